Context: an optimization exercise on an open-source flow, tuned for small area. The choices shown serve that exercise and are no tape-out recipe.
At most, simulation tests tie the RTL to the original design; equivalence was not proved.
Runs are listed by start time; runs that overlapped did not see each other's results, and the first one shown may already differ from the original design.
Not every run is shown, and edits may drop behaviour that the tests do not exercise.
Function not checked in run 7: the RTL went through the layout flow alone.
The flow treats the clock pin as an ideal source, which a real chip does not have.
Power figures rest on the tool's default switching activity, not on a simulated workload.

### flow/config.mk
export PLATFORM = sky130hd
export DESIGN_NAME = pdm_mic
export DESIGN_NICKNAME = pdm_mic
export VERILOG_FILES = /design/flow/design.v
export SDC_FILE = /design/flow/constraint.sdc
export NUM_CORES = 4
export LEC_CHECK = 0
export CAP_MARGIN = 20
export CORE_MARGIN = 2
export CORE_UTILIZATION = 40
export SLEW_MARGIN = 20
### flow/constraint.sdc
create_clock -name core_clock -period 10.0 [get_ports {clk}]
set_input_delay 2.0000 -clock core_clock [delete_from_list [all_inputs] [get_ports {clk}]]
set_output_delay 2.0000 -clock core_clock [all_outputs]
set_load 0.01 [all_outputs]
### flow/design.v
module cic3_pdm (
    input  wire        clk,         
    input  wire        ce,          
    input  wire        rst,         
    input  wire        pdm_in,      
    output wire signed [15:0] pcm_out,  
    output wire        pcm_valid
);
    parameter OUTPUT_SHIFT = 8;  
    reg signed [31:0] integrator_0;
    reg signed [31:0] integrator_1;
    reg signed [31:0] integrator_2;
    reg [5:0] decim_counter;
    reg signed [31:0] comb_0;
    reg signed [31:0] comb_1;
    /*verilator lint_off UNUSEDSIGNAL*/
    reg signed [31:0] comb_2;
    reg signed [31:0] delay_0, delay_1, delay_2;
    reg signed [15:0] pcm_out_r;
    reg pcm_valid_r;
    always @(posedge clk) begin
        if (rst) begin
            integrator_0 <= 0;
            integrator_1 <= 0;
            integrator_2 <= 0;
        end else if (ce) begin
            integrator_0 <= integrator_0 + (pdm_in ? 1 : -1);
            integrator_1 <= integrator_1 + integrator_0;
            integrator_2 <= integrator_2 + integrator_1;
        end
    end
    always @(posedge clk) begin
        if (rst)
            decim_counter <= 0;
        else if (ce)
            decim_counter <= decim_counter + 1;
    end
    always @(posedge clk) begin
        if (rst) begin
            comb_0 <= 0;
            comb_1 <= 0;
            comb_2 <= 0;
            delay_0 <= 0;
            delay_1 <= 0;
            delay_2 <= 0;
            pcm_valid_r <= 0;
            pcm_out_r <= 0;
        end else if (ce) begin
            if (decim_counter == 63) begin
                comb_0 <= integrator_2 - delay_0;
                delay_0 <= integrator_2;
                comb_1 <= comb_0 - delay_1;
                delay_1 <= comb_0;
                comb_2 <= comb_1 - delay_2;
                delay_2 <= comb_1;
                pcm_out_r <= comb_2[OUTPUT_SHIFT + 15 : OUTPUT_SHIFT];
                pcm_valid_r <= 1;
            end else begin
                pcm_valid_r <= 0;  
            end
        end
    end
    assign pcm_out = pcm_out_r;
    assign pcm_valid = pcm_valid_r;
endmodule
`default_nettype none
module pdm_mic (
    input wire clk,
    input wire rst,
    input wire enable,
    input wire [15:0] period,   
    input wire pdm_data_in,
    output wire pdm_clk_out,
    output reg [15:0] pcm_sample,
    output reg pcm_valid
);
    reg [15:0] pdm_counter;
    reg pdm_clk;
    wire pdm_tick = !rst && enable && (pdm_counter >= (period >> 1)) && !pdm_clk;
    always @(posedge clk) begin
        if (rst || !enable) begin
            pdm_counter <= 0;
            pdm_clk <= 0;
        end else begin
            if (pdm_counter >= (period >> 1)) begin   
                pdm_counter <= 0;
                pdm_clk <= ~pdm_clk;
            end else begin
                pdm_counter <= pdm_counter + 1;
            end
        end
    end
    assign pdm_clk_out = enable & pdm_clk;
    wire [15:0] pcm_from_filter;
    wire pcm_valid_from_filter;
    cic3_pdm cic(
        .clk(clk),
        .ce(pdm_tick),
        .rst(rst),
        .pdm_in(pdm_data_in),
        .pcm_out(pcm_from_filter),
        .pcm_valid(pcm_valid_from_filter)
    );
    reg pcm_valid_sync1, pcm_valid_sync2, pcm_valid_sync3;
    always @(posedge clk) begin
        if (rst) begin
            pcm_valid_sync1 <= 0;
            pcm_valid_sync2 <= 0;
            pcm_valid_sync3 <= 0;
            pcm_valid <= 0;
            pcm_sample <= 0;
        end else begin
            pcm_valid_sync1 <= pcm_valid_from_filter;
            pcm_valid_sync2 <= pcm_valid_sync1;
            pcm_valid_sync3 <= pcm_valid_sync2;
            pcm_valid <= pcm_valid_sync2 & ~pcm_valid_sync3;
            if (pcm_valid_sync2 & ~pcm_valid_sync3) begin
                pcm_sample <= pcm_from_filter;
            end
        end
    end
endmodule
`default_nettype wire
### flow/run.sh
#!/bin/bash
# synth_recipe.tcl (not shown) runs the flow's synth.tcl, then flattens the netlist and writes it again
# the make line also repeats each setting of config.mk as NAME=value (left out here)
make -C /OpenROAD-flow-scripts/flow DESIGN_CONFIG=/design/flow/config.mk WORK_HOME=/design/flow/orfs CLKGATE_MAP_FILE= SYNTH_SCRIPT=/design/flow/synth_recipe.tcl finish
==> flow_metrics.py, run 1 <==
metrics = {
    "run_status": {
        "status": "no timing/DRC/antenna violations",
    },
    "setup_path": {
        "critical_path.startpoint_type": "input port",
        "delay_contributed_by_the_slowest_stage_of_the_critical_path_ns": 0.70,
        "path_class": "input port to flop",
        "critical_path_s_top_delay_family": "buffers and inverters",
        "crit_path_max_fanout": 86,
        "worstPathBufferInverterCount": 5,
        "timing.reg2reg.worst_path_depth": 13,
        "timing.critical_path.required_ns": 10.50,
        "critPathArrivalTime_ns": 6.27,
        "crit_path_cells": "clkdlybuf4s50_1, inv_1, ha_1, a211o_2, o221ai_2, nor2_1, a2111oi_2, or3_2, buf_4, nor4_4, buf_4, buf_4, o21ai_0, a21oi_1",
        "endpoint_kind": "flop",
        "crit_top_cell": "buf_4",
        "critical-path-slowest-cell": "buf_4",
        "cp_num_cells": 14,
    },
    "synth": {
        "synth_edf_count": 0,
        "fraction_of_the_mapped_netlist_area_in_compound_gates_pct": 22.38,
        "post_synth_xor_area_fraction_pct": 5.976,
        "syn-num-nets": 2287,
        "synthesis.area_per_instance_um2": 7.713,
        "netlist-cell-type-count": 67,
        "synth.yosys.seq_area_share_pct": 32.98,
        "syn-cell-area_um2": 16270,
        "netlist.area_leader.share_pct": 32.98,
        "synth_top_area_cells": "dfxtp_1 (33%), ha_1 (12%), nand2_1 (9.4%), a21oi_1 (9.0%), xnor2_1 (3.6%)",
        "synth_top_cell_by_area": "dfxtp_1",
        "synth_seq_cells": 268,
        "yosys.area_share.simple_pct": 20.98,
        "dominant_combinational_cell_family_by_area_after_synthesis": "compound AO/OA/AOI/OAI gates",
        "post_synth_fa_ha_maj_area_fraction_pct": 12.38,
        "synth-main-ff-cell": "dfxtp_1",
        "synth.mux.area_fraction_pct": 0.4384,
        "async_reset_ff_share_pct": 0,
        "netlist_instances": 2109,
        "warning_count_from_the_yosys_run": 2,
    },
    "drt": {
        "wl_per_cell_um": 12.69,
        "drt_iter0_drc": 473,
        "avgViaCountPerCell": 5.172,
        "dr_total_vias": 13650,
        "postRouteAntennaNets": 0,
        "drt_wl_total_um": 33490,
        "drt_pass1_iterations": 4,
        "drc": 0,
    },
    "floorplanning": {
        "core_ar_um2": 39910,
        "design.die.area_um2": 42300,
        "placementRows": 73,
        "die_width_um": 205.7,
        "initial_core_util_pct": 40.75,
        "dieHeight_um": 205.7,
        "design.portCount": 38,
    },
    "clock_tree": {
        "clk_root_buffer_cell": "clkbuf_16",
        "clock_buffers_created_by_tritoncts": 30,
        "cts.clk_slew.worst_paths_ns": 0.06,
        "clk_latency_ns": 0.56,
        "max-clock-path-buffers": 3,
        "ctsResizeCount": 0,
        "cts_htree_levels": 1,
        "post_cts.repair.setup_buffers": 0,
        "cts.sinks": 268,
        "cts_hold_buf": 0,
        "clock_tree_from_tritoncts": "built",
    },
    "timing": {
        "setup_tns_ns": 0,
        "period_share_pct": 57.74,
        "period_needed_ns": 5.774,
        "setup-violations-final": 0,
        "slew_violations": 0,
        "max_transition_margin_pct": 28.53,
        "hold_violations": 0,
        "grt_setup_unrepaired": "no",
        "worst-slew-pin-transition_ns": 1.072,
        "skew_ns": 0.02222,
        "max_freq_mhz": 173.2,
    },
    "job": {
        "cap_viol_max_count": 0,
    },
    "pwr": {
        "pwr_density_cell_nw_per_um2": 124.8,
        "worst_ir_drop_on_vdd_uv": 118.9,
        "power_leakage_nw": 7.122,
    },
    "finish": {
        "fin_nets": 2270,
        "layout_commonest_cell": "nand2_1",
        "stdcell_count": 2639,
        "num_antenna_cells": 0,
        "syn2layout_area_growth_pct": 10.81,
        "fillCellCount": 3968,
        "layout-drive-gt1-share_pct": 3.879,
        "mostFrequentLayoutCells": "nand2_1 (406), a21oi_1 (294), dfxtp_1 (268)",
    },
    "grt": {
        "maximum_number_of_pins_on_one_net_before_global_route_repair": 100,
        "initial_antenna_violation_count": 0,
        "global_route.overflow_total": 0,
        "groute.usage.overall_pct": 16.08,
        "grt_first_pass_wirelength_um": 59060,
        "number_of_global_route_vias_before_repair": 13020,
    },
    "worst_hold_path": {
        "holdCritPathClass": "flop to flop",
        "hold_path_cell_cnt": 2,
    },
    "placed_design": {
        "place.port_buffers": 36,
        "dp_hpwl_um": 23120,
        "post-place-cells": 2585,
        "place.gp.congestion": 0.8566,
    },
}
==> synth_stat cells, types with 8 or more instances <==
cell	instances
o21a_1	24
xnor2_1	67
nor2b_1	29
a21o_1	65
dfxtp_1	268
and2_1	8
nand2b_1	19
a31oi_1	18
a211oi_1	36
clkbuf_1	68
ha_1	153
a21oi_1	294
nand2_1	406
nand4_1	19
nor2_1	115
xor2_1	44
inv_1	106
and3_1	26
o21ai_0	80
nand3_1	54
nor3_1	31
buf_2	22
nand3b_1	9
o21bai_1	13
or3_1	9
==> sequential cells by signal, summed over array words and instances, names as in the netlist <==
| signal | count |
|---|---|
| pdm_clk | 1 |
| cic.delay_2 | 24 |
| pcm_sample | 16 |
| cic.integrator_2 | 24 |
| cic.delay_0 | 24 |
| cic.integrator_0 | 24 |
| pcm_valid_sync1 | 1 |
| cic.pcm_valid_r | 1 |
| cic.comb_1 | 24 |
| pcm_valid | 1 |
| pdm_counter | 16 |
| pcm_valid_sync2 | 1 |
| cic.decim_counter | 6 |
| cic.comb_0 | 24 |
| cic.pcm_out_r | 16 |
| cic.comb_2 | 16 |
| cic.delay_1 | 24 |
| pcm_valid_sync3 | 1 |
| cic.integrator_1 | 24 |
==> report_power, final <==
part	internal, mW	leakage, nW	switching [mW]	total [mW]
sequential	1.07	2.16	0.000589	1.07
clock	0.692	0.502	0.434	1.13
combinational	0.0190	4.46	0.0358	0.0549
total	1.78	7.12	0.470	2.25
==> metal layers <==
metal | part of all wire [%] | GRT usage [%]
met1 | 49 | 20.26
met2 | 46 | 28.52
met3 | 2.3 | 2.138
met4 | 2.4 | 4.625
met5 | 0 | 0
==> layout make-up <==
type	count	area, µm²	area share [%]
Clock buffer	44	894.6	4.963
Inverter	107	401.6	2.228
Tap cell	525	656.9	3.644
Multi-Input combinational cell	1638	10130	56.22
Clock inverter	10	130.1	0.7219
Sequential cell	268	5365	29.76
Timing Repair Buffer	47	444.2	2.464
==> metrics by stage <==
| step | setup slack [ns] | utilization, % | cell area [µm²] | power (mW) | hold WS, ns |
|---|---|---|---|---|---|
| detailed placement | 3.556 | 42.59 | 17000 | 1.147 | 0.4279 |
| CTS | 4.155 | 45.16 | 18020 | 2.283 | 0.4378 |
| global route | 3.845 | 45.16 | 18030 | 2.333 | 0.4672 |
| global placement | 3.606 | 42.57 | 16990 | 1.146 | 0.4221 |
| floorplan | 5.219 | - | 16270 | 1.130 | 0.4059 |
| finish | 4.226 | 45.16 | 18030 | 2.249 | 0.4475 |
==> worst paths after layout <==
kind	startpoint	endpoint	slack (ns)
setup / recovery	period[9]	cic.comb_0[13]	4.23
hold / removal	cic.pcm_out_r[14]	pcm_sample[14]	0.45
setup reg to reg	pdm_counter[0]	cic.comb_0[13]	5.72
hold reg to reg	cic.pcm_out_r[14]	pcm_sample[14]	0.45
==> tightest hold or removal path, stage by stage, from the launching register on <==
cell and delay (ns):
dfxtp_1 0.31, nand2_1 0.05, a21oi_1 0.05
==> cell families (layout without fill, tap and decap cells) <==
| group | Yosys count | in the layout |
|---|---|---|
| AND/OR/NAND/NOR | 761 | 761 |
| flip-flops | 268 | 268 |
| XOR/XNOR | 111 | 111 |
| adder cells (fa/ha/maj) | 158 | 158 |
| multiplexers | 7 | 7 |
| AO/OA/AOI/OAI | 601 | 601 |
| buffers and inverters | 203 | 208 |
==> inputs of run 2 (changes only) <==
==> flow/design.v (replaced) <==
module cic3_pdm (
    input  wire        clk,
    input  wire        ce,          
    input  wire        rst,         
    input  wire        pdm_in,      
    output wire [15:0] pcm_out,     
    output wire        pcm_valid    
);
    reg [5:0]  decim_counter;
    reg [19:0] integrator_0, integrator_1, integrator_2;
    reg [19:0] comb_0, comb_1;
    reg [11:0] res_0, res_1, res_2, res_3, sample;
    reg [1:0]  dly;
    reg        valid;
    wire dec = ce & (&decim_counter);
    wire [19:0] diff_1 = integrator_2 - comb_0;
    wire [19:0] diff_2 = diff_1 - comb_1;
    always @(posedge clk) begin
        if (rst) begin
            decim_counter <= 0;
            integrator_0 <= 0;
            integrator_1 <= 0;
            integrator_2 <= 0;
            comb_0 <= 0;
            comb_1 <= 0;
            res_0 <= 0;
            res_1 <= 0;
            res_2 <= 0;
            res_3 <= 0;
            sample <= 0;
            dly <= 0;
            valid <= 0;
        end else begin
            if (ce) begin
                decim_counter <= decim_counter + 1'b1;
                integrator_0 <= integrator_0 + {{19{~pdm_in}}, 1'b1};
                integrator_1 <= integrator_1 + integrator_0;
                integrator_2 <= (dec ? 20'd0 : integrator_2) + integrator_1;
            end
            if (dec) begin
                comb_0 <= integrator_2;
                comb_1 <= diff_1;
                res_0 <= diff_2[19:8];
                res_1 <= res_0;
                res_2 <= res_1;
                res_3 <= res_2;
            end
            if (dly == 2'd3)
                sample <= res_3;
            valid <= (dly == 2'd3);
            if (dec)
                dly <= 2'd1;
            else if (dly != 2'd0)
                dly <= dly + 1'b1;
        end
    end
    assign pcm_out = {{4{sample[11]}}, sample};
    assign pcm_valid = valid;
endmodule
`default_nettype none
module pdm_mic (
    input wire clk,
    input wire rst,
    input wire enable,
    input wire [15:0] period,
    input wire pdm_data_in,
    output wire pdm_clk_out,
    output wire [15:0] pcm_sample,
    output wire pcm_valid
);
    reg [14:0] pdm_counter;
    reg pdm_clk;
    wire wrap = (pdm_counter >= period[15:1]);
    wire pdm_tick = !rst && enable && wrap && !pdm_clk;
    always @(posedge clk) begin
        if (rst || !enable) begin
            pdm_counter <= 0;
            pdm_clk <= 0;
        end else if (wrap) begin
            pdm_counter <= 0;
            pdm_clk <= ~pdm_clk;
        end else begin
            pdm_counter <= pdm_counter + 1'b1;
        end
    end
    assign pdm_clk_out = enable & pdm_clk;
    cic3_pdm cic (
        .clk(clk),
        .ce(pdm_tick),
        .rst(rst),
        .pdm_in(pdm_data_in),
        .pcm_out(pcm_sample),
        .pcm_valid(pcm_valid)
    );
endmodule
`default_nettype wire
==> run 2 against run 1 <==
Still clean. Fmax decreased by 18%. Register-to-register slack got worse by 1.1 ns. Via count decreased by 35%. Area after synthesis decreased by 32%. Worst hold slack improved by 0.0024 ns. Sequential power decreased by 31%. Clock-buffer cell count decreased by 27. Critical path depth increased by 6. Highest routed layer unchanged.
==> flow_metrics.py, run 2 <==
metrics = {
    "run_status": {
        "status": "no timing/DRC/antenna violations",
    },
    "setup_path": {
        "timing.reg2reg.worst_path_depth": 20,
        "critical_path.startpoint_type": "input port",
        "crit_path_cells": "clkdlybuf4s50_1, inv_1, ha_1, nand3_1, nor4_1, a21o_1, o31a_2, buf_4, nand2b_4, and2_1, ha_1, and3_1, a221oi_1, a211oi_2, a41oi_1, a21oi_1, nor4_1, a311oi_1, or3_1, o311ai_1",
        "reg2reg_setup_slack_ns": 4.59,
        "critPathArrivalTime_ns": 7.41,
        "critical-path-slowest-cell": "buf_4",
        "path_class": "input port to flop",
        "timing.critical_path.required_ns": 10.34,
        "crit_path_max_fanout": 61,
        "r2r_endpoint": "cic.integrator_2[19]",
        "delay_contributed_by_the_slowest_stage_of_the_critical_path_ns": 0.53,
        "crit-reg2reg-launch": "pdm_counter[0]",
        "endpoint_kind": "flop",
    },
    "placed_design": {
        "place.port_buffers": 36,
        "pre_cts_ws_ns": 2.461,
        "dp_hpwl_um": 14560,
        "place.gp.congestion": 0.8257,
    },
    "drt": {
        "drt_wl_total_um": 21360,
        "drc": 0,
        "wl_per_cell_um": 11.91,
        "avgViaCountPerCell": 4.977,
        "dr_total_vias": 8924,
        "drt_iter0_drc": 522,
        "postRouteAntennaNets": 0,
        "drt_pass1_iterations": 5,
    },
    "worst_hold_path": {
        "holdCritPathClass": "flop to flop",
        "min_delay_worst_endpoint": "cic.res_1[11]",
        "hold_start": "cic.res_0[11]",
        "hold_path_cell_cnt": 2,
    },
    "timing": {
        "setup-violations-final": 0,
        "grt_setup_unrepaired": "no",
        "hold_ws_ns": 0.4499,
        "max_transition_margin_pct": 40.50,
        "skew_ns": 0.02036,
        "max_freq_mhz": 141.4,
        "worst-slew-pin-transition_ns": 0.8925,
        "final_setup_margin_ns": 2.930,
        "slew_violations": 0,
        "period_needed_ns": 7.070,
        "hold_violations": 0,
        "setup_tns_ns": 0,
        "period_share_pct": 70.70,
    },
    "finish": {
        "num_antenna_cells": 0,
        "layout-drive-gt1-share_pct": 3.659,
        "seqCellArea_um2": 3704,
        "multi_input_area_um2": 6820,
        "fillCellCount": 2696,
        "syn2layout_area_growth_pct": 11.51,
        "fin_nets": 1544,
        "layout_commonest_cell": "nand2_1",
        "mostFrequentLayoutCells": "nand2_1 (281), a21oi_1 (186), dfxtp_1 (185)",
    },
    "clock_tree": {
        "cts_hold_buf": 0,
        "clock_buffers_created_by_tritoncts": 17,
        "ctsResizeCount": 0,
        "cts.sinks": 185,
        "cts.clk_slew.worst_paths_ns": 0.09,
        "clk_latency_ns": 0.44,
        "clock_tree_from_tritoncts": "built",
        "cts_htree_levels": 4,
        "post_cts.repair.setup_buffers": 0,
        "clk_root_buffer_cell": "clkbuf_16",
        "max-clock-path-buffers": 2,
    },
    "synth": {
        "syn-num-nets": 1544,
        "warning_count_from_the_yosys_run": 2,
        "synth.yosys.seq_area_share_pct": 33.45,
        "synthesis.area_per_instance_um2": 7.864,
        "synth.top_cells.by_count": "nand2_1 (281), a21oi_1 (186), dfxtp_1 (185)",
        "netlist.area_leader.share_pct": 33.45,
        "synth_top_area_cells": "dfxtp_1 (33%), ha_1 (13%), nand2_1 (9.5%), a21oi_1 (8.4%), xnor2_1 (4.4%)",
        "netlist-cell-type-count": 62,
        "synthMostInstantiatedCell": "nand2_1",
        "netlist_instances": 1408,
        "synth_edf_count": 0,
        "syn-cell-area_um2": 11070,
        "synth_top_cell_by_area": "dfxtp_1",
        "async_reset_ff_share_pct": 0,
        "synth-main-ff-cell": "dfxtp_1",
        "synth_seq_cells": 185,
    },
    "grt": {
        "grt_util_met2_pct": 27.82,
        "met3_track_demand_over_resource_in_global_routing_pct": 2.605,
        "top_usage_layer": "met2",
        "initial_antenna_violation_count": 0,
        "maximum_number_of_pins_on_one_net_before_global_route_repair": 88,
        "grt_first_pass_wirelength_um": 38320,
        "global_route.overflow_total": 0,
        "number_of_global_route_vias_before_repair": 8515,
        "groute.usage.overall_pct": 15.52,
        "grt_use_met1_pct": 19.55,
    },
    "floorplanning": {
        "placementRows": 60,
        "design.portCount": 38,
        "dieHeight_um": 170.4,
        "design.die.area_um2": 29030,
        "initial_core_util_pct": 40.86,
        "die_width_um": 170.4,
        "core_ar_um2": 27100,
    },
    "pwr": {
        "pwr_density_cell_nw_per_um2": 122.2,
        "power_leakage_nw": 4.906,
        "worst_ir_drop_on_vdd_uv": 107.5,
    },
    "job": {
        "cap_viol_max_count": 0,
    },
}
-- run 2: changes by cell type after synthesis, moves of 20 or more --
cell,delta
nor3_1,-20
ha_1,-41
a21o_1,-34
dfxtp_1,-83
nand2_1,-125
o21ai_0,-50
nand3_1,-32
inv_1,-25
a21oi_1,-108
a211oi_1,-20
nor2_1,-26
-- run 2: report_power, final --
part           leakage (nW)  switching (mW)  internal (mW)
Sequential             1.49         0.00316          0.739
Clock                 0.309           0.363          0.354
Combinational          3.11          0.0296         0.0212
Total                  4.91           0.396           1.11
-- run 2: final cells by class --
class / instances / area share, %
Clock buffer: 17 / 3.445
Clock inverter: 15 / 1.773
Inverter: 81 / 2.462
Multi-Input combinational cell: 1080 / 55.23
Sequential cell: 185 / 29.99
Tap cell: 372 / 3.769
Timing Repair Buffer: 43 / 3.324
-- run 2: critical path: cells and delay by family --
kind / cells / cell delay [ns]
AO/OA/AOI/OAI: 8 / 1.77
adder cells (fa/ha/maj): 2 / 0.64
buffers and inverters: 3 / 1.02
AND/OR/NAND/NOR: 7 / 1.95
-- run 2: cells by family (layout without fill, tap and decap cells) --
group,after synthesis,after routing,synth area share (%)
fa+ha+maj,116,116,13.38
xor+xnor,92,92,7.277
mux,16,16,1.458
compound gates,357,357,19.58
flops,185,185,33.45
buf+inv,143,156,5.186
simple gates,499,499,19.67
-- run 2: worst max-delay path by stage --
stage	endpoint	start	cells after the start
after floorplan	cic.integrator_2[19]	period[5]	23
after global placement	cic.integrator_2[19]	period[14]	20
after detailed placement	cic.integrator_2[19]	period[14]	20
after CTS	cic.integrator_2[19]	period[14]	20
after global routing	cic.integrator_2[19]	period[14]	20
final	cic.integrator_2[19]	period[14]	20
-- run 2: through the flow --
step	std cells	area, µm²	power [mW]	util, %
final	1793	12350	1.509	45.56
after global routing	1793	12350	1.570	45.56
after CTS	1793	12350	1.537	45.56
after detailed placement	1761	11700	0.8106	43.19
after global placement	1761	11700	0.8096	43.19
after floorplan	1408	11070	0.7956	-
-- run 2: per-layer routing --
layer / share of wire, % / wire length (µm)
met2: 47 / 10070
met5: 0 / 0
met3: 1.8 / 395
met1: 50 / 10770
met4: 0.54 / 116
==> inputs of run 3 (changes only) <==
==> flow/design.v (replaced) <==
module cic3_pdm (
    input  wire        clk,
    input  wire        ce,          
    input  wire        rst,         
    input  wire        pdm_in,      
    output wire [15:0] pcm_out,     
    output wire        pcm_valid    
);
    reg [5:0] decim_counter;
    reg v1, v2, v3, v4;
    reg x1, x2, x3, x4;
    reg d1, d2, d3, d4;
    reg ph, rst_d;
    reg act, ax, adec;           
    reg [9:0] i0a, i0b, i1a, i1b, j2a, j2b, c0a, c0b, sa, sb;
    reg c_i0, c_i1, c_j2, c_s, c_f, j9;
    reg [11:0] h, q3, q2, sample;
    wire clr  = rst | rst_d;
    wire go   = ~ph & (v3 | v4) & ~rst;       
    wire px   = v3 ? x3 : x4;
    wire pd   = v3 ? d3 : d4;
    wire HI   = act & ~rst;                   
    wire P    = go | HI;                      
    wire X    = HI ? ax : px;
    wire D    = HI ? adec : go & pd;         
    wire [9:0] add_i0_b = {{9{P & ~X}}, P & (HI ? ~X : 1'b1)};
    wire [9:0] s_i0, s_i1, s_j2, s_s, s_f;
    wire co_i0, co_i1, co_j2, co_s, co_f;
    rca10 u_i0 (.a(clr ? 10'd0 : i0b),        .b(add_i0_b),
                .ci(HI & c_i0), .s(s_i0), .co(co_i0));
    rca10 u_i1 (.a(clr ? 10'd0 : i1b),        .b(P ? i0b : 10'd0),
                .ci(HI & c_i1), .s(s_i1), .co(co_i1));
    rca10 u_j2 (.a((clr | D) ? 10'd0 : j2b),  .b(P ? i1b : 10'd0),
                .ci(HI & c_j2), .s(s_j2), .co(co_j2));
    rca10 u_s  (.a({j2b[8:0], HI & j9}),      .b(~c0b),
                .ci(HI ? c_s : 1'b1), .s(s_s), .co(co_s));
    rca10 u_f  (.a(j2b),                      .b(~sb),
                .ci(HI ? c_f : 1'b1), .s(s_f), .co(co_f));
    always @(posedge clk) begin
        i0a <= s_i0;  i0b <= i0a;
        i1a <= s_i1;  i1b <= i1a;
        j2a <= s_j2;  j2b <= j2a;
        c0a <= clr ? 10'd0 : D ? j2b : c0b;   c0b <= c0a;
        sa  <= clr ? 10'd0 : D ? s_s : sb;    sb  <= sa;
        c_i0 <= co_i0;
        c_i1 <= co_i1;
        c_j2 <= co_j2;
        c_s  <= co_s;
        c_f  <= co_f;
        j9   <= j2b[9];
        rst_d <= rst;
        x1 <= pdm_in;
        x2 <= x1;
        x3 <= x2;
        x4 <= x3;
        d1 <= &decim_counter;
        d2 <= d1;
        d3 <= d2;
        d4 <= d3;
        ax <= px;
        adec <= pd;
        if (rst) begin
            decim_counter <= 0;
            v1 <= 0; v2 <= 0; v3 <= 0; v4 <= 0;
            ph <= 0;
            act <= 0;
            h <= 0;
            q3 <= 0;
            q2 <= 0;
            sample <= 0;
        end else begin
            if (ce)
                decim_counter <= decim_counter + 1'b1;
            v1 <= ce;
            v2 <= v1;
            v3 <= v2;
            v4 <= v3;
            ph <= ~ph;
            act <= go;
            if (D & ~HI)
                h[1:0] <= s_f[9:8];
            if (D & HI)
                h[11:2] <= s_f;
            if (v3 & d3) begin
                sample <= q2;
                q2 <= q3;
                q3 <= h;
            end
        end
    end
    assign pcm_out = {{4{sample[11]}}, sample};
    assign pcm_valid = v4 & d4;
endmodule
module rca10 (
    input  wire [9:0] a,
    input  wire [9:0] b,
    input  wire       ci,
    output wire [9:0] s,
    output wire       co
);
    wire [10:0] c;
    assign c[0] = ci;
    genvar k;
    generate
        for (k = 0; k < 10; k = k + 1) begin : g
            assign s[k] = a[k] ^ b[k] ^ c[k];
            assign c[k+1] = (a[k] & b[k]) | (c[k] & (a[k] ^ b[k]));
        end
    endgenerate
    assign co = c[10];
endmodule
`default_nettype none
module pdm_mic (
    input wire clk,
    input wire rst,
    input wire enable,
    input wire [15:0] period,
    input wire pdm_data_in,
    output wire pdm_clk_out,
    output wire [15:0] pcm_sample,
    output wire pcm_valid
);
    reg [14:0] pdm_counter;
    reg pdm_clk;
    wire wrap = (pdm_counter >= period[15:1]);
    wire pdm_tick = !rst && enable && wrap && !pdm_clk;
    always @(posedge clk) begin
        if (rst || !enable) begin
            pdm_counter <= 0;
            pdm_clk <= 0;
        end else if (wrap) begin
            pdm_counter <= 0;
            pdm_clk <= ~pdm_clk;
        end else begin
            pdm_counter <= pdm_counter + 1'b1;
        end
    end
    assign pdm_clk_out = enable & pdm_clk;
    cic3_pdm cic (
        .clk(clk),
        .ce(pdm_tick),
        .rst(rst),
        .pdm_in(pdm_data_in),
        .pcm_out(pcm_sample),
        .pcm_valid(pcm_valid)
    );
endmodule
`default_nettype wire
==> run 3 against run 2 <==
Clock-buffer cell count stayed put. Non-clock buffer count is 4 lower. Design area is 31% lower. Clock skew is 0.0087 ns lower. Register-to-register slack worse by 0.73 ns. Largest cell class is now flip-flops and latches. Clock power is 0.8% higher. Global-route usage is 2.2 points lower. Wire length is 43% lower. Via count is 49% lower. Cell count is 45% lower.
==> flow_metrics.py, run 3 <==
metrics = {
    "run_status": {
        "status": "no timing/DRC/antenna violations",
    },
    "synth": {
        "synth.top_cells.by_count": "dfxtp_1 (193), nand2_1 (133), a21oi_1 (60)",
        "async_reset_ff_share_pct": 0,
        "netlist-cell-type-count": 43,
        "synthesis.area_per_instance_um2": 10.26,
        "netlist.area_leader.share_pct": 51.86,
        "synthMostInstantiatedCell": "dfxtp_1",
        "synth_top_cell_by_area": "dfxtp_1",
        "warning_count_from_the_yosys_run": 2,
        "synth_top_area_cells": "dfxtp_1 (52%), fa_1 (13%), nand2_1 (6.7%), a21oi_1 (4.0%), inv_1 (3.0%)",
        "synth_seq_cells": 193,
        "synth-main-ff-cell": "dfxtp_1",
        "synth_edf_count": 0,
        "netlist_instances": 726,
        "synth.yosys.seq_area_share_pct": 51.86,
        "syn-cell-area_um2": 7450,
        "syn-num-nets": 813,
    },
    "finish": {
        "largest_register_ffs": 15,
        "max_flop_register": "pdm_counter",
        "fin_nets": 836,
        "layout-drive-gt1-share_pct": 6.316,
        "multi_input_area_um2": 3187,
        "mostFrequentLayoutCells": "dfxtp_1 (193), nand2_1 (132), a21oi_1 (60)",
        "num_antenna_cells": 0,
        "fillCellCount": 1685,
        "seqCellArea_um2": 3864,
        "layout_commonest_cell": "dfxtp_1",
        "syn2layout_area_growth_pct": 15.08,
    },
    "drt": {
        "dr_total_vias": 4593,
        "drt_iter0_drc": 169,
        "drt_pass1_iterations": 4,
        "postRouteAntennaNets": 0,
        "avgViaCountPerCell": 4.644,
        "drt_wl_total_um": 12110,
        "wl_per_cell_um": 12.24,
        "drc": 0,
    },
    "clock_tree": {
        "ctsResizeCount": 0,
        "clock_buffers_created_by_tritoncts": 17,
        "max-clock-path-buffers": 2,
        "clk_root_buffer_cell": "clkbuf_16",
        "clk_latency_ns": 0.43,
        "cts.sinks": 193,
        "post_cts.repair.setup_buffers": 0,
        "cts_hold_buf": 0,
        "cts_htree_levels": 4,
        "clock_tree_from_tritoncts": "built",
        "cts.clk_slew.worst_paths_ns": 0.07,
    },
    "setup_path": {
        "endpoint_kind": "flop",
        "critical-path-slowest-cell": "a21boi_0",
        "path_class": "input port to flop",
        "crit_top_cell": "fa_1",
        "crit_path_cells": "buf_2, buf_4, nor2_1, a21boi_0, a21boi_0, inv_1, fa_1, fa_1, fa_1, fa_1, fa_1, fa_1, fa_1, inv_1, fa_1, fa_1",
        "crit_path_max_fanout": 42,
        "delay_contributed_by_the_slowest_stage_of_the_critical_path_ns": 0.61,
        "timing.critical_path.required_ns": 10.31,
        "critical_path.startpoint_type": "input port",
        "critPathArrivalTime_ns": 8.05,
    },
    "timing": {
        "grt_setup_unrepaired": "no",
        "hold_ws_ns": 0.3209,
        "skew_ns": 0.01162,
        "max_freq_mhz": 129.2,
        "period_needed_ns": 7.743,
        "hold_violations": 0,
        "period_share_pct": 77.43,
        "slew_violations": 0,
        "max_transition_margin_pct": 53.94,
        "setup-violations-final": 0,
        "worst-slew-pin-transition_ns": 0.6847,
        "setup_tns_ns": 0,
    },
    "floorplanning": {
        "core_ar_um2": 18150,
        "design.die.area_um2": 19730,
        "design.portCount": 38,
        "initial_core_util_pct": 41.05,
        "dieHeight_um": 140.5,
        "die_width_um": 140.5,
        "placementRows": 49,
    },
    "placed_design": {
        "place.gp.congestion": 0.7582,
        "place.port_buffers": 36,
        "dp_hpwl_um": 8488,
    },
    "job": {
        "cap_viol_max_count": 0,
    },
    "grt": {
        "grt_first_pass_wirelength_um": 21340,
        "groute.usage.overall_pct": 13.37,
        "global_route.overflow_total": 0,
        "maximum_number_of_pins_on_one_net_before_global_route_repair": 43,
        "initial_antenna_violation_count": 0,
        "number_of_global_route_vias_before_repair": 4691,
    },
    "worst_hold_path": {
        "holdCritPathClass": "flop to flop",
    },
    "pwr": {
        "pwr_density_cell_nw_per_um2": 177.3,
        "worst_ir_drop_on_vdd_uv": 148.1,
        "power_leakage_nw": 3.299,
    },
}
## run 3: cell types whose count changed after synthesis, moves of 26 or more
cell | previous run | this run
clkbuf_1 | 51 | 17
fa_1 | 4 | 50
a21o_1 | 31 | 1
xnor2_1 | 56 | 6
nor2_1 | 89 | 43
a21oi_1 | 186 | 60
xor2_1 | 36 | 7
o21ai_0 | 30 | 4
ha_1 | 112 | 17
nand2_1 | 281 | 133
## run 3: worst paths after layout
check	start	end	slack (ns)	cells after the start
worst min register to register	cic.i1a[0]	cic.i1b[0]	0.32	0
worst max-delay path	rst	cic.i0a[9]	2.26	16
worst max register to register	cic.v3	cic.i0a[9]	3.86	16
worst min-delay path	cic.i1a[0]	cic.i1b[0]	0.32	0
## run 3: final cells by class
| type | count | share of cell area [%] |
|---|---|---|
| clock buffers | 17 | 4.962 |
| inverters | 59 | 2.583 |
| clock inverters | 13 | 2.466 |
| multi-input cells | 439 | 37.17 |
| flip-flops and latches | 193 | 45.07 |
| well taps | 229 | 3.342 |
| repair buffers | 39 | 4.407 |
## run 3: kinds of logic after synthesis
logic type	count (synthesis)	synth area share, %
compound gates	92	7.525
xor+xnor	13	1.528
fa+ha+maj	67	16.29
buf+inv	94	5.408
flops	193	51.86
mux	9	1.360
simple gates	258	16.02
## run 3: metal layers
layer  up-vias  global-route usage [%]  share of wire [%]
met1      2181                   17.11                 48
met2        54                   21.75                 48
met3        13                   3.521                2.8
li1       2345                       -                  -
met5         -                       0                  0
met4         0                   5.211                1.7
## run 3: worst max-delay path, delay by kind of cell
family | cells | cell delay [ns]
adder cells (fa/ha/maj) | 9 | 3.44
buffers and inverters | 4 | 1.44
AO/OA/AOI/OAI | 2 | 0.95
AND/OR/NAND/NOR | 1 | 0.20
## run 3: power breakdown
group / internal (mW) / switching [mW] / leakage [nW] / total [mW]
Combinational: 0.0109 / 0.0143 / 1.44 / 0.0252
Clock: 0.441 / 0.282 / 0.297 / 0.723
Sequential: 0.770 / 0.000922 / 1.56 / 0.771
## run 3: metrics by stage
stage          instance area, µm²  instances  worst slack [ns]  util (%)  total power [mW]
2_1_floorplan                7450        726             2.811         -            0.8031
3_3_place_gp                 7933        959             1.892     43.71            0.8130
3_5_place_dp                 7933        959             1.770     43.71            0.8140
4_1_cts                      8569        989             2.250     47.22             1.539
5_1_grt                      8573        989             1.742     47.24             1.574
6_report                     8573        989             2.257     47.24             1.520
==> inputs of run 4 (changes only) <==
--- a/flow/config.mk
+++ b/flow/config.mk
@@ -9,3 +9,4 @@
 export CORE_MARGIN = 2
 export CORE_UTILIZATION = 40
+export CTS_BUF_LIST = sky130_fd_sc_hd__clkbuf_8
 export SLEW_MARGIN = 20
==> run 4 against run 3 <==
Still clean on timing, DRC and antenna. Utilization down 1.1 points. Sequential share of layout area grew 1.0 points. Worst hold slack improved by 0.0040 ns. Clock power decreased by 23%. Critical path depth unchanged. Cell count stayed put. Die area unchanged. Non-clock buffer count unchanged. Synthesized cell count stayed put. Via count is essentially flat. Sequential power about the same. Combinational power is essentially flat. Largest cell class unchanged. Highest routed layer unchanged.
==> flow_metrics.py, run 4 <==
metrics = {
    "clock_tree": {
        "clk_root_buffer_cell": "clkbuf_8",
        "ctsResizeCount": 0,
        "clock_buffers_created_by_tritoncts": 17,
        "cts.sinks": 193,
        "cts_htree_levels": 4,
        "clk_latency_ns": 0.46,
        "cts_hold_buf": 0,
        "clock_tree_from_tritoncts": "built",
        "max-clock-path-buffers": 2,
        "post_cts.repair.setup_buffers": 0,
        "cts.clk_slew.worst_paths_ns": 0.09,
    },
    "worst_hold_path": {
        "hold_start": "cic.d1",
        "holdCritPathClass": "flop to flop",
        "min_delay_worst_endpoint": "cic.d2",
        "hold_path_cell_cnt": 0,
    },
    "drt": {
        "dr_total_vias": 4591,
        "postRouteAntennaNets": 0,
        "drt_iter0_drc": 164,
        "drt_wl_total_um": 12030,
        "drt_pass1_iterations": 4,
        "avgViaCountPerCell": 4.642,
        "drc": 0,
        "wl_per_cell_um": 12.16,
    },
    "synth": {
        "syn-cell-area_um2": 7450,
        "synthMostInstantiatedCell": "dfxtp_1",
        "synth_top_area_cells": "dfxtp_1 (52%), fa_1 (13%), nand2_1 (6.7%), a21oi_1 (4.0%), inv_1 (3.0%)",
        "synth.top_cells.by_count": "dfxtp_1 (193), nand2_1 (133), a21oi_1 (60)",
        "warning_count_from_the_yosys_run": 2,
        "synth.yosys.seq_area_share_pct": 51.86,
        "synth_seq_cells": 193,
        "synth-main-ff-cell": "dfxtp_1",
        "netlist-cell-type-count": 43,
        "syn-num-nets": 813,
        "synth_top_cell_by_area": "dfxtp_1",
        "synth_edf_count": 0,
        "synthesis.area_per_instance_um2": 10.26,
        "netlist.area_leader.share_pct": 51.86,
        "netlist_instances": 726,
        "async_reset_ff_share_pct": 0,
    },
    "finish": {
        "max_flop_register": "pdm_counter",
        "fillCellCount": 1707,
        "largest_register_ffs": 15,
        "num_antenna_cells": 0,
        "finalCoreUtilization_pct": 46.19,
        "layout_commonest_cell": "dfxtp_1",
        "fin_nets": 836,
        "syn2layout_area_growth_pct": 12.51,
        "mostFrequentLayoutCells": "dfxtp_1 (193), nand2_1 (132), a21oi_1 (60)",
        "layout-drive-gt1-share_pct": 6.316,
    },
    "placed_design": {
        "place.gp.congestion": 0.7582,
        "place.port_buffers": 36,
        "dp_hpwl_um": 8488,
    },
    "grt": {
        "groute.usage.overall_pct": 13.25,
        "number_of_global_route_vias_before_repair": 4694,
        "grt_first_pass_wirelength_um": 21260,
        "initial_antenna_violation_count": 0,
        "maximum_number_of_pins_on_one_net_before_global_route_repair": 43,
        "global_route.overflow_total": 0,
    },
    "setup_path": {
        "critical_path_s_top_delay_family": "adder cells",
        "reg2reg_setup_slack_ns": 3.86,
        "timing.critical_path.required_ns": 10.35,
        "delay_contributed_by_the_slowest_stage_of_the_critical_path_ns": 0.60,
        "critPathArrivalTime_ns": 8.05,
        "endpoint_kind": "flop",
        "r2r_endpoint": "cic.i0a[9]",
        "cp_num_cells": 16,
        "worst_setup_path_startpoint": "rst",
        "critical-path-slowest-cell": "a21boi_0",
        "path_class": "input port to flop",
        "timing.reg2reg.worst_path_depth": 16,
        "crit_top_cell": "fa_1",
        "critical_path.startpoint_type": "input port",
        "worstPathBufferInverterCount": 4,
        "crit_path_max_fanout": 42,
        "crit_path_cells": "buf_2, buf_4, nor2_1, a21boi_0, a21boi_0, inv_1, fa_1, fa_1, fa_1, fa_1, fa_1, fa_1, fa_1, inv_1, fa_1, fa_1",
        "crit-reg2reg-launch": "cic.v3",
    },
    "job": {
        "cap_viol_max_count": 0,
    },
    "floorplanning": {
        "design.die.area_um2": 19730,
        "initial_core_util_pct": 41.05,
        "die_width_um": 140.5,
        "core_ar_um2": 18150,
        "design.portCount": 38,
        "dieHeight_um": 140.5,
        "placementRows": 49,
    },
    "pwr": {
        "worst_ir_drop_on_vdd_uv": 101.8,
        "pwr_density_cell_nw_per_um2": 161.4,
        "power_leakage_nw": 3.212,
    },
    "timing": {
        "setup-violations-final": 0,
        "period_needed_ns": 7.703,
        "hold_violations": 0,
        "max_freq_mhz": 129.8,
        "setup_tns_ns": 0,
        "max_transition_margin_pct": 53.90,
        "slew_violations": 0,
        "skew_ns": 0.01123,
        "period_share_pct": 77.03,
        "grt_setup_unrepaired": "no",
        "worst-slew-pin-transition_ns": 0.6914,
    },
    "run_status": {
        "status": "no timing/DRC/antenna violations",
    },
}
## run 4: worst max-delay path by stage
stage | end | slack, ns
3_3_place_gp | cic.i0a[9] | 1.89
2_1_floorplan | cic.h[11] | 2.81
6_report | cic.i0a[9] | 2.30
5_1_grt | cic.i0a[9] | 1.79
4_1_cts | cic.i0a[9] | 2.29
3_5_place_dp | cic.i0a[9] | 1.77
## run 4: through the flow
stage	instance area (µm²)	worst slack, ns	total power, mW	hold WS, ns	instances
CTS	8378	2.292	1.369	0.3274	989
detailed placement	7933	1.770	0.8140	0.3121	959
global route	8382	1.793	1.405	0.3271	989
floorplan	7450	2.811	0.8031	0.3096	726
global placement	7933	1.892	0.8130	0.3098	959
finish	8382	2.297	1.353	0.3250	989
## run 4: layout make-up
class	count	area [µm²]	share of cell area (%)
clock buffer	17	234.0	2.791
clock inverter	13	211.5	2.523
inverter	59	221.5	2.642
multi-input combinational	439	3187	38.02
sequential	193	3864	46.10
tap	229	286.5	3.418
timing repair buffer	39	377.9	4.508
## run 4: routing by layer
metal,wire length (µm),up-vias,global-route usage [%]
li1,-,2336,-
met1,5714,2186,17.13
met2,5738,55,21.70
met3,410,14,3.521
met4,167,0,4.421
met5,0,-,0
## run 4: cell families after synthesis
kind of cell / synth area share, %
compound gates: 7.525
fa+ha+maj: 16.29
buf+inv: 5.408
xor+xnor: 1.528
mux: 1.360
simple gates: 16.02
flops: 51.86
## run 4: power breakdown
part	switching [mW]	internal, mW
registers	0.000923	0.770
clock network	0.262	0.295
logic	0.0142	0.0109
total	0.277	1.08
==> inputs of run 5 (changes only) <==
--- a/flow/config.mk
+++ b/flow/config.mk
@@ -8,5 +8,5 @@
 export CAP_MARGIN = 20
 export CORE_MARGIN = 2
-export CORE_UTILIZATION = 40
+export CORE_UTILIZATION = 70
 export CTS_BUF_LIST = sky130_fd_sc_hd__clkbuf_8
 export SLEW_MARGIN = 20
==> run 5 against run 4 <==
Sequential cell count did not move. Fmax rose by 4.1%. Synthesized cell count did not move. Worst hold slack barely moved. Highest routed layer unchanged. Via count rose by 1.0%. Die area fell by 42%. Largest power group unchanged. Wire length rose by 2.1%. Critical endpoint unchanged. Clock-buffer cell count rose by 5. Register-to-register slack got worse by 0.08 ns. Combinational power barely moved. Largest cell class unchanged. Utilization rose by 33 points.
==> flow_metrics.py, run 5 <==
metrics = {
    "finish": {
        "layout-drive-gt1-share_pct": 6.562,
        "largest_register_ffs": 15,
        "syn2layout_area_growth_pct": 10.14,
        "fillCellCount": 665,
        "fin_nets": 836,
        "seqCellArea_um2": 3864,
        "layout_commonest_cell": "dfxtp_1",
        "num_antenna_cells": 0,
        "multi_input_area_um2": 3187,
        "mostFrequentLayoutCells": "dfxtp_1 (193), nand2_1 (132), a21oi_1 (60)",
        "final_area_um2": 8205,
        "max_flop_register": "pdm_counter",
    },
    "timing": {
        "setup-violations-final": 0,
        "worst-slew-pin-transition_ns": 0.7708,
        "hold_violations": 0,
        "period_needed_ns": 7.402,
        "max_transition_margin_pct": 48.15,
        "setup_tns_ns": 0,
        "grt_setup_unrepaired": "no",
        "period_share_pct": 74.02,
        "slew_violations": 0,
        "max_freq_mhz": 135.1,
        "final_setup_margin_ns": 2.598,
        "skew_ns": 0.01183,
    },
    "drt": {
        "dr_total_vias": 4639,
        "routed_wl_met3_um": 353,
        "drt_pass1_iterations": 5,
        "drt_iter0_drc": 237,
        "drc": 0,
        "met2RoutedLength_um": 6072,
        "postRouteAntennaNets": 0,
        "wl_per_cell_um": 13.67,
        "drt_wl_total_um": 12280,
        "avgViaCountPerCell": 5.166,
        "m1WireLength_um": 5671,
        "routed.top_layer": "met4",
    },
    "grt": {
        "maximum_number_of_pins_on_one_net_before_global_route_repair": 50,
        "initial_antenna_violation_count": 0,
        "number_of_global_route_vias_before_repair": 4750,
        "global_route.overflow_total": 0,
        "groute.usage.overall_pct": 24.11,
        "grt_first_pass_wirelength_um": 21450,
    },
    "synth": {
        "warning_count_from_the_yosys_run": 2,
        "synth.yosys.seq_area_share_pct": 51.86,
        "synth_seq_cells": 193,
        "syn-num-nets": 813,
        "synth_top_area_cells": "dfxtp_1 (52%), fa_1 (13%), nand2_1 (6.7%), a21oi_1 (4.0%), inv_1 (3.0%)",
        "netlist-cell-type-count": 43,
        "synthMostInstantiatedCell": "dfxtp_1",
        "synth.top_cells.by_count": "dfxtp_1 (193), nand2_1 (133), a21oi_1 (60)",
        "netlist_instances": 726,
        "synth_top_cell_by_area": "dfxtp_1",
        "syn-cell-area_um2": 7450,
        "synth_edf_count": 0,
        "async_reset_ff_share_pct": 0,
        "synth-main-ff-cell": "dfxtp_1",
        "synthesis.area_per_instance_um2": 10.26,
        "netlist.area_leader.share_pct": 51.86,
    },
    "pwr": {
        "seq_power_share_pct": 60.3,
        "worst_ir_drop_on_vdd_uv": 133.0,
        "internal_power_mw": 1.009,
        "sw_frac_of_total_pct": 21.05,
        "pwr_density_cell_nw_per_um2": 155.7,
        "p_comb_share_pct": 1.9,
        "clkPwrFrac_pct": 37.7,
        "power_leakage_nw": 3.209,
        "netSwitchingPower_uw": 268.9,
    },
    "setup_path": {
        "timing.reg2reg.worst_path_depth": 16,
        "critical-path-slowest-cell": "a21boi_0",
        "endpoint_kind": "flop",
        "crit_path_max_fanout": 26,
        "reg2reg_setup_slack_ns": 3.78,
        "crit-reg2reg-launch": "cic.v3",
        "critPathArrivalTime_ns": 7.74,
        "crit_top_cell": "fa_1",
        "r2r_endpoint": "cic.i0a[9]",
        "path_class": "input port to flop",
        "delay_contributed_by_the_slowest_stage_of_the_critical_path_ns": 0.68,
        "critical_path.startpoint_type": "input port",
        "crit_path_cells": "buf_2, a21oi_2, buf_4, a21boi_0, a21boi_0, inv_1, fa_1, fa_1, fa_1, fa_1, fa_1, fa_1, fa_1, inv_1, fa_1, fa_1",
        "timing.critical_path.required_ns": 10.34,
    },
    "placed_design": {
        "placedInstanceArea_um2": 7816,
        "pre_cts_ws_ns": 2.166,
        "dp_hpwl_um": 8397,
        "place.gp.congestion": 0.8088,
        "place.port_buffers": 36,
    },
    "clock_tree": {
        "cts.sinks": 193,
        "clk_latency_ns": 0.46,
        "max-clock-path-buffers": 2,
        "ctsResizeCount": 0,
        "post_cts.repair.setup_buffers": 0,
        "cts_htree_levels": 4,
        "cts.clk_slew.worst_paths_ns": 0.09,
        "clock_tree_from_tritoncts": "built",
        "clk_root_buffer_cell": "clkbuf_8",
        "clock_buffers_created_by_tritoncts": 17,
        "cts_hold_buf": 0,
    },
    "floorplanning": {
        "initial_core_util_pct": 72.16,
        "core_ar_um2": 10320,
        "design.die.area_um2": 11480,
        "design.portCount": 38,
        "placementRows": 37,
        "dieHeight_um": 107.2,
        "die_width_um": 107.2,
    },
    "worst_hold_path": {
        "hold_start": "cic.sa[9]",
        "min_delay_worst_endpoint": "cic.sb[9]",
        "holdCritPathClass": "flop to flop",
        "hold_path_cell_cnt": 0,
    },
    "job": {
        "cap_viol_max_count": 0,
    },
    "run_status": {
        "status": "no timing/DRC/antenna violations",
    },
}
[run 5: cell counts after synthesis]
No cell type changed its count.
[run 5: per-layer routing]
| layer | up-vias | global-route usage, % |
|---|---|---|
| li1 | 2344 | - |
| met2 | 55 | 39.15 |
| met3 | 22 | 6.444 |
| met5 | - | 0 |
| met4 | 0 | 7.885 |
| met1 | 2218 | 31.63 |
[run 5: worst max-delay path, delay by kind of cell]
| kind | cells | cell delay [ns] |
|---|---|---|
| buffers and inverters | 4 | 1.03 |
| AOI/OAI and AO/OA | 3 | 1.17 |
| adders and majority gates | 9 | 3.54 |
[run 5: area by class of cell]
cell class	count	share of cell area [%]
sequential	193	47.09
clock buffer	22	3.690
tap	136	2.074
multi-input combinational	439	38.84
clock inverter	10	1.006
timing repair buffer	39	4.605
inverter	59	2.699
[run 5: worst max-delay path by stage]
| stage | slack [ns] | end | cells past startpoint | startpoint |
|---|---|---|---|---|
| finish | 2.60 | cic.i0a[9] | 16 | rst |
| global route | 2.20 | cic.i0a[9] | 16 | rst |
| CTS | 2.63 | cic.i0a[9] | 16 | rst |
| detailed placement | 2.17 | cic.i0a[9] | 16 | rst |
| global placement | 2.26 | cic.h[11] | 16 | rst |
| floorplan | 2.81 | cic.h[11] | 16 | rst |
[run 5: power by group through the flow]
stage / Clock (mW) / Sequential, mW / Combinational (mW)
5_1_grt: 0.520 / 0.771 / 0.0279
6_report: 0.482 / 0.771 / 0.0248
4_1_cts: 0.490 / 0.771 / 0.0251
3_3_place_gp: 0 / 0.789 / 0.0241
2_1_floorplan: 0 / 0.788 / 0.0146
3_5_place_dp: 0 / 0.789 / 0.0248
[run 5: through the flow]
step | cells | util, % | hold slack (ns) | total power, mW
floorplan | 726 | - | 0.3096 | 0.8031
CTS | 898 | 79.44 | 0.3284 | 1.285
global placement | 866 | 75.71 | 0.3095 | 0.8128
global route | 898 | 79.48 | 0.3299 | 1.319
finish | 898 | 79.48 | 0.3251 | 1.277
detailed placement | 866 | 75.71 | 0.3121 | 0.8136
[run 5: cell families after synthesis]
family          count (synthesis)  synth area share [%]
compound gates                 92                 7.525
xor+xnor                       13                 1.528
fa+ha+maj                      67                 16.29
buf+inv                        94                 5.408
flops                         193                 51.86
mux                             9                 1.360
simple gates                  258                 16.02
==> inputs of run 6 (changes only) <==
--- a/flow/config.mk
+++ b/flow/config.mk
@@ -9,4 +9,4 @@
 export CORE_MARGIN = 2
 export CORE_UTILIZATION = 70
-export CTS_BUF_LIST = sky130_fd_sc_hd__clkbuf_8
+export CTS_BUF_LIST = sky130_fd_sc_hd__clkbuf_4 sky130_fd_sc_hd__clkbuf_8
 export SLEW_MARGIN = 20
==> run 6 against run 5 <==
Combinational power hardly changed. Critical path depth unchanged. Largest power group unchanged. Die area unchanged. First-iteration DRC count did not move. Still clean on timing, DRC and antenna. Critical path type unchanged. Largest cell class unchanged. Clock power hardly changed.
==> flow_metrics.py, run 6 <==
metrics = {
    "clock_tree": {
        "post_cts.repair.setup_buffers": 0,
        "clk_root_buffer_cell": "clkbuf_8",
        "clock_buffers_created_by_tritoncts": 17,
        "cts.sinks": 193,
        "cts.clk_slew.worst_paths_ns": 0.09,
        "clock_tree_from_tritoncts": "built",
        "max-clock-path-buffers": 2,
        "cts_hold_buf": 0,
        "ctsResizeCount": 0,
        "clk_latency_ns": 0.46,
        "cts_htree_levels": 4,
    },
    "grt": {
        "grt_first_pass_wirelength_um": 21450,
        "maximum_number_of_pins_on_one_net_before_global_route_repair": 50,
        "groute.usage.overall_pct": 24.11,
        "initial_antenna_violation_count": 0,
        "global_route.overflow_total": 0,
        "number_of_global_route_vias_before_repair": 4750,
    },
    "synth": {
        "syn-cell-area_um2": 7450,
        "netlist.area_leader.share_pct": 51.86,
        "dominant_combinational_cell_family_by_area_after_synthesis": "adder cells",
        "netlist_instances": 726,
        "async_reset_ff_share_pct": 0,
        "synth_seq_cells": 193,
        "synth.mux.area_fraction_pct": 1.360,
        "netlist-cell-type-count": 43,
        "yosys.area_share.simple_pct": 16.02,
        "synth_top_cell_by_area": "dfxtp_1",
        "synthMostInstantiatedCell": "dfxtp_1",
        "synth_top_area_cells": "dfxtp_1 (52%), fa_1 (13%), nand2_1 (6.7%), a21oi_1 (4.0%), inv_1 (3.0%)",
        "synth-main-ff-cell": "dfxtp_1",
        "warning_count_from_the_yosys_run": 2,
        "fraction_of_the_mapped_netlist_area_in_compound_gates_pct": 7.524,
        "syn-num-nets": 813,
        "synth_edf_count": 0,
        "post_synth_xor_area_fraction_pct": 1.528,
        "post_synth_fa_ha_maj_area_fraction_pct": 16.29,
        "synth.yosys.seq_area_share_pct": 51.86,
        "synthesis.area_per_instance_um2": 10.26,
        "synth.top_cells.by_count": "dfxtp_1 (193), nand2_1 (133), a21oi_1 (60)",
    },
    "timing": {
        "skew_ns": 0.01183,
        "hold_violations": 0,
        "max_freq_mhz": 135.1,
        "setup_tns_ns": 0,
        "setup-violations-final": 0,
        "period_share_pct": 74.02,
        "worst-slew-pin-transition_ns": 0.7708,
        "grt_setup_unrepaired": "no",
        "period_needed_ns": 7.402,
        "slew_violations": 0,
        "max_transition_margin_pct": 48.15,
    },
    "setup_path": {
        "critical_path_s_top_delay_family": "adder cells",
        "worstPathBufferInverterCount": 4,
        "endpoint_kind": "flop",
        "path_class": "input port to flop",
        "reg2reg_setup_slack_ns": 3.78,
        "crit_top_cell": "fa_1",
        "crit-reg2reg-launch": "cic.v3",
        "delay_contributed_by_the_slowest_stage_of_the_critical_path_ns": 0.68,
        "crit_path_max_fanout": 26,
        "critPathArrivalTime_ns": 7.74,
        "critical_path.startpoint_type": "input port",
        "worst_setup_path_startpoint": "rst",
        "critical-path-slowest-cell": "a21boi_0",
        "cp_num_cells": 16,
        "crit_path_cells": "buf_2, a21oi_2, buf_4, a21boi_0, a21boi_0, inv_1, fa_1, fa_1, fa_1, fa_1, fa_1, fa_1, fa_1, inv_1, fa_1, fa_1",
        "timing.critical_path.required_ns": 10.34,
        "timing.reg2reg.worst_path_depth": 16,
        "r2r_endpoint": "cic.i0a[9]",
    },
    "pwr": {
        "worst_ir_drop_on_vdd_uv": 133.0,
        "clkPwrFrac_pct": 37.7,
        "pwr_density_cell_nw_per_um2": 155.7,
        "internal_power_mw": 1.009,
        "netSwitchingPower_uw": 268.9,
        "sw_frac_of_total_pct": 21.05,
        "seq_power_share_pct": 60.3,
        "p_comb_share_pct": 1.9,
        "power_leakage_nw": 3.209,
    },
    "drt": {
        "drt_iter0_drc": 237,
        "postRouteAntennaNets": 0,
        "wl_per_cell_um": 13.67,
        "drc": 0,
        "drt_wl_total_um": 12280,
        "avgViaCountPerCell": 5.166,
        "drt_pass1_iterations": 5,
        "dr_total_vias": 4639,
    },
    "floorplanning": {
        "design.die.area_um2": 11480,
        "design.portCount": 38,
        "die_width_um": 107.2,
        "initial_core_util_pct": 72.16,
        "core_ar_um2": 10320,
        "placementRows": 37,
        "dieHeight_um": 107.2,
    },
    "finish": {
        "num_antenna_cells": 0,
        "mostFrequentLayoutCells": "dfxtp_1 (193), nand2_1 (132), a21oi_1 (60)",
        "stdcell_count": 898,
        "fin_nets": 836,
        "largest_register_ffs": 15,
        "syn2layout_area_growth_pct": 10.14,
        "max_flop_register": "pdm_counter",
        "layout_commonest_cell": "dfxtp_1",
        "layout-drive-gt1-share_pct": 6.562,
        "final_area_um2": 8205,
    },
    "placed_design": {
        "place.port_buffers": 36,
        "dp_hpwl_um": 8397,
        "place.gp.congestion": 0.8088,
        "post-place-cells": 866,
        "placedInstanceArea_um2": 7816,
    },
    "worst_hold_path": {
        "min_delay_worst_endpoint": "cic.sb[9]",
        "hold_path_cell_cnt": 0,
        "holdCritPathClass": "flop to flop",
        "hold_start": "cic.sa[9]",
    },
    "run_status": {
        "status": "no timing/DRC/antenna violations",
    },
    "job": {
        "cap_viol_max_count": 0,
    },
}
## run 6: cell families (layout without fill, tap and decap cells)
kind of cell    after synthesis  in the layout
fa+ha+maj                    67             67
compound gates               92             92
mux                           9              9
flops                       193            193
xor+xnor                     13             13
buf+inv                      94            130
simple gates                258            258
## run 6: per-layer routing
metal	part of all wire (%)	wire [µm]	track usage [%]
met3	2.9	353	6.444
met2	49	6072	39.15
met4	1.5	181	7.885
met1	46	5671	31.63
met5	0	0	0
## run 6: worst max path at each step
stage	slack, ns	to
finish	2.60	cic.i0a[9]
global route	2.20	cic.i0a[9]
CTS	2.63	cic.i0a[9]
detailed placement	2.17	cic.i0a[9]
global placement	2.26	cic.h[11]
floorplan	2.81	cic.h[11]
## run 6: cell type report
cell class | count | area, µm²
clock inverter | 10 | 82.58
tap | 136 | 170.2
multi-input combinational | 439 | 3187
sequential | 193 | 3864
inverter | 59 | 221.5
fill | 665 | 2118
clock buffer | 22 | 302.8
timing repair buffer | 39 | 377.9
## run 6: power groups by stage
stage / clock network (mW) / registers (mW) / logic (mW)
after floorplan: 0 / 0.788 / 0.0146
after global placement: 0 / 0.789 / 0.0241
after detailed placement: 0 / 0.789 / 0.0248
after CTS: 0.490 / 0.771 / 0.0251
after global routing: 0.520 / 0.771 / 0.0279
final: 0.482 / 0.771 / 0.0248
## run 6: per-stage QoR
| stage | power (mW) | setup WS (ns) | hold slack [ns] | utilization [%] |
|---|---|---|---|---|
| global route | 1.319 | 2.198 | 0.3299 | 79.48 |
| global placement | 0.8128 | 2.264 | 0.3095 | 75.71 |
| finish | 1.277 | 2.598 | 0.3251 | 79.48 |
| floorplan | 0.8031 | 2.811 | 0.3096 | - |
| detailed placement | 0.8136 | 2.166 | 0.3121 | 75.71 |
| CTS | 1.285 | 2.627 | 0.3284 | 79.44 |
==> inputs of run 7 (changes only) <==
--- a/flow/design.v
+++ b/flow/design.v
@@ -13,5 +13,5 @@
     reg ph, rst_d;
     reg act, ax, adec;           
-    reg [9:0] i0a, i0b, i1a, i1b, j2a, j2b, c0a, c0b, sa, sb;
+    reg [9:0] i0a, i0b, i1a, i1b, j2a, j2b, c0a, c0b, nsa, nsb;
     reg c_i0, c_i1, c_j2, c_s, c_f, j9;
     reg [11:0] h, q3, q2, sample;
@@ -33,7 +33,7 @@
     rca10 u_j2 (.a((clr | D) ? 10'd0 : j2b),  .b(P ? i1b : 10'd0),
                 .ci(HI & c_j2), .s(s_j2), .co(co_j2));
-    rca10 u_s  (.a({j2b[8:0], HI & j9}),      .b(~c0b),
-                .ci(HI ? c_s : 1'b1), .s(s_s), .co(co_s));
-    rca10 u_f  (.a(j2b),                      .b(~sb),
+    rca10 u_s  (.a(~{j2b[8:0], HI & j9}),     .b(c0b),
+                .ci(HI & c_s), .s(s_s), .co(co_s));
+    rca10 u_f  (.a(j2b),                      .b(nsb),
                 .ci(HI ? c_f : 1'b1), .s(s_f), .co(co_f));
     always @(posedge clk) begin
@@ -42,5 +42,5 @@
         j2a <= s_j2;  j2b <= j2a;
         c0a <= clr ? 10'd0 : D ? j2b : c0b;   c0b <= c0a;
-        sa  <= clr ? 10'd0 : D ? s_s : sb;    sb  <= sa;
+        nsa <= clr ? 10'h3ff : D ? s_s : nsb; nsb <= nsa;
         c_i0 <= co_i0;
         c_i1 <= co_i1;
@@ -105,5 +105,5 @@
         for (k = 0; k < 10; k = k + 1) begin : g
             assign s[k] = a[k] ^ b[k] ^ c[k];
-            assign c[k+1] = (a[k] & b[k]) | (c[k] & (a[k] ^ b[k]));
+            assign c[k+1] = (a[k] & b[k]) | (a[k] & c[k]) | (b[k] & c[k]);
         end
     endgenerate
@@ -123,5 +123,14 @@
     reg [14:0] pdm_counter;
     reg pdm_clk;
-    wire wrap = (pdm_counter >= period[15:1]);
+    wire [15:0] ge;
+    assign ge[0] = 1'b1;
+    genvar k;
+    generate
+        for (k = 0; k < 15; k = k + 1) begin : g_cmp
+            assign ge[k+1] = pdm_counter[k] ? (~period[k+1] | ge[k])
+                                            : (~period[k+1] & ge[k]);
+        end
+    endgenerate
+    wire wrap = ge[15];
     wire pdm_tick = !rst && enable && wrap && !pdm_clk;
     always @(posedge clk) begin
==> flow/flow/run.sh (new file) <==
#!/bin/bash
# The standard layout (standard.sh), with two changes: the port buffers
# are the smallest buffer cell, and the clock tree uses clkbuf_8 without
# dummy loads. All tool output goes to standard.log here; ORFS keeps its
# per-step logs under orfs/logs.
set -euo pipefail
export BUFFER_PORTS_ARGS="-buffer_cell sky130_fd_sc_hd__buf_1"
export CTS_ARGS="-sink_clustering_enable -repair_clock_nets -buf_list sky130_fd_sc_hd__clkbuf_8 -dont_use_dummy_load"
bash standard.sh > standard.log 2>&1
==> flow/standard.sh (new file) <==
#!/bin/bash
# synth_recipe.tcl (not shown) runs the flow's synth.tcl, then flattens the netlist and writes it again
# the make line also repeats each setting of config.mk as NAME=value (left out here)
make -C /OpenROAD-flow-scripts/flow DESIGN_CONFIG=/design/flow/config.mk WORK_HOME=/design/flow/orfs CLKGATE_MAP_FILE= SYNTH_SCRIPT=/design/flow/synth_recipe.tcl "${@:-finish}"
--- a/flow/config.mk
+++ b/flow/config.mk
@@ -9,4 +9,4 @@
 export CORE_MARGIN = 2
 export CORE_UTILIZATION = 70
-export CTS_BUF_LIST = sky130_fd_sc_hd__clkbuf_4 sky130_fd_sc_hd__clkbuf_8
+export CTS_BUF_LIST = sky130_fd_sc_hd__clkbuf_8
 export SLEW_MARGIN = 20
removed: flow/run.sh
==> run 7 against run 6 <==
Critical path depth decreased by 1. Combinational power decreased by 25%. Highest routed layer unchanged. Power decreased by 9.2%. First-iteration DRC count increased by 4.6%. Critical path type unchanged. Largest cell class unchanged. Clock skew increased by 0.0074 ns. Still clean on timing, DRC and antenna. Clock-buffer cell count decreased by 5. Non-clock buffer count decreased by 1. Design area decreased by 6.4%. Sequential share of layout area increased by 3.2 points. Wire length decreased by 4.4%. Sequential power about the same. Global-route usage decreased by 0.24 points.
==> flow_metrics.py, run 7 <==
metrics = {
    "run_status": {
        "status": "no timing/DRC/antenna violations",
    },
    "timing": {
        "grt_setup_unrepaired": "no",
        "period_share_pct": 79.94,
        "worst-slew-pin-transition_ns": 0.9808,
        "setup_tns_ns": 0,
        "max_freq_mhz": 125.1,
        "hold_violations": 0,
        "final_setup_margin_ns": 2.006,
        "slew_violations": 0,
        "hold_ws_ns": 0.3179,
        "max_transition_margin_pct": 34.62,
        "skew_ns": 0.01924,
        "setup-violations-final": 0,
        "period_needed_ns": 7.994,
    },
    "clock_tree": {
        "cts_hold_buf": 0,
        "clk_root_buffer_cell": "clkbuf_8",
        "clock_buffers_created_by_tritoncts": 17,
        "post_cts.repair.setup_buffers": 0,
        "clock_tree_from_tritoncts": "built",
        "cts.sinks": 193,
        "cts_htree_levels": 4,
        "clk_latency_ns": 0.45,
        "ctsResizeCount": 0,
        "max-clock-path-buffers": 2,
        "cts.clk_slew.worst_paths_ns": 0.09,
    },
    "synth": {
        "synth_top_area_cells": "dfxtp_1 (53%), fa_1 (14%), nand2_1 (7.2%), and2_1 (3.6%), a21oi_1 (3.2%)",
        "warning_count_from_the_yosys_run": 2,
        "synth.yosys.seq_area_share_pct": 53.21,
        "netlist-cell-type-count": 55,
        "syn-num-nets": 768,
        "async_reset_ff_share_pct": 0,
        "netlist_instances": 696,
        "synthMostInstantiatedCell": "dfxtp_1",
        "synth_seq_cells": 193,
        "synth_edf_count": 0,
        "synthesis.area_per_instance_um2": 10.43,
        "syn-cell-area_um2": 7261,
        "synth.top_cells.by_count": "dfxtp_1 (193), nand2_1 (139), fa_1 (50)",
        "synth-main-ff-cell": "dfxtp_1",
        "synth_top_cell_by_area": "dfxtp_1",
        "netlist.area_leader.share_pct": 53.21,
    },
    "placed_design": {
        "placedInstanceArea_um2": 7441,
        "post-place-cells": 839,
        "pre_cts_ws_ns": 1.485,
        "place.gp.congestion": 0.7645,
        "dp_hpwl_um": 8225,
        "place.port_buffers": 36,
    },
    "finish": {
        "fin_nets": 794,
        "num_antenna_cells": 0,
        "final_area_um2": 7679,
        "multi_input_area_um2": 3090,
        "layout-drive-gt1-share_pct": 5.694,
        "max_flop_register": "pdm_counter",
        "largest_register_ffs": 15,
        "seqCellArea_um2": 3864,
        "stdcell_count": 856,
        "syn2layout_area_growth_pct": 5.756,
        "fillCellCount": 725,
        "mostFrequentLayoutCells": "dfxtp_1 (193), nand2_1 (138), fa_1 (50)",
        "layout_commonest_cell": "dfxtp_1",
        "finalCoreUtilization_pct": 75.39,
    },
    "floorplanning": {
        "placementRows": 37,
        "dieHeight_um": 105.8,
        "core_ar_um2": 10180,
        "design.portCount": 38,
        "design.die.area_um2": 11200,
        "die_width_um": 105.8,
        "initial_core_util_pct": 71.29,
    },
    "setup_path": {
        "critPathArrivalTime_ns": 8.34,
        "endpoint_kind": "flop",
        "critical_path.startpoint_type": "input port",
        "crit_path_max_fanout": 52,
        "crit-reg2reg-launch": "cic.act",
        "path_class": "input port to flop",
        "worst_setup_path_startpoint": "rst",
        "timing.critical_path.required_ns": 10.35,
    },
    "grt": {
        "groute.usage.overall_pct": 23.87,
        "number_of_global_route_vias_before_repair": 4635,
        "maximum_number_of_pins_on_one_net_before_global_route_repair": 53,
        "global_route.overflow_total": 0,
        "grt_first_pass_wirelength_um": 20930,
        "initial_antenna_violation_count": 0,
    },
    "drt": {
        "drt_iter0_drc": 248,
        "avgViaCountPerCell": 5.290,
        "postRouteAntennaNets": 0,
        "drt_pass1_iterations": 7,
        "drt_wl_total_um": 11730,
        "dr_total_vias": 4528,
        "wl_per_cell_um": 13.71,
        "drc": 0,
    },
    "pwr": {
        "worst_ir_drop_on_vdd_uv": 139.5,
        "pwr_density_cell_nw_per_um2": 151.0,
        "finalPower_mw": 1.160,
        "power_leakage_nw": 3.070,
    },
    "worst_hold_path": {
        "hold_start": "cic.i0a[0]",
        "holdCritPathClass": "flop to flop",
    },
    "job": {
        "cap_viol_max_count": 0,
    },
}
## run 7: final cells by class
cell class              count  share of cell area [%]
flip-flops and latches    193                   50.32
multi-input cells         427                   40.25
clock buffers              17                   3.047
well taps                 136                   2.216
inverters                  45                   2.200
repair buffers             38                   1.972
## run 7: final timing paths
kind	end	slack [ns]	depth (start not counted)
hold reg to reg	cic.i0b[0]	0.32	0
setup reg to reg	cic.h[11]	3.87	14
hold / removal	cic.i0b[0]	0.32	0
setup / recovery	cic.h[11]	2.01	15
## run 7: worst max-delay path: stages
cell      delay, ns
clkbuf_2       0.52
nor2b_1        0.69
nand2b_1       0.19
fa_1           0.49
fa_1           0.48
fa_1           0.47
fa_1           0.46
fa_1           0.46
fa_1           0.46
fa_1           0.46
fa_1           0.46
fa_1           0.42
inv_1          0.09
fa_1           0.43
a211oi_1       0.23
## run 7: power by group
| part | switching [mW] | internal [mW] |
|---|---|---|
| Sequential | 0.00102 | 0.770 |
| Clock | 0.220 | 0.150 |
| Combinational | 0.0129 | 0.00561 |
| Total | 0.234 | 0.926 |
## run 7: layer usage
metal  wire [µm]  up-vias  track usage [%]
met2        5883       69            38.85
met1        5260     2189            30.77
met4         199        0            9.023
li1            -     2253                -
met3         391       17            6.432
met5           0        -                0
## run 7: cell families after synthesis
family	after synthesis	synth area share (%)
muxes	5	0.7754
adders and majority gates	54	14.42
DFF	193	53.21
buffers and inverters	76	4.308
and+or+nand+nor	272	18.03
AOI/OAI and AO/OA	83	7.686
xor gates and xnor gates	13	1.568
==> inputs of run 8 (changes only) <==
--- a/flow/design.v
+++ b/flow/design.v
@@ -10,5 +10,7 @@
     reg v1, v2, v3, v4;
     reg x1, x2, x3, x4;
-    reg d1, d2, d3, d4;
+    wire c_lo = ~|decim_counter[5:1];
+    wire d3 = c_lo & (decim_counter[0] == v1);
+    wire d4 = c_lo & (decim_counter[0] == (v1 | v2));
     reg ph, rst_d;
     reg act, ax, adec;           
@@ -16,4 +18,5 @@
     reg c_i0, c_i1, c_j2, c_s, c_f, j9;
     reg [11:0] h, q3, q2, sample;
+    reg [1:0] nd;
     wire clr  = rst | rst_d;
     wire go   = ~ph & (v3 | v4) & ~rst;       
@@ -54,8 +57,4 @@
         x3 <= x2;
         x4 <= x3;
-        d1 <= &decim_counter;
-        d2 <= d1;
-        d3 <= d2;
-        d4 <= d3;
         ax <= px;
         adec <= pd;
@@ -65,7 +64,5 @@
             ph <= 0;
             act <= 0;
-            h <= 0;
-            q3 <= 0;
-            q2 <= 0;
+            nd <= 0;
             sample <= 0;
         end else begin
@@ -78,13 +75,17 @@
             ph <= ~ph;
             act <= go;
-            if (D & ~HI)
-                h[1:0] <= s_f[9:8];
-            if (D & HI)
-                h[11:2] <= s_f;
             if (v3 & d3) begin
-                sample <= q2;
-                q2 <= q3;
-                q3 <= h;
+                sample <= (&nd) ? q2 : 12'd0;
+                if (~&nd)
+                    nd <= nd + 1'b1;
             end
+        end
+        if (D & ~HI)
+            h[1:0] <= s_f[9:8];
+        if (D & HI)
+            h[11:2] <= s_f;
+        if (v3 & d3) begin
+            q2 <= q3;
+            q3 <= h;
         end
     end
==> flow/run.sh (new file) <==
#!/bin/bash
# synth_recipe.tcl (not shown) runs the flow's synth.tcl, then flattens the netlist and writes it again
# the make line also repeats each setting of config.mk as NAME=value (left out here)
make -C /OpenROAD-flow-scripts/flow DESIGN_CONFIG=/design/flow/config.mk WORK_HOME=/design/flow/orfs CLKGATE_MAP_FILE= SYNTH_SCRIPT=/design/flow/synth_recipe.tcl finish
removed: flow/flow/run.sh
removed: flow/standard.sh
==> run 8 against run 7 <==
Utilization increased by 4.5 points. Worst setup slack improved by 0.16 ns. Cell count decreased by 7.1%. Clock skew decreased by 0.0087 ns. Largest cell class unchanged. First-iteration DRC count decreased by 41%. Register-to-register slack about the same. Clock power increased by 51%. Critical path depth increased by 2. Via count decreased by 6.9%. Area after synthesis decreased by 0.74%.
==> flow_metrics.py, run 8 <==
metrics = {
    "drt": {
        "drc": 0,
        "dr_total_vias": 4215,
        "drt_pass1_iterations": 4,
        "postRouteAntennaNets": 0,
        "avgViaCountPerCell": 5.302,
        "drt_wl_total_um": 12120,
        "drt_iter0_drc": 147,
        "wl_per_cell_um": 15.24,
    },
    "synth": {
        "synth-main-ff-cell": "dfxtp_1",
        "synth_top_cell_by_area": "dfxtp_1",
        "netlist.area_leader.share_pct": 43.06,
        "async_reset_ff_share_pct": 0,
        "synth.top_cells.by_count": "dfxtp_1 (155), and2_1 (56), fa_1 (50), inv_1 (50), nor2_1 (44)",
        "synth_top_area_cells": "dfxtp_1 (43%), edfxtp_1 (15%), fa_1 (14%), and2_1 (4.9%), inv_1 (2.6%)",
        "synthMostInstantiatedCell": "dfxtp_1",
        "synth_edf_count": 36,
        "syn-num-nets": 683,
        "synth.yosys.seq_area_share_pct": 58.06,
        "netlist-cell-type-count": 50,
        "warning_count_from_the_yosys_run": 2,
        "netlist_instances": 610,
        "synthesis.area_per_instance_um2": 11.81,
        "syn-cell-area_um2": 7207,
        "synth_seq_cells": 191,
    },
    "timing": {
        "hold_violations": 0,
        "period_share_pct": 78.36,
        "period_needed_ns": 7.836,
        "setup-violations-final": 0,
        "max_freq_mhz": 127.6,
        "final_setup_margin_ns": 2.164,
        "worst-slew-pin-transition_ns": 0.7088,
        "slew_violations": 0,
        "setup_tns_ns": 0,
        "max_transition_margin_pct": 52.61,
        "skew_ns": 0.01052,
        "grt_setup_unrepaired": "no",
    },
    "clock_tree": {
        "cts_htree_levels": 4,
        "ctsResizeCount": 0,
        "post_cts.repair.setup_buffers": 0,
        "clk_latency_ns": 0.45,
        "cts_hold_buf": 0,
        "clock_tree_from_tritoncts": "built",
        "clk_root_buffer_cell": "clkbuf_8",
        "cts.clk_slew.worst_paths_ns": 0.09,
        "clock_buffers_created_by_tritoncts": 17,
        "max-clock-path-buffers": 2,
        "cts.sinks": 191,
    },
    "setup_path": {
        "timing.critical_path.required_ns": 10.33,
        "reg2reg_setup_slack_ns": 3.87,
        "timing.reg2reg.worst_path_depth": 21,
        "endpoint_kind": "flop",
        "path_class": "input port to flop",
        "worst_setup_path_startpoint": "rst",
        "critical_path.startpoint_type": "input port",
        "critPathArrivalTime_ns": 8.16,
        "crit-reg2reg-launch": "cic.v3",
        "crit_path_max_fanout": 25,
        "r2r_endpoint": "cic.j2a[9]",
    },
    "grt": {
        "groute.usage.overall_pct": 24.48,
        "maximum_number_of_pins_on_one_net_before_global_route_repair": 37,
        "number_of_global_route_vias_before_repair": 4315,
        "initial_antenna_violation_count": 0,
        "grt_first_pass_wirelength_um": 20600,
        "global_route.overflow_total": 0,
    },
    "finish": {
        "syn2layout_area_growth_pct": 12.34,
        "max_flop_register": "pdm_counter",
        "layout_commonest_cell": "dfxtp_1",
        "largest_register_ffs": 15,
        "mostFrequentLayoutCells": "dfxtp_1 (155), and2_1 (56), inv_1 (51)",
        "num_antenna_cells": 0,
        "layout-drive-gt1-share_pct": 6.525,
        "stdcell_count": 795,
        "fin_nets": 719,
    },
    "pwr": {
        "netSwitchingPower_uw": 270.6,
        "clkPwrFrac_pct": 40.9,
        "worst_ir_drop_on_vdd_uv": 146.1,
        "power_leakage_nw": 3.206,
        "sw_frac_of_total_pct": 19.90,
        "p_comb_share_pct": 1.5,
        "seq_power_share_pct": 57.6,
        "internal_power_mw": 1.089,
        "pwr_density_cell_nw_per_um2": 167.9,
    },
    "floorplanning": {
        "design.die.area_um2": 11120,
        "core_ar_um2": 10140,
        "dieHeight_um": 105.5,
        "design.portCount": 38,
        "initial_core_util_pct": 71.08,
        "die_width_um": 105.5,
        "placementRows": 37,
    },
    "worst_hold_path": {
        "hold_path_cell_cnt": 0,
        "holdCritPathClass": "flop to flop",
        "hold_start": "cic.i0a[2]",
        "min_delay_worst_endpoint": "cic.i0b[2]",
    },
    "run_status": {
        "status": "no timing/DRC/antenna violations",
    },
    "placed_design": {
        "post-place-cells": 763,
        "place.port_buffers": 36,
        "pre_cts_ws_ns": 1.819,
        "dp_hpwl_um": 7815,
        "place.gp.congestion": 0.8113,
    },
    "job": {
        "cap_viol_max_count": 0,
    },
}
## run 8: cell count changes after synthesis, sizes merged, moves of 5 or more
cell,delta
dfxtp,-38
nand3,+5
and2,+14
o211ai,-8
a21oi,-21
xor2,+5
inv,+5
nor3,+14
o21ai,+12
clkbuf,-7
nand2,-101
nor2,+15
and3,-7
edfxtp,+36
## run 8: power by group through the flow
stage	Clock, mW	Sequential [mW]	Combinational (mW)
CTS	0.564	0.783	0.0206
global placement	0	0.801	0.0197
finish	0.557	0.783	0.0205
global route	0.591	0.783	0.0226
floorplan	0	0.800	0.00948
detailed placement	0	0.801	0.0203
## run 8: how the worst max path moves through the flow
stage | cells after the start | endpoint | slack [ns]
floorplan | 15 | cic.nsa[9] | 2.92
global placement | 16 | cic.h[1] | 1.93
detailed placement | 17 | cic.nsa[9] | 1.82
CTS | 17 | cic.nsa[9] | 2.18
global route | 22 | cic.j2a[9] | 1.92
finish | 17 | cic.nsa[9] | 2.16
## run 8: cell families after synthesis
family	count (synthesis)	synth area share [%]
simple gates	209	14.91
flops	191	58.06
buf+inv	74	4.392
compound gates	61	5.417
fa+ha+maj	53	14.41
xor+xnor	16	1.944
mux	6	0.8681
## run 8: metrics by stage
step	hold WS (ns)	power, mW	util [%]	cell area (µm²)
floorplan	0.3096	0.8099	-	7207
global placement	0.3106	0.8203	75.42	7646
detailed placement	0.3121	0.8210	75.42	7646
CTS	0.3285	1.367	79.86	8097
global route	0.3283	1.396	79.86	8097
finish	0.3315	1.360	79.86	8097
## run 8: per-layer routing
| metal | wire (µm) | track usage (%) | vias to the layer above | part of all wire [%] |
|---|---|---|---|---|
| li1 | - | - | 2052 | - |
| met1 | 5097 | 29.29 | 2038 | 42 |
| met2 | 6208 | 42.58 | 97 | 51 |
| met3 | 507 | 6.246 | 28 | 4.2 |
| met4 | 303 | 9.333 | 0 | 2.5 |
| met5 | 0 | 0 | - | 0 |
## run 8: cell type report
| type | instances | area [µm²] |
|---|---|---|
| inverters | 50 | 187.7 |
| well taps | 136 | 170.2 |
| multi-input cells | 345 | 2706 |
| clock buffers | 17 | 234.0 |
| fillers | 605 | 2042 |
| repair buffers | 41 | 397.9 |
| flip-flops and latches | 191 | 4184 |
| clock inverters | 15 | 216.5 |
## run 8: critical path, cell delays in order
cell and delay [ns]:
clkdlybuf4s50_1 0.40, buf_4 0.22, nor2b_1 0.51, nand2_1 0.19
fa_1 0.45, fa_1 0.47, fa_1 0.47, fa_1 0.49
fa_1 0.47, fa_1 0.47, fa_1 0.47, fa_1 0.47
fa_1 0.43, inv_1 0.09, fa_1 0.38, nand2_1 0.07
o211ai_1 0.08
==> inputs of run 9 (changes only) <==
==> flow/flow/run.sh (new file) <==
#!/bin/bash
# The standard layout (standard.sh), with two changes: the port buffers
# are the smallest buffer cell, and the clock tree uses clkbuf_8 without
# dummy loads. All tool output goes to standard.log here; ORFS keeps its
# per-step logs under orfs/logs.
set -euo pipefail
export BUFFER_PORTS_ARGS="-buffer_cell sky130_fd_sc_hd__buf_1"
export CTS_ARGS="-sink_clustering_enable -repair_clock_nets -buf_list sky130_fd_sc_hd__clkbuf_8 -dont_use_dummy_load"
bash standard.sh > standard.log 2>&1
==> flow/standard.sh (new file) <==
#!/bin/bash
# synth_recipe.tcl (not shown) runs the flow's synth.tcl, then flattens the netlist and writes it again
# the make line also repeats each setting of config.mk as NAME=value (left out here)
make -C /OpenROAD-flow-scripts/flow DESIGN_CONFIG=/design/flow/config.mk WORK_HOME=/design/flow/orfs CLKGATE_MAP_FILE= SYNTH_SCRIPT=/design/flow/synth_recipe.tcl "${@:-finish}"
removed: flow/run.sh
==> run 9 against run 8 <==
Still clean. Highest routed layer unchanged. Sequential share of layout area rose by 3.0 points. Cell count fell by 1.9%. Critical path type unchanged. Register-to-register slack improved by 0.21 ns.
==> flow_metrics.py, run 9 <==
metrics = {
    "synth": {
        "synthMostInstantiatedCell": "dfxtp_1",
        "synth_top_area_cells": "dfxtp_1 (43%), edfxtp_1 (15%), fa_1 (14%), and2_1 (4.9%), inv_1 (2.6%)",
        "netlist_instances": 610,
        "warning_count_from_the_yosys_run": 2,
        "syn-cell-area_um2": 7207,
        "synth.yosys.seq_area_share_pct": 58.06,
        "post_synth_fa_ha_maj_area_fraction_pct": 14.41,
        "synth_edf_count": 36,
        "yosys.area_share.simple_pct": 14.91,
        "fraction_of_the_mapped_netlist_area_in_compound_gates_pct": 5.417,
        "synthesis.area_per_instance_um2": 11.81,
        "async_reset_ff_share_pct": 0,
        "netlist-cell-type-count": 50,
        "post_synth_xor_area_fraction_pct": 1.944,
        "dominant_combinational_cell_family_by_area_after_synthesis": "simple AND/OR/NAND/NOR gates",
        "synth_top_cell_by_area": "dfxtp_1",
        "synth.top_cells.by_count": "dfxtp_1 (155), and2_1 (56), fa_1 (50), inv_1 (50), nor2_1 (44)",
        "synth.mux.area_fraction_pct": 0.8681,
        "synth-main-ff-cell": "dfxtp_1",
        "synth_seq_cells": 191,
        "netlist.area_leader.share_pct": 43.06,
        "syn-num-nets": 683,
    },
    "timing": {
        "max_transition_margin_pct": 53.78,
        "worst-slew-pin-transition_ns": 0.6912,
        "period_needed_ns": 7.292,
        "grt_setup_unrepaired": "no",
        "setup_tns_ns": 0,
        "slew_violations": 0,
        "max_freq_mhz": 137.1,
        "skew_ns": 0.02828,
        "period_share_pct": 72.92,
        "hold_violations": 0,
        "setup-violations-final": 0,
        "final_setup_margin_ns": 2.708,
    },
    "clock_tree": {
        "ctsResizeCount": 0,
        "clock_tree_from_tritoncts": "built",
        "clk_latency_ns": 0.44,
        "clock_buffers_created_by_tritoncts": 17,
        "cts.clk_slew.worst_paths_ns": 0.07,
        "post_cts.repair.setup_buffers": 0,
        "clk_root_buffer_cell": "clkbuf_8",
        "cts_htree_levels": 4,
        "cts_hold_buf": 0,
        "cts.sinks": 191,
        "max-clock-path-buffers": 2,
    },
    "finish": {
        "layout_commonest_cell": "dfxtp_1",
        "syn2layout_area_growth_pct": 6.215,
        "num_antenna_cells": 0,
        "fin_nets": 719,
        "mostFrequentLayoutCells": "dfxtp_1 (155), and2_1 (56), fa_1 (50)",
        "final_area_um2": 7655,
        "largest_register_ffs": 15,
        "layout-drive-gt1-share_pct": 4.658,
        "max_flop_register": "pdm_counter",
        "finalCoreUtilization_pct": 75.50,
    },
    "drt": {
        "dr_total_vias": 4087,
        "postRouteAntennaNets": 0,
        "wl_per_cell_um": 13.76,
        "drt_pass1_iterations": 6,
        "drt_wl_total_um": 10740,
        "avgViaCountPerCell": 5.240,
        "drt_iter0_drc": 168,
        "drc": 0,
    },
    "floorplanning": {
        "placementRows": 37,
        "die_width_um": 105.5,
        "design.die.area_um2": 11120,
        "design.portCount": 38,
        "core_ar_um2": 10140,
        "initial_core_util_pct": 71.08,
        "dieHeight_um": 105.5,
    },
    "pwr": {
        "sw_frac_of_total_pct": 19.16,
        "netSwitchingPower_uw": 222.4,
        "worst_ir_drop_on_vdd_uv": 111.2,
        "power_leakage_nw": 3.002,
        "seq_power_share_pct": 67.5,
        "internal_power_uw": 937.9,
        "clkPwrFrac_pct": 31.2,
        "pwr_density_cell_nw_per_um2": 151.6,
        "p_comb_share_pct": 1.4,
    },
    "grt": {
        "initial_antenna_violation_count": 0,
        "groute.usage.overall_pct": 21.90,
        "maximum_number_of_pins_on_one_net_before_global_route_repair": 37,
        "number_of_global_route_vias_before_repair": 4042,
        "grt_first_pass_wirelength_um": 18800,
        "global_route.overflow_total": 0,
    },
    "setup_path": {
        "timing.reg2reg.worst_path_depth": 20,
        "crit_path_max_fanout": 25,
        "endpoint_kind": "flop",
        "r2r_endpoint": "cic.j2a[9]",
        "critPathArrivalTime_ns": 7.59,
        "critical_path.startpoint_type": "input port",
        "reg2reg_setup_slack_ns": 4.08,
        "timing.critical_path.required_ns": 10.30,
        "crit-reg2reg-launch": "cic.decim_counter[0]",
        "path_class": "input port to flop",
    },
    "placed_design": {
        "place.gp.congestion": 0.8090,
        "placedInstanceArea_um2": 7421,
        "pre_cts_ws_ns": 2.226,
        "place.port_buffers": 36,
        "dp_hpwl_um": 7485,
    },
    "worst_hold_path": {
        "holdCritPathClass": "flop to flop",
        "hold_start": "cic.i0a[2]",
        "hold_path_cell_cnt": 0,
        "min_delay_worst_endpoint": "cic.i0b[2]",
    },
    "run_status": {
        "status": "no timing/DRC/antenna violations",
    },
    "job": {
        "cap_viol_max_count": 0,
    },
}
## run 9: cell types whose count changed in the layout (fill, tap and decap cells not counted)
cell	previous run	this run
bufinv_16	5	0
buf_1	0	36
inv_1	51	49
clkinv_2	3	0
clkinv_4	2	0
clkdlybuf4s50_1	36	0
inv_6	3	0
## run 9: power groups by stage
stage | logic (mW) | clock network (mW) | registers, mW
global placement | 0.0151 | 0 | 0.801
global route | 0.0177 | 0.401 | 0.783
CTS | 0.0159 | 0.373 | 0.783
detailed placement | 0.0158 | 0 | 0.801
finish | 0.0159 | 0.361 | 0.783
floorplan | 0.00948 | 0 | 0.800
## run 9: final cells by class
| cell class | instances | area (µm²) |
|---|---|---|
| clock buffers | 17 | 234.0 |
| fillers | 670 | 2484 |
| inverters | 50 | 187.7 |
| multi-input cells | 345 | 2706 |
| flip-flops and latches | 191 | 4184 |
| well taps | 136 | 170.2 |
| repair buffers | 41 | 172.7 |
## run 9: critical path, cell delays in order
cell and delay [ns]:
buf_1 0.07, buf_4 0.21, nor2b_1 0.42, nand2b_1 0.15, fa_1 0.46, fa_1 0.47
fa_1 0.46, fa_1 0.46, fa_1 0.46, fa_1 0.46, fa_1 0.46, fa_1 0.47
fa_1 0.44, inv_1 0.10, fa_1 0.42, inv_1 0.09
## run 9: kinds of logic (layout without fill, tap and decap cells)
| kind of cell | after synthesis | count (layout) |
|---|---|---|
| mux | 6 | 6 |
| fa+ha+maj | 53 | 53 |
| flops | 191 | 191 |
| compound gates | 61 | 61 |
| buf+inv | 74 | 108 |
| simple gates | 209 | 209 |
| xor+xnor | 16 | 16 |
## run 9: how the worst max path moves through the flow
stage,from,to,slack (ns),depth (start not counted)
4_1_cts,rst,cic.h[11],2.69,16
5_1_grt,rst,cic.h[11],2.41,16
3_5_place_dp,rst,cic.h[1],2.23,16
6_report,rst,cic.h[11],2.71,16
3_3_place_gp,rst,cic.h[1],2.27,16
2_1_floorplan,rst,cic.nsa[9],2.92,15
## run 9: per-stage QoR
step / power (mW) / std cells / hold WS (ns)
after floorplan: 0.8099 / 610 / 0.3096
after global placement: 0.8157 / 763 / 0.3102
after detailed placement: 0.8165 / 763 / 0.3121
after CTS: 1.172 / 780 / 0.3014
after global routing: 1.201 / 780 / 0.3160
final: 1.160 / 780 / 0.3053
## run 9: routing by layer
layer	part of all wire, %	GRT usage (%)	wire [µm]	vias to the layer above
met5	0	0	0	-
met4	2.0	9.333	218	0
met3	3.3	5.257	351	22
met2	47	34.10	5057	72
met1	48	29.69	5108	1955
li1	-	-	-	2038
==> inputs of run 10 (changes only) <==
--- a/flow/config.mk
+++ b/flow/config.mk
@@ -6,4 +6,5 @@
 export NUM_CORES = 4
 export LEC_CHECK = 0
+export ABC_AREA = 1
 export CAP_MARGIN = 20
 export CORE_MARGIN = 2
==> run 10 against run 9 <==
Still clean. Clock skew is 0.0055 ns lower. Die area decreased by 0.40%. Worst hold slack improved by 0.0093 ns. Combinational power up 6%. Cell count up 6.9%. Design area hardly changed. Synthesized cell count grew 8.4%. Utilization increased by 2.1 points. Worst setup slack lost 0.66 ns.
==> flow_metrics.py, run 10 <==
metrics = {
    "run_status": {
        "status": "no timing/DRC/antenna violations",
    },
    "synth": {
        "netlist_instances": 661,
        "netlist.area_leader.share_pct": 43.24,
        "synth.yosys.seq_area_share_pct": 58.30,
        "synth-main-ff-cell": "dfxtp_1",
        "netlist-cell-type-count": 38,
        "warning_count_from_the_yosys_run": 2,
        "synthesis.area_per_instance_um2": 10.86,
        "synth_seq_cells": 191,
        "syn-num-nets": 734,
        "async_reset_ff_share_pct": 0,
        "synth.top_cells.by_count": "dfxtp_1 (155), inv_1 (113), nand2_1 (77)",
        "synth_top_cell_by_area": "dfxtp_1",
        "synth_edf_count": 36,
        "syn-cell-area_um2": 7177,
        "synthMostInstantiatedCell": "dfxtp_1",
        "synth_top_area_cells": "dfxtp_1 (43%), edfxtp_1 (15%), fa_1 (14%), inv_1 (5.9%), nand2_1 (4.0%)",
    },
    "finish": {
        "max_flop_register": "pdm_counter",
        "finalCoreUtilization_pct": 77.56,
        "layout_commonest_cell": "dfxtp_1",
        "seqCellArea_um2": 4184,
        "fin_nets": 776,
        "num_antenna_cells": 0,
        "multi_input_area_um2": 2455,
        "fillCellCount": 650,
        "layout-drive-gt1-share_pct": 7.133,
        "largest_register_ffs": 15,
        "mostFrequentLayoutCells": "dfxtp_1 (155), inv_1 (112), nand2_1 (77)",
        "stdcell_count": 834,
        "final_area_um2": 7651,
        "syn2layout_area_growth_pct": 6.607,
    },
    "grt": {
        "maximum_number_of_pins_on_one_net_before_global_route_repair": 38,
        "initial_antenna_violation_count": 0,
        "groute.usage.overall_pct": 22.42,
        "number_of_global_route_vias_before_repair": 4340,
        "global_route.overflow_total": 0,
        "grt_first_pass_wirelength_um": 19260,
    },
    "worst_hold_path": {
        "hold_path_cell_cnt": 0,
        "holdCritPathClass": "flop to flop",
        "hold_start": "cic.nsa[2]",
    },
    "floorplanning": {
        "core_ar_um2": 9864,
        "design.portCount": 38,
        "design.die.area_um2": 11080,
        "placementRows": 36,
        "initial_core_util_pct": 72.75,
        "die_width_um": 105.3,
        "dieHeight_um": 105.3,
    },
    "setup_path": {
        "endpoint_kind": "flop",
        "timing.reg2reg.worst_path_depth": 23,
        "path_class": "input port to flop",
        "critical_path.startpoint_type": "input port",
        "critPathArrivalTime_ns": 8.35,
        "cp_num_cells": 24,
        "crit-reg2reg-launch": "cic.act",
        "crit_path_cells": "buf_1, buf_4, nor2_1, inv_1, nor2_1, nor2_4, inv_2, nor2_2, inv_2, nor2_1, fa_1, inv_1, fa_1, inv_1, fa_1, fa_1, fa_1, fa_1, fa_1, fa_1, fa_1, inv_1, fa_1, inv_1",
        "critical_path_s_top_delay_family": "adder cells",
        "worst_setup_path_startpoint": "rst",
        "critical-path-slowest-cell": "nor2_1",
        "delay_contributed_by_the_slowest_stage_of_the_critical_path_ns": 0.75,
        "timing.critical_path.required_ns": 10.40,
        "crit_top_cell": "fa_1",
        "crit_path_max_fanout": 37,
        "worstPathBufferInverterCount": 9,
    },
    "placed_design": {
        "post-place-cells": 817,
        "place.gp.congestion": 0.8244,
        "place.port_buffers": 36,
        "pre_cts_ws_ns": 1.518,
        "placedInstanceArea_um2": 7417,
        "dp_hpwl_um": 7728,
    },
    "timing": {
        "max_transition_margin_pct": 37.35,
        "period_share_pct": 79.48,
        "hold_ws_ns": 0.3146,
        "period_needed_ns": 7.948,
        "setup_tns_ns": 0,
        "slew_violations": 0,
        "hold_violations": 0,
        "max_freq_mhz": 125.8,
        "worst-slew-pin-transition_ns": 0.9363,
        "final_setup_margin_ns": 2.052,
        "grt_setup_unrepaired": "no",
        "skew_ns": 0.02280,
        "setup-violations-final": 0,
    },
    "clock_tree": {
        "post_cts.repair.setup_buffers": 0,
        "max-clock-path-buffers": 2,
        "cts_htree_levels": 4,
        "cts.sinks": 191,
        "clk_latency_ns": 0.45,
        "clock_buffers_created_by_tritoncts": 17,
        "ctsResizeCount": 0,
        "clock_tree_from_tritoncts": "built",
        "cts.clk_slew.worst_paths_ns": 0.09,
        "cts_hold_buf": 0,
        "clk_root_buffer_cell": "clkbuf_8",
    },
    "drt": {
        "avgViaCountPerCell": 5.048,
        "drt_pass1_iterations": 5,
        "drt_iter0_drc": 186,
        "drc": 0,
        "postRouteAntennaNets": 0,
        "dr_total_vias": 4210,
        "wl_per_cell_um": 13.21,
        "drt_wl_total_um": 11020,
    },
    "job": {
        "cap_viol_max_count": 0,
    },
    "pwr": {
        "power_leakage_nw": 3.055,
        "pwr_density_cell_nw_per_um2": 152.8,
        "finalPower_mw": 1.169,
        "worst_ir_drop_on_vdd_uv": 133.5,
    },
}
run 10: power breakdown:
group	internal (mW)	total [mW]	switching [mW]
Combinational	0.00533	0.0169	0.0116
Clock	0.150	0.370	0.219
Sequential	0.782	0.783	0.000808
run 10: final timing paths:
kind	endpoint	slack [ns]
max	cic.j2a[9]	2.05
min	cic.nsb[2]	0.31
max reg2reg	cic.j2a[9]	3.55
min reg2reg	cic.nsb[2]	0.31
run 10: layout make-up:
cell class	instances	area share (%)
clock buffers	17	3.058
inverters	119	5.838
multi-input cells	334	32.08
flip-flops and latches	191	54.69
well taps	133	2.175
repair buffers	40	2.159
run 10: layer usage:
layer  wire length, µm  GRT usage (%)
met1              5030          28.42
met2              5405          36.91
met3               387          6.370
met4               191          8.381
met5                 0              0
run 10: kinds of logic after synthesis:
family	Yosys count	share of synthesized area (%)
flip-flops	191	58.30
XOR/XNOR	9	1.098
AND/OR/NAND/NOR	197	12.57
AO/OA/AOI/OAI	75	6.067
buffers and inverters	136	7.497
adder cells (fa/ha/maj)	53	14.47
==> inputs of run 11 (changes only) <==
--- a/flow/design.v
+++ b/flow/design.v
@@ -8,4 +8,5 @@
 );
     reg [5:0] decim_counter;
+    wire lfsr_in = decim_counter[5] ^ decim_counter[4] ^ ~|decim_counter[4:0];
     reg v1, v2, v3, v4;
     reg x1, x2, x3, x4;
@@ -68,5 +69,5 @@
         end else begin
             if (ce)
-                decim_counter <= decim_counter + 1'b1;
+                decim_counter <= {decim_counter[4:0], lfsr_in};
             v1 <= ce;
             v2 <= v1;
==> run 11 against run 10 <==
Fmax grew 6.3%. Worst setup slack gained 0.47 ns. Power shrank 0.40%. Synthesized cell count grew 0.30%. Largest cell class unchanged. Wire length shrank 1.5%. Design area shrank 0.64%. First-iteration DRC count shrank 3.8%. Area after synthesis shrank 0.92%. Largest power group unchanged.
==> flow_metrics.py, run 11 <==
metrics = {
    "finish": {
        "layout_commonest_cell": "dfxtp_1",
        "syn2layout_area_growth_pct": 6.915,
        "max_flop_register": "pdm_counter",
        "mostFrequentLayoutCells": "dfxtp_1 (155), inv_1 (110), nand2_1 (87)",
        "layout-drive-gt1-share_pct": 5.824,
        "largest_register_ffs": 15,
        "num_antenna_cells": 0,
        "finalCoreUtilization_pct": 77.42,
        "fillCellCount": 663,
        "fin_nets": 778,
    },
    "synth": {
        "synth.mux.area_fraction_pct": 0,
        "netlist_instances": 663,
        "syn-num-nets": 735,
        "post_synth_xor_area_fraction_pct": 0.7390,
        "synth_top_cell_by_area": "dfxtp_1",
        "netlist.area_leader.share_pct": 43.64,
        "synth_edf_count": 36,
        "synth_top_area_cells": "dfxtp_1 (44%), edfxtp_1 (15%), fa_1 (14%), inv_1 (5.8%), nand2_1 (4.6%)",
        "syn-cell-area_um2": 7111,
        "synth.yosys.seq_area_share_pct": 58.84,
        "async_reset_ff_share_pct": 0,
        "synthesis.area_per_instance_um2": 10.72,
        "warning_count_from_the_yosys_run": 2,
        "fraction_of_the_mapped_netlist_area_in_compound_gates_pct": 6.194,
        "post_synth_fa_ha_maj_area_fraction_pct": 14.43,
        "synth-main-ff-cell": "dfxtp_1",
        "yosys.area_share.simple_pct": 12.14,
        "synth.top_cells.by_count": "dfxtp_1 (155), inv_1 (110), nand2_1 (87)",
        "synth_seq_cells": 191,
        "synthMostInstantiatedCell": "dfxtp_1",
        "dominant_combinational_cell_family_by_area_after_synthesis": "adder cells",
        "netlist-cell-type-count": 35,
    },
    "clock_tree": {
        "max-clock-path-buffers": 2,
        "clock_buffers_created_by_tritoncts": 17,
        "cts_hold_buf": 0,
        "clock_tree_from_tritoncts": "built",
        "clk_root_buffer_cell": "clkbuf_8",
        "clk_latency_ns": 0.45,
        "post_cts.repair.setup_buffers": 0,
        "ctsResizeCount": 0,
        "cts_htree_levels": 4,
        "cts.sinks": 191,
        "cts.clk_slew.worst_paths_ns": 0.10,
    },
    "floorplanning": {
        "core_ar_um2": 9819,
        "placementRows": 36,
        "dieHeight_um": 104.8,
        "design.portCount": 38,
        "design.die.area_um2": 10980,
        "die_width_um": 104.8,
        "initial_core_util_pct": 72.41,
    },
    "job": {
        "cap_viol_max_count": 0,
    },
    "setup_path": {
        "path_class": "input port to flop",
        "timing.critical_path.required_ns": 10.32,
        "crit_top_cell": "fa_1",
        "crit_path_cells": "buf_1, buf_4, nor2_1, inv_1, or2_2, fa_1, fa_1, fa_1, fa_1, fa_1, fa_1, fa_1, fa_1, fa_1, inv_1, fa_1, inv_1",
        "critical_path.startpoint_type": "input port",
        "critical-path-slowest-cell": "fa_1",
        "endpoint_kind": "flop",
        "reg2reg_setup_slack_ns": 3.85,
        "critPathArrivalTime_ns": 7.80,
        "crit_path_max_fanout": 21,
        "delay_contributed_by_the_slowest_stage_of_the_critical_path_ns": 0.48,
        "timing.reg2reg.worst_path_depth": 26,
    },
    "timing": {
        "worst-slew-pin-transition_ns": 0.7393,
        "hold_ws_ns": 0.3189,
        "period_share_pct": 74.80,
        "setup_tns_ns": 0,
        "grt_setup_unrepaired": "no",
        "period_needed_ns": 7.480,
        "skew_ns": 0.03596,
        "setup-violations-final": 0,
        "hold_violations": 0,
        "max_transition_margin_pct": 50.60,
        "slew_violations": 0,
        "max_freq_mhz": 133.7,
    },
    "drt": {
        "postRouteAntennaNets": 0,
        "avgViaCountPerCell": 4.970,
        "drt_iter0_drc": 179,
        "drc": 0,
        "wl_per_cell_um": 12.97,
        "drt_wl_total_um": 10850,
        "drt_pass1_iterations": 4,
        "dr_total_vias": 4160,
    },
    "pwr": {
        "finalPower_mw": 1.165,
        "power_leakage_nw": 3.074,
        "worst_ir_drop_on_vdd_uv": 88.96,
        "pwr_density_cell_nw_per_um2": 153.2,
    },
    "placed_design": {
        "place.port_buffers": 36,
        "dp_hpwl_um": 7788,
        "place.gp.congestion": 0.7696,
    },
    "grt": {
        "initial_antenna_violation_count": 0,
        "maximum_number_of_pins_on_one_net_before_global_route_repair": 38,
        "global_route.overflow_total": 0,
        "number_of_global_route_vias_before_repair": 4241,
        "groute.usage.overall_pct": 22.13,
        "grt_first_pass_wirelength_um": 18990,
    },
    "worst_hold_path": {
        "hold_path_cell_cnt": 0,
        "holdCritPathClass": "flop to flop",
    },
    "run_status": {
        "status": "no timing/DRC/antenna violations",
    },
}
## run 11: cell types whose count changed after synthesis, sizes merged, moves of 2 or more
cell / change
nor2: +10
nor4: -4
nand4: +2
nor3: -5
inv: -4
nand2: +7
xor2: -3
## run 11: worst max-delay path, delay by kind of cell
family | cells | cell delay [ns]
adders and majority gates | 10 | 4.55
buffers and inverters | 5 | 0.65
and+or+nand+nor | 2 | 0.59
## run 11: logic make-up (layout without fill, tap and decap cells)
| logic type | Yosys count | in the layout |
|---|---|---|
| adders and majority gates | 52 | 52 |
| AOI/OAI and AO/OA | 74 | 74 |
| DFF | 191 | 191 |
| buffers and inverters | 134 | 175 |
| xor gates and xnor gates | 6 | 6 |
| and+or+nand+nor | 206 | 206 |
## run 11: power breakdown
| group | switching [mW] | internal (mW) |
|---|---|---|
| Sequential | 0.000879 | 0.782 |
| Clock | 0.215 | 0.151 |
| Combinational | 0.0111 | 0.00516 |
## run 11: cell type report
class | count | area [µm²] | area share (%)
Multi-Input combinational cell | 338 | 2382 | 31.34
Sequential cell | 191 | 4184 | 55.04
Inverter | 116 | 435.4 | 5.727
Timing Repair Buffer | 42 | 200.2 | 2.633
Tap cell | 133 | 166.4 | 2.189
Clock buffer | 17 | 234.0 | 3.078
## run 11: final timing paths
check | start | to
max reg2reg | cic.decim_counter[2] | cic.j2a[9]
max | rst | cic.h[1]
min reg2reg | cic.c0a[5] | cic.c0b[5]
min | cic.c0a[5] | cic.c0b[5]
## run 11: through the flow
stage / cells / setup WS [ns] / instance area [µm²]
final: 837 / 2.520 / 7602
after global routing: 837 / 2.248 / 7602
after CTS: 837 / 2.473 / 7602
after detailed placement: 820 / 1.997 / 7368
after global placement: 819 / 2.069 / 7341
after floorplan: 663 / 2.597 / 7111
## run 11: metal layers
layer | GRT usage (%) | routed length (µm)
met1 | 28.82 | 5036
met4 | 7.333 | 87
met2 | 36.36 | 5451
met5 | 0 | 0
met3 | 5.864 | 278
==> inputs of run 12 (changes only) <==
--- a/flow/config.mk
+++ b/flow/config.mk
@@ -6,5 +6,4 @@
 export NUM_CORES = 4
 export LEC_CHECK = 0
-export ABC_AREA = 1
 export CAP_MARGIN = 20
 export CORE_MARGIN = 2
==> run 12 against run 11 <==
Worst hold slack lost 0.0044 ns. First-iteration DRC count grew 1.7%. Design area shrank 0.21%. Critical path depth is the same. Clock-buffer cell count is the same. Cell count shrank 8.1%. Largest cell class unchanged. Highest routed layer unchanged.
==> flow_metrics.py, run 12 <==
metrics = {
    "timing": {
        "max_freq_mhz": 133.8,
        "skew_ns": 0.02505,
        "hold_ws_ns": 0.3145,
        "setup_tns_ns": 0,
        "period_needed_ns": 7.474,
        "slew_violations": 0,
        "hold_violations": 0,
        "grt_setup_unrepaired": "no",
        "worst-slew-pin-transition_ns": 0.6417,
        "max_transition_margin_pct": 57.16,
        "setup-violations-final": 0,
        "period_share_pct": 74.74,
    },
    "synth": {
        "synth_edf_count": 36,
        "warning_count_from_the_yosys_run": 2,
        "post_synth_xor_area_fraction_pct": 1.841,
        "syn-cell-area_um2": 7137,
        "netlist.area_leader.share_pct": 43.48,
        "fraction_of_the_mapped_netlist_area_in_compound_gates_pct": 6.119,
        "netlist_instances": 602,
        "synth-main-ff-cell": "dfxtp_1",
        "synth_top_cell_by_area": "dfxtp_1",
        "synth.top_cells.by_count": "dfxtp_1 (155), and2_1 (54), fa_1 (50)",
        "synthMostInstantiatedCell": "dfxtp_1",
        "netlist-cell-type-count": 44,
        "async_reset_ff_share_pct": 0,
        "dominant_combinational_cell_family_by_area_after_synthesis": "simple AND/OR/NAND/NOR gates",
        "synth_seq_cells": 191,
        "synthesis.area_per_instance_um2": 11.86,
        "yosys.area_share.simple_pct": 14.48,
        "synth_top_area_cells": "dfxtp_1 (43%), edfxtp_1 (15%), fa_1 (14%), and2_1 (4.7%), inv_1 (2.4%)",
        "syn-num-nets": 674,
        "synth.mux.area_fraction_pct": 0.4558,
        "synth.yosys.seq_area_share_pct": 58.63,
        "post_synth_fa_ha_maj_area_fraction_pct": 14.38,
    },
    "placed_design": {
        "dp_hpwl_um": 7823,
        "place.port_buffers": 36,
        "place.gp.congestion": 0.8264,
        "placedInstanceArea_um2": 7352,
    },
    "worst_hold_path": {
        "hold_start": "cic.i0a[1]",
        "holdCritPathClass": "flop to flop",
    },
    "setup_path": {
        "critPathArrivalTime_ns": 7.78,
        "crit_path_max_fanout": 30,
        "crit_path_cells": "buf_1, buf_4, nor2b_1, nand2_1, fa_1, fa_1, fa_1, fa_1, fa_1, fa_1, fa_1, fa_1, fa_1, inv_1, fa_1, nand2_1, o211ai_1",
        "worstPathBufferInverterCount": 3,
        "delay_contributed_by_the_slowest_stage_of_the_critical_path_ns": 0.50,
        "worst_setup_path_startpoint": "rst",
        "critical-path-slowest-cell": "nor2b_1",
        "endpoint_kind": "flop",
        "crit-reg2reg-launch": "cic.decim_counter[1]",
        "timing.critical_path.required_ns": 10.30,
        "path_class": "input port to flop",
        "critical_path.startpoint_type": "input port",
        "critical_path_s_top_delay_family": "adder cells",
        "crit_top_cell": "fa_1",
    },
    "finish": {
        "num_antenna_cells": 0,
        "layout-drive-gt1-share_pct": 4.245,
        "final_area_um2": 7586,
        "layout_commonest_cell": "dfxtp_1",
        "mostFrequentLayoutCells": "dfxtp_1 (155), and2_1 (54), fa_1 (50)",
        "fin_nets": 710,
        "largest_register_ffs": 15,
        "max_flop_register": "pdm_counter",
        "finalCoreUtilization_pct": 77.26,
        "syn2layout_area_growth_pct": 6.294,
        "fillCellCount": 673,
    },
    "grt": {
        "global_route.overflow_total": 0,
        "initial_antenna_violation_count": 0,
        "grt_use_met1_pct": 30.66,
        "met3_track_demand_over_resource_in_global_routing_pct": 5.864,
        "top_usage_layer": "met2",
        "grt_util_met2_pct": 38.27,
        "number_of_global_route_vias_before_repair": 4174,
        "maximum_number_of_pins_on_one_net_before_global_route_repair": 37,
        "grt_first_pass_wirelength_um": 19720,
        "groute.usage.overall_pct": 23.13,
    },
    "run_status": {
        "status": "no timing/DRC/antenna violations",
    },
    "floorplanning": {
        "design.die.area_um2": 11020,
        "initial_core_util_pct": 72.68,
        "design.portCount": 38,
        "placementRows": 36,
        "die_width_um": 105.0,
        "core_ar_um2": 9819,
        "dieHeight_um": 105.0,
    },
    "drt": {
        "wl_per_cell_um": 14.68,
        "drt_pass1_iterations": 4,
        "drt_wl_total_um": 11290,
        "drt_iter0_drc": 182,
        "dr_total_vias": 4100,
        "avgViaCountPerCell": 5.332,
        "drc": 0,
        "postRouteAntennaNets": 0,
    },
    "clock_tree": {
        "max-clock-path-buffers": 2,
        "cts_htree_levels": 4,
        "clock_tree_from_tritoncts": "built",
        "clock_buffers_created_by_tritoncts": 17,
        "clk_root_buffer_cell": "clkbuf_8",
        "post_cts.repair.setup_buffers": 0,
        "clk_latency_ns": 0.44,
        "ctsResizeCount": 0,
        "cts.sinks": 191,
        "cts.clk_slew.worst_paths_ns": 0.08,
        "cts_hold_buf": 0,
    },
    "pwr": {
        "worst_ir_drop_on_vdd_uv": 97.66,
        "finalPower_mw": 1.165,
        "pwr_density_cell_nw_per_um2": 153.5,
        "power_leakage_nw": 2.946,
    },
    "job": {
        "cap_viol_max_count": 0,
    },
}
[run 12: logic make-up (layout without fill, tap and decap cells)]
group,after synthesis,in the layout
DFF,191,191
AOI/OAI and AO/OA,72,72
muxes,3,3
and+or+nand+nor,200,200
xor gates and xnor gates,15,15
buffers and inverters,69,103
adders and majority gates,52,52
[run 12: path summary, 6_finish.rpt]
| check | end | slack, ns | cells after the start |
|---|---|---|---|
| setup / recovery | cic.nsa[9] | 2.53 | 17 |
| hold / removal | cic.i0b[1] | 0.31 | 0 |
| setup reg to reg | cic.j2a[9] | 3.84 | 21 |
| hold reg to reg | cic.i0b[1] | 0.31 | 0 |
[run 12: area by class of cell]
| cell class | instances | area [µm²] | share of cell area [%] |
|---|---|---|---|
| multi-input cells | 342 | 2660 | 35.07 |
| clock buffers | 17 | 234.0 | 3.084 |
| repair buffers | 41 | 172.7 | 2.276 |
| flip-flops and latches | 191 | 4184 | 55.15 |
| inverters | 45 | 168.9 | 2.227 |
| well taps | 133 | 166.4 | 2.194 |
[run 12: power by group]
part           leakage [nW]  internal, mW  switching (mW)  total, mW
combinational          1.25       0.00518          0.0105     0.0156
clock                 0.122         0.151           0.215      0.366
sequential             1.58         0.782         0.00101      0.783
total                  2.95         0.938           0.227       1.16
[run 12: layer usage]
| metal | share of wire (%) | vias to the layer above |
|---|---|---|
| li1 | - | 2012 |
| met1 | 45 | 1988 |
| met2 | 51 | 86 |
| met3 | 3.4 | 14 |
| met4 | 1.4 | 0 |
| met5 | 0 | - |
[run 12: through the flow]
stage | setup slack, ns | instances
2_1_floorplan | 2.698 | 602
5_1_grt | 2.364 | 769
3_5_place_dp | 2.103 | 752
4_1_cts | 2.557 | 769
6_report | 2.526 | 769
3_3_place_gp | 2.228 | 752
[run 12: worst register-to-register path, delay by kind of cell (launching register included)]
| family | cells | cell delay [ns] |
|---|---|---|
| buffers and inverters | 5 | 0.53 |
| and+or+nand+nor | 5 | 1.29 |
| DFF | 1 | 0.33 |
| AOI/OAI and AO/OA | 1 | 0.31 |
| adders and majority gates | 10 | 3.66 |
==> inputs of run 13 (changes only) <==
--- a/flow/flow/run.sh
+++ b/flow/flow/run.sh
@@ -6,4 +6,4 @@
 set -euo pipefail
 export BUFFER_PORTS_ARGS="-buffer_cell sky130_fd_sc_hd__buf_1"
-export CTS_ARGS="-sink_clustering_enable -repair_clock_nets -buf_list sky130_fd_sc_hd__clkbuf_8 -dont_use_dummy_load"
+export CTS_ARGS="-sink_clustering_enable -repair_clock_nets -buf_list sky130_fd_sc_hd__clkbuf_16 -sink_clustering_size 30 -sink_clustering_max_diameter 100 -dont_use_dummy_load"
 bash standard.sh > standard.log 2>&1
==> run 13 against run 12 <==
Utilization grew 1.9 points. Worst hold slack improved by 0.0054 ns. Still clean. Sequential power is essentially flat.
==> flow_metrics.py, run 13 <==
metrics = {
    "synth": {
        "netlist.area_leader.share_pct": 43.48,
        "synth_seq_cells": 191,
        "synth.yosys.seq_area_share_pct": 58.63,
        "post_synth_fa_ha_maj_area_fraction_pct": 14.38,
        "warning_count_from_the_yosys_run": 2,
        "synth_edf_count": 36,
        "synth_top_cell_by_area": "dfxtp_1",
        "synthMostInstantiatedCell": "dfxtp_1",
        "dominant_combinational_cell_family_by_area_after_synthesis": "simple AND/OR/NAND/NOR gates",
        "async_reset_ff_share_pct": 0,
        "synth.mux.area_fraction_pct": 0.4558,
        "post_synth_xor_area_fraction_pct": 1.841,
        "synth_top_area_cells": "dfxtp_1 (43%), edfxtp_1 (15%), fa_1 (14%), and2_1 (4.7%), inv_1 (2.4%)",
        "syn-num-nets": 674,
        "synthesis.area_per_instance_um2": 11.86,
        "netlist_instances": 602,
        "netlist-cell-type-count": 44,
        "synth.top_cells.by_count": "dfxtp_1 (155), and2_1 (54), fa_1 (50)",
        "syn-cell-area_um2": 7137,
        "fraction_of_the_mapped_netlist_area_in_compound_gates_pct": 6.119,
        "yosys.area_share.simple_pct": 14.48,
        "synth-main-ff-cell": "dfxtp_1",
    },
    "timing": {
        "max_transition_margin_pct": 55.81,
        "hold_violations": 0,
        "skew_ns": 0.01903,
        "setup_tns_ns": 0,
        "slew_violations": 0,
        "hold_ws_ns": 0.3199,
        "worst-slew-pin-transition_ns": 0.6619,
        "max_freq_mhz": 133.1,
        "period_needed_ns": 7.514,
        "grt_setup_unrepaired": "no",
        "period_share_pct": 75.14,
        "setup-violations-final": 0,
    },
    "grt": {
        "maximum_number_of_pins_on_one_net_before_global_route_repair": 37,
        "initial_antenna_violation_count": 0,
        "grt_first_pass_wirelength_um": 20840,
        "groute.usage.overall_pct": 24.62,
        "number_of_global_route_vias_before_repair": 4367,
        "global_route.overflow_total": 0,
    },
    "clock_tree": {
        "cts_hold_buf": 0,
        "clock_buffers_created_by_tritoncts": 17,
        "clock_tree_from_tritoncts": "built",
        "max-clock-path-buffers": 2,
        "cts.sinks": 191,
        "ctsResizeCount": 0,
        "clk_root_buffer_cell": "clkbuf_16",
        "cts.clk_slew.worst_paths_ns": 0.06,
        "post_cts.repair.setup_buffers": 0,
        "cts_htree_levels": 4,
        "clk_latency_ns": 0.42,
    },
    "run_status": {
        "status": "no timing/DRC/antenna violations",
    },
    "finish": {
        "largest_register_ffs": 15,
        "layout_commonest_cell": "dfxtp_1",
        "mostFrequentLayoutCells": "dfxtp_1 (155), and2_1 (54), fa_1 (50)",
        "syn2layout_area_growth_pct": 8.976,
        "max_flop_register": "pdm_counter",
        "fin_nets": 710,
        "layout-drive-gt1-share_pct": 4.245,
        "num_antenna_cells": 0,
    },
    "setup_path": {
        "crit_path_cells": "buf_1, buf_4, nor2b_1, nand2b_1, fa_1, fa_1, fa_1, fa_1, fa_1, fa_1, fa_1, fa_1, fa_1, inv_1, fa_1, inv_1",
        "crit-reg2reg-launch": "cic.decim_counter[1]",
        "r2r_endpoint": "cic.j2a[9]",
        "termination_of_the_worst_setup_path": "cic.h[11]",
        "crit_path_max_fanout": 30,
        "path_class": "input port to flop",
        "delay_contributed_by_the_slowest_stage_of_the_critical_path_ns": 0.49,
        "endpoint_kind": "flop",
        "critPathArrivalTime_ns": 7.79,
        "worst_setup_path_startpoint": "rst",
        "timing.reg2reg.worst_path_depth": 21,
        "critical_path.startpoint_type": "input port",
        "crit_top_cell": "fa_1",
        "cp_num_cells": 16,
        "reg2reg_setup_slack_ns": 3.82,
        "worstPathBufferInverterCount": 4,
        "critical-path-slowest-cell": "nor2b_1",
        "timing.critical_path.required_ns": 10.28,
        "critical_path_s_top_delay_family": "adder cells",
    },
    "drt": {
        "postRouteAntennaNets": 0,
        "avgViaCountPerCell": 5.443,
        "drt_wl_total_um": 12170,
        "drt_pass1_iterations": 4,
        "dr_total_vias": 4186,
        "wl_per_cell_um": 15.82,
        "drc": 0,
        "drt_iter0_drc": 169,
    },
    "floorplanning": {
        "die_width_um": 105.0,
        "core_ar_um2": 9819,
        "placementRows": 36,
        "initial_core_util_pct": 72.68,
        "design.die.area_um2": 11020,
        "dieHeight_um": 105.0,
        "design.portCount": 38,
    },
    "pwr": {
        "worst_ir_drop_on_vdd_uv": 129.7,
        "power_leakage_nw": 3.033,
        "pwr_density_cell_nw_per_um2": 171.9,
    },
    "placed_design": {
        "dp_hpwl_um": 7823,
        "place.port_buffers": 36,
        "place.gp.congestion": 0.8264,
    },
    "job": {
        "cap_viol_max_count": 0,
    },
    "worst_hold_path": {
        "holdCritPathClass": "flop to flop",
    },
}
run 13: through the flow:
stage	utilization, %	std cells	power (mW)	setup slack, ns	cell area (µm²)
floorplan	-	602	0.8098	2.698	7137
global placement	74.87	752	0.8152	2.228	7352
detailed placement	74.87	752	0.8161	2.103	7352
CTS	79.20	769	1.344	2.484	7777
global route	79.20	769	1.376	2.322	7777
finish	79.20	769	1.337	2.486	7777
run 13: cells by family after synthesis:
group,count (synthesis)
xor+xnor,15
buf+inv,69
mux,3
simple gates,200
fa+ha+maj,52
flops,191
compound gates,72
run 13: cell type report:
class,instances,area (µm²)
fill,612,2042
inverter,45,168.9
timing repair buffer,41,172.7
sequential,191,4184
multi-input combinational,342,2660
clock buffer,17,425.4
tap,133,166.4
run 13: layer usage:
metal / wire length (µm) / track usage (%) / share of wire, % / vias to the layer above
li1: - / - / - / 2013
met1: 5193 / 30.73 / 43 / 2056
met2: 6224 / 41.79 / 51 / 96
met3: 528 / 6.550 / 4.3 / 21
met4: 223 / 8.286 / 1.8 / 0
met5: 0 / 0 / 0 / -
run 13: worst min path at each step:
stage                    start    endpoint  slack, ns  cells past startpoint
finish              cic.i1a[6]  cic.i1b[6]       0.32                      0
global route        cic.c0a[1]  cic.c0b[1]       0.33                      0
CTS                 cic.i0a[1]  cic.i0b[1]       0.32                      0
detailed placement  cic.c0a[8]  cic.c0b[8]       0.31                      0
global placement    cic.c0a[4]  cic.c0b[4]       0.31                      0
floorplan           cic.c0a[0]  cic.c0b[0]       0.31                      0
run 13: power by group:
group	switching, mW	internal [mW]
logic	0.0105	0.00518
registers	0.00104	0.783
clock network	0.242	0.296
total	0.253	1.08
==> inputs of run 14 (changes only) <==
--- a/flow/flow/run.sh
+++ b/flow/flow/run.sh
@@ -6,4 +6,4 @@
 set -euo pipefail
 export BUFFER_PORTS_ARGS="-buffer_cell sky130_fd_sc_hd__buf_1"
-export CTS_ARGS="-sink_clustering_enable -repair_clock_nets -buf_list sky130_fd_sc_hd__clkbuf_16 -sink_clustering_size 30 -sink_clustering_max_diameter 100 -dont_use_dummy_load"
+export CTS_ARGS="-repair_clock_nets -buf_list sky130_fd_sc_hd__clkbuf_8 -dont_use_dummy_load"
 bash standard.sh > standard.log 2>&1
==> run 14 against run 13 <==
Area after synthesis unchanged. Design area decreased by 2.5%. Via count decreased by 2.1%. Register-to-register slack improved by 0.02 ns. Critical path type unchanged. Fmax increased by 0.54%.
==> flow_metrics.py, run 14 <==
metrics = {
    "synth": {
        "synth_seq_cells": 191,
        "syn-cell-area_um2": 7137,
        "post_synth_xor_area_fraction_pct": 1.841,
        "async_reset_ff_share_pct": 0,
        "netlist.area_leader.share_pct": 43.48,
        "netlist-cell-type-count": 44,
        "synth.yosys.seq_area_share_pct": 58.63,
        "synthMostInstantiatedCell": "dfxtp_1",
        "syn-num-nets": 674,
        "synth-main-ff-cell": "dfxtp_1",
        "netlist_instances": 602,
        "synth.top_cells.by_count": "dfxtp_1 (155), and2_1 (54), fa_1 (50)",
        "fraction_of_the_mapped_netlist_area_in_compound_gates_pct": 6.119,
        "dominant_combinational_cell_family_by_area_after_synthesis": "simple AND/OR/NAND/NOR gates",
        "yosys.area_share.simple_pct": 14.48,
        "synthesis.area_per_instance_um2": 11.86,
        "synth_top_area_cells": "dfxtp_1 (43%), edfxtp_1 (15%), fa_1 (14%), and2_1 (4.7%), inv_1 (2.4%)",
        "post_synth_fa_ha_maj_area_fraction_pct": 14.38,
        "warning_count_from_the_yosys_run": 2,
        "synth.mux.area_fraction_pct": 0.4558,
        "synth_top_cell_by_area": "dfxtp_1",
        "synth_edf_count": 36,
    },
    "finish": {
        "mostFrequentLayoutCells": "dfxtp_1 (155), and2_1 (54), fa_1 (50)",
        "layout-drive-gt1-share_pct": 4.245,
        "final_area_um2": 7586,
        "layout_commonest_cell": "dfxtp_1",
        "fillCellCount": 673,
        "syn2layout_area_growth_pct": 6.294,
        "max_flop_register": "pdm_counter",
        "finalCoreUtilization_pct": 77.26,
        "largest_register_ffs": 15,
        "num_antenna_cells": 0,
        "fin_nets": 710,
    },
    "grt": {
        "maximum_number_of_pins_on_one_net_before_global_route_repair": 37,
        "initial_antenna_violation_count": 0,
        "groute.usage.overall_pct": 23.13,
        "number_of_global_route_vias_before_repair": 4174,
        "global_route.overflow_total": 0,
        "grt_first_pass_wirelength_um": 19720,
    },
    "setup_path": {
        "crit_path_max_fanout": 30,
        "r2r_endpoint": "cic.j2a[9]",
        "crit_top_cell": "fa_1",
        "delay_contributed_by_the_slowest_stage_of_the_critical_path_ns": 0.50,
        "critical-path-slowest-cell": "nor2b_1",
        "critPathArrivalTime_ns": 7.78,
        "critical_path_s_top_delay_family": "adder cells",
        "timing.reg2reg.worst_path_depth": 21,
        "endpoint_kind": "flop",
        "crit_path_cells": "buf_1, buf_4, nor2b_1, nand2_1, fa_1, fa_1, fa_1, fa_1, fa_1, fa_1, fa_1, fa_1, fa_1, inv_1, fa_1, nand2_1, o211ai_1",
        "worst_setup_path_startpoint": "rst",
        "termination_of_the_worst_setup_path": "cic.nsa[9]",
        "timing.critical_path.required_ns": 10.30,
        "worstPathBufferInverterCount": 3,
        "reg2reg_setup_slack_ns": 3.84,
        "cp_num_cells": 17,
        "crit-reg2reg-launch": "cic.decim_counter[1]",
        "path_class": "input port to flop",
        "critical_path.startpoint_type": "input port",
    },
    "clock_tree": {
        "clk_latency_ns": 0.44,
        "cts.sinks": 191,
        "post_cts.repair.setup_buffers": 0,
        "clock_buffers_created_by_tritoncts": 17,
        "cts_hold_buf": 0,
        "clk_root_buffer_cell": "clkbuf_8",
        "ctsResizeCount": 0,
        "clock_tree_from_tritoncts": "built",
        "cts.clk_slew.worst_paths_ns": 0.08,
        "cts_htree_levels": 4,
        "max-clock-path-buffers": 2,
    },
    "timing": {
        "setup-violations-final": 0,
        "slew_violations": 0,
        "setup_tns_ns": 0,
        "grt_setup_unrepaired": "no",
        "max_freq_mhz": 133.8,
        "final_setup_margin_ns": 2.526,
        "skew_ns": 0.02505,
        "hold_ws_ns": 0.3145,
        "max_transition_margin_pct": 57.16,
        "period_share_pct": 74.74,
        "period_needed_ns": 7.474,
        "worst-slew-pin-transition_ns": 0.6417,
        "hold_violations": 0,
    },
    "floorplanning": {
        "design.die.area_um2": 11020,
        "die_width_um": 105.0,
        "initial_core_util_pct": 72.68,
        "dieHeight_um": 105.0,
        "placementRows": 36,
        "design.portCount": 38,
        "core_ar_um2": 9819,
    },
    "placed_design": {
        "pre_cts_ws_ns": 2.103,
        "place.port_buffers": 36,
        "placedInstanceArea_um2": 7352,
        "dp_hpwl_um": 7823,
        "place.gp.congestion": 0.8264,
    },
    "job": {
        "cap_viol_max_count": 0,
    },
    "drt": {
        "wl_per_cell_um": 14.68,
        "drc": 0,
        "drt_pass1_iterations": 4,
        "drt_iter0_drc": 182,
        "dr_total_vias": 4100,
        "avgViaCountPerCell": 5.332,
        "postRouteAntennaNets": 0,
        "drt_wl_total_um": 11290,
    },
    "pwr": {
        "power_leakage_nw": 2.946,
        "pwr_density_cell_nw_per_um2": 153.5,
        "worst_ir_drop_on_vdd_uv": 97.66,
    },
    "run_status": {
        "status": "no timing/DRC/antenna violations",
    },
    "worst_hold_path": {
        "holdCritPathClass": "flop to flop",
    },
}
run 14: cell counts after synthesis:
No cell type changed its count.
run 14: kinds of logic after synthesis:
kind of cell | count (synthesis)
xor gates and xnor gates | 15
muxes | 3
buffers and inverters | 69
AOI/OAI and AO/OA | 72
DFF | 191
and+or+nand+nor | 200
adders and majority gates | 52
run 14: worst register-to-register path: cells and delay by family (launching register included):
family	cells	cell delay, ns
AO/OA/AOI/OAI	1	0.31
flip-flops	1	0.33
buffers and inverters	5	0.53
adder cells (fa/ha/maj)	10	3.66
AND/OR/NAND/NOR	5	1.29
run 14: power by group:
part / switching (mW) / internal (mW) / leakage, nW / total [mW]
clock network: 0.215 / 0.151 / 0.122 / 0.366
registers: 0.00101 / 0.782 / 1.58 / 0.783
logic: 0.0105 / 0.00518 / 1.25 / 0.0156
total: 0.227 / 0.938 / 2.95 / 1.16
run 14: area by class of cell:
cell class	instances	area [µm²]	area share (%)
clock buffer	17	234.0	3.084
inverter	45	168.9	2.227
multi-input combinational	342	2660	35.07
sequential	191	4184	55.15
tap	133	166.4	2.194
timing repair buffer	41	172.7	2.276
run 14: through the flow:
step                power [mW]  std cells
floorplan               0.8098        602
global placement        0.8152        752
detailed placement      0.8161        752
CTS                      1.171        769
global route             1.203        769
finish                   1.165        769
run 14: routing by layer:
| layer | GRT usage [%] | part of all wire, % | vias to the layer above |
|---|---|---|---|
| met5 | 0 | 0 | - |
| met4 | 6.381 | 1.4 | 0 |
| met3 | 5.864 | 3.4 | 14 |
| met2 | 38.27 | 51 | 86 |
| met1 | 30.66 | 45 | 1988 |
| li1 | - | - | 2012 |
run 14: worst min-delay path by stage:
stage          slack (ns)       start  cells after the start    endpoint
2_1_floorplan        0.31  cic.c0a[0]                      0  cic.c0b[0]
3_3_place_gp         0.31  cic.c0a[4]                      0  cic.c0b[4]
5_1_grt              0.33  cic.i0a[4]                      0  cic.i0b[4]
6_report             0.31  cic.i0a[1]                      0  cic.i0b[1]
3_5_place_dp         0.31  cic.c0a[8]                      0  cic.c0b[8]
4_1_cts              0.32  cic.i0a[1]                      0  cic.i0b[1]
==> inputs of run 15 (changes only) <==
--- a/flow/design.v
+++ b/flow/design.v
@@ -15,5 +15,5 @@
     wire d4 = c_lo & (decim_counter[0] == (v1 | v2));
     reg ph, rst_d;
-    reg act, ax, adec;           
+    reg act, adec;               
     reg [9:0] i0a, i0b, i1a, i1b, j2a, j2b, c0a, c0b, nsa, nsb;
     reg c_i0, c_i1, c_j2, c_s, c_f, j9;
@@ -26,14 +26,13 @@
     wire HI   = act & ~rst;                   
     wire P    = go | HI;                      
-    wire X    = HI ? ax : px;
     wire D    = HI ? adec : go & pd;         
-    wire [9:0] add_i0_b = {{9{P & ~X}}, P & (HI ? ~X : 1'b1)};
+    wire [9:0] add_i0_b = {8'd0, go & px, 1'b0};    
     wire [9:0] s_i0, s_i1, s_j2, s_s, s_f;
     wire co_i0, co_i1, co_j2, co_s, co_f;
-    rca10 u_i0 (.a(clr ? 10'd0 : i0b),        .b(add_i0_b),
+    rca10 u_i0 (.a(clr ? (rst ? 10'h040 : 10'h040) : i0b),        .b(add_i0_b),
                 .ci(HI & c_i0), .s(s_i0), .co(co_i0));
-    rca10 u_i1 (.a(clr ? 10'd0 : i1b),        .b(P ? i0b : 10'd0),
+    rca10 u_i1 (.a(clr ? (rst ? 10'h3e1 : 10'h3e0) : i1b),        .b(P ? i0b : 10'd0),
                 .ci(HI & c_i1), .s(s_i1), .co(co_i1));
-    rca10 u_j2 (.a((clr | D) ? 10'd0 : j2b),  .b(P ? i1b : 10'd0),
+    rca10 u_j2 (.a(clr ? (rst ? 10'h3a1 : 10'h3a1) : D ? 10'd0 : j2b),  .b(P ? i1b : 10'd0),
                 .ci(HI & c_j2), .s(s_j2), .co(co_j2));
     rca10 u_s  (.a(~{j2b[8:0], HI & j9}),     .b(c0b),
@@ -45,6 +44,6 @@
         i1a <= s_i1;  i1b <= i1a;
         j2a <= s_j2;  j2b <= j2a;
-        c0a <= clr ? 10'd0 : D ? j2b : c0b;   c0b <= c0a;
-        nsa <= clr ? 10'h3ff : D ? s_s : nsb; nsb <= nsa;
+        c0a <= clr ? (rst ? 10'h026 : 10'h320) : D ? j2b : c0b;  c0b <= c0a;
+        nsa <= clr ? (rst ? 10'h3e1 : 10'h0df) : D ? s_s : nsb;  nsb <= nsa;
         c_i0 <= co_i0;
         c_i1 <= co_i1;
@@ -58,5 +57,4 @@
         x3 <= x2;
         x4 <= x3;
-        ax <= px;
         adec <= pd;
         if (rst) begin
@@ -85,5 +83,5 @@
             h[1:0] <= s_f[9:8];
         if (D & HI)
-            h[11:2] <= s_f;
+            h[11:2] <= {s_f[9] ^ ~s_f[8], ~s_f[8], s_f[7:0]};   
         if (v3 & d3) begin
             q2 <= q3;
--- a/flow/flow/run.sh
+++ b/flow/flow/run.sh
@@ -6,4 +6,4 @@
 set -euo pipefail
 export BUFFER_PORTS_ARGS="-buffer_cell sky130_fd_sc_hd__buf_1"
-export CTS_ARGS="-repair_clock_nets -buf_list sky130_fd_sc_hd__clkbuf_8 -dont_use_dummy_load"
+export CTS_ARGS="-sink_clustering_enable -repair_clock_nets -buf_list sky130_fd_sc_hd__clkbuf_8 -dont_use_dummy_load"
 bash standard.sh > standard.log 2>&1
==> run 15 against run 14 <==
Die area is 0.52% lower. Critical endpoint is now cic.nsa[9]. Sequential cell count decreased by 1. Worst hold slack improved by 0.00089 ns. Still clean. Via count fell by 2.6%. Cell count is 1.4% lower. Highest routed layer unchanged.
==> flow_metrics.py, run 15 <==
metrics = {
    "timing": {
        "max_freq_mhz": 134.1,
        "period_needed_ns": 7.456,
        "hold_violations": 0,
        "setup-violations-final": 0,
        "setup_tns_ns": 0,
        "worst-slew-pin-transition_ns": 0.7245,
        "final_setup_margin_ns": 2.544,
        "max_transition_margin_pct": 51.59,
        "period_share_pct": 74.56,
        "grt_setup_unrepaired": "no",
        "skew_ns": 0.01582,
        "slew_violations": 0,
    },
    "floorplanning": {
        "core_ar_um2": 9819,
        "design.die.area_um2": 10960,
        "design.portCount": 38,
        "initial_core_util_pct": 72.29,
        "placementRows": 36,
        "die_width_um": 104.7,
        "dieHeight_um": 104.7,
    },
    "synth": {
        "netlist_instances": 593,
        "synth_top_cell_by_area": "dfxtp_1",
        "synth.yosys.seq_area_share_pct": 58.66,
        "async_reset_ff_share_pct": 0,
        "synthMostInstantiatedCell": "dfxtp_1",
        "synth_top_area_cells": "dfxtp_1 (43%), edfxtp_1 (15%), fa_1 (12%), and2_1 (2.7%), inv_1 (2.6%)",
        "post_synth_xor_area_fraction_pct": 2.098,
        "dominant_combinational_cell_family_by_area_after_synthesis": "adder cells",
        "synthesis.area_per_instance_um2": 11.97,
        "yosys.area_share.simple_pct": 13.01,
        "fraction_of_the_mapped_netlist_area_in_compound_gates_pct": 5.905,
        "post_synth_fa_ha_maj_area_fraction_pct": 13.66,
        "syn-cell-area_um2": 7098,
        "synth.top_cells.by_count": "dfxtp_1 (154), inv_1 (50), fa_1 (41), nand2_1 (41), nor2_1 (39)",
        "warning_count_from_the_yosys_run": 2,
        "synth-main-ff-cell": "dfxtp_1",
        "synth_edf_count": 36,
        "netlist-cell-type-count": 48,
        "synth.mux.area_fraction_pct": 2.133,
        "synth_seq_cells": 190,
        "netlist.area_leader.share_pct": 43.43,
        "syn-num-nets": 665,
    },
    "grt": {
        "global_route.overflow_total": 0,
        "initial_antenna_violation_count": 0,
        "grt_first_pass_wirelength_um": 19170,
        "number_of_global_route_vias_before_repair": 4057,
        "groute.usage.overall_pct": 22.73,
        "maximum_number_of_pins_on_one_net_before_global_route_repair": 40,
    },
    "setup_path": {
        "critical_path.startpoint_type": "input port",
        "crit_path_max_fanout": 39,
        "timing.reg2reg.worst_path_depth": 15,
        "critPathArrivalTime_ns": 7.77,
        "reg2reg_setup_slack_ns": 4.13,
        "r2r_endpoint": "cic.nsa[9]",
        "endpoint_kind": "flop",
        "timing.critical_path.required_ns": 10.31,
        "crit-reg2reg-launch": "cic.act",
        "path_class": "input port to flop",
    },
    "pwr": {
        "worst_ir_drop_on_vdd_uv": 117.9,
        "power_leakage_nw": 3.073,
        "pwr_density_cell_nw_per_um2": 157.4,
    },
    "finish": {
        "multi_input_area_um2": 2613,
        "fin_nets": 699,
        "largest_register_ffs": 15,
        "mostFrequentLayoutCells": "dfxtp_1 (154), inv_1 (49), nand2_1 (41), fa_1 (41), nor2_1 (39)",
        "fillCellCount": 657,
        "finalCoreUtilization_pct": 76.64,
        "syn2layout_area_growth_pct": 6.029,
        "num_antenna_cells": 0,
        "layout-drive-gt1-share_pct": 4.800,
        "seqCellArea_um2": 4164,
        "max_flop_register": "pdm_counter",
        "final_area_um2": 7526,
        "layout_commonest_cell": "dfxtp_1",
    },
    "drt": {
        "postRouteAntennaNets": 0,
        "dr_total_vias": 3992,
        "avgViaCountPerCell": 5.266,
        "drt_pass1_iterations": 4,
        "drt_wl_total_um": 11140,
        "drc": 0,
        "wl_per_cell_um": 14.70,
        "drt_iter0_drc": 148,
    },
    "clock_tree": {
        "cts_htree_levels": 4,
        "cts.sinks": 190,
        "cts_hold_buf": 0,
        "max-clock-path-buffers": 2,
        "clk_latency_ns": 0.44,
        "clock_buffers_created_by_tritoncts": 17,
        "post_cts.repair.setup_buffers": 0,
        "clock_tree_from_tritoncts": "built",
        "ctsResizeCount": 0,
        "cts.clk_slew.worst_paths_ns": 0.08,
        "clk_root_buffer_cell": "clkbuf_8",
    },
    "worst_hold_path": {
        "holdCritPathClass": "flop to flop",
        "hold_start": "cic.i1a[3]",
        "hold_path_cell_cnt": 0,
        "min_delay_worst_endpoint": "cic.i1b[3]",
    },
    "placed_design": {
        "placedInstanceArea_um2": 7292,
        "place.port_buffers": 36,
        "dp_hpwl_um": 7669,
        "pre_cts_ws_ns": 2.017,
        "place.gp.congestion": 0.7962,
    },
    "run_status": {
        "status": "no timing/DRC/antenna violations",
    },
    "job": {
        "cap_viol_max_count": 0,
    },
}
run 15: worst max path at each step:
stage                     startpoint          to  slack (ns)  cells after the start
after floorplan                  rst  cic.nsa[9]        2.90                     15
after global placement           rst  cic.nsa[9]        2.13                     17
after detailed placement         rst  cic.nsa[9]        2.02                     17
after CTS                        rst  cic.nsa[9]        2.49                     17
after global routing             rst  cic.nsa[9]        2.25                     17
final                            rst  cic.nsa[9]        2.54                     17
run 15: final cells by class:
class / count / area share (%)
Tap cell: 133 / 2.211
Clock buffer: 17 / 3.109
Timing Repair Buffer: 39 / 2.095
Multi-Input combinational cell: 328 / 34.71
Sequential cell: 190 / 55.33
Inverter: 51 / 2.544
run 15: logic make-up after synthesis:
| group | after synthesis |
|---|---|
| simple gates | 182 |
| fa+ha+maj | 53 |
| buf+inv | 75 |
| compound gates | 61 |
| flops | 190 |
| mux | 15 |
| xor+xnor | 17 |
run 15: per-stage QoR:
step	hold slack (ns)	power, mW	instances
final	0.3154	1.185	758
after global routing	0.3278	1.226	758
after CTS	0.3249	1.194	758
after detailed placement	0.3121	0.8369	741
after global placement	0.3103	0.8352	741
after floorplan	0.3096	0.8263	593
run 15: metal layers:
metal	wire length (µm)	GRT usage, %
met1	4991	29.37
met2	5611	37.63
met3	443	6.425
met4	94	7.048
met5	0	0
run 15: where the power goes:
group	internal [mW]	switching (mW)	total, mW	leakage [nW]
Combinational	0.0105	0.0179	0.0283	1.38
Clock	0.151	0.215	0.366	0.122
Sequential	0.786	0.00473	0.791	1.58
Total	0.947	0.238	1.18	3.07
run 15: worst max-delay path, stage by stage:
cell,delay (ns)
buf_1,0.08
buf_4,0.40
nor2b_1,0.23
and2_1,0.23
fa_1,0.45
fa_1,0.47
fa_1,0.46
fa_1,0.46
fa_1,0.46
fa_1,0.46
fa_1,0.48
fa_1,0.46
fa_1,0.43
inv_1,0.10
fa_1,0.38
mux2i_1,0.13
o21ai_1,0.07
==> inputs of run 16 (changes only) <==
==> flow/flow/run.sh (replaced) <==
#!/bin/bash
# The standard layout (standard.sh), with three changes: the port
# buffers are the smallest buffer cell, the clock tree uses clkbuf_8 without
# dummy loads, and after CTS each leaf clock buffer whose estimated sink slew
# allows it becomes clkbuf_4 (flow/clk_downsize.tcl). All tool output goes
# to standard.log here; ORFS keeps its per-step logs under orfs/logs.
set -euo pipefail
export BUFFER_PORTS_ARGS="-buffer_cell sky130_fd_sc_hd__buf_1"
export CTS_ARGS="-sink_clustering_enable -repair_clock_nets -buf_list sky130_fd_sc_hd__clkbuf_8 -dont_use_dummy_load"
export POST_CTS_TCL="$PWD/flow/clk_downsize.tcl"
bash standard.sh > standard.log 2>&1
==> flow/flow/clk_downsize.tcl (new file) <==
proc worst_sink_slew {name} {
  set net [get_nets -of_objects [get_pins $name/X]]
  set worst 0
  foreach p [get_pins -of_objects $net] {
    if {[get_property $p direction] == "input"} {
      set s [get_property $p slew_max]
      if {$s > $worst} { set worst $s }
    }
  }
  return $worst
}
set limit 0.115
estimate_parasitics -placement
foreach inst [[ord::get_db_block] getInsts] {
  set name [$inst getName]
  if {[[$inst getMaster] getName] ne "sky130_fd_sc_hd__clkbuf_8"} { continue }
  set net [get_nets -of_objects [get_pins $name/X]]
  # leaf buffers only: every load is a flip-flop clock pin
  set leaf 1
  foreach p [get_pins -of_objects $net] {
    if {[get_property $p direction] == "input" && ![string match "*/CLK" [get_full_name $p]]} { set leaf 0 }
  }
  if {!$leaf} { continue }
  replace_cell $name sky130_fd_sc_hd__clkbuf_4
  estimate_parasitics -placement
  set s [worst_sink_slew $name]
  if {$s > $limit} {
    replace_cell $name sky130_fd_sc_hd__clkbuf_8
    estimate_parasitics -placement
    puts "clk_downsize: $name kept clkbuf_8 ([format %.1f [expr {$s * 1000}]] ps with clkbuf_4)"
  } else {
    puts "clk_downsize: $name now clkbuf_4 ([format %.1f [expr {$s * 1000}]] ps)"
  }
}
==> run 16 against run 15 <==
Design area shrank 0.50%. Clock skew grew 0.027 ns. Clock power shrank 7.9%. Utilization shrank 0.38 points. Critical path type unchanged. Largest cell class unchanged. Highest routed layer unchanged.
==> flow_metrics.py, run 16 <==
metrics = {
    "run_status": {
        "status": "no timing/DRC/antenna violations",
    },
    "setup_path": {
        "crit_path_cells": "buf_1, buf_4, nor2b_1, nand2_1, fa_1, fa_1, fa_1, fa_1, fa_1, fa_1, fa_1, fa_1, fa_1, inv_1, fa_1, mux2i_1, o21ai_1",
        "critical-path-slowest-cell": "fa_1",
        "critical_path.startpoint_type": "input port",
        "endpoint_kind": "flop",
        "timing.critical_path.required_ns": 10.29,
        "critPathArrivalTime_ns": 7.77,
        "worstPathBufferInverterCount": 3,
        "crit-reg2reg-launch": "cic.act",
        "critical_path_s_top_delay_family": "adder cells",
        "delay_contributed_by_the_slowest_stage_of_the_critical_path_ns": 0.48,
        "crit_top_cell": "fa_1",
        "worst_setup_path_startpoint": "rst",
        "path_class": "input port to flop",
        "crit_path_max_fanout": 39,
    },
    "placed_design": {
        "dp_hpwl_um": 7669,
        "place.port_buffers": 36,
        "placedInstanceArea_um2": 7292,
        "place.gp.congestion": 0.7962,
        "post-place-cells": 741,
    },
    "pwr": {
        "pwr_density_cell_nw_per_um2": 154.4,
        "seq_power_share_pct": 68.4,
        "sw_frac_of_total_pct": 20.25,
        "netSwitchingPower_uw": 234.2,
        "clkPwrFrac_pct": 29.2,
        "worst_ir_drop_on_vdd_uv": 106.6,
        "internal_power_uw": 922.1,
        "power_leakage_nw": 3.057,
        "p_comb_share_pct": 2.4,
        "finalPower_mw": 1.156,
    },
    "timing": {
        "grt_setup_unrepaired": "no",
        "slew_violations": 0,
        "worst-slew-pin-transition_ns": 0.7158,
        "skew_ns": 0.04327,
        "hold_ws_ns": 0.3002,
        "setup-violations-final": 0,
        "period_share_pct": 74.76,
        "max_transition_margin_pct": 52.17,
        "period_needed_ns": 7.476,
        "hold_violations": 0,
        "max_freq_mhz": 133.8,
        "setup_tns_ns": 0,
    },
    "drt": {
        "drt_wl_total_um": 11070,
        "drt_pass1_iterations": 4,
        "dr_total_vias": 3974,
        "drt_iter0_drc": 145,
        "avgViaCountPerCell": 5.243,
        "postRouteAntennaNets": 0,
        "wl_per_cell_um": 14.61,
        "drc": 0,
    },
    "floorplanning": {
        "placementRows": 36,
        "dieHeight_um": 104.7,
        "initial_core_util_pct": 72.29,
        "die_width_um": 104.7,
        "design.die.area_um2": 10960,
        "design.portCount": 38,
        "core_ar_um2": 9819,
    },
    "synth": {
        "synth_top_area_cells": "dfxtp_1 (43%), edfxtp_1 (15%), fa_1 (12%), and2_1 (2.7%), inv_1 (2.6%)",
        "syn-num-nets": 665,
        "warning_count_from_the_yosys_run": 2,
        "synth_seq_cells": 190,
        "synth_top_cell_by_area": "dfxtp_1",
        "synthesis.area_per_instance_um2": 11.97,
        "syn-cell-area_um2": 7098,
        "async_reset_ff_share_pct": 0,
        "netlist_instances": 593,
        "synthMostInstantiatedCell": "dfxtp_1",
        "synth-main-ff-cell": "dfxtp_1",
        "netlist-cell-type-count": 48,
        "synth_edf_count": 36,
        "synth.top_cells.by_count": "dfxtp_1 (154), inv_1 (50), fa_1 (41), nand2_1 (41), nor2_1 (39)",
        "synth.yosys.seq_area_share_pct": 58.66,
        "netlist.area_leader.share_pct": 43.43,
    },
    "clock_tree": {
        "cts.clk_slew.worst_paths_ns": 0.12,
        "clk_latency_ns": 0.45,
        "cts.sinks": 190,
        "clock_tree_from_tritoncts": "built",
    },
    "grt": {
        "number_of_global_route_vias_before_repair": 4056,
        "initial_antenna_violation_count": 0,
        "grt_first_pass_wirelength_um": 19190,
        "groute.usage.overall_pct": 22.76,
        "global_route.overflow_total": 0,
        "maximum_number_of_pins_on_one_net_before_global_route_repair": 40,
    },
    "finish": {
        "num_antenna_cells": 0,
        "largest_register_ffs": 15,
        "fillCellCount": 664,
        "final_area_um2": 7488,
        "syn2layout_area_growth_pct": 5.500,
        "layout-drive-gt1-share_pct": 4.800,
        "fin_nets": 699,
        "layout_commonest_cell": "dfxtp_1",
        "max_flop_register": "pdm_counter",
        "stdcell_count": 758,
        "mostFrequentLayoutCells": "dfxtp_1 (154), inv_1 (49), nand2_1 (41), fa_1 (41), nor2_1 (39)",
    },
    "worst_hold_path": {
        "hold_start": "cic.c0a[1]",
        "holdCritPathClass": "flop to flop",
    },
    "job": {
        "cap_viol_max_count": 0,
    },
}
run 16: changes by cell type in the layout (fill, tap and decap cells not counted):
cell      change
clkbuf_4      +6
clkbuf_8      -6
run 16: worst paths after layout:
| check | to | slack, ns | depth (start not counted) |
|---|---|---|---|
| worst max register to register | cic.nsa[9] | 4.07 | 15 |
| worst max-delay path | cic.nsa[9] | 2.52 | 17 |
| worst min-delay path | cic.c0b[1] | 0.30 | 0 |
| worst min register to register | cic.c0b[1] | 0.30 | 0 |
run 16: final cells by class:
type                    count  area [µm²]  area share, %
inverters                  51       191.4          2.556
flip-flops and latches    190        4164          55.61
clock buffers              17       196.4          2.623
repair buffers             39       157.7          2.105
multi-input cells         328        2613          34.89
well taps                 133       166.4          2.222
run 16: through the flow:
stage                     utilization (%)  worst slack (ns)
final                               76.26             2.524
after global routing                76.26             2.226
after detailed placement            74.26             2.017
after global placement              74.26             2.131
after floorplan                         -             2.897
run 16: kinds of logic after synthesis:
| kind of cell | after synthesis | share of synthesized area, % |
|---|---|---|
| compound gates | 61 | 5.905 |
| xor+xnor | 17 | 2.098 |
| fa+ha+maj | 53 | 13.66 |
| buf+inv | 75 | 4.530 |
| flops | 190 | 58.66 |
| mux | 15 | 2.133 |
| simple gates | 182 | 13.01 |
run 16: worst register-to-register path, cell delays in order (launching register included):
cell	delay (ns)
dfxtp_1	0.37
nor2b_1	0.43
nand2_1	0.16
fa_1	0.44
fa_1	0.47
fa_1	0.46
fa_1	0.46
fa_1	0.46
fa_1	0.46
fa_1	0.48
fa_1	0.46
fa_1	0.43
inv_1	0.10
fa_1	0.38
mux2i_1	0.13
o21ai_1	0.07
run 16: power groups by stage:
stage	Clock, mW	Combinational, mW	Sequential [mW]
6_report	0.337	0.0282	0.791
5_1_grt	0.374	0.0325	0.792
3_5_place_dp	0	0.0284	0.808
3_3_place_gp	0	0.0273	0.808
2_1_floorplan	0	0.0199	0.806
run 16: routing by layer:
layer	up-vias	routed length (µm)	GRT usage [%]
li1	1990	-	-
met1	1903	4969	29.63
met2	67	5569	37.44
met3	14	403	6.425
met4	0	129	7.048
met5	-	0	0
==> inputs of run 17 (changes only) <==
--- a/flow/config.mk
+++ b/flow/config.mk
@@ -8,5 +8,5 @@
 export CAP_MARGIN = 20
 export CORE_MARGIN = 2
-export CORE_UTILIZATION = 70
+export CORE_UTILIZATION = 80
 export CTS_BUF_LIST = sky130_fd_sc_hd__clkbuf_8
 export SLEW_MARGIN = 20
==> run 17 against run 16 <==
Still clean on timing, DRC and antenna. Sequential share of layout area is 0.18 points higher. Non-clock buffer count did not move. Clock-buffer cell count did not move. Combinational power up 5%. Global-route usage up 5.4 points. Critical path depth stayed put. Power shrank 0.60%. Synthesized cell count stayed put. Worst hold slack worse by 0.0084 ns. First-iteration DRC count up 23%. Fmax down 3.9%. Largest power group unchanged. Highest routed layer unchanged.
==> flow_metrics.py, run 17 <==
metrics = {
    "finish": {
        "max_flop_register": "pdm_counter",
        "multi_input_area_um2": 2613,
        "finalCoreUtilization_pct": 86.02,
        "fillCellCount": 424,
        "stdcell_count": 733,
        "layout_commonest_cell": "dfxtp_1",
        "fin_nets": 699,
        "mostFrequentLayoutCells": "dfxtp_1 (154), inv_1 (49), nand2_1 (41), fa_1 (41), nor2_1 (39)",
        "syn2layout_area_growth_pct": 5.165,
        "layout-drive-gt1-share_pct": 4.800,
        "num_antenna_cells": 0,
        "seqCellArea_um2": 4164,
        "largest_register_ffs": 15,
    },
    "job": {
        "cap_viol_max_count": 0,
    },
    "floorplanning": {
        "initial_core_util_pct": 81.79,
        "placementRows": 34,
        "design.die.area_um2": 9642,
        "die_width_um": 98.20,
        "core_ar_um2": 8678,
        "dieHeight_um": 98.20,
        "design.portCount": 38,
    },
    "setup_path": {
        "delay_contributed_by_the_slowest_stage_of_the_critical_path_ns": 0.58,
        "critical_path.startpoint_type": "input port",
        "crit_path_cells": "buf_1, buf_4, nor2b_1, nand2_1, fa_1, fa_1, fa_1, fa_1, fa_1, fa_1, fa_1, fa_1, fa_1, inv_1, fa_1, mux2i_1, o21ai_1",
        "timing.reg2reg.worst_path_depth": 15,
        "crit_path_max_fanout": 39,
        "critical-path-slowest-cell": "nor2b_1",
        "timing.critical_path.required_ns": 10.31,
        "worst_setup_path_startpoint": "rst",
        "endpoint_kind": "flop",
        "reg2reg_setup_slack_ns": 3.77,
        "r2r_endpoint": "cic.nsa[9]",
        "worstPathBufferInverterCount": 3,
        "path_class": "input port to flop",
        "crit-reg2reg-launch": "cic.act",
        "critPathArrivalTime_ns": 8.09,
        "critical_path_s_top_delay_family": "adder cells",
        "crit_top_cell": "fa_1",
    },
    "timing": {
        "period_needed_ns": 7.779,
        "max_transition_margin_pct": 53.09,
        "hold_violations": 0,
        "worst-slew-pin-transition_ns": 0.7020,
        "max_freq_mhz": 128.5,
        "hold_ws_ns": 0.2918,
        "slew_violations": 0,
        "setup-violations-final": 0,
        "period_share_pct": 77.79,
        "skew_ns": 0.03492,
        "grt_setup_unrepaired": "no",
        "setup_tns_ns": 0,
    },
    "worst_hold_path": {
        "min_delay_worst_endpoint": "cic.j2b[4]",
        "holdCritPathClass": "flop to flop",
        "hold_start": "cic.j2a[4]",
        "hold_path_cell_cnt": 0,
    },
    "drt": {
        "dr_total_vias": 4205,
        "postRouteAntennaNets": 0,
        "avgViaCountPerCell": 5.737,
        "drt_pass1_iterations": 5,
        "drt_wl_total_um": 12340,
        "drt_iter0_drc": 179,
        "drc": 0,
        "wl_per_cell_um": 16.83,
    },
    "synth": {
        "synth_top_cell_by_area": "dfxtp_1",
        "synthMostInstantiatedCell": "dfxtp_1",
        "synth.yosys.seq_area_share_pct": 58.66,
        "netlist.area_leader.share_pct": 43.43,
        "syn-num-nets": 665,
        "syn-cell-area_um2": 7098,
        "synthesis.area_per_instance_um2": 11.97,
        "synth_top_area_cells": "dfxtp_1 (43%), edfxtp_1 (15%), fa_1 (12%), and2_1 (2.7%), inv_1 (2.6%)",
        "synth_edf_count": 36,
        "async_reset_ff_share_pct": 0,
        "warning_count_from_the_yosys_run": 2,
        "synth-main-ff-cell": "dfxtp_1",
        "synth_seq_cells": 190,
        "netlist-cell-type-count": 48,
        "netlist_instances": 593,
        "synth.top_cells.by_count": "dfxtp_1 (154), inv_1 (50), fa_1 (41), nand2_1 (41), nor2_1 (39)",
    },
    "clock_tree": {
        "cts.sinks": 190,
        "clock_tree_from_tritoncts": "built",
        "clk_latency_ns": 0.44,
        "cts.clk_slew.worst_paths_ns": 0.11,
    },
    "pwr": {
        "finalPower_mw": 1.149,
        "pwr_density_cell_nw_per_um2": 154.0,
        "worst_ir_drop_on_vdd_uv": 180.6,
        "power_leakage_nw": 3.062,
    },
    "grt": {
        "initial_antenna_violation_count": 0,
        "global_route.overflow_total": 0,
        "grt_first_pass_wirelength_um": 20910,
        "maximum_number_of_pins_on_one_net_before_global_route_repair": 40,
        "number_of_global_route_vias_before_repair": 4473,
        "groute.usage.overall_pct": 28.16,
    },
    "placed_design": {
        "post-place-cells": 715,
        "place.port_buffers": 36,
        "dp_hpwl_um": 8312,
        "place.gp.congestion": 0.7914,
    },
    "run_status": {
        "status": "no timing/DRC/antenna violations",
    },
}
## run 17: stage by stage
step	area (µm²)	worst slack, ns
finish	7465	2.221
global route	7465	2.026
detailed placement	7253	1.941
global placement	7253	2.141
floorplan	7098	2.897
## run 17: kinds of logic (layout without fill, tap and decap cells)
group | count (synthesis) | count (layout) | share of synthesized area (%)
XOR/XNOR | 17 | 17 | 2.098
adder cells (fa/ha/maj) | 53 | 53 | 13.66
buffers and inverters | 75 | 107 | 4.530
multiplexers | 15 | 15 | 2.133
AO/OA/AOI/OAI | 61 | 61 | 5.905
flip-flops | 190 | 190 | 58.66
AND/OR/NAND/NOR | 182 | 182 | 13.01
## run 17: routing by layer
layer  vias up  global-route usage, %  wire length [µm]
met1      2075                  33.69              4898
li1       1990                      -                 -
met4         0                  10.43               311
met3        29                  5.941               558
met5         -                      0                 0
met2       111                  50.47              6569
## run 17: cell type report
| class | count | area share [%] |
|---|---|---|
| repair buffers | 39 | 2.380 |
| clock buffers | 17 | 2.464 |
| multi-input cells | 328 | 35.00 |
| flip-flops and latches | 190 | 55.78 |
| inverters | 51 | 2.565 |
| well taps | 108 | 1.810 |
## run 17: how the worst max path moves through the flow
stage / cells past startpoint / slack, ns / endpoint
after global placement: 17 / 2.14 / cic.nsa[9]
after detailed placement: 17 / 1.94 / cic.nsa[9]
final: 17 / 2.22 / cic.nsa[9]
after floorplan: 15 / 2.90 / cic.nsa[9]
after global routing: 17 / 2.03 / cic.nsa[9]
## run 17: where the power goes
part | leakage, nW | internal [mW] | total, mW | switching, mW
clock network | 0.102 | 0.118 | 0.329 | 0.211
registers | 1.58 | 0.786 | 0.791 | 0.00483
logic | 1.39 | 0.0108 | 0.0295 | 0.0187

[port drivers added, routing unchanged]
Ports are ideal in the flow. The routed layouts listed here were re-timed in OpenROAD. Step 1: set_driving_cell puts a clkbuf_16 on clk and a buf_2 on each other input, an assumption about the parent block. Step 2 adds t to the input delays and takes it off the output delays; t is the mean of the earliest and latest rising clock arrival at the registers after step 1. Input paths then give back, and output paths get back, about the clock's delay inside the block. Three values: ideal ports, drivers, drivers and shift; two values: the first two.
run | t (ns) | setup slack, ns | worst hold slack (ns) | slew at the worst register clock pin (ns) | cell pins on the clock port's net
run 1 | 0.603 | 4.226 / 4.246 / 3.643 | 0.447 / 0.447 / 0.447 | 0.06 / 0.06 | 1
run 2 | 0.483 | 2.930 / 2.955 / 2.472 | 0.450 / 0.450 / 0.450 | 0.09 / 0.09 | 1
run 3 | 0.465 | 2.257 / 2.264 / 1.799 | 0.321 / 0.321 / 0.321 | 0.07 / 0.07 | 1
run 4 | 0.488 | 2.297 / 2.297 / 1.809 | 0.325 / 0.325 / 0.325 | 0.09 / 0.09 | 1
run 5 | 0.492 | 2.598 / 2.611 / 2.119 | 0.325 / 0.325 / 0.325 | 0.09 / 0.09 | 1
run 6 | 0.492 | 2.598 / 2.611 / 2.119 | 0.325 / 0.325 / 0.325 | 0.09 / 0.09 | 1
run 7 | 0.479 | 2.006 / 2.009 / 1.530 | 0.318 / 0.318 / 0.318 | 0.09 / 0.09 | 1
run 8 | 0.477 | 2.164 / 2.174 / 1.696 | 0.331 / 0.331 / 0.331 | 0.09 / 0.09 | 1
run 9 | 0.463 | 2.708 / 2.725 / 2.262 | 0.305 / 0.305 / 0.305 | 0.10 / 0.10 | 1
run 10 | 0.472 | 2.052 / 2.066 / 1.594 | 0.315 / 0.315 / 0.315 | 0.09 / 0.09 | 1
run 11 | 0.466 | 2.520 / 2.538 / 2.072 | 0.319 / 0.319 / 0.319 | 0.10 / 0.10 | 1
run 12 | 0.458 | 2.526 / 2.541 / 2.083 | 0.314 / 0.314 / 0.314 | 0.09 / 0.09 | 1
run 13 | 0.452 | 2.486 / 2.504 / 2.052 | 0.320 / 0.320 / 0.320 | 0.07 / 0.07 | 1
run 14 | 0.458 | 2.526 / 2.541 / 2.083 | 0.314 / 0.314 / 0.314 | 0.09 / 0.09 | 1
run 15 | 0.469 | 2.544 / 2.558 / 2.089 | 0.315 / 0.315 / 0.315 | 0.09 / 0.09 | 1
run 16 | 0.467 | 2.524 / 2.540 / 2.074 | 0.300 / 0.300 / 0.300 | 0.12 / 0.12 | 1
run 17 | 0.455 | 2.221 / 2.234 / 1.779 | 0.292 / 0.292 / 0.292 | 0.11 / 0.11 | 1
After both steps every run listed still meets setup and hold. The setup slack of run 1, which loses most, moves by +0.020 ns with the drivers and by -0.583 ns with both steps.
